What follows belongs to an exercise in optimizing a design on an open flow for small area; a production flow would make more cautious choices.
RTL that was checked went through simulation tests only; none was proved equivalent to the original.
The runs stand in the order in which they began. Some may have run side by side, so a run need not build on the results above it, and the first need not be the original design.
Not every run is shown, and edits may drop behaviour that the tests do not exercise.
Function not checked in runs 4 to 9: the RTL went through the layout flow alone.
Power figures rest on the tool's default switching activity, not on a simulated workload.

[flow/run.sh]
#!/bin/bash
# synth_recipe.tcl (not shown) runs the flow's synth.tcl, then flattens the netlist and writes it again
# the make line also repeats each setting of config.mk as NAME=value (left out here)
make -C /OpenROAD-flow-scripts/flow DESIGN_CONFIG=/design/flow/config.mk WORK_HOME=/design/flow/orfs CLKGATE_MAP_FILE= SYNTH_SCRIPT=/design/flow/synth_recipe.tcl finish
[flow/config.mk]
export PLATFORM = sky130hd
export DESIGN_NAME = CPU
export DESIGN_NICKNAME = CPU
export VERILOG_FILES = /design/flow/design.v
export SDC_FILE = /design/flow/constraint.sdc
export NUM_CORES = 4
export LEC_CHECK = 0
export CAP_MARGIN = 20
export CORE_MARGIN = 2
export CORE_UTILIZATION = 40
export SETUP_SLACK_MARGIN = 0.2
export SLEW_MARGIN = 20
[flow/constraint.sdc]
create_clock -name core_clock -period 7.0 [get_ports {clk}]
set_input_delay 1.4000 -clock core_clock [delete_from_list [all_inputs] [get_ports {clk}]]
set_output_delay 1.4000 -clock core_clock [all_outputs]
set_load 0.01 [all_outputs]
[flow/design.v]
module    Prgm_Counter(clk, reset, PCsrc, address, PCreg);
input                 PCsrc, clk, reset;
input         [8 : 0] address;
output    reg [7 : 0] PCreg;
wire          [7 : 0] temp;
assign    temp = PCreg + 1;
always@(posedge clk, negedge reset)
begin
    if (reset == 0) begin
        PCreg = 0;
	end
    else begin
        if (PCsrc == 1)
            PCreg = temp + address;
        else
            PCreg = temp;
    end
end
endmodule
module ALU (ALUselect, ALUin1, ALUin2, ALUout);
    input		[3  : 0]	ALUselect;
    input		[15 : 0]	ALUin1, ALUin2;
    output	reg	[15 : 0]	ALUout;
    always@(*) 
    begin 
		if  (ALUselect == 0 || ALUselect == 5 || ALUselect == 7 || ALUselect == 8)
			ALUout = ALUin1 + ALUin2;
		else if (ALUselect == 1) 
			ALUout = ALUin1 << ALUin2;
		else if  (ALUselect == 2) 
			ALUout = ALUin1 >> ALUin2;
		else if (ALUselect == 3)
			ALUout = ALUin1 | ALUin2;
		else  if (ALUselect == 4)
			ALUout = ALUin1 & ALUin2;
		else if (ALUselect == 6)
			ALUout = ALUin2;
		else
			ALUout = 0;
    end
endmodule
module Control_Unit(clk, reset, inst_in, opCode, dst, src1, src2, shamt, iconst, jconst, regWrite, memWrite, PCsrc, memtoReg, ALUsrc);
input					clk, reset;
input		[15 : 0]	inst_in;
output		[3  : 0]	opCode;
output		[5  : 0]	iconst; 
output		[8  : 0]	jconst;
output		[2  : 0]	dst, src1, src2, shamt;
output	reg				regWrite, memWrite, PCsrc, memtoReg;  
output	reg	[1  : 0]	ALUsrc;  
assign	opCode	=	inst_in	[3  :  0];
assign	dst		=	inst_in	[6  :  4];
assign	src1	=	inst_in	[9  :  7];
assign	src2	=	inst_in	[12 : 10];
assign	shamt	=	inst_in	[15 : 13];
assign	iconst	=	inst_in	[15 : 10];
assign	jconst	=	inst_in	[12 :  4];
always@(*) begin
    if (reset == 0) begin
        regWrite	= 0;
        memWrite	= 0;
        PCsrc		= 0;
        memtoReg	= 0;
		ALUsrc		= 0;
    end  
    else begin  
        if (opCode < 4'b 1000)
            regWrite = 1'b 1;
        else
            regWrite = 1'b 0;
        if (opCode == 4'b 1000)
            memWrite = 1'b 1;
        else
            memWrite = 1'b 0;
        if (opCode == 4'b 1001)
            PCsrc = 1'b 1;
        else
            PCsrc = 1'b 0;
        if (opCode == 4'b 0111)
            memtoReg = 1'b 1;
        else
            memtoReg = 1'b 0;   
		if (opCode == 4'b 0101 || opCode == 4'b 0110 || opCode == 4'b 0111 || opCode == 4'b 1000)
			ALUsrc = 2'b 01;
		else if (opCode == 4'b 0001 || opCode == 4'b 0010)
			ALUsrc = 2'b 10;
		else
			ALUsrc = 2'b 00;
    end  
end
endmodule
module DataPath (clk, reset, ALUselect, dst, src1, src2, shamt, iconst, regWrite, memtoReg, memWrite, ALUsrc, reg0, reg1, reg2, reg3, reg4, reg5, reg6, reg7, dataMemValue0, dataMemValue1, dataMemValue2, dataMemValue3, dataMemValue4, dataMemValue5, dataMemValue6, dataMemValue7, ALUout, ALUin1, ALUin2, regDataIn);
output		[15 : 0]	reg0, reg1, reg2, reg3, reg4, reg5, reg6, reg7, dataMemValue0, dataMemValue1, dataMemValue2, dataMemValue3, dataMemValue4, dataMemValue5, dataMemValue6, dataMemValue7, ALUout, ALUin1;
output reg	[15 : 0]	ALUin2;
output reg	[15 : 0]	regDataIn;
input					clk, reset, regWrite, memtoReg, memWrite;
input		[1  : 0]	ALUsrc;
input		[2  : 0]	dst, src1, src2, shamt;
input  		[3  : 0]	ALUselect;
input		[5  : 0]	iconst;
reg			[127 : 0]	regFile;
reg			[511 : 0]	dataMem;
localparam	[511 : 0]	DMEM_RESET = {
	{19{16'd0}},
	16'b 0100, 16'b 0011, 16'b 0010, 16'b 0001, 16'b 0101,	 
	16'b 0101, 16'b 1100, 16'b 1000, 16'b 0011,				 
	16'b 0110, 16'b 0001, 16'b 0010, 16'b 0100				 
};
wire		[15 : 0]	nextData;
wire		[15 : 0]	memReadData;
wire		[15 : 0]	dstData;
wire					memInRange;
assign ALUin1	=	regFile[16*src1 +: 16];
assign dstData	=	regFile[16*dst +: 16];
ALU		DP1	(ALUselect, ALUin1, ALUin2, ALUout);
assign	  reg0 = regFile[  0 +: 16];
assign	  reg1 = regFile[ 16 +: 16];
assign    reg2 = regFile[ 32 +: 16];
assign    reg3 = regFile[ 48 +: 16];
assign    reg4 = regFile[ 64 +: 16];
assign    reg5 = regFile[ 80 +: 16];
assign    reg6 = regFile[ 96 +: 16];
assign    reg7 = regFile[112 +: 16];
assign	  dataMemValue0  = dataMem[  0 +: 16];
assign	  dataMemValue1  = dataMem[ 16 +: 16];
assign    dataMemValue2  = dataMem[ 32 +: 16];
assign    dataMemValue3  = dataMem[ 48 +: 16];
assign    dataMemValue4  = dataMem[ 64 +: 16];
assign    dataMemValue5  = dataMem[ 80 +: 16];
assign    dataMemValue6  = dataMem[ 96 +: 16];
assign    dataMemValue7  = dataMem[112 +: 16];
assign memInRange	=	(ALUout[15 : 5] == 11'd0);
assign memReadData	=	memInRange ? dataMem[16*ALUout[4 : 0] +: 16] : 16'd0;
assign nextData		=	(memtoReg == 1) ? memReadData : ALUout;
always@(posedge clk, negedge reset)
begin
	if (reset == 0) begin
		regFile	<=	128'd0;
		dataMem	<=	DMEM_RESET;
	end  
	else begin
		if (regWrite == 1)
			regFile[16*dst +: 16]			<=	nextData;
		if (memWrite == 1 && memInRange)
			dataMem[16*ALUout[4 : 0] +: 16]	<=	dstData;
	end  
end  
always@(posedge clk)
begin
	if (reset == 1)
		regDataIn	<=	nextData;
end
always@(*)
begin
	if (ALUsrc == 0)
		ALUin2	=	regFile[16*src2 +: 16];
	else if (ALUsrc == 1)
		ALUin2 = {10'd0, iconst};
	else if (ALUsrc == 2)
		ALUin2 = {13'd0, shamt};
	else
		ALUin2 = 16'd0;
end
endmodule
module	CPU(clk, reset, instr, pc, reg0, reg1, reg2, reg3, reg4, reg5, reg6, reg7, dataMemValue0, dataMemValue1, dataMemValue2, dataMemValue3, dataMemValue4, dataMemValue5, dataMemValue6, dataMemValue7, ALUout, ALUin1, ALUin2, regDataIn);
output	[15 : 0]	reg0, reg1, reg2, reg3, reg4, reg5, reg6, reg7, dataMemValue0, dataMemValue1, dataMemValue2, dataMemValue3, dataMemValue4, dataMemValue5, dataMemValue6, dataMemValue7, ALUout, ALUin1, ALUin2, regDataIn;
input				clk, reset;
input	[15 : 0]	instr;
output	[7  : 0]	pc;
wire	[7  : 0]	prgm_cntr;
wire 				PCsrc, regWrite, memWrite, memtoReg;
wire	[1  : 0]	ALUsrc;
wire 	[3  : 0]	opCode;
wire	[2	: 0]	dst, src1, src2, shamt;
wire	[5  : 0]	iconst;
wire	[8  : 0]	jconst;
assign pc		=	prgm_cntr;
Prgm_Counter	C1	(clk, reset, PCsrc, jconst, prgm_cntr);
Control_Unit	C2	(clk, reset, instr, opCode, dst, src1, src2, shamt, iconst, jconst, regWrite, memWrite, PCsrc, memtoReg, ALUsrc);
DataPath		C3	(clk, reset, opCode, dst, src1, src2, shamt, iconst, regWrite, memtoReg, memWrite, ALUsrc, reg0, reg1, reg2, reg3, reg4, reg5, reg6, reg7, dataMemValue0, dataMemValue1, dataMemValue2, dataMemValue3, dataMemValue4, dataMemValue5, dataMemValue6, dataMemValue7, ALUout, ALUin1, ALUin2, regDataIn);
endmodule
==> flow_summary_export.csv, run 1 <==
group,metric,value,unit
power_and_ir_drop,leakage,22.9,nW
sta,final_max_slew_viol_count,0,
synthesis,synth_flop_cell,"dfrtp_1",
placed_design,dp_hpwl,115,mm
route,routed_wl,156,mm
critical_path,cp-startpoint,"instr[12]",
power_and_ir_drop,powerDensity,241,nW/µm²
final_layout,fin_area,49400,µm²
final_layout,fin_nets,4317,
sta,fin_setup_tns,0,ns
sta,grt_setup_unrepaired,"true",
clock_tree,tritoncts,"built",
floorplanning,coreArea,95300,µm²
sta,setup_viol,0,
final_layout,final_common_cell,"dfrtp_1",
sta,clock_skew,0.0477,ns
critical_path,worstReg2RegEnd,"C3.dataMem[283]",
floorplanning,die-height,314,µm
clock_tree,htreeDepth,3,
route,drcViolationCount,0,
synthesis,synth_edf_count,16,
critical_path,crit_path_end_kind,"output port",
global_route,gr-total-overflow,0,
clock_tree,clk_latency,0.67,ns
placed_design,dp.cells,5422,
final_layout,fin_util,51.8,%
placed_design,portBuffers,345,
synthesis,ys_async_sr_fraction,97.6,%
critical_path,critPathCapture,"ALUout[6]",
critical_path,crit_required,5.60,ns
critical_path,r2r_cells,25,
sta,finalWorstSetupSlack,0.201,ns
final_layout,multi_input_area,19500,µm²
route,dr.pass1.iters,6,
clock_tree,numCtsBuffers,74,
global_route,grt_max_degree,131,
final_layout,drive_gt1_share,28.1,%
sta,fin_crit,6.80,ns
critical_path,r2r_slack,1.03,ns
sta,worst_pin_slew,1.05,ns
route,vias,32887,
run_status,status,"complete, no violations",
power_and_ir_drop,max-vdd-ir-drop,0.000154,V
hold_path,worstHoldPathType,"flip-flop to flip-flop",
sta,maxSlewHeadroom,29.5,%
floorplanning,io_pins,346,
final_layout,stdcell_count,5572,
clock_tree,cts.path.max_buffers,3,
critical_path,start_kind,"primary input",
sta,hold_violations,0,
synthesis,avgSynthCellArea,10.5,µm²
clock_tree,clock_sinks,664,
power_and_ir_drop,power,11.9,mW
floorplanning,die_area,98800,µm²
synthesis,syn_nets,3728,
floorplanning,num_rows,113,
synthesis,yosysWarnings,4,
placed_design,placed_cell_area,46400,µm²
final_layout,layout_common_cells,"dfrtp_1 (629), nand2_1 (589), buf_4 (485), clkdlybuf4s50_1 (322), mux2_2 (291)",
synthesis,synth_cell_type_count,108,
critical_path,r2r-start,"C3.regFile[96]",
route,drt_iter0_drc,3568,
final_layout,n_antenna_cell,0,
sta,fmax,147,MHz
global_route,grt_pass1_wl,226,mm
route,ant_nets,0,
critical_path,arrival,5.40,ns
global_route,grt_pass1_vias,32071,
synthesis,synth_cells,3662,
global_route,grt_usage,30.9,%
run,max_cap_violations,0,
sta,period_share,97.1,%
clock_tree,cts-root-buf,"clkbuf_16",
sta,whs,0.484,ns
clock_tree,clk_pin_slew,0.05,ns
final_layout,syn_to_final_growth,28.2,%
final_layout,fillCellCount,8539,
floorplanning,start_util,40.4,%
placed_design,gp_congestion,1.03,
synthesis,synth_seq_area_share,43.4,%
critical_path,critPathMaxFanout,7,
critical_path,path_class,"primary input to output port",
final_layout,seq_area,16700,µm²
route,wl_per_cell,27.9,µm
clock_tree,holdBufCountCts,0,
global_route,antenna_found_initial,3,
route,viasPerCell,5.90,
synthesis,ys_ff_latch,664,
synthesis,netlist_area,38500,µm²
floorplanning,die_w,314,µm
placed_design,place_ws,-0.271,ns
metal layers:
layer | vias to the layer above | wire, µm | GRT usage [%]
met5 | - | 23 | 0
met4 | 4 | 9090 | 15.8
met3 | 335 | 12100 | 5.25
met2 | 1534 | 70100 | 48.3
met1 | 16698 | 64400 | 41.5
li1 | 14316 | - | -
registers in the layout (all words and copies together), names as in the netlist:
| signal | count |
|---|---|
| C1.PCreg | 8 |
| C3.dataMem | 512 |
| C3.regDataIn | 16 |
| C3.regFile | 128 |
critical path: stages:
cell,delay (ns)
clkdlybuf4s50_1,0.51
buf_4,0.19
nand2_1,0.21
buf_4,0.23
buf_4,0.16
o22ai_1,0.09
a211oi_1,0.82
nor4_4,0.08
buf_4,0.20
nand4_4,0.15
buf_4,0.13
o221ai_1,0.11
a221o_2,0.46
o21a_4,0.17
clkdlybuf4s50_1,0.48
cells by family (layout without fill, tap and decap cells):
| kind of cell | after synthesis | after routing | share of synthesized area, % |
|---|---|---|---|
| AND/OR/NAND/NOR | 1062 | 1062 | 13.0 |
| multiplexers | 728 | 728 | 22.8 |
| flip-flops | 664 | 664 | 43.4 |
| AO/OA/AOI/OAI | 661 | 661 | 11.6 |
| buffers and inverters | 470 | 1115 | 6.88 |
| adder cells (fa/ha/maj) | 48 | 48 | 1.60 |
| XOR/XNOR | 29 | 29 | 0.659 |
synth_stat cells, drive strengths merged, types with 43 or more instances:
cell / count / share of area [%]
nand2: 600 / 5.9
nor2: 105 / 1.1
nand3: 138 / 2.2
clkbuf: 133 / 1.3
o22ai: 58 / 0.97
o21ai: 194 / 2.6
a31oi: 47 / 0.78
ha: 46 / 1.5
mux2i: 113 / 2.9
a21oi: 91 / 1.2
mux4: 65 / 3.8
mux2: 550 / 16
buf: 273 / 5.0
a22oi: 63 / 1.2
inv: 60 / 0.58
dfrtp: 629 / 41
and3: 53 / 0.86
nor3: 43 / 0.63
worst min path at each step:
| stage | slack [ns] | depth (start not counted) | start | to |
|---|---|---|---|---|
| final | 0.48 | 1 | C3.dataMem[286] | C3.dataMem[286] |
| after global routing | 0.50 | 1 | C3.dataMem[327] | C3.dataMem[327] |
| after CTS | 0.49 | 1 | C3.dataMem[408] | C3.dataMem[408] |
| after detailed placement | 0.47 | 1 | C3.dataMem[153] | C3.dataMem[153] |
| after global placement | 0.47 | 1 | C3.dataMem[155] | C3.dataMem[155] |
| after floorplan | 0.46 | 1 | C3.dataMem[150] | C3.dataMem[150] |
cell type report:
type                       instances  share of cell area, %
inverter                          64                  0.504
multi-input combinational       2528                   39.4
clock inverter                    24                  0.603
tap                             1265                   3.20
sequential                       664                   33.8
clock buffer                     108                   4.56
timing repair buffer             919                   17.9
what timing repair did:
action | CTS | global route
pin swaps | 9 | 12
resized for setup | 42 | 39
buffers inserted | 14 | 4
endpoints found under the setup margin | 15 | 559
power breakdown:
group | internal, mW | total [mW] | switching (mW)
sequential | 4.00 | 4.30 | 0.300
clock | 2.36 | 4.07 | 1.70
combinational | 1.49 | 3.54 | 2.05
==> inputs of run 2 (changes only) <==
==> flow/config.mk (replaced) <==
export PLATFORM = sky130hd
export DESIGN_NAME = CPU
export DESIGN_NICKNAME = CPU
export VERILOG_FILES = /design/flow/design.v
export SDC_FILE = /design/flow/constraint.sdc
export NUM_CORES = 4
export LEC_CHECK = 0
export ABC_AREA = 1
export CAP_MARGIN = 20
export CORE_MARGIN = 2
export CORE_UTILIZATION = 60
export CTS_BUF_LIST = sky130_fd_sc_hd__clkbuf_4 sky130_fd_sc_hd__clkbuf_8
export CTS_CLUSTER_SIZE = 30
export SETUP_SLACK_MARGIN = 0.05
export SLEW_MARGIN = 20
==> run 2 against run 1 <==
Net effect:
- still clean
- fmax up 1.1%
- die area down 28%
- global-route usage up 12 points
- utilization up 19 points
- clock power down 3%
- critical endpoint is now ALUout[5]
- largest power group unchanged
==> flow_summary_export.csv, run 2 <==
group,metric,value,unit
clock_tree,holdBufCountCts,0,
clock_tree,clk_latency,0.81,ns
synthesis,synth_fa_ha_area_share,1.49,%
critical_path,critPathMaxFanout,22,
synthesis,synth_seq_area_share,40.6,%
synthesis,synth_flop_cell,"dfrtp_1",
placed_design,dp_hpwl,104,mm
placed_design,gp_congestion,1.05,
run_status,status,"complete, no violations",
route,drt_iter0_drc,5462,
route,ant_nets,0,
final_layout,drive_gt1_share,11.7,%
floorplanning,start_util,60.4,%
sta,clock_skew,0.0759,ns
clock_tree,cts.path.max_buffers,3,
run,max_cap_violations,0,
synthesis,synthTopCellsByArea,"dfrtp_1 (38%), nand2_1 (13%), nand3_1 (11%)",
global_route,grt_usage,42.5,%
route,wl_per_cell,21.2,µm
synthesis,yosysWarnings,4,
synthesis,ys_top_cells_by_count,"nand2_1 (1441), nand3_1 (907), inv_1 (873)",
route,top_layer_used,"met5",
synthesis,synth.top_cell.area_share,38.2,%
critical_path,path_class,"primary input to output port",
synthesis,synth_xor_area_share,0.319,%
sta,maxSlewHeadroom,21.3,%
global_route,grt_pass1_vias,39126,
synthesis,synth_mux_area_share,0,%
floorplanning,num_rows,96,
synthesis,synth_largest_area_cell,"dfrtp_1",
synthesis,netlist_area,41200,µm²
synthesis,ys_ff_latch,664,
final_layout,top_register,"C3.dataMem",
sta,hold_violations,0,
final_layout,largest_reg_flops,512,
clock_tree,numCtsBuffers,112,
route,dr.pass1.iters,7,
hold_path,hold_start,"C3.dataMem[177]",
placed_design,place_ws,-0.0646,ns
synthesis,synth_simple_gate_area_share,29.3,%
floorplanning,die-height,266,µm
final_layout,syn_to_final_growth,18.0,%
critical_path,r2r_cells,32,
critical_path,worstReg2RegEnd,"C3.regFile[60]",
synthesis,avgSynthCellArea,6.97,µm²
hold_path,holdPathStages,2,
hold_path,worstHoldPathType,"flip-flop to flip-flop",
power_and_ir_drop,p_seq_share,35.4,%
floorplanning,die_w,266,µm
synthesis,synth_top_family_by_area,"simple AND/OR/NAND/NOR gates",
power_and_ir_drop,pwr-share-clk,31.5,%
floorplanning,die_area,70800,µm²
synthesis,synth-compound-area-share,13.1,%
final_layout,final_common_cell,"nand2_1",
clock_tree,clk_pin_slew,0.05,ns
placed_design,portBuffers,345,
global_route,grt_pass1_wl,231,mm
power_and_ir_drop,p_comb_share,33.1,%
sta,finalWorstSetupSlack,0.277,ns
synthesis,synth_most_common_cell,"nand2_1",
critical_path,start_kind,"primary input",
critical_path,critPathCapture,"ALUout[5]",
sta,final_max_slew_viol_count,0,
route,dr_wl_met2,66.0,mm
sta,fmax,149,MHz
final_layout,fin_nets,6206,
synthesis,synth_edf_count,16,
global_route,gr-total-overflow,0,
route,routed_wl,151,mm
sta,fin_crit,6.72,ns
power_and_ir_drop,powerDensity,258,nW/µm²
final_layout,largestRegisters,"C3.dataMem (512), C3.regFile (128), C3.regDataIn (16)",
route,wl_met1,59.0,mm
final_layout,fin_util,71.3,%
clock_tree,tritoncts,"built",
sta,grt_setup_unrepaired,"false",
synthesis,synth_cell_type_count,58,
synthesis,syn_nets,5978,
global_route,antenna_found_initial,3,
sta,period_share,96.0,%
power_and_ir_drop,netSwitchingFraction,38.1,%
sta,worst_pin_slew,1.18,ns
clock_tree,cts-root-buf,"clkbuf_8",
clock_tree,clock_sinks,664,
route,viasPerCell,5.84,
critical_path,cp-startpoint,"instr[12]",
final_layout,layout_common_cells,"nand2_1 (1438), nand3_1 (905), inv_1 (871), dfrtp_1 (629), o21ai_0 (344)",
critical_path,r2r_slack,1.73,ns
synthesis,ys_async_sr_fraction,97.6,%
route,drcViolationCount,0,
route,dr_wl_met3,15.4,mm
power_and_ir_drop,leakage,23.9,nW
critical_path,crit_path_end_kind,"output port",
sta,setup_viol,0,
power_and_ir_drop,max-vdd-ir-drop,0.000293,V
floorplanning,io_pins,346,
power_and_ir_drop,power_switching,4.78,mW
critical_path,r2r-start,"C3.regFile[80]",
floorplanning,coreArea,68200,µm²
global_route,grt_max_degree,121,
critical_path,arrival,5.32,ns
clock_tree,htreeDepth,3,
power_and_ir_drop,internal_power,7.78,mW
synthesis,synth_cells,5912,
route,vias,41546,
critical_path,crit_required,5.60,ns
## run 2: final cells by class
type / instances / area [µm²]
diodes: 1 / 2.50
clock buffers: 188 / 2330
clock inverters: 21 / 265
fillers: 5698 / 19600
inverters: 919 / 3460
multi-input cells: 3815 / 18400
flip-flops and latches: 664 / 16700
well taps: 882 / 1100
repair buffers: 628 / 6340
## run 2: worst min path at each step
stage / endpoint / slack, ns
final: C3.dataMem[177] / 0.47
after global routing: C3.dataMem[216] / 0.50
after CTS: C3.dataMem[177] / 0.47
after detailed placement: C3.dataMem[194] / 0.47
after global placement: C3.dataMem[243] / 0.46
after floorplan: C3.dataMem[243] / 0.44
## run 2: metrics by stage
stage	instances	hold slack [ns]	setup TNS [ns]	instance area, µm²	power [mW]
after floorplan	5912	0.444	0	41200	6.52
after global placement	6906	0.458	-0.105	45900	8.48
after detailed placement	6906	0.465	-0.121	45900	8.49
after CTS	7115	0.473	0	48500	12.4
after global routing	7118	0.500	0	48600	13.0
final	7118	0.474	0	48600	12.6
## run 2: repair_timing
item,CTS,global route
setup endpoints to repair,3,10
pin swaps,0,7
gates resized for setup,7,20
setup buffers,0,2
## run 2: cell families (layout without fill, tap and decap cells)
group / Yosys count / after routing
compound gates: 992 / 992
xor+xnor: 15 / 15
other cells: 0 / 1
flops: 664 / 664
fa+ha+maj: 48 / 48
buf+inv: 1433 / 1756
simple gates: 2760 / 2760
## run 2: power groups by stage
stage	Sequential (mW)	Combinational (mW)	Clock (mW)
2_1_floorplan	4.46	2.06	0
3_3_place_gp	4.48	3.99	0
3_5_place_dp	4.48	4.01	0
4_1_cts	4.42	4.04	3.97
5_1_grt	4.46	4.44	4.14
6_report	4.44	4.15	3.96
## run 2: worst max-delay path: stages
cell and delay, ns:
clkdlybuf4s50_1 0.66, buf_4 0.22, buf_4 0.23, nand3_1 0.11, nand2_1 0.09, nor2_2 0.05
nor2_1 0.23, nand2_1 0.13, nor2_4 0.11, buf_12 0.17, nand3_1 0.12, nand2_1 0.12
nand3_1 0.10, a21oi_1 0.34, nand2_1 0.09, nand2_1 0.07, nand2_1 0.05, nand4_1 0.07
o21ai_0 0.15, inv_1 0.21, clkdlybuf4s50_1 0.57
## run 2: layer usage
| metal | vias up | global-route usage (%) |
|---|---|---|
| li1 | 19108 | - |
| met3 | 531 | 7.90 |
| met4 | 2 | 27.3 |
| met5 | - | 0 |
| met1 | 19354 | 56.2 |
| met2 | 2551 | 64.3 |
==> inputs of run 3 (changes only) <==
--- a/flow/config.mk
+++ b/flow/config.mk
@@ -9,7 +9,5 @@
 export CAP_MARGIN = 20
 export CORE_MARGIN = 2
 export CORE_UTILIZATION = 60
-export CTS_BUF_LIST = sky130_fd_sc_hd__clkbuf_4 sky130_fd_sc_hd__clkbuf_8
-export CTS_CLUSTER_SIZE = 30
 export SETUP_SLACK_MARGIN = 0.05
 export SLEW_MARGIN = 20
==> run 3 against run 2 <==
Net effect:
- non-clock buffer count stayed put
- power up 0.93%
- critical path depth unchanged
- synthesized cell count stayed put
- global-route usage up 0.26 points
- sequential power about the same
- critical path type unchanged
- largest cell class unchanged
==> flow_summary_export.csv, run 3 <==
group,metric,value,unit
placed_design,dp_hpwl,104,mm
sta,fmax,148,MHz
run,max_cap_violations,0,
clock_tree,holdBufCountCts,0,
final_layout,syn_to_final_growth,17.8,%
floorplanning,start_util,60.4,%
clock_tree,numCtsBuffers,75,
final_layout,drive_gt1_share,10.5,%
clock_tree,tritoncts,"built",
floorplanning,io_pins,346,
global_route,grt_usage,42.7,%
route,viasPerCell,5.90,
global_route,grt_pass1_wl,232,mm
synthesis,synth_cells,5912,
power_and_ir_drop,leakage,23.8,nW
hold_path,worstHoldPathType,"flip-flop to flip-flop",
clock_tree,cts-root-buf,"clkbuf_16",
critical_path,path_class,"primary input to output port",
critical_path,start_kind,"primary input",
placed_design,placed_cell_area,45900,µm²
route,drt_iter0_drc,5443,
critical_path,cp-startpoint,"instr[12]",
critical_path,arrival,5.34,ns
clock_tree,clock_sinks,664,
run_status,status,"complete, no violations",
clock_tree,clk_latency,0.64,ns
floorplanning,coreArea,68200,µm²
critical_path,max_stage_delay,0.67,ns
synthesis,synthTopCellsByArea,"dfrtp_1 (38%), nand2_1 (13%), nand3_1 (11%)",
synthesis,synth_edf_count,16,
sta,period_share,96.3,%
power_and_ir_drop,max-vdd-ir-drop,0.000301,V
sta,fin_setup_tns,0,ns
route,ant_nets,0,
route,wl_per_cell,21.5,µm
clock_tree,htreeDepth,3,
synthesis,syn_nets,5978,
critical_path,r2r-start,"C3.regFile[112]",
critical_path,r2r_slack,1.74,ns
route,routed_wl,152,mm
final_layout,top_register,"C3.dataMem",
floorplanning,die-height,266,µm
final_layout,n_antenna_cell,0,
synthesis,yosysWarnings,4,
final_layout,final_common_cell,"nand2_1",
route,vias,41583,
sta,hold_violations,0,
final_layout,fin_area,48500,µm²
sta,setup_viol,0,
critical_path,critPathCapture,"ALUout[5]",
sta,whs,0.472,ns
critical_path,worstReg2RegEnd,"C3.dataMem[110]",
critical_path,crit_required,5.60,ns
final_layout,fillCellCount,5680,
clock_tree,clk_pin_slew,0.05,ns
power_and_ir_drop,powerDensity,261,nW/µm²
sta,final_max_slew_viol_count,0,
synthesis,synth_cell_type_count,58,
global_route,gr-total-overflow,0,
synthesis,synth_flop_cell,"dfrtp_1",
sta,clock_skew,0.0219,ns
floorplanning,die_w,266,µm
critical_path,r2r_cells,33,
sta,fin_crit,6.74,ns
route,drcViolationCount,0,
sta,grt_setup_unrepaired,"false",
synthesis,avgSynthCellArea,6.97,µm²
placed_design,portBuffers,345,
final_layout,largestRegisters,"C3.dataMem (512), C3.regFile (128), C3.regDataIn (16)",
critical_path,crit_path_end_kind,"output port",
synthesis,synth_most_common_cell,"nand2_1",
clock_tree,cts.path.max_buffers,3,
critical_path,crit_path_top_delay_cell,"clkdlybuf4s50_1",
final_layout,largest_reg_flops,512,
critical_path,worstPathCellList,"clkdlybuf4s50_1 -> buf_4 -> buf_4 -> nand3_1 -> nand2_1 -> nor2_2 -> nor2_1 -> nand2_1 -> nor2_4 -> buf_12 -> nand3_1 -> nand2_1 -> nand3_1 -> a21oi_1 -> nand2_1 -> nand2_1 -> nand2_1 -> nand4_1 -> o21ai_0 -> inv_1 -> clkdlybuf4s50_1",
power_and_ir_drop,power,12.7,mW
route,dr.pass1.iters,8,
final_layout,layout_common_cells,"nand2_1 (1438), nand3_1 (905), inv_1 (871), dfrtp_1 (629), o21ai_0 (344)",
global_route,antenna_found_initial,1,
placed_design,gp_congestion,1.05,
critical_path,critPathMaxFanout,22,
final_layout,fin_nets,6169,
sta,worst_pin_slew,1.19,ns
floorplanning,die_area,70800,µm²
synthesis,synth.top_cell.area_share,38.2,%
synthesis,synth_largest_area_cell,"dfrtp_1",
critical_path,path_common_cell,"nand2_1",
global_route,grt_pass1_vias,39217,
global_route,grt_max_degree,121,
synthesis,ys_top_cells_by_count,"nand2_1 (1441), nand3_1 (907), inv_1 (873)",
synthesis,ys_ff_latch,664,
synthesis,ys_async_sr_fraction,97.6,%
sta,maxSlewHeadroom,20.6,%
floorplanning,num_rows,96,
synthesis,netlist_area,41200,µm²
synthesis,synth_seq_area_share,40.6,%
## run 3: cell count changes in the layout (fill, tap and decap cells not counted), moves of 2 or more
cell,before,now
clkbuf_16,0,75
clkbuf_4,41,0
clkinv_1,8,10
clkinv_2,10,20
inv_6,2,5
clkbuf_8,147,11
bufinv_16,3,6
clkinvlp_4,3,1
clkinv_4,0,3
clkbuf_1,0,14
inv_12,3,0
## run 3: worst min-delay path by stage
| stage | cells after the start | startpoint | slack [ns] | end |
|---|---|---|---|---|
| 5_1_grt | 2 | C3.dataMem[216] | 0.50 | C3.dataMem[216] |
| 3_3_place_gp | 2 | C3.dataMem[243] | 0.46 | C3.dataMem[243] |
| 2_1_floorplan | 2 | C3.dataMem[243] | 0.44 | C3.dataMem[243] |
| 6_report | 2 | C3.dataMem[177] | 0.47 | C3.dataMem[177] |
| 3_5_place_dp | 2 | C3.dataMem[194] | 0.47 | C3.dataMem[194] |
| 4_1_cts | 2 | C3.dataMem[177] | 0.47 | C3.dataMem[177] |
## run 3: kinds of logic after synthesis
logic type / Yosys count / share of synthesized area, %
simple gates: 2760 / 29.3
buf+inv: 1433 / 15.2
compound gates: 992 / 13.1
flops: 664 / 40.6
fa+ha+maj: 48 / 1.49
xor+xnor: 15 / 0.319
## run 3: critical path, delay by kind of cell
| kind | cells | cell delay [ns] |
|---|---|---|
| AO/OA/AOI/OAI | 2 | 0.51 |
| AND/OR/NAND/NOR | 13 | 1.33 |
| buffers and inverters | 6 | 2.06 |
## run 3: routing by layer
metal  share of wire [%]  global-route usage (%)  vias to the layer above  wire [µm]
li1                    -                       -                    19035          -
met1                  39                    56.5                    19419      58500
met2                  44                    64.4                     2553      66300
met3                  10                    8.02                      576      15600
met4                 7.4                    28.0                        0      11200
met5                   0                       0                        -          0
## run 3: area by class of cell
type	count	area, µm²	area share (%)
Clock buffer	100	2080	4.29
Clock inverter	39	438	0.902
Inverter	919	3460	7.13
Multi-Input combinational cell	3815	18400	37.9
Sequential cell	664	16700	34.4
Tap cell	882	1100	2.27
Timing Repair Buffer	628	6340	13.1
## run 3: repair_timing
item                                    in CTS  in global routing
setup buffers                                0                  2
endpoints found under the setup margin       3                 10
gates resized for setup                      7                 20
hold endpoints to repair                     0                  0
gates cloned                                 0                  0
pin swaps                                    0                  7
## run 3: stage by stage
step                      worst slack (ns)  util, %  std cells
after global routing                0.0559     71.1       7047
final                                0.258     71.1       7047
after detailed placement           -0.0646     67.3       6906
after global placement             -0.0529     67.3       6906
after floorplan                      0.681        -       5912
after CTS                           0.0704     71.0       7045
## run 3: report_power, final
| part | internal (mW) | switching [mW] | leakage, nW |
|---|---|---|---|
| clock network | 2.34 | 1.73 | 1.25 |
| registers | 4.09 | 0.348 | 7.04 |
| logic | 1.45 | 2.71 | 15.5 |
| total | 7.89 | 4.78 | 23.8 |
==> inputs of run 4 (changes only) <==
==> flow/design.v (replaced) <==
module    Prgm_Counter(clk, reset, PCsrc, offset, PCreg);
input                 PCsrc, clk, reset;
input         [7 : 0] offset;
output    reg [7 : 0] PCreg;
always@(posedge clk, negedge reset)
begin
    if (reset == 0)
        PCreg <= 8'd0;
    else
        PCreg <= PCreg + (PCsrc ? offset : 8'd0) + 8'd1;
end
endmodule
module ALU (op, A, B, sh, imm, ALUout);
    input		[3  : 0]	op;
    input		[15 : 0]	A, B;		 
    input		[2  : 0]	sh;
    input		[5  : 0]	imm;
    output	reg	[15 : 0]	ALUout;
    wire		[15 : 0]	addB = (op == 4'd0) ? B : {10'd0, imm};
    wire		[15 : 0]	sum  = A + addB;
    always@(*)
    begin
        case (op)
            4'd0, 4'd5, 4'd7, 4'd8:	ALUout = sum;
            4'd1:					ALUout = A << sh;
            4'd2:					ALUout = A >> sh;
            4'd3:					ALUout = A | B;
            4'd4:					ALUout = A & B;
            4'd6:					ALUout = {10'd0, imm};
            default:				ALUout = 16'd0;
        endcase
    end
endmodule
module Control_Unit(inst_in, isJump, isSw, isLw, regWrite, useImm, useSh);
input		[15 : 0]	inst_in;
output					isJump, isSw, isLw, regWrite, useImm, useSh;
wire		[3  : 0]	op = inst_in[3 : 0];
assign isJump	= (op == 4'd9);
assign isSw		= (op == 4'd8);
assign isLw		= (op == 4'd7);
assign regWrite	= ~op[3];
assign useImm	= (op == 4'd5 || op == 4'd6 || op == 4'd7 || op == 4'd8);
assign useSh	= (op == 4'd1 || op == 4'd2);
endmodule
module DataPath (clk, reset, nextData, regDataIn);
input					clk, reset;
input		[15 : 0]	nextData;
output reg	[15 : 0]	regDataIn;
always@(posedge clk)
begin
	if (reset == 1)
		regDataIn	<=	nextData;
end
endmodule
module Word (clk, reset, we, d, q);
parameter	[15 : 0]	INIT = 16'd0;
input					clk, reset, we;
input		[15 : 0]	d;
output reg	[15 : 0]	q;
always@(posedge clk, negedge reset)
begin
	if (reset == 0)
		q	<=	INIT;
	else if (we)
		q	<=	d;
end
endmodule
module RegFile (clk, reset, ra, rb, wa, we, wd, qa, qb, r0, r1, r2, r3, r4, r5, r6, r7);
input					clk, reset, we;
input		[2  : 0]	ra, rb, wa;
input		[15 : 0]	wd;
output		[15 : 0]	qa, qb, r0, r1, r2, r3, r4, r5, r6, r7;
wire		[7  : 0]	wsel;
genvar w;
generate
	for (w = 0; w < 8; w = w + 1) begin : g_ws
		assign wsel[w] = we && (wa == w);
	end
endgenerate
Word	W0 (clk, reset, wsel[0], wd, r0);
Word	W1 (clk, reset, wsel[1], wd, r1);
Word	W2 (clk, reset, wsel[2], wd, r2);
Word	W3 (clk, reset, wsel[3], wd, r3);
Word	W4 (clk, reset, wsel[4], wd, r4);
Word	W5 (clk, reset, wsel[5], wd, r5);
Word	W6 (clk, reset, wsel[6], wd, r6);
Word	W7 (clk, reset, wsel[7], wd, r7);
Mux8	MA (ra, r0, r1, r2, r3, r4, r5, r6, r7, qa);
Mux8	MB (rb, r0, r1, r2, r3, r4, r5, r6, r7, qb);
endmodule
module Mux8 (s, i0, i1, i2, i3, i4, i5, i6, i7, y);
input		[2  : 0]	s;
input		[15 : 0]	i0, i1, i2, i3, i4, i5, i6, i7;
output reg	[15 : 0]	y;
always@(*)
	case (s)
		3'd0: y = i0;	3'd1: y = i1;	3'd2: y = i2;	3'd3: y = i3;
		3'd4: y = i4;	3'd5: y = i5;	3'd6: y = i6;	default: y = i7;
	endcase
endmodule
module DataMem (clk, reset, addr, we, wd, rdata, m0, m1, m2, m3, m4, m5, m6, m7);
input					clk, reset, we;
input		[15 : 0]	addr, wd;
output reg	[15 : 0]	rdata;
output		[15 : 0]	m0, m1, m2, m3, m4, m5, m6, m7;
localparam	[511 : 0]	DMEM_RESET = {
	{19{16'd0}},
	16'd4, 16'd3, 16'd2, 16'd1, 16'd5,	 
	16'd5, 16'd12, 16'd8, 16'd3,		 
	16'd6, 16'd1, 16'd2, 16'd4			 
};
wire					inRange	=	(addr[15 : 5] == 11'd0);
wire		[31 : 0]	sel;
wire		[511 : 0]	mem;
genvar w;
generate
	for (w = 0; w < 32; w = w + 1) begin : g_w
		assign sel[w] = (addr[4 : 0] == w);
		Word #(.INIT(DMEM_RESET[16*w +: 16])) W (clk, reset, we && inRange && sel[w], wd, mem[16*w +: 16]);
	end
endgenerate
assign m0 = mem[  0 +: 16];
assign m1 = mem[ 16 +: 16];
assign m2 = mem[ 32 +: 16];
assign m3 = mem[ 48 +: 16];
assign m4 = mem[ 64 +: 16];
assign m5 = mem[ 80 +: 16];
assign m6 = mem[ 96 +: 16];
assign m7 = mem[112 +: 16];
integer k;
always@(*)
begin
	rdata = 16'd0;
	for (k = 0; k < 32; k = k + 1)
		rdata = rdata | (mem[16*k +: 16] & {16{sel[k]}});
	rdata = inRange ? rdata : 16'd0;
end
endmodule
module	CPU(clk, reset, instr, pc, reg0, reg1, reg2, reg3, reg4, reg5, reg6, reg7, dataMemValue0, dataMemValue1, dataMemValue2, dataMemValue3, dataMemValue4, dataMemValue5, dataMemValue6, dataMemValue7, ALUout, ALUin1, ALUin2, regDataIn);
output	[15 : 0]	reg0, reg1, reg2, reg3, reg4, reg5, reg6, reg7, dataMemValue0, dataMemValue1, dataMemValue2, dataMemValue3, dataMemValue4, dataMemValue5, dataMemValue6, dataMemValue7, ALUout, ALUin1, ALUin2, regDataIn;
input				clk, reset;
input	[15 : 0]	instr;
output	[7  : 0]	pc;
wire	[3  : 0]	op		=	instr[3 : 0];
wire	[2  : 0]	rd		=	instr[6 : 4];
wire	[2  : 0]	rs1		=	instr[9 : 7];
wire	[2  : 0]	rs2		=	instr[12 : 10];
wire	[2  : 0]	sh		=	instr[15 : 13];
wire	[5  : 0]	imm		=	instr[15 : 10];
wire				isJump, isSw, isLw, regWrite, useImm, useSh;
Control_Unit	C2	(instr, isJump, isSw, isLw, regWrite, useImm, useSh);
Prgm_Counter	C1	(clk, reset, isJump, instr[11 : 4], pc);
wire	[2  : 0]	addrB	=	isSw ? rd : rs2;
wire	[15 : 0]	portA, portB;
RegFile			RF	(clk, reset, rs1, addrB, rd, regWrite, nextData, portA, portB,
					 reg0, reg1, reg2, reg3, reg4, reg5, reg6, reg7);
assign ALUin1 = portA;
assign ALUin2 = useSh ? {13'd0, sh} : useImm ? {10'd0, imm} : portB;
ALU				DP1	(op, portA, portB, sh, imm, ALUout);
wire	[15 : 0]	memRead;
DataMem			DM	(clk, reset, ALUout, isSw, portB, memRead,
					 dataMemValue0, dataMemValue1, dataMemValue2, dataMemValue3,
					 dataMemValue4, dataMemValue5, dataMemValue6, dataMemValue7);
wire	[15 : 0]	nextData	=	isLw ? memRead : ALUout;
DataPath		RDI	(clk, reset, nextData, regDataIn);
endmodule
==> flow/flow/run.sh (new file) <==
#!/bin/bash
# Standard ORFS layout with two changes: synthesis maps logic with an
# area-oriented ABC script (flow/abc_area.script), and the ports are
# buffered with the smallest buffer cell.
set -euo pipefail
W=$(pwd)
rm -rf "$W/scripts_mod"
cp -r "$FLOW_HOME/scripts" "$W/scripts_mod"
cp "$W/flow/abc_area.script" "$W/scripts_mod/abc_area.script"
bash "$W/standard.sh" "SCRIPTS_DIR=$W/scripts_mod" \
  "BUFFER_PORTS_ARGS=-buffer_cell sky130_fd_sc_hd__buf_1" finish > "$W/standard_make.log" 2>&1
==> flow/flow/abc_area.script (new file) <==
strash
dch -f
&get -n
&nf -R 1000 -p
&put
topo
==> flow/standard.sh (new file) <==
#!/bin/bash
# synth_recipe.tcl (not shown) runs the flow's synth.tcl, then flattens the netlist and writes it again
# the make line also repeats each setting of config.mk as NAME=value (left out here)
make -C /OpenROAD-flow-scripts/flow DESIGN_CONFIG=/design/flow/config.mk WORK_HOME=/design/flow/orfs CLKGATE_MAP_FILE= SYNTH_SCRIPT=/design/flow/synth_recipe.tcl "${@:-finish}"
--- a/flow/config.mk
+++ b/flow/config.mk
@@ -8,6 +8,6 @@
 export ABC_AREA = 1
 export CAP_MARGIN = 20
 export CORE_MARGIN = 2
-export CORE_UTILIZATION = 60
+export CORE_UTILIZATION = 40
 export SETUP_SLACK_MARGIN = 0.05
 export SLEW_MARGIN = 20
removed: flow/run.sh
==> run 4 against run 3 <==
Net effect:
- now fails the layout checks on negative setup slack
- flip-flop and latch count stayed put
- design area is 15% lower
- sequential power is 7.4% higher
- utilization is 14 points lower
- sequential share of layout area is 6.1 points higher
- via count is 29% lower
- die area is 6.5% higher
- clock-buffer cell count is 7 higher
- fmax is 4.2% lower
- critical endpoint is now ALUout[10]
- largest cell class is now flip-flops and latches
- largest power group unchanged
==> flow_summary_export.csv, run 4 <==
group,metric,value,unit
route,viasPerCell,5.93,
critical_path,r2r_cells,26,
global_route,grt_usage,32.9,%
route,vias,29718,
final_layout,fillCellCount,6513,
power_and_ir_drop,powerDensity,283,nW/µm²
global_route,grt_max_degree,167,
sta,hold_violations,0,
route,routed_wl,128,mm
critical_path,critPathCapture,"ALUout[10]",
final_layout,stdcell_count,5012,
sta,fmax,142,MHz
final_layout,seq_area,16700,µm²
run_status,check.faults,"negative setup slack",
sta,maxSlewHeadroom,40.0,%
global_route,antenna_found_initial,1,
clock_tree,clock_sinks,664,
sta,fin_crit,7.04,ns
clock_tree,cts-root-buf,"clkbuf_16",
sta,period_share,101,%
clock_tree,numCtsBuffers,74,
synthesis,synth_mux_area_share,0.244,%
route,ant_nets,0,
placed_design,dp.cells,4788,
sta,finalWorstSetupSlack,-0.0353,ns
power_and_ir_drop,internal_power,7.68,mW
sta,setup_viol,3,
critical_path,arrival,5.64,ns
critical_path,path_class,"primary input to output port",
floorplanning,io_pins,346,
synthesis,synth_seq_area_share,57.1,%
synthesis,yosysWarnings,15,
synthesis,netlist_area,29300,µm²
synthesis,synth_edf_count,16,
critical_path,path_delay_family,"simple AND/OR/NAND/NOR gates",
critical_path,max_stage_delay,0.34,ns
synthesis,synth_fa_ha_area_share,1.08,%
synthesis,ys_top_cells_by_count,"nor2_1 (652), dfrtp_1 (629), a21oi_1 (607)",
sta,worst_pin_slew,0.901,ns
floorplanning,coreArea,72700,µm²
critical_path,r2r_slack,1.31,ns
power_and_ir_drop,power,11.6,mW
final_layout,top_register,"DM.g_w.W.q",
global_route,grt_pass1_vias,27846,
synthesis,synth_cell_type_count,51,
final_layout,n_antenna_cell,0,
floorplanning,num_rows,99,
critical_path,critPathBufInv,7,
clock_tree,htreeDepth,3,
synthesis,ys_ff_latch,664,
synthesis,synth_cells,3060,
power_and_ir_drop,netSwitchingFraction,34.0,%
final_layout,drive_gt1_share,24.0,%
synthesis,synth_most_common_cell,"nor2_1",
route,dr.pass1.iters,6,
clock_tree,clk_pin_slew,0.06,ns
critical_path,start_kind,"primary input",
hold_path,worstHoldPathType,"flip-flop to flip-flop",
floorplanning,die_area,75400,µm²
route,drt_iter0_drc,3567,
global_route,gr-total-overflow,0,
synthesis,synth_xor_area_share,0.329,%
critical_path,worstReg2RegEnd,"RDI.regDataIn[13]",
floorplanning,die_w,275,µm
synthesis,ys_async_sr_fraction,97.6,%
run_status,status,"complete, but fails checks",
critical_path,r2r-start,"RF.W0.q[0]",
critical_path,cp.depth,29,
final_layout,multi_input_area,14300,µm²
critical_path,critPathMaxFanout,5,
floorplanning,die-height,275,µm
clock_tree,tritoncts,"built",
power_and_ir_drop,p_comb_share,23.9,%
run,max_cap_violations,0,
clock_tree,holdBufCountCts,0,
sta,clock_skew,0.0288,ns
synthesis,synth_largest_area_cell,"dfrtp_1",
critical_path,crit_path_top_delay_cell,"fa_2",
synthesis,synth_flop_cell,"dfrtp_1",
final_layout,fin_util,56.6,%
placed_design,gp_congestion,0.997,
final_layout,final_common_cell,"dfrtp_1",
floorplanning,start_util,40.3,%
synthesis,synth-compound-area-share,25.0,%
power_and_ir_drop,max-vdd-ir-drop,0.000245,V
global_route,grt_pass1_wl,184,mm
clock_tree,clk_latency,0.66,ns
synthesis,avgSynthCellArea,9.57,µm²
synthesis,syn_nets,3102,
sta,final_max_slew_viol_count,0,
critical_path,crit_required,5.60,ns
power_and_ir_drop,leakage,18.6,nW
power_and_ir_drop,p_seq_share,41.0,%
placed_design,dp_hpwl,88.4,mm
final_layout,layout_common_cells,"dfrtp_1 (629), nor2_1 (611), a21oi_1 (592), buf_4 (386), buf_1 (331)",
final_layout,syn_to_final_growth,40.7,%
synthesis,synth_top_family_by_area,"compound AO/OA/AOI/OAI gates",
critical_path,cp-startpoint,"instr[2]",
power_and_ir_drop,power_switching,3.96,mW
critical_path,crit_path_end_kind,"output port",
route,drcViolationCount,0,
synthesis,synth_simple_gate_area_share,15.7,%
power_and_ir_drop,pwr-share-clk,35.2,%
route,wl_per_cell,25.6,µm
final_layout,fin_nets,4035,
clock_tree,cts.path.max_buffers,3,
sta,grt_setup_unrepaired,"true",
synthesis,synthTopCellsByArea,"dfrtp_1 (54%), a21oi_1 (10%), nor2_1 (8.4%)",
placed_design,portBuffers,345,
synthesis,synth.top_cell.area_share,53.8,%
final_layout,largest_reg_flops,512,
[run 4: cell types whose count changed after synthesis, sizes merged, moves of 203 or more]
cell	before	now
a21oi	316	607
a22oi	5	284
buf	311	0
clkbuf	203	0
inv	911	0
nand2	1463	210
nand3	924	49
nor2	303	652
o21ai	607	174
[run 4: worst min-delay path, delay by kind of cell, from the launching register on]
family / cells / cell delay [ns]
AO/OA/AOI/OAI: 1 / 0.04
flip-flops: 1 / 0.37
AND/OR/NAND/NOR: 1 / 0.09
[run 4: logic make-up (layout without fill, tap and decap cells)]
family | Yosys count | in the layout
DFF | 664 | 664
muxes | 7 | 7
buffers and inverters | 44 | 1036
and+or+nand+nor | 1091 | 1092
AOI/OAI and AO/OA | 1219 | 1219
xor gates and xnor gates | 11 | 11
adders and majority gates | 24 | 24
[run 4: area by class of cell]
class	instances	area share, %
clock buffers	107	5.16
clock inverters	29	1.06
inverters	44	0.483
multi-input cells	2353	34.6
flip-flops and latches	664	40.6
well taps	959	2.91
repair buffers	856	15.2
[run 4: worst min-delay path by stage]
stage,startpoint,endpoint,slack (ns),cells after the start
final,DM.g_w[12].W.q[2],DM.g_w[12].W.q[2],0.51,2
after global routing,DM.g_w[3].W.q[1],DM.g_w[3].W.q[1],0.54,2
after CTS,DM.g_w[12].W.q[2],DM.g_w[12].W.q[2],0.51,2
after detailed placement,DM.g_w[8].W.q[2],DM.g_w[8].W.q[2],0.50,2
after global placement,DM.g_w[8].W.q[0],DM.g_w[8].W.q[0],0.49,2
after floorplan,DM.g_w[11].W.q[0],DM.g_w[11].W.q[0],0.48,2
[run 4: per-stage QoR]
| stage | setup slack [ns] | area (µm²) | hold slack, ns | setup TNS (ns) |
|---|---|---|---|---|
| 2_1_floorplan | -1.02 | 30100 | 0.481 | -540.48 |
| 3_3_place_gp | -0.669 | 36600 | 0.488 | -141.42 |
| 3_5_place_dp | -0.711 | 36600 | 0.496 | -194.36 |
| 4_1_cts | -0.0139 | 39400 | 0.505 | -0.0139 |
| 5_1_grt | -0.355 | 41200 | 0.541 | -7.95 |
| 6_report | -0.0353 | 41200 | 0.507 | -0.0678 |
[run 4: metal layers]
metal	part of all wire, %	vias to the layer above	routed length (µm)	GRT usage (%)
li1	-	13297	-	-
met1	40	14730	51500	43.8
met2	47	1403	60300	53.1
met3	7.8	286	9980	5.53
met4	5.0	2	6460	14.6
met5	0.0070	-	9	0
[run 4: power groups by stage]
stage	Combinational (mW)	Sequential, mW	Clock, mW
after global routing	2.97	4.81	4.29
final	2.78	4.77	4.09
after floorplan	1.03	4.75	0
after global placement	2.41	4.81	0
after detailed placement	2.45	4.81	0
after CTS	2.48	4.75	4.13
[run 4: what timing repair did]
action,in CTS,in global routing
buffers inserted,13,62
cloned,0,14
endpoints found under the hold margin,0,0
pin swaps,33,133
setup endpoints to repair,34,174
gates resized for setup,35,372
==> inputs of run 5 (changes only) <==
--- a/flow/design.v
+++ b/flow/design.v
@@ -2,34 +2,98 @@
 input                 PCsrc, clk, reset;
 input         [7 : 0] offset;
 output    reg [7 : 0] PCreg;
+wire          [8 : 0] sum = {PCreg, 1'b1} + {(PCsrc ? offset : 8'd0), 1'b1};
 always@(posedge clk, negedge reset)
 begin
     if (reset == 0)
         PCreg <= 8'd0;
     else
-        PCreg <= PCreg + (PCsrc ? offset : 8'd0) + 8'd1;
-end
-endmodule
-module ALU (op, A, B, sh, imm, ALUout);
+        PCreg <= sum[8 : 1];
+end
+endmodule
+module ALU (op, A, X, sh, ALUout);
     input		[3  : 0]	op;
-    input		[15 : 0]	A, B;		 
+    input		[15 : 0]	A, X;
     input		[2  : 0]	sh;
-    input		[5  : 0]	imm;
     output	reg	[15 : 0]	ALUout;
-    wire		[15 : 0]	addB = (op == 4'd0) ? B : {10'd0, imm};
-    wire		[15 : 0]	sum  = A + addB;
+    wire		[15 : 0]	sum;
+    Adder16		ADD	(A, X, sum);
+    wire					left = ~op[1];
+    wire		[15 : 0]	Arev, src, shr, shrRev;
+    genvar i;
+    generate
+        for (i = 0; i < 16; i = i + 1) begin : g_rev
+            assign Arev[i]   = A[15 - i];
+            assign shrRev[i] = shr[15 - i];
+        end
+    endgenerate
+    assign src = left ? Arev : A;
+    assign shr = src >> sh;
     always@(*)
     begin
         case (op)
             4'd0, 4'd5, 4'd7, 4'd8:	ALUout = sum;
-            4'd1:					ALUout = A << sh;
-            4'd2:					ALUout = A >> sh;
-            4'd3:					ALUout = A | B;
-            4'd4:					ALUout = A & B;
-            4'd6:					ALUout = {10'd0, imm};
+            4'd1:					ALUout = shrRev;
+            4'd2:					ALUout = shr;
+            4'd3:					ALUout = A | X;
+            4'd4:					ALUout = A & X;
+            4'd6:					ALUout = X;
             default:				ALUout = 16'd0;
         endcase
     end
+endmodule
+module Adder16 (a, b, s);
+    input		[15 : 0]	a, b;
+    output		[15 : 0]	s;
+    wire		[15 : 0]	g = a & b;
+    wire		[15 : 0]	p = a ^ b;
+    wire		[15 : 0]	G1, P1, G2, P2, G3, P3;
+    wire		[15 : 0]	C;
+    genvar i;
+    generate
+        for (i = 0; i < 16; i = i + 1) begin : g_l1
+            if (i % 2 == 1) begin : g_o
+                assign G1[i] = g[i] | (p[i] & g[i-1]);
+                assign P1[i] = p[i] & p[i-1];
+            end else begin : g_e
+                assign G1[i] = g[i];
+                assign P1[i] = p[i];
+            end
+        end
+        for (i = 0; i < 16; i = i + 1) begin : g_l2
+            if (i % 4 == 3) begin : g_o
+                assign G2[i] = G1[i] | (P1[i] & G1[i-2]);
+                assign P2[i] = P1[i] & P1[i-2];
+            end else begin : g_e
+                assign G2[i] = G1[i];
+                assign P2[i] = P1[i];
+            end
+        end
+        for (i = 0; i < 16; i = i + 1) begin : g_l3
+            if (i % 8 == 7) begin : g_o
+                assign G3[i] = G2[i] | (P2[i] & G2[i-4]);
+                assign P3[i] = P2[i] & P2[i-4];
+            end else begin : g_e
+                assign G3[i] = G2[i];
+                assign P3[i] = P2[i];
+            end
+        end
+    endgenerate
+    assign C[0]  = g[0];
+    assign C[1]  = G1[1];
+    assign C[3]  = G2[3];
+    assign C[7]  = G3[7];
+    assign C[15] = G3[15] | (P3[15] & C[7]);
+    assign C[11] = G2[11] | (P2[11] & C[7]);
+    assign C[5]  = G1[5]  | (P1[5]  & C[3]);
+    assign C[9]  = G1[9]  | (P1[9]  & C[7]);
+    assign C[13] = G1[13] | (P1[13] & C[11]);
+    generate
+        for (i = 2; i < 16; i = i + 2) begin : g_l7
+            assign C[i] = g[i] | (p[i] & C[i-1]);
+        end
+    endgenerate
+    assign s = p ^ {C[14 : 0], 1'b0};
 endmodule
 module Control_Unit(inst_in, isJump, isSw, isLw, regWrite, useImm, useSh);
 input		[15 : 0]	inst_in;
@@ -156,7 +220,7 @@
 					 reg0, reg1, reg2, reg3, reg4, reg5, reg6, reg7);
 assign ALUin1 = portA;
 assign ALUin2 = useSh ? {13'd0, sh} : useImm ? {10'd0, imm} : portB;
-ALU				DP1	(op, portA, portB, sh, imm, ALUout);
+ALU				DP1	(op, portA, ALUin2, sh, ALUout);
 wire	[15 : 0]	memRead;
 DataMem			DM	(clk, reset, ALUout, isSw, portB, memRead,
 					 dataMemValue0, dataMemValue1, dataMemValue2, dataMemValue3,
==> run 5 against run 4 <==
Net effect:
- setup slack worse by 0.91 ns
- hold slack worse by 0.0047 ns
- clock power decreased by 1%
- power rose by 2.0%
- still fails the layout checks on negative setup slack
- clock skew is 0.014 ns higher
- critical path depth grew 6
- global-route usage shrank 1.5 points
- first-iteration DRC count down 10%
- fmax down 11%
- sequential power barely moved
==> flow_summary_export.csv, run 5 <==
group,metric,value,unit
run_status,status,"complete, but fails checks",
run_status,check.faults,"negative setup slack",
route,vias,29684,
final_layout,fin_nets,4078,
route,wl_per_cell,25.1,µm
critical_path,arrival,6.55,ns
floorplanning,die-height,275,µm
synthesis,synth_edf_count,16,
sta,setup_viol,669,
critical_path,critPathMaxFanout,4,
synthesis,synth_seq_area_share,57.1,%
final_layout,top_register,"DM.g_w.W.q",
floorplanning,coreArea,72700,µm²
global_route,grt_pass1_vias,27460,
clock_tree,cts.path.max_buffers,3,
placed_design,dp_hpwl,83.0,mm
power_and_ir_drop,powerDensity,272,nW/µm²
clock_tree,cts-root-buf,"clkbuf_16",
synthesis,avgSynthCellArea,9.76,µm²
sta,fin_crit,7.95,ns
final_layout,syn_to_final_growth,49.1,%
critical_path,path_common_cell,"a21o_1",
synthesis,synth_cells,3002,
synthesis,synth_flop_cell,"dfrtp_1",
clock_tree,holdBufCountCts,0,
clock_tree,htreeDepth,3,
final_layout,fin_util,60.1,%
critical_path,crit_path_top_delay_cell,"fa_2",
placed_design,placed_cell_area,36800,µm²
route,drcViolationCount,0,
global_route,gr-total-overflow,0,
floorplanning,die_area,75400,µm²
power_and_ir_drop,leakage,19.4,nW
clock_tree,tritoncts,"built",
sta,final_max_slew_viol_count,0,
sta,hold_violations,0,
final_layout,n_antenna_cell,0,
synthesis,synth.top_cell.area_share,53.7,%
floorplanning,io_pins,346,
sta,maxSlewHeadroom,40.2,%
floorplanning,start_util,40.3,%
sta,period_share,114,%
synthesis,synth_cell_type_count,49,
final_layout,largest_reg_flops,512,
placed_design,gp_congestion,1.01,
floorplanning,num_rows,99,
critical_path,crit_required,5.60,ns
global_route,antenna_found_initial,0,
global_route,grt_pass1_wl,178,mm
synthesis,synth_most_common_cell,"dfrtp_1",
route,ant_nets,0,
route,routed_wl,126,mm
final_layout,final_common_cell,"dfrtp_1",
sta,finalWorstSetupSlack,-0.949,ns
clock_tree,clk_pin_slew,0.05,ns
synthesis,synth_largest_area_cell,"dfrtp_1",
placed_design,portBuffers,345,
synthesis,netlist_area,29300,µm²
global_route,grt_usage,31.4,%
critical_path,max_stage_delay,0.35,ns
final_layout,fillCellCount,6016,
floorplanning,die_w,275,µm
final_layout,drive_gt1_share,30.0,%
route,dr.pass1.iters,12,
critical_path,path_class,"primary input to output port",
clock_tree,clk_latency,0.64,ns
power_and_ir_drop,max-vdd-ir-drop,0.000223,V
sta,grt_setup_unrepaired,"true",
hold_path,worstHoldPathType,"flip-flop to flip-flop",
critical_path,crit_path_end_kind,"output port",
final_layout,layout_common_cells,"dfrtp_1 (629), nor2_1 (454), a21oi_1 (413), buf_4 (408), a22oi_1 (334)",
sta,worst_pin_slew,0.896,ns
sta,clock_skew,0.0426,ns
critical_path,start_kind,"primary input",
synthesis,ys_async_sr_fraction,97.6,%
global_route,grt_max_degree,145,
final_layout,fin_area,43700,µm²
clock_tree,clock_sinks,664,
route,drt_iter0_drc,3210,
sta,fmax,126,MHz
clock_tree,numCtsBuffers,75,
synthesis,ys_top_cells_by_count,"dfrtp_1 (629), nor2_1 (617), a21oi_1 (580)",
route,viasPerCell,5.90,
synthesis,syn_nets,3068,
synthesis,ys_ff_latch,664,
synthesis,synthTopCellsByArea,"dfrtp_1 (54%), a21oi_1 (9.9%), a22oi_1 (8.6%)",
synthesis,yosysWarnings,15,
run,max_cap_violations,0,
run 5: changes by cell type in the layout (fill, tap and decap cells not counted), sizes merged, moves of 36 or more:
cell,change
nand3,-36
a22oi,+53
nor2,-36
buf,+60
run 5: final timing paths:
path	slack [ns]	end	cells after the start	startpoint
hold reg to reg	0.50	DM.g_w[10].W.q[1]	2	DM.g_w[10].W.q[1]
min in group asynchronous	0.77	DM.g_w[4].W.q[8]	1	reset
setup reg to reg	0.57	DM.g_w[21].W.q[1]	38	RF.W6.q[0]
setup / recovery	-0.95	ALUout[15]	35	instr[1]
hold / removal	0.50	DM.g_w[10].W.q[1]	2	DM.g_w[10].W.q[1]
max in group asynchronous	5.03	DM.g_w[1].W.q[10]	2	reset
run 5: metrics by stage:
stage	TNS, ns	hold WS (ns)	cells	total power, mW	worst slack, ns
after global routing	-659.73	0.525	5030	12.3	-1.14
final	-503.27	0.502	5030	11.9	-0.949
after global placement	-799.26	0.489	4773	7.29	-1.53
after detailed placement	-845.02	0.491	4773	7.33	-1.59
after floorplan	-1514.02	0.481	3002	5.73	-2.56
after CTS	-365.75	0.503	4983	11.5	-0.899
run 5: area by class of cell:
class	instances	area (µm²)	share of cell area [%]
Tap cell	959	1200	2.75
Clock inverter	25	320	0.733
Multi-Input combinational cell	2278	15300	35.0
Sequential cell	664	16700	38.3
Timing Repair Buffer	933	7740	17.7
Inverter	60	235	0.538
Clock buffer	111	2190	5.02
run 5: where the power goes:
part / switching (mW) / internal, mW
clock network: 1.68 / 2.37
registers: 0.514 / 4.27
logic: 1.85 / 1.19
total: 4.04 / 7.83
run 5: kinds of logic after synthesis:
group | synth area share [%]
AOI/OAI and AO/OA | 23.8
xor gates and xnor gates | 0.419
adders and majority gates | 2.28
buffers and inverters | 0.769
DFF | 57.1
muxes | 1.05
and+or+nand+nor | 14.6
run 5: critical path: cells and delay by family:
| kind | cells | cell delay, ns |
|---|---|---|
| xor+xnor | 1 | 0.17 |
| compound gates | 13 | 1.78 |
| simple gates | 10 | 1.26 |
| buf+inv | 7 | 0.75 |
| fa+ha+maj | 3 | 0.90 |
| mux | 1 | 0.29 |
run 5: repair_timing:
item / in CTS / in global routing
resized for setup: 177 / 603
endpoints found under the setup margin: 669 / 670
endpoints found under the hold margin: 0 / 0
gates cloned: 21 / 30
setup buffers: 53 / 25
pin swaps: 52 / 94
run 5: metal layers:
layer,global-route usage [%],part of all wire (%),vias up
met1,41.9,40,14647
met4,16.7,6.6,0
met5,0,0,-
met3,5.02,7.6,376
li1,-,-,13147
met2,49.3,46,1514
==> inputs of run 6 (changes only) <==
--- a/flow/config.mk
+++ b/flow/config.mk
@@ -9,5 +9,6 @@
 export CAP_MARGIN = 20
 export CORE_MARGIN = 2
 export CORE_UTILIZATION = 40
+export GPL_TIMING_DRIVEN = 0
 export SETUP_SLACK_MARGIN = 0.05
 export SLEW_MARGIN = 20
==> run 6 against run 5 <==
Net effect:
- the layout still fails its checks (negative setup slack)
- cell count down 2.1%
- synthesized cell count unchanged
- sequential power down 1%
- setup slack worse by 0.36 ns
- largest cell class unchanged
- highest routed layer is now met5
==> flow_summary_export.csv, run 6 <==
group,metric,value,unit
floorplanning,coreArea,72700,µm²
sta,fin_crit,8.31,ns
sta,fmax,120,MHz
floorplanning,num_rows,99,
run_status,check.faults,"negative setup slack",
power_and_ir_drop,leakage,19.6,nW
synthesis,yosysWarnings,15,
sta,period_share,119,%
run,max_cap_violations,0,
synthesis,synth_cell_type_count,49,
final_layout,syn_to_final_growth,54.7,%
synthesis,synth_most_common_cell,"dfrtp_1",
global_route,grt_pass1_vias,26892,
critical_path,arrival,6.91,ns
route,wl_per_cell,28.3,µm
route,drcViolationCount,0,
route,dr.pass1.iters,7,
critical_path,crit_path_end_kind,"output port",
global_route,gr-total-overflow,0,
power_and_ir_drop,max-vdd-ir-drop,0.000231,V
clock_tree,cts.path.max_buffers,3,
final_layout,n_antenna_cell,0,
synthesis,synth_edf_count,16,
floorplanning,die_area,75400,µm²
floorplanning,start_util,40.3,%
synthesis,syn_nets,3068,
clock_tree,tritoncts,"built",
critical_path,r2r_cells,26,
synthesis,netlist_area,29300,µm²
synthesis,synth_cells,3002,
sta,finalWorstSetupSlack,-1.31,ns
route,vias,30936,
floorplanning,die-height,275,µm
hold_path,holdPathStages,2,
critical_path,crit_required,5.60,ns
placed_design,dp_hpwl,81.7,mm
global_route,grt_pass1_wl,178,mm
run_status,status,"complete, but fails checks",
global_route,grt_max_degree,33,
final_layout,final_common_cell,"dfrtp_1",
critical_path,crit_path_top_delay_cell,"fa_2",
route,routed_wl,140,mm
synthesis,ys_top_cells_by_count,"dfrtp_1 (629), nor2_1 (617), a21oi_1 (580)",
route,viasPerCell,6.28,
critical_path,critPathMaxFanout,5,
final_layout,fin_nets,3970,
final_layout,layout_common_cells,"dfrtp_1 (629), nor2_1 (350), a21oi_1 (337), buf_1 (331), a22oi_1 (324)",
synthesis,avgSynthCellArea,9.76,µm²
final_layout,top_register,"DM.g_w.W.q",
placed_design,gp_congestion,0.935,
final_layout,largest_reg_flops,512,
route,ant_nets,0,
sta,maxSlewHeadroom,13.9,%
sta,fin_setup_tns,-703.24,ns
synthesis,synthTopCellsByArea,"dfrtp_1 (54%), a21oi_1 (9.9%), a22oi_1 (8.6%)",
sta,clock_skew,0.0384,ns
clock_tree,clk_latency,0.65,ns
sta,worst_pin_slew,1.28,ns
synthesis,ys_async_sr_fraction,97.6,%
placed_design,portBuffers,345,
final_layout,fin_util,62.3,%
clock_tree,htreeDepth,3,
final_layout,drive_gt1_share,34.7,%
route,drt_iter0_drc,4228,
floorplanning,die_w,275,µm
clock_tree,clk_pin_slew,0.06,ns
sta,setup_viol,672,
power_and_ir_drop,powerDensity,263,nW/µm²
floorplanning,io_pins,346,
critical_path,path_class,"primary input to output port",
hold_path,worstHoldPathType,"flip-flop to flip-flop",
critical_path,max_stage_delay,0.43,ns
clock_tree,clock_sinks,664,
sta,final_max_slew_viol_count,0,
sta,hold_violations,0,
synthesis,ys_ff_latch,664,
sta,grt_setup_unrepaired,"true",
global_route,grt_usage,31.8,%
synthesis,synth.top_cell.area_share,53.7,%
synthesis,synth_seq_area_share,57.1,%
synthesis,synth_largest_area_cell,"dfrtp_1",
critical_path,path_common_cell,"a21o_1",
clock_tree,cts-root-buf,"clkbuf_16",
critical_path,start_kind,"primary input",
clock_tree,numCtsBuffers,74,
synthesis,synth_flop_cell,"dfrtp_1",
global_route,antenna_found_initial,1,
## run 6: final timing paths
check	end	slack [ns]	start
min reg2reg	DM.g_w[10].W.q[1]	0.50	DM.g_w[10].W.q[1]
max in group asynchronous	DM.g_w[26].W.q[10]	4.33	reset
min	DM.g_w[10].W.q[1]	0.50	DM.g_w[10].W.q[1]
max reg2reg	DM.g_w[31].W.q[6]	0.32	RF.W0.q[3]
max	ALUout[8]	-1.31	instr[0]
min in group asynchronous	C1.PCreg[0]	0.82	reset
## run 6: layout make-up
type / count / area [µm²]
inverter: 60 / 285
tap: 959 / 1200
clock inverter: 28 / 314
sequential: 664 / 16700
timing repair buffer: 812 / 7950
timing repair inverter: 1 / 16.3
fill: 5580 / 27400
multi-input combinational: 2291 / 16700
clock buffer: 108 / 2130
## run 6: kinds of logic after synthesis
group           synth area share [%]
xor+xnor                       0.419
compound gates                  23.8
simple gates                    14.6
buf+inv                        0.769
fa+ha+maj                       2.28
mux                             1.05
flops                           57.1
## run 6: power by group
group | total [mW] | internal (mW) | switching, mW
combinational | 3.22 | 1.18 | 2.04
clock | 3.98 | 2.25 | 1.73
sequential | 4.73 | 4.27 | 0.458
## run 6: worst max-delay path, delay by kind of cell
family          cells  cell delay (ns)
simple gates        6             0.89
compound gates     10             2.10
mux                 1             0.35
fa+ha+maj           2             0.67
buf+inv            11             1.45
## run 6: through the flow
step	std cells	hold WS, ns	total power, mW	setup WS [ns]	cell area [µm²]
floorplan	3002	0.481	5.73	-2.56	29700
global placement	4306	0.492	6.78	-31.65	32100
detailed placement	4418	0.493	7.02	-4.46	34400
CTS	4750	0.504	11.5	-1.19	40100
global route	4923	0.523	12.3	-1.47	45300
finish	4923	0.503	11.9	-1.31	45300
## run 6: per-layer routing
layer | track usage [%] | part of all wire [%] | vias up | routed length, µm
li1 | - | - | 12986 | -
met1 | 40.8 | 36 | 15341 | 49900
met2 | 49.2 | 45 | 2032 | 62900
met3 | 7.25 | 11 | 575 | 15200
met4 | 19.0 | 8.2 | 2 | 11500
met5 | 0 | 0.0079 | - | 11
## run 6: repair_timing
action                     4_1_cts  5_1_grt
resized for setup              425      806
hold buffers                     0        0
buffers inserted               178      111
cloned                          20       71
setup endpoints to repair      672      672
pin swaps                      186      154
==> inputs of run 7 (changes only) <==
==> flow/flow/run.sh (replaced) <==
#!/bin/bash
# Standard ORFS layout with these changes: synthesis maps logic with an
# area-oriented ABC script (flow/abc_area.script), except the adder, which
# is mapped with ORFS's speed script (flow/patch_synth.py); and the ports
# are buffered with the smallest buffer cell.
set -euo pipefail
W=$(pwd)
rm -rf "$W/scripts_mod"
cp -r "$FLOW_HOME/scripts" "$W/scripts_mod"
cp "$W/flow/abc_area.script" "$W/scripts_mod/abc_area.script"
python3 "$W/flow/patch_synth.py" "$W/scripts_mod/synth.tcl"
bash "$W/standard.sh" "SCRIPTS_DIR=$W/scripts_mod" \
  "BUFFER_PORTS_ARGS=-buffer_cell sky130_fd_sc_hd__buf_1" finish > "$W/standard_make.log" 2>&1
==> flow/flow/patch_synth.py (new file) <==
# Patch the copied ORFS synth.tcl: keep module Adder16 as its own module
# through synthesis and map it with ABC's speed script; the rest of the
# design is mapped with the area script. synth_recipe.tcl flattens afterwards.
import sys
path = sys.argv[1]
s = open(path).read()
a = "hierarchy -check -top $::env(DESIGN_NAME)\n"
assert a in s
s = s.replace(a, a + "setattr -mod -set keep_hierarchy 1 Adder16\n", 1)
b = "  log_cmd abc {*}$abc_args\n"
assert b in s
s = s.replace(b,
    "  set fast_args [lreplace $abc_args 1 1 $::env(SCRIPTS_DIR)/abc_speed.script]\n"
    "  log_cmd abc {*}$abc_args $::env(DESIGN_NAME)\n"
    "  log_cmd abc {*}$fast_args Adder16\n", 1)
open(path, "w").write(s)
--- a/flow/config.mk
+++ b/flow/config.mk
@@ -9,6 +9,5 @@
 export CAP_MARGIN = 20
 export CORE_MARGIN = 2
 export CORE_UTILIZATION = 40
-export GPL_TIMING_DRIVEN = 0
 export SETUP_SLACK_MARGIN = 0.05
 export SLEW_MARGIN = 20
==> run 7 against run 6 <==
Net effect:
- the layout still fails its checks (negative setup slack)
- register-to-register slack better by 0.68 ns
- setup slack better by 0.91 ns
- sequential power up 3%
- routed wire length down 4.9%
==> flow_summary_export.csv, run 7 <==
group,metric,value,unit
global_route,antenna_found_initial,3,
route,wl_per_cell,26.4,µm
critical_path,arrival,5.99,ns
synthesis,avgSynthCellArea,9.86,µm²
sta,fmax,135,MHz
global_route,grt_max_degree,156,
critical_path,r2r_cells,26,
route,drcViolationCount,0,
clock_tree,clk_pin_slew,0.06,ns
route,viasPerCell,6.07,
synthesis,synth_flop_cell,"dfrtp_1",
synthesis,ys_async_sr_fraction,97.6,%
floorplanning,die-height,274,µm
critical_path,path_delay_family,"compound AO/OA/AOI/OAI gates",
synthesis,synth_edf_count,16,
final_layout,top_register,"DM.g_w.W.q",
sta,finalWorstSetupSlack,-0.391,ns
final_layout,fin_nets,4057,
critical_path,crit_required,5.60,ns
final_layout,drive_gt1_share,34.4,%
hold_path,holdPathStages,2,
clock_tree,clk_latency,0.63,ns
final_layout,fin_util,62.7,%
run,max_cap_violations,0,
synthesis,netlist_area,29100,µm²
floorplanning,start_util,40.5,%
synthesis,ys_ff_latch,664,
synthesis,syn_nets,2997,
route,dr.pass1.iters,8,
clock_tree,cts-root-buf,"clkbuf_16",
floorplanning,io_pins,346,
critical_path,crit_path_end_kind,"output port",
sta,worst_pin_slew,0.915,ns
critical_path,max_stage_delay,0.53,ns
placed_design,placed_cell_area,36800,µm²
global_route,grt_usage,33.4,%
clock_tree,tritoncts,"built",
final_layout,fillCellCount,5779,
critical_path,cp.depth,27,
clock_tree,numCtsBuffers,74,
synthesis,synth_largest_area_cell,"dfrtp_1",
floorplanning,die_w,274,µm
placed_design,gp_congestion,0.984,
placed_design,portBuffers,345,
floorplanning,coreArea,71700,µm²
run_status,check.faults,"negative setup slack",
critical_path,start_kind,"primary input",
final_layout,stdcell_count,5018,
sta,hold_violations,0,
sta,clock_skew,0.0280,ns
hold_path,worstHoldPathType,"flip-flop to flip-flop",
critical_path,crit_path_top_delay_cell,"fa_2",
synthesis,synth_cell_type_count,50,
synthesis,synth_cells,2950,
global_route,grt_pass1_wl,188,mm
global_route,gr-total-overflow,0,
final_layout,largest_reg_flops,512,
clock_tree,clock_sinks,664,
power_and_ir_drop,leakage,19.6,nW
final_layout,n_antenna_cell,0,
clock_tree,htreeDepth,3,
critical_path,path_common_cell,"buf_6",
placed_design,dp_hpwl,84.3,mm
clock_tree,cts.path.max_buffers,3,
synthesis,ys_top_cells_by_count,"dfrtp_1 (629), a21oi_1 (587), nor2_1 (584)",
critical_path,path_class,"primary input to output port",
critical_path,critPathMaxFanout,5,
power_and_ir_drop,max-vdd-ir-drop,0.000233,V
synthesis,synthTopCellsByArea,"dfrtp_1 (54%), a21oi_1 (10%), a22oi_1 (8.9%)",
final_layout,syn_to_final_growth,54.7,%
global_route,grt_pass1_vias,29227,
route,ant_nets,0,
route,vias,30439,
floorplanning,die_area,74900,µm²
final_layout,layout_common_cells,"dfrtp_1 (629), buf_4 (393), nor2_1 (375), a21oi_1 (348), buf_1 (333)",
sta,setup_viol,568,
sta,whs,0.509,ns
sta,grt_setup_unrepaired,"true",
route,drt_iter0_drc,3542,
power_and_ir_drop,powerDensity,271,nW/µm²
route,routed_wl,133,mm
synthesis,synth_most_common_cell,"dfrtp_1",
final_layout,final_common_cell,"dfrtp_1",
sta,maxSlewHeadroom,38.6,%
sta,final_max_slew_viol_count,0,
floorplanning,num_rows,98,
synthesis,synth.top_cell.area_share,54.1,%
placed_design,dp.cells,4715,
sta,period_share,106,%
sta,fin_crit,7.39,ns
critical_path,critPathBufInv,9,
synthesis,yosysWarnings,15,
run_status,status,"complete, but fails checks",
synthesis,synth_seq_area_share,57.5,%
final_layout,fin_area,45000,µm²
## run 7: changes by cell type after synthesis, moves of 8 or more
cell	previous run	this run
nand2_1	202	161
nor2_1	617	584
and3_1	2	33
ha_1	39	20
a222oi_1	4	19
or4_1	1	16
clkinv_1	60	46
inv_1	0	14
nor4_1	17	3
nand2b_1	22	11
a221o_1	8	0
nand3_1	13	21
## run 7: worst min-delay path, delay by kind of cell (launching register included)
family / cells / cell delay, ns
AND/OR/NAND/NOR: 1 / 0.09
AO/OA/AOI/OAI: 1 / 0.05
flip-flops: 1 / 0.37
## run 7: layer usage
layer	global-route usage [%]	vias up	wire (µm)
li1	-	13176	-
met1	42.9	15229	51200
met2	53.9	1638	62900
met3	6.38	390	10800
met4	17.1	6	7630
met5	0	-	38
## run 7: path summary, 6_finish.rpt
check / to / from / slack (ns)
max in group asynchronous: DM.g_w[2].W.q[4] / reset / 4.50
min reg2reg: DM.g_w[12].W.q[2] / DM.g_w[12].W.q[2] / 0.51
max: ALUout[10] / instr[0] / -0.39
min in group asynchronous: DM.g_w[17].W.q[12] / reset / 0.83
min: DM.g_w[12].W.q[2] / DM.g_w[12].W.q[2] / 0.51
max reg2reg: DM.g_w[28].W.q[11] / RF.W3.q[5] / 1.00
## run 7: Yosys stat by module, one instance, submodules excluded
module	cell area, µm²	flops+latches	times used
CPU	28500	664	1
Adder16	584	0	1
## run 7: logic make-up (layout without fill, tap and decap cells)
| logic type | after synthesis | count (layout) | share of synthesized area [%] |
|---|---|---|---|
| XOR/XNOR | 15 | 15 | 0.452 |
| buffers and inverters | 60 | 1178 | 0.774 |
| AND/OR/NAND/NOR | 969 | 969 | 14.3 |
| AO/OA/AOI/OAI | 1185 | 1185 | 24.4 |
| adder cells (fa/ha/maj) | 29 | 29 | 1.48 |
| multiplexers | 28 | 28 | 1.13 |
| flip-flops | 664 | 664 | 57.5 |
## run 7: layout make-up
cell class	instances	area [µm²]	share of cell area (%)
Sequential cell	664	16700	37.2
Timing Repair Buffer	984	8920	19.8
Inverter	60	236	0.526
Clock buffer	109	2170	4.83
Tap cell	950	1190	2.64
Multi-Input combinational cell	2226	15500	34.4
Clock inverter	25	258	0.573
## run 7: metrics by stage
stage / worst slack (ns) / power [mW] / TNS [ns]
finish: -0.391 / 12.2 / -87.48
global route: -0.552 / 12.6 / -215.97
CTS: -0.357 / 11.9 / -20.99
detailed placement: -1.03 / 7.55 / -545.97
global placement: -0.939 / 7.51 / -558.82
floorplan: -1.34 / 5.90 / -738.38
## run 7: report_power, final
| part | internal, mW | switching (mW) |
|---|---|---|
| Combinational | 1.38 | 1.99 |
| Clock | 2.31 | 1.65 |
| Sequential | 4.32 | 0.559 |
## run 7: what timing repair did
| action | CTS | global route |
|---|---|---|
| setup endpoints to repair | 667 | 670 |
| hold endpoints to repair | 0 | 0 |
| buffers inserted | 70 | 53 |
| resized for setup | 334 | 561 |
| hold buffers | 0 | 0 |
| cloned | 48 | 22 |
| pin swaps | 63 | 113 |
==> inputs of run 8 (changes only) <==
--- a/flow/design.v
+++ b/flow/design.v
@@ -10,6 +10,25 @@
     else
         PCreg <= sum[8 : 1];
 end
+endmodule
+module ExecUnit (instr, r0, r1, r2, r3, r4, r5, r6, r7, ALUin1, ALUin2, ALUout, storeN);
+input		[15 : 0]	instr, r0, r1, r2, r3, r4, r5, r6, r7;
+output		[15 : 0]	ALUin1, ALUin2, ALUout, storeN;
+wire		[15 : 0]	portB;
+wire		[3  : 0]	op		=	instr[3 : 0];
+wire		[2  : 0]	rd		=	instr[6 : 4];
+wire		[2  : 0]	rs1		=	instr[9 : 7];
+wire		[2  : 0]	rs2		=	instr[12 : 10];
+wire		[2  : 0]	sh		=	instr[15 : 13];
+wire		[5  : 0]	imm		=	instr[15 : 10];
+wire					isSw	=	(op == 4'd8);
+wire					useImm	=	(op == 4'd5 || op == 4'd6 || op == 4'd7 || op == 4'd8);
+wire					useSh	=	(op == 4'd1 || op == 4'd2);
+Mux8	MA (rs1, r0, r1, r2, r3, r4, r5, r6, r7, ALUin1);
+Mux8	MB (isSw ? rd : rs2, r0, r1, r2, r3, r4, r5, r6, r7, portB);
+assign storeN = ~portB;
+assign ALUin2 = useSh ? {13'd0, sh} : useImm ? {10'd0, imm} : portB;
+ALU		DP1	(op, ALUin1, ALUin2, sh, ALUout);
 endmodule
 module ALU (op, A, X, sh, ALUout);
     input		[3  : 0]	op;
@@ -129,11 +148,11 @@
 		q	<=	d;
 end
 endmodule
-module RegFile (clk, reset, ra, rb, wa, we, wd, qa, qb, r0, r1, r2, r3, r4, r5, r6, r7);
+module RegFile (clk, reset, wa, we, wd, r0, r1, r2, r3, r4, r5, r6, r7);
 input					clk, reset, we;
-input		[2  : 0]	ra, rb, wa;
+input		[2  : 0]	wa;
 input		[15 : 0]	wd;
-output		[15 : 0]	qa, qb, r0, r1, r2, r3, r4, r5, r6, r7;
+output		[15 : 0]	r0, r1, r2, r3, r4, r5, r6, r7;
 wire		[7  : 0]	wsel;
 genvar w;
 generate
@@ -149,18 +168,15 @@
 Word	W5 (clk, reset, wsel[5], wd, r5);
 Word	W6 (clk, reset, wsel[6], wd, r6);
 Word	W7 (clk, reset, wsel[7], wd, r7);
-Mux8	MA (ra, r0, r1, r2, r3, r4, r5, r6, r7, qa);
-Mux8	MB (rb, r0, r1, r2, r3, r4, r5, r6, r7, qb);
 endmodule
 module Mux8 (s, i0, i1, i2, i3, i4, i5, i6, i7, y);
 input		[2  : 0]	s;
 input		[15 : 0]	i0, i1, i2, i3, i4, i5, i6, i7;
-output reg	[15 : 0]	y;
-always@(*)
-	case (s)
-		3'd0: y = i0;	3'd1: y = i1;	3'd2: y = i2;	3'd3: y = i3;
-		3'd4: y = i4;	3'd5: y = i5;	3'd6: y = i6;	default: y = i7;
-	endcase
+output		[15 : 0]	y;
+assign y =	({16{s == 3'd0}} & i0) | ({16{s == 3'd1}} & i1) |
+			({16{s == 3'd2}} & i2) | ({16{s == 3'd3}} & i3) |
+			({16{s == 3'd4}} & i4) | ({16{s == 3'd5}} & i5) |
+			({16{s == 3'd6}} & i6) | ({16{s == 3'd7}} & i7);
 endmodule
 module DataMem (clk, reset, addr, we, wd, rdata, m0, m1, m2, m3, m4, m5, m6, m7);
 input					clk, reset, we;
@@ -214,17 +230,16 @@
 wire				isJump, isSw, isLw, regWrite, useImm, useSh;
 Control_Unit	C2	(instr, isJump, isSw, isLw, regWrite, useImm, useSh);
 Prgm_Counter	C1	(clk, reset, isJump, instr[11 : 4], pc);
-wire	[2  : 0]	addrB	=	isSw ? rd : rs2;
-wire	[15 : 0]	portA, portB;
-RegFile			RF	(clk, reset, rs1, addrB, rd, regWrite, nextData, portA, portB,
-					 reg0, reg1, reg2, reg3, reg4, reg5, reg6, reg7);
-assign ALUin1 = portA;
-assign ALUin2 = useSh ? {13'd0, sh} : useImm ? {10'd0, imm} : portB;
-ALU				DP1	(op, portA, ALUin2, sh, ALUout);
+wire	[15 : 0]	nextData;
+wire	[15 : 0]	r0, r1, r2, r3, r4, r5, r6, r7;
+RegFile			RF	(clk, reset, rd, regWrite, nextData, r0, r1, r2, r3, r4, r5, r6, r7);
+assign {reg0, reg1, reg2, reg3, reg4, reg5, reg6, reg7} = {r0, r1, r2, r3, r4, r5, r6, r7};
+wire	[15 : 0]	storeN;
+ExecUnit		EX	(instr, r0, r1, r2, r3, r4, r5, r6, r7, ALUin1, ALUin2, ALUout, storeN);
 wire	[15 : 0]	memRead;
-DataMem			DM	(clk, reset, ALUout, isSw, portB, memRead,
+DataMem			DM	(clk, reset, ALUout, isSw, ~storeN, memRead,
 					 dataMemValue0, dataMemValue1, dataMemValue2, dataMemValue3,
 					 dataMemValue4, dataMemValue5, dataMemValue6, dataMemValue7);
-wire	[15 : 0]	nextData	=	isLw ? memRead : ALUout;
+assign				nextData	=	isLw ? memRead : ALUout;
 DataPath		RDI	(clk, reset, nextData, regDataIn);
 endmodule
==> flow/flow/run.sh (replaced) <==
#!/bin/bash
# Standard ORFS layout with these changes: synthesis maps logic with an
# area-oriented ABC script (flow/abc_area.script), except the register reads and ALU (module ExecUnit), which
# is mapped with a delay-oriented script (flow/abc_fast.script, flow/patch_synth.py); and the ports
# are buffered with the smallest buffer cell.
set -euo pipefail
W=$(pwd)
rm -rf "$W/scripts_mod"
cp -r "$FLOW_HOME/scripts" "$W/scripts_mod"
cp "$W/flow/abc_area.script" "$W/flow/abc_fast.script" "$W/scripts_mod/"
python3 "$W/flow/patch_synth.py" "$W/scripts_mod/synth.tcl"
bash "$W/standard.sh" "SCRIPTS_DIR=$W/scripts_mod" \
  "BUFFER_PORTS_ARGS=-buffer_cell sky130_fd_sc_hd__buf_1" finish > "$W/standard_make.log" 2>&1
==> flow/flow/abc_fast.script (new file) <==
strash
dch -f
&get -n
&nf -p
&put
topo
==> flow/flow/patch_synth.py (replaced) <==
# Patch the copied ORFS synth.tcl: keep module ExecUnit (register reads,
# operand selection, ALU) as its own module through synthesis and map it with
# a delay-oriented ABC script (abc_fast.script, copied beside synth.tcl); the
# rest of the design is mapped with the area script. synth_recipe.tcl
# flattens the design afterwards.
import sys
path = sys.argv[1]
s = open(path).read()
a = "hierarchy -check -top $::env(DESIGN_NAME)\n"
assert a in s
s = s.replace(a, a + "setattr -mod -set keep_hierarchy 1 ExecUnit\n", 1)
b = "  log_cmd abc {*}$abc_args\n"
assert b in s
s = s.replace(b,
    "  set fast_args [lreplace $abc_args 1 1 $::env(SCRIPTS_DIR)/abc_fast.script]\n"
    "  log_cmd abc {*}$abc_args $::env(DESIGN_NAME)\n"
    "  log_cmd abc {*}$fast_args ExecUnit\n", 1)
open(path, "w").write(s)
==> run 8 against run 7 <==
Net effect:
- still fails the layout checks on negative setup slack
- critical path depth increased by 1
- clock power is essentially flat
- flip-flop and latch count unchanged
- via count down 3.5%
- synthesized area increased by 0.97%
==> flow_summary_export.csv, run 8 <==
group,metric,value,unit
floorplanning,die-height,275,µm
global_route,gr-total-overflow,0,
route,routed_wl,133,mm
hold_path,whs_endpoint,"DM.g_w[8].W.q[0]",
floorplanning,die_w,275,µm
sta,period_share,115,%
sta,clock_skew,0.0206,ns
route,dr.pass1.iters,6,
sta,worst_pin_slew,1.02,ns
synthesis,syn_nets,2987,
floorplanning,die_area,75600,µm²
synthesis,synth_edf_count,16,
run_status,status,"complete, but fails checks",
placed_design,gp_congestion,0.986,
floorplanning,num_rows,99,
clock_tree,holdBufCountCts,0,
route,drcViolationCount,0,
power_and_ir_drop,powerDensity,298,nW/µm²
critical_path,arrival,6.64,ns
run_status,check.faults,"negative setup slack",
power_and_ir_drop,leakage,18.3,nW
sta,fin_crit,8.04,ns
final_layout,drive_gt1_share,23.0,%
global_route,grt_pass1_vias,26816,
synthesis,synth.top_cell.area_share,53.6,%
hold_path,hold_start,"DM.g_w[8].W.q[0]",
sta,maxSlewHeadroom,31.8,%
route,wl_per_cell,27.3,µm
sta,finalWorstSetupSlack,-1.04,ns
global_route,grt_max_degree,165,
synthesis,synth_seq_area_share,56.9,%
power_and_ir_drop,max-vdd-ir-drop,0.000207,V
synthesis,ys_top_cells_by_count,"dfrtp_1 (629), nor2_1 (549), a21oi_1 (532)",
synthesis,netlist_area,29400,µm²
route,vias,29379,
final_layout,layout_common_cells,"dfrtp_1 (629), nor2_1 (507), a21oi_1 (498), buf_4 (382), buf_1 (333)",
global_route,antenna_found_initial,1,
placed_design,dp.cells,4680,
clock_tree,clk_latency,0.62,ns
synthesis,synth_fa_ha_area_share,2.28,%
critical_path,critPathMaxFanout,6,
route,ant_nets,0,
sta,whs,0.504,ns
floorplanning,io_pins,346,
floorplanning,start_util,40.3,%
synthesis,synth_top_family_by_area,"compound AO/OA/AOI/OAI gates",
final_layout,fin_util,56.3,%
hold_path,holdPathStages,2,
sta,grt_setup_unrepaired,"true",
critical_path,r2r_slack,0.80,ns
critical_path,worstReg2RegEnd,"DM.g_w[6].W.q[15]",
sta,fmax,124,MHz
sta,final_max_slew_viol_count,0,
floorplanning,coreArea,72800,µm²
clock_tree,numCtsBuffers,72,
synthesis,synth_flop_cell,"dfrtp_1",
synthesis,ys_async_sr_fraction,97.6,%
placed_design,portBuffers,345,
clock_tree,tritoncts,"built",
placed_design,dp_hpwl,90.2,mm
synthesis,synth_cell_type_count,47,
synthesis,yosysWarnings,14,
clock_tree,cts-root-buf,"clkbuf_16",
synthesis,synth_cells,2921,
run,max_cap_violations,0,
synthesis,ys_ff_latch,664,
clock_tree,clk_pin_slew,0.06,ns
hold_path,worstHoldPathType,"flip-flop to flip-flop",
critical_path,crit_path_end_kind,"output port",
synthesis,synth_most_common_cell,"dfrtp_1",
clock_tree,clock_sinks,664,
sta,setup_viol,670,
final_layout,fin_nets,3928,
final_layout,final_common_cell,"dfrtp_1",
synthesis,synth_simple_gate_area_share,14.3,%
synthesis,synth_xor_area_share,0.418,%
critical_path,start_kind,"primary input",
clock_tree,htreeDepth,3,
synthesis,synth_mux_area_share,1.53,%
route,drt_iter0_drc,3651,
final_layout,largest_reg_flops,512,
synthesis,synth-compound-area-share,23.7,%
clock_tree,cts.path.max_buffers,3,
global_route,grt_usage,32.2,%
final_layout,stdcell_count,4881,
critical_path,r2r_cells,30,
route,viasPerCell,6.02,
critical_path,r2r-start,"RF.W0.q[0]",
final_layout,top_register,"DM.g_w.W.q",
sta,hold_violations,0,
final_layout,syn_to_final_growth,39.6,%
global_route,grt_pass1_wl,181,mm
critical_path,path_class,"primary input to output port",
synthesis,avgSynthCellArea,10.1,µm²
synthesis,synth_largest_area_cell,"dfrtp_1",
synthesis,synthTopCellsByArea,"dfrtp_1 (54%), a21oi_1 (9.1%), nor2_1 (7.0%)",
critical_path,crit_required,5.60,ns
-- run 8: layout make-up --
type	count	area, µm²
Clock buffer	110	2190
Multi-Input combinational cell	2195	13700
Tap cell	959	1200
Clock inverter	23	259
Inverter	62	238
Timing Repair Buffer	867	6680
Fill cell	6462	31800
Antenna cell	1	2.50
Sequential cell	664	16700
-- run 8: repair_timing --
item	4_1_cts	5_1_grt
gates cloned	0	27
pin swaps	25	46
setup buffers	21	21
endpoints found under the setup margin	670	670
resized for setup	67	271
-- run 8: worst max-delay path, stage by stage --
cell and delay (ns):
buf_8 0.10, nor4b_4 0.32, buf_4 0.21, buf_12 0.11, mux2i_4 0.33, nor3b_4 0.31
a22oi_1 0.14, and4_4 0.20, nand2b_4 0.14, a31oi_4 0.17, clkinv_2 0.10, fa_2 0.40
inv_2 0.06, a21o_1 0.15, a21oi_4 0.07, buf_6 0.12, o21bai_4 0.10, a21oi_2 0.08
o21bai_2 0.17, a21oi_2 0.08, o21a_2 0.23, o21ai_4 0.26, a31oi_4 0.13, fa_2 0.55
o221ai_2 0.10, a221o_1 0.32, buf_6 0.15, buf_6 0.11
-- run 8: per-stage QoR --
step           setup TNS (ns)  cell area [µm²]  setup slack (ns)  power [mW]
3_5_place_dp         -1029.65            36300             -1.77        8.00
3_3_place_gp         -1054.11            36300             -1.79        7.97
4_1_cts               -429.85            39200             -1.05        12.0
6_report              -413.00            41000             -1.04        12.2
5_1_grt               -543.28            41000             -1.18        12.7
2_1_floorplan         -993.25            29600             -1.58        6.21
-- run 8: per-layer routing --
layer / GRT usage [%] / routed length (µm) / part of all wire (%) / up-vias
met5: 0 / 0 / 0 / -
met1: 44.8 / 53100 / 40 / 14471
li1: - / - / - / 12803
met3: 5.53 / 12600 / 9.5 / 365
met4: 10.7 / 6480 / 4.9 / 0
met2: 51.2 / 61100 / 46 / 1740
-- run 8: report_power, final --
group / leakage [nW] / total, mW / internal (mW) / switching, mW
sequential: 9.01 / 5.02 / 4.41 / 0.614
clock: 1.21 / 3.97 / 2.35 / 1.62
combinational: 8.04 / 3.25 / 1.26 / 1.99
-- run 8: cells by family (layout without fill, tap and decap cells) --
logic type	count (synthesis)	in the layout
muxes	42	42
adders and majority gates	48	48
DFF	664	664
AOI/OAI and AO/OA	1125	1125
and+or+nand+nor	966	966
buffers and inverters	62	1062
other	0	1
xor gates and xnor gates	14	14
-- run 8: how the worst max path moves through the flow --
stage | start | endpoint | slack (ns) | cells after the start
finish | instr[0] | ALUout[14] | -1.04 | 28
detailed placement | instr[2] | DM.g_w[28].W.q[7] | -1.77 | 34
global placement | instr[2] | DM.g_w[28].W.q[6] | -1.79 | 34
CTS | instr[1] | ALUout[15] | -1.05 | 32
floorplan | instr[2] | DM.g_w[23].W.q[11] | -1.58 | 28
global route | instr[0] | ALUout[14] | -1.18 | 28
-- run 8: per-module statistics from Yosys, one instance, submodules excluded --
module	cells inside	flops+latches	times used	area, µm²
CPU	2448	664	1	25900
ExecUnit	473	0	1	3480
==> inputs of run 9 (changes only) <==
--- a/flow/design.v
+++ b/flow/design.v
@@ -24,8 +24,16 @@
 wire					isSw	=	(op == 4'd8);
 wire					useImm	=	(op == 4'd5 || op == 4'd6 || op == 4'd7 || op == 4'd8);
 wire					useSh	=	(op == 4'd1 || op == 4'd2);
-Mux8	MA (rs1, r0, r1, r2, r3, r4, r5, r6, r7, ALUin1);
-Mux8	MB (isSw ? rd : rs2, r0, r1, r2, r3, r4, r5, r6, r7, portB);
+wire		[7  : 0]	selA, selB;
+genvar k;
+generate
+	for (k = 0; k < 8; k = k + 1) begin : g_sel
+		assign selA[k] = (rs1 == k);
+		assign selB[k] = isSw ? (rd == k) : (rs2 == k);
+	end
+endgenerate
+Mux8	MA (selA, r0, r1, r2, r3, r4, r5, r6, r7, ALUin1);
+Mux8	MB (selB, r0, r1, r2, r3, r4, r5, r6, r7, portB);
 assign storeN = ~portB;
 assign ALUin2 = useSh ? {13'd0, sh} : useImm ? {10'd0, imm} : portB;
 ALU		DP1	(op, ALUin1, ALUin2, sh, ALUout);
@@ -170,13 +178,11 @@
 Word	W7 (clk, reset, wsel[7], wd, r7);
 endmodule
 module Mux8 (s, i0, i1, i2, i3, i4, i5, i6, i7, y);
-input		[2  : 0]	s;
+input		[7  : 0]	s;
 input		[15 : 0]	i0, i1, i2, i3, i4, i5, i6, i7;
 output		[15 : 0]	y;
-assign y =	({16{s == 3'd0}} & i0) | ({16{s == 3'd1}} & i1) |
-			({16{s == 3'd2}} & i2) | ({16{s == 3'd3}} & i3) |
-			({16{s == 3'd4}} & i4) | ({16{s == 3'd5}} & i5) |
-			({16{s == 3'd6}} & i6) | ({16{s == 3'd7}} & i7);
+assign y =	({16{s[0]}} & i0) | ({16{s[1]}} & i1) | ({16{s[2]}} & i2) | ({16{s[3]}} & i3) |
+			({16{s[4]}} & i4) | ({16{s[5]}} & i5) | ({16{s[6]}} & i6) | ({16{s[7]}} & i7);
 endmodule
 module DataMem (clk, reset, addr, we, wd, rdata, m0, m1, m2, m3, m4, m5, m6, m7);
 input					clk, reset, we;
==> flow/flow/run.sh (replaced) <==
#!/bin/bash
# Standard ORFS layout with these changes:
# - synthesis maps logic with ABC scripts of its own (flow/patch_synth.py):
#   an area-oriented one for most of the design, delay-oriented ones for the
#   register reads, operand selection and ALU;
# - no full-adder extraction before ABC (ADDER_MAP_FILE empty);
# - the ports are buffered with the smallest buffer cell.
# Every tool's output goes to ORFS's logs under orfs/logs and to standard_make.log.
set -euo pipefail
W=$(pwd)
rm -rf "$W/scripts_mod"
cp -r "$FLOW_HOME/scripts" "$W/scripts_mod"
cp "$W/flow/abc_area.script" "$W/flow/abc_fast.script" "$W/flow/abc_add.script" "$W/scripts_mod/"
python3 "$W/flow/patch_synth.py" "$W/scripts_mod/synth.tcl"
bash "$W/standard.sh" "SCRIPTS_DIR=$W/scripts_mod" "ADDER_MAP_FILE=" \
  "BUFFER_PORTS_ARGS=-buffer_cell sky130_fd_sc_hd__buf_1" finish > "$W/standard_make.log" 2>&1
==> flow/flow/abc_add.script (new file) <==
strash
dch -f
map
topo
==> flow/flow/patch_synth.py (replaced) <==
# Patch the copied ORFS synth.tcl so that ABC maps three parts of the design
# with different scripts (all copied beside synth.tcl):
#   Adder16  (the ALU's adder)                      abc_add.script  (delay)
#   ExecUnit (register reads, operands, ALU)        abc_fast.script (delay)
#   the rest (register file, data memory, PC, ...)  abc_area.script (area)
# Adder16 and ExecUnit are kept as modules through synthesis only;
# synth_recipe.tcl flattens the design afterwards.
import sys
path = sys.argv[1]
s = open(path).read()
a = "hierarchy -check -top $::env(DESIGN_NAME)\n"
assert a in s
s = s.replace(a, a + "setattr -mod -set keep_hierarchy 1 ExecUnit Adder16\n", 1)
b = "  log_cmd abc {*}$abc_args\n"
assert b in s
s = s.replace(b,
    "  set fast_args [lreplace $abc_args 1 1 $::env(SCRIPTS_DIR)/abc_fast.script]\n"
    "  set add_args [lreplace $abc_args 1 1 $::env(SCRIPTS_DIR)/abc_add.script]\n"
    "  log_cmd abc {*}$abc_args $::env(DESIGN_NAME)\n"
    "  log_cmd abc {*}$fast_args ExecUnit\n"
    "  log_cmd abc {*}$add_args Adder16\n", 1)
open(path, "w").write(s)
==> run 9 against run 8 <==
Net effect:
- the layout still fails its checks (negative setup slack)
- non-clock buffer count up 57
- flip-flop and latch count unchanged
- sequential share of layout area hardly changed
- first-iteration DRC count is 15% lower
- design area hardly changed
- register-to-register slack better by 0.52 ns
- power is 3.2% higher
- utilization fell by 0.24 points
- critical endpoint is now ALUout[15]
==> flow_summary_export.csv, run 9 <==
group,metric,value,unit
critical_path,crit_path_end_kind,"output port",
sta,fin_setup_tns,-0.0352,ns
floorplanning,start_util,40.5,%
floorplanning,num_rows,99,
route,wl_per_cell,26.3,µm
final_layout,syn_to_final_growth,38.5,%
placed_design,place_ws,-0.963,ns
critical_path,critPathMaxFanout,7,
placed_design,portBuffers,345,
sta,final_max_slew_viol_count,0,
power_and_ir_drop,powerDensity,308,nW/µm²
global_route,grt_pass1_vias,28442,
synthesis,netlist_area,29600,µm²
sta,period_share,101,%
route,ant_nets,0,
critical_path,arrival,5.64,ns
route,routed_wl,132,mm
final_layout,top_register,"DM.g_w.W.q",
sta,finalWorstSetupSlack,-0.0352,ns
clock_tree,htreeDepth,3,
power_and_ir_drop,max-vdd-ir-drop,0.000206,V
clock_tree,numCtsBuffers,73,
global_route,grt_pass1_wl,190,mm
clock_tree,clock_sinks,664,
final_layout,layout_common_cells,"dfrtp_1 (629), nor2_1 (555), a21oi_1 (532), buf_4 (479), buf_1 (337)",
global_route,grt_max_degree,153,
final_layout,drive_gt1_share,22.5,%
synthesis,synth_largest_area_cell,"dfrtp_1",
synthesis,synth.top_cell.area_share,53.2,%
sta,worst_pin_slew,0.949,ns
synthesis,ys_async_sr_fraction,97.6,%
run_status,status,"complete, but fails checks",
route,drcViolationCount,0,
final_layout,stdcell_count,5015,
synthesis,ys_top_cells_by_count,"dfrtp_1 (629), nor2_1 (570), a21oi_1 (542)",
critical_path,crit_required,5.60,ns
run_status,check.faults,"negative setup slack",
clock_tree,clk_pin_slew,0.06,ns
route,viasPerCell,6.03,
global_route,grt_usage,34.0,%
clock_tree,cts.path.max_buffers,3,
floorplanning,coreArea,73100,µm²
critical_path,path_class,"primary input to output port",
critical_path,start_kind,"primary input",
synthesis,synth_seq_area_share,56.5,%
power_and_ir_drop,power,12.6,mW
synthesis,synth_edf_count,16,
synthesis,synthTopCellsByArea,"dfrtp_1 (53%), a21oi_1 (9.2%), nor2_1 (7.2%)",
placed_design,gp_congestion,1.01,
clock_tree,tritoncts,"built",
synthesis,syn_nets,3016,
synthesis,avgSynthCellArea,9.86,µm²
synthesis,synth_most_common_cell,"dfrtp_1",
sta,grt_setup_unrepaired,"true",
sta,maxSlewHeadroom,36.4,%
sta,clock_skew,0.0454,ns
final_layout,largest_reg_flops,512,
global_route,antenna_found_initial,1,
final_layout,fin_area,41000,µm²
final_layout,fin_nets,4015,
hold_path,worstHoldPathType,"flip-flop to flip-flop",
clock_tree,cts-root-buf,"clkbuf_16",
synthesis,synth_cell_type_count,55,
placed_design,placed_cell_area,37600,µm²
sta,setup_viol,1,
sta,fin_crit,7.04,ns
sta,hold_violations,0,
final_layout,final_common_cell,"dfrtp_1",
floorplanning,die_w,276,µm
route,dr.pass1.iters,26,
synthesis,synth_flop_cell,"dfrtp_1",
synthesis,ys_ff_latch,664,
synthesis,synth_cells,2998,
power_and_ir_drop,leakage,18.4,nW
final_layout,fillCellCount,6495,
placed_design,dp_hpwl,95.1,mm
placed_design,dp.cells,4849,
global_route,gr-total-overflow,0,
route,vias,30233,
floorplanning,die_area,76100,µm²
route,drt_iter0_drc,3097,
floorplanning,die-height,276,µm
synthesis,yosysWarnings,14,
sta,fmax,142,MHz
floorplanning,io_pins,346,
clock_tree,holdBufCountCts,0,
run,max_cap_violations,0,
clock_tree,clk_latency,0.67,ns
-- run 9: stage by stage --
stage / hold WS, ns / util (%)
floorplan: 0.481 / -
global placement: 0.491 / 51.5
detailed placement: 0.492 / 51.5
CTS: 0.505 / 55.3
global route: 0.535 / 56.0
finish: 0.506 / 56.0
-- run 9: final cells by class --
class	count	area [µm²]	share of cell area, %
Sequential cell	664	16700	40.8
Multi-Input combinational cell	2299	13700	33.4
Timing Repair Buffer	924	6740	16.5
Clock buffer	100	2090	5.10
Tap cell	959	1200	2.93
Clock inverter	32	398	0.971
Inverter	35	131	0.321
Antenna cell	2	5.00	0.0122
-- run 9: report_power, final --
group          total [mW]  switching, mW  internal [mW]
Combinational        3.53           2.17           1.36
Sequential           5.11          0.646           4.46
Clock                3.99           1.72           2.27
Total                12.6           4.54           8.10
-- run 9: modules after synthesis, one instance, submodules excluded --
module / flip-flops and latches / copies in the design / area [µm²]
Adder16: 0 / 1 / 612
ExecUnit: 0 / 1 / 3140
CPU: 664 / 1 / 25800
-- run 9: path summary, 6_finish.rpt --
| kind | start | end | slack, ns | depth (start not counted) |
|---|---|---|---|---|
| min reg2reg | DM.g_w[10].W.q[1] | DM.g_w[10].W.q[1] | 0.51 | 2 |
| max in group asynchronous | reset | RF.W1.q[8] | 4.73 | 3 |
| min in group asynchronous | reset | DM.g_w[4].W.q[6] | 0.85 | 1 |
| max | instr[2] | ALUout[15] | -0.04 | 26 |
| min | DM.g_w[10].W.q[1] | DM.g_w[10].W.q[1] | 0.51 | 2 |
| max reg2reg | RF.W0.q[0] | RDI.regDataIn[13] | 1.32 | 19 |
-- run 9: repair_timing --
action | CTS | global route
gates resized for setup | 46 | 83
endpoints found under the setup margin | 652 | 653
buffers inserted | 12 | 18
gates cloned | 0 | 2
pin swaps | 22 | 41
-- run 9: kinds of logic (layout without fill, tap and decap cells) --
group	count (synthesis)	in the layout	share of synthesized area (%)
compound gates	1121	1121	23.2
xor+xnor	31	31	0.918
fa+ha+maj	3	3	0.102
buf+inv	35	1091	0.444
flops	664	664	56.5
mux	44	44	2.20
other cells	0	2	0
simple gates	1100	1100	16.6
-- run 9: worst max-delay path, cell delays in order --
cell and delay, ns:
buf_8 0.10, nor4b_4 0.28, buf_6 0.20, buf_8 0.14, mux2i_4 0.32, buf_6 0.19
nor3_4 0.06, buf_6 0.14, buf_4 0.16, a22o_1 0.21, nor3_4 0.22, buf_12 0.16
nor2_4 0.04, or2_4 0.23, and2_4 0.14, nand2_1 0.05, nor2_1 0.05, nor2_2 0.20
a21oi_4 0.10, o21bai_4 0.18, o2bb2ai_2 0.11, nand2_1 0.06, a222oi_1 0.37, o311ai_2 0.18
buf_4 0.18, buf_6 0.11
-- run 9: routing by layer --
layer,up-vias,part of all wire [%],track usage [%],routed length (µm)
met3,375,9.7,6.47,12800
li1,13254,-,-,-
met4,2,5.7,17.2,7500
met1,14876,39,45.3,51300
met5,-,0.0076,0,10
met2,1726,46,53.0,60300
==> inputs of run 10 (changes only) <==
--- a/flow/design.v
+++ b/flow/design.v
@@ -11,9 +11,9 @@
         PCreg <= sum[8 : 1];
 end
 endmodule
-module ExecUnit (instr, r0, r1, r2, r3, r4, r5, r6, r7, ALUin1, ALUin2, ALUout, storeN);
+module ExecUnit (instr, r0, r1, r2, r3, r4, r5, r6, r7, ALUin1, ALUin2, ALUout, storeN, memAddr);
 input		[15 : 0]	instr, r0, r1, r2, r3, r4, r5, r6, r7;
-output		[15 : 0]	ALUin1, ALUin2, ALUout, storeN;
+output		[15 : 0]	ALUin1, ALUin2, ALUout, storeN, memAddr;
 wire		[15 : 0]	portB;
 wire		[3  : 0]	op		=	instr[3 : 0];
 wire		[2  : 0]	rd		=	instr[6 : 4];
@@ -36,15 +36,18 @@
 Mux8	MB (selB, r0, r1, r2, r3, r4, r5, r6, r7, portB);
 assign storeN = ~portB;
 assign ALUin2 = useSh ? {13'd0, sh} : useImm ? {10'd0, imm} : portB;
-ALU		DP1	(op, ALUin1, ALUin2, sh, ALUout);
-endmodule
-module ALU (op, A, X, sh, ALUout);
+ALU		DP1	(op, ALUin1, portB, imm, sh, ALUout, memAddr);
+endmodule
+module ALU (op, A, B, imm, sh, ALUout, sumI);
     input		[3  : 0]	op;
-    input		[15 : 0]	A, X;
+    input		[15 : 0]	A, B;
+    input		[5  : 0]	imm;
     input		[2  : 0]	sh;
     output	reg	[15 : 0]	ALUout;
-    wire		[15 : 0]	sum;
-    Adder16		ADD	(A, X, sum);
+    output		[15 : 0]	sumI;
+    wire		[15 : 0]	sumB;
+    Adder16		ADD	(A, B, sumB);
+    assign sumI = A + {10'd0, imm};
     wire					left = ~op[1];
     wire		[15 : 0]	Arev, src, shr, shrRev;
     genvar i;
@@ -59,12 +62,13 @@
     always@(*)
     begin
         case (op)
-            4'd0, 4'd5, 4'd7, 4'd8:	ALUout = sum;
+            4'd0:					ALUout = sumB;
+            4'd5, 4'd7, 4'd8:		ALUout = sumI;
             4'd1:					ALUout = shrRev;
             4'd2:					ALUout = shr;
-            4'd3:					ALUout = A | X;
-            4'd4:					ALUout = A & X;
-            4'd6:					ALUout = X;
+            4'd3:					ALUout = A | B;
+            4'd4:					ALUout = A & B;
+            4'd6:					ALUout = {10'd0, imm};
             default:				ALUout = 16'd0;
         endcase
     end
@@ -240,10 +244,10 @@
 wire	[15 : 0]	r0, r1, r2, r3, r4, r5, r6, r7;
 RegFile			RF	(clk, reset, rd, regWrite, nextData, r0, r1, r2, r3, r4, r5, r6, r7);
 assign {reg0, reg1, reg2, reg3, reg4, reg5, reg6, reg7} = {r0, r1, r2, r3, r4, r5, r6, r7};
-wire	[15 : 0]	storeN;
-ExecUnit		EX	(instr, r0, r1, r2, r3, r4, r5, r6, r7, ALUin1, ALUin2, ALUout, storeN);
+wire	[15 : 0]	storeN, memAddr;
+ExecUnit		EX	(instr, r0, r1, r2, r3, r4, r5, r6, r7, ALUin1, ALUin2, ALUout, storeN, memAddr);
 wire	[15 : 0]	memRead;
-DataMem			DM	(clk, reset, ALUout, isSw, ~storeN, memRead,
+DataMem			DM	(clk, reset, memAddr, isSw, ~storeN, memRead,
 					 dataMemValue0, dataMemValue1, dataMemValue2, dataMemValue3,
 					 dataMemValue4, dataMemValue5, dataMemValue6, dataMemValue7);
 assign				nextData	=	isLw ? memRead : ALUout;
==> flow/flow/run.sh (replaced) <==
#!/bin/bash
# Standard ORFS layout with these changes:
# - synthesis maps logic with ABC scripts of its own (flow/patch_synth.py):
#   an area-oriented one for most of the design, delay-oriented ones for the
#   register reads, operand selection and ALU;
# - no full-adder extraction before ABC (ADDER_MAP_FILE empty);
# - the ports are buffered with the smallest buffer cell;
# - the clock tree uses larger sink clusters of clkbuf_16 and no dummy loads.
# Every tool's output goes to ORFS's logs under orfs/logs and to standard_make.log.
set -euo pipefail
W=$(pwd)
rm -rf "$W/scripts_mod"
cp -r "$FLOW_HOME/scripts" "$W/scripts_mod"
cp "$W/flow/abc_area.script" "$W/flow/abc_fast.script" "$W/flow/abc_add.script" "$W/scripts_mod/"
python3 "$W/flow/patch_synth.py" "$W/scripts_mod/synth.tcl"
bash "$W/standard.sh" "SCRIPTS_DIR=$W/scripts_mod" "ADDER_MAP_FILE=" \
  "BUFFER_PORTS_ARGS=-buffer_cell sky130_fd_sc_hd__buf_1" \
  "CTS_ARGS=-sink_clustering_enable -repair_clock_nets -dont_use_dummy_load -sink_clustering_size 24 -sink_clustering_max_diameter 120 -sink_clustering_buffer sky130_fd_sc_hd__clkbuf_16 -buf_list {sky130_fd_sc_hd__clkbuf_8 sky130_fd_sc_hd__clkbuf_16}" finish > "$W/standard_make.log" 2>&1
--- a/flow/config.mk
+++ b/flow/config.mk
@@ -8,6 +8,6 @@
 export ABC_AREA = 1
 export CAP_MARGIN = 20
 export CORE_MARGIN = 2
-export CORE_UTILIZATION = 40
-export SETUP_SLACK_MARGIN = 0.05
+export CORE_UTILIZATION = 45
+export SETUP_SLACK_MARGIN = 0.1
 export SLEW_MARGIN = 20
==> run 10 against run 9 <==
Net effect:
- now clean on timing, DRC and antenna
- clock-buffer cell count down 66
- clock skew grew 0.0092 ns
- sequential share of layout area increased by 3.5 points
- combinational power fell by 35%
- clock power shrank 47%
- fmax increased by 2.6%
- critical endpoint unchanged
- largest cell class unchanged
- largest power group unchanged
- highest routed layer is now met4
==> flow_summary_export.csv, run 10 <==
group,metric,value,unit
run_status,status,"complete, no violations",
synthesis,netlist_area,30100,µm²
route,dr_wl_met2,65.3,mm
hold_path,worstHoldPathType,"flip-flop to flip-flop",
sta,finalWorstSetupSlack,0.141,ns
power_and_ir_drop,internal_power,6.09,mW
sta,fmax,146,MHz
sta,final_max_slew_viol_count,0,
route,ant_nets,0,
global_route,grt_max_degree,171,
final_layout,drive_gt1_share,15.7,%
final_layout,fin_nets,3880,
power_and_ir_drop,power,9.22,mW
placed_design,gp_congestion,0.943,
final_layout,syn_to_final_growth,25.5,%
clock_tree,numCtsBuffers,34,
synthesis,synth_cells,3068,
power_and_ir_drop,leakage,16.9,nW
power_and_ir_drop,p_comb_share,24.7,%
synthesis,avgSynthCellArea,9.81,µm²
clock_tree,cts-root-buf,"clkbuf_16",
synthesis,ys_ff_latch,664,
critical_path,path_class,"primary input to output port",
clock_tree,holdBufCountCts,0,
critical_path,critPathMaxFanout,10,
synthesis,synth_most_common_cell,"dfrtp_1",
critical_path,worstPathCellList,"buf_8 -> nor4b_4 -> buf_12 -> mux2_2 -> nor3_2 -> buf_6 -> buf_4 -> a22oi_1 -> nand4_1 -> or2b_2 -> nand2_1 -> nand3_2 -> a21oi_4 -> buf_6 -> o21bai_4 -> a21oi_2 -> o21bai_1 -> nand3_1 -> nand2_1 -> a32oi_1 -> o21ai_1 -> a221o_1 -> buf_2",
synthesis,synth_largest_area_cell,"dfrtp_1",
floorplanning,die-height,263,µm
placed_design,dp_hpwl,99.9,mm
power_and_ir_drop,power_switching,3.12,mW
clock_tree,clk_latency,0.60,ns
clock_tree,clk_pin_slew,0.07,ns
clock_tree,htreeDepth,2,
global_route,grt_pass1_vias,28606,
clock_tree,tritoncts,"built",
synthesis,synthTopCellsByArea,"dfrtp_1 (52%), a21oi_1 (9.3%), nor2_1 (7.1%)",
global_route,antenna_found_initial,0,
final_layout,layout_common_cells,"dfrtp_1 (629), nor2_1 (568), a21oi_1 (556), buf_4 (344), buf_1 (336)",
power_and_ir_drop,powerDensity,244,nW/µm²
sta,hold_violations,0,
floorplanning,die_w,263,µm
route,routed_wl,137,mm
global_route,grt_pass1_wl,198,mm
synthesis,yosysWarnings,14,
floorplanning,die_area,69000,µm²
route,viasPerCell,6.35,
synthesis,synth_flop_cell,"dfrtp_1",
sta,period_share,98.0,%
critical_path,max_stage_delay,0.38,ns
sta,worst_pin_slew,1.03,ns
synthesis,ys_top_cells_by_count,"dfrtp_1 (629), nor2_1 (573), a21oi_1 (559)",
clock_tree,clock_sinks,664,
global_route,gr-total-overflow,0,
final_layout,n_antenna_cell,0,
placed_design,place_ws,0.00411,ns
power_and_ir_drop,pwr-share-clk,22.8,%
route,drt_iter0_drc,3654,
synthesis,synth.top_cell.area_share,52.3,%
power_and_ir_drop,netSwitchingFraction,33.9,%
power_and_ir_drop,p_seq_share,52.5,%
floorplanning,io_pins,346,
synthesis,ys_async_sr_fraction,97.6,%
final_layout,fillCellCount,5848,
synthesis,synth_edf_count,16,
critical_path,arrival,5.46,ns
synthesis,synth_seq_area_share,55.6,%
floorplanning,coreArea,66000,µm²
sta,fin_crit,6.86,ns
global_route,grt_usage,38.8,%
synthesis,synth_cell_type_count,60,
route,vias,29976,
critical_path,critPathBufInv,6,
route,wl_per_cell,29.0,µm
floorplanning,num_rows,94,
route,dr.pass1.iters,8,
power_and_ir_drop,max-vdd-ir-drop,0.000223,V
sta,clock_skew,0.0546,ns
final_layout,final_common_cell,"dfrtp_1",
sta,grt_setup_unrepaired,"true",
floorplanning,start_util,45.6,%
sta,maxSlewHeadroom,31.1,%
route,wl_met1,51.8,mm
route,drcViolationCount,0,
clock_tree,cts.path.max_buffers,3,
critical_path,path_delay_family,"simple AND/OR/NAND/NOR gates",
final_layout,top_register,"DM.g_w.W.q",
placed_design,portBuffers,345,
route,dr_wl_met3,10.9,mm
critical_path,crit_required,5.60,ns
sta,setup_viol,0,
synthesis,syn_nets,3086,
final_layout,fin_util,57.2,%
final_layout,largest_reg_flops,512,
route,top_layer_used,"met4",
run,max_cap_violations,0,
critical_path,start_kind,"primary input",
critical_path,crit_path_top_delay_cell,"mux2_2",
critical_path,crit_path_end_kind,"output port",
-- run 10: cell count changes after synthesis, moves of 11 or more --
cell | before | now
o2111ai_1 | 14 | 0
mux2i_1 | 12 | 23
nor4bb_1 | 1 | 16
a22oi_1 | 256 | 283
a21oi_1 | 542 | 559
nand4_1 | 88 | 37
clkinv_1 | 35 | 47
a22o_1 | 70 | 49
-- run 10: layout make-up --
class / instances / area, µm² / share of cell area (%)
Clock buffer: 34 / 851 / 2.25
Multi-Input combinational cell: 2357 / 13700 / 36.3
Sequential cell: 664 / 16700 / 44.3
Inverter: 47 / 176 / 0.467
Timing Repair Buffer: 758 / 5200 / 13.8
Tap cell: 864 / 1080 / 2.86
-- run 10: power groups by stage --
stage	Clock (mW)	Combinational (mW)	Sequential (mW)
finish	2.10	2.28	4.84
global route	2.25	2.44	4.89
CTS	2.12	2.23	4.82
detailed placement	0	2.21	4.90
global placement	0	2.16	4.87
floorplan	0	0.970	4.85
-- run 10: modules after synthesis, one instance, submodules excluded --
module,cells,flops+latches
Adder16,110,0
CPU,2446,664
ExecUnit,512,0
-- run 10: cells by family after synthesis --
group / after synthesis / share of synthesized area [%]
muxes: 40 / 1.78
xor gates and xnor gates: 43 / 1.25
AOI/OAI and AO/OA: 1180 / 24.1
and+or+nand+nor: 1090 / 16.6
adders and majority gates: 4 / 0.133
DFF: 664 / 55.6
buffers and inverters: 47 / 0.586
-- run 10: routing by layer --
| metal | global-route usage, % | vias up |
|---|---|---|
| li1 | - | 13011 |
| met5 | 0 | - |
| met2 | 64.1 | 1682 |
| met1 | 49.5 | 14906 |
| met4 | 21.7 | 0 |
| met3 | 5.41 | 377 |
-- run 10: path summary, 6_finish.rpt --
path / from / cells after the start / slack (ns) / to
min reg2reg: DM.g_w[12].W.q[2] / 2 / 0.52 / DM.g_w[12].W.q[2]
min in group asynchronous: reset / 1 / 0.96 / RF.W7.q[6]
max in group asynchronous: reset / 2 / 4.46 / DM.g_w[5].W.q[4]
min: DM.g_w[12].W.q[2] / 2 / 0.52 / DM.g_w[12].W.q[2]
max reg2reg: RF.W7.q[0] / 19 / 1.58 / RDI.regDataIn[1]
max: instr[1] / 23 / 0.14 / ALUout[15]
-- run 10: repair_timing --
item / CTS / global route
resized for setup: 21 / 57
setup endpoints to repair: 4 / 11
hold endpoints to repair: 0 / 0
pin swaps: 11 / 28
buffers inserted: 7 / 14
-- run 10: per-stage QoR --
step                area, µm²  cells  setup TNS [ns]  hold WS, ns
detailed placement      36500   4668               0        0.492
finish                  37700   4724               0        0.516
global route            37700   4724         -0.0120        0.519
global placement        36400   4668               0        0.491
CTS                     37400   4709               0        0.510
floorplan               30100   3068               0        0.481
-- run 10: worst min-delay path: stages, from the launching register on --
cell	delay [ns]
dfstp_2	0.37
nor2_1	0.09
a21oi_1	0.05
==> inputs of run 11 (changes only) <==
--- a/flow/config.mk
+++ b/flow/config.mk
@@ -8,6 +8,6 @@
 export ABC_AREA = 1
 export CAP_MARGIN = 20
 export CORE_MARGIN = 2
-export CORE_UTILIZATION = 45
+export CORE_UTILIZATION = 50
 export SETUP_SLACK_MARGIN = 0.1
 export SLEW_MARGIN = 20
==> run 11 against run 10 <==
Net effect:
- still clean
- design area fell by 2.1%
- hold slack got worse by 0.0029 ns
- clock-buffer cell count did not move
- critical path depth fell by 1
- flip-flop and latch count did not move
- register-to-register slack got worse by 0.21 ns
- clock skew rose by 0.015 ns
- utilization rose by 5.2 points
==> flow_summary_export.csv, run 11 <==
group,metric,value,unit
global_route,grt_pass1_vias,28231,
sta,final_max_slew_viol_count,0,
synthesis,ys_async_sr_fraction,97.6,%
final_layout,n_antenna_cell,0,
synthesis,synthTopCellsByArea,"dfrtp_1 (52%), a21oi_1 (9.3%), nor2_1 (7.1%)",
floorplanning,coreArea,59200,µm²
clock_tree,tritoncts,"built",
sta,clock_skew,0.0693,ns
floorplanning,num_rows,89,
synthesis,ys_top_cells_by_count,"dfrtp_1 (629), nor2_1 (573), a21oi_1 (559)",
placed_design,place_ws,-0.143,ns
final_layout,syn_to_final_growth,22.8,%
synthesis,synth_cell_type_count,60,
sta,setup_viol,0,
synthesis,netlist_area,30100,µm²
placed_design,portBuffers,345,
global_route,antenna_found_initial,1,
critical_path,crit_path_top_delay_cell,"a2111o_1",
final_layout,largest_reg_flops,512,
critical_path,arrival,5.41,ns
floorplanning,die-height,249,µm
power_and_ir_drop,netSwitchingFraction,34.0,%
synthesis,synth.top_cell.area_share,52.3,%
sta,fmax,147,MHz
sta,period_share,97.3,%
global_route,grt_usage,41.7,%
route,vias,29993,
critical_path,r2r-start,"RF.W4.q[3]",
critical_path,cp-startpoint,"instr[1]",
power_and_ir_drop,power_switching,3.11,mW
critical_path,worstReg2RegEnd,"RDI.regDataIn[4]",
clock_tree,clk_pin_slew,0.09,ns
route,viasPerCell,6.57,
power_and_ir_drop,internal_power,6.03,mW
synthesis,syn_nets,3086,
critical_path,crit_required,5.60,ns
sta,maxSlewHeadroom,17.2,%
synthesis,synth_seq_area_share,55.6,%
clock_tree,clock_sinks,664,
final_layout,fin_nets,3811,
clock_tree,cts-root-buf,"clkbuf_16",
synthesis,ys_ff_latch,664,
clock_tree,holdBufCountCts,0,
route,drt_iter0_drc,3378,
synthesis,synth_largest_area_cell,"dfrtp_1",
sta,hold_violations,0,
final_layout,final_common_cell,"dfrtp_1",
global_route,gr-total-overflow,0,
sta,fin_crit,6.81,ns
final_layout,drive_gt1_share,14.3,%
clock_tree,numCtsBuffers,34,
placed_design,gp_congestion,1.01,
synthesis,yosysWarnings,14,
synthesis,synth_flop_cell,"dfrtp_1",
run,max_cap_violations,0,
sta,worst_pin_slew,1.24,ns
placed_design,dp_hpwl,96.0,mm
route,wl_per_cell,28.8,µm
critical_path,crit_path_end_kind,"output port",
run_status,status,"complete, no violations",
critical_path,cp.depth,22,
power_and_ir_drop,leakage,16.5,nW
clock_tree,clk_latency,0.61,ns
critical_path,critPathMaxFanout,8,
route,drcViolationCount,0,
sta,grt_setup_unrepaired,"false",
critical_path,r2r_slack,1.37,ns
critical_path,r2r_cells,16,
power_and_ir_drop,powerDensity,247,nW/µm²
critical_path,start_kind,"primary input",
route,dr.pass1.iters,6,
power_and_ir_drop,p_seq_share,52.9,%
final_layout,layout_common_cells,"dfrtp_1 (629), nor2_1 (566), a21oi_1 (554), buf_1 (335), buf_4 (293)",
critical_path,critPathCapture,"ALUout[15]",
critical_path,critPathBufInv,6,
global_route,grt_max_degree,169,
critical_path,worstPathCellList,"clkbuf_4 -> nor4b_4 -> buf_12 -> mux2i_1 -> buf_4 -> nor3_2 -> buf_6 -> buf_4 -> a22oi_2 -> nand2_1 -> a2111o_1 -> xor2_2 -> a31o_2 -> o21bai_4 -> a21oi_2 -> o21bai_1 -> o2bb2ai_1 -> nand2_1 -> a32oi_1 -> o21ai_1 -> a221o_1 -> buf_2",
power_and_ir_drop,power,9.14,mW
clock_tree,htreeDepth,2,
final_layout,fin_util,62.4,%
power_and_ir_drop,pwr-share-clk,23.2,%
synthesis,avgSynthCellArea,9.81,µm²
critical_path,path_class,"primary input to output port",
power_and_ir_drop,max-vdd-ir-drop,0.000262,V
route,routed_wl,131,mm
floorplanning,die_area,62200,µm²
floorplanning,io_pins,346,
critical_path,max_stage_delay,0.52,ns
route,ant_nets,0,
global_route,grt_pass1_wl,192,mm
synthesis,synth_edf_count,16,
critical_path,path_delay_family,"compound AO/OA/AOI/OAI gates",
synthesis,synth_most_common_cell,"dfrtp_1",
power_and_ir_drop,p_comb_share,23.9,%
synthesis,synth_cells,3068,
hold_path,worstHoldPathType,"flip-flop to flip-flop",
clock_tree,cts.path.max_buffers,3,
sta,finalWorstSetupSlack,0.188,ns
floorplanning,die_w,249,µm
final_layout,top_register,"DM.g_w.W.q",
floorplanning,start_util,50.8,%
-- run 11: changes by cell type in the layout (fill, tap and decap cells not counted), moves of 3 or more --
cell    delta
buf_4     -51
buf_12    -10
and4_2     -3
buf_6      -6
-- run 11: cell families (layout without fill, tap and decap cells) --
group           after synthesis  in the layout  share of synthesized area [%]
compound gates             1180           1180                           24.1
buf+inv                      47            770                          0.586
mux                          40             40                           1.78
simple gates               1090           1090                           16.6
flops                       664            664                           55.6
xor+xnor                     43             43                           1.25
fa+ha+maj                     4              4                          0.133
-- run 11: per-module statistics from Yosys (local to each module, per instance) --
module | area, µm² | flip-flops and latches | copies in the design
Adder16 | 612 | 0 | 1
CPU | 25800 | 664 | 1
ExecUnit | 3670 | 0 | 1
-- run 11: area by class of cell --
cell class,instances,area (µm²)
multi-input cells,2357,13700
inverters,47,176
clock buffers,34,851
well taps,773,967
flip-flops and latches,664,16700
repair buffers,689,4520
fillers,5041,22300
-- run 11: how the worst min path moves through the flow --
stage | from | end | slack (ns) | cells after the start
after global placement | DM.g_w[8].W.q[0] | DM.g_w[8].W.q[0] | 0.49 | 2
after floorplan | DM.g_w[11].W.q[1] | DM.g_w[11].W.q[1] | 0.48 | 2
after detailed placement | DM.g_w[12].W.q[2] | DM.g_w[12].W.q[2] | 0.49 | 2
final | DM.g_w[8].W.q[0] | DM.g_w[8].W.q[0] | 0.51 | 2
after global routing | DM.g_w[8].W.q[0] | DM.g_w[8].W.q[0] | 0.53 | 2
after CTS | DM.g_w[8].W.q[0] | DM.g_w[8].W.q[0] | 0.51 | 2
-- run 11: timing repair --
action	in CTS	in global routing
pin swaps	3	27
endpoints found under the setup margin	5	10
gates resized for setup	6	71
buffers inserted	1	4
gates cloned	0	0
-- run 11: power by group through the flow --
stage	sequential (mW)	combinational [mW]	clock (mW)
3_3_place_gp	4.87	2.05	0
5_1_grt	4.89	2.34	2.26
3_5_place_dp	4.90	2.10	0
2_1_floorplan	4.85	0.970	0
4_1_cts	4.82	2.11	2.13
6_report	4.83	2.18	2.12
-- run 11: worst register-to-register path, delay by kind of cell, from the launching register on --
kind	cells	cell delay (ns)
XOR/XNOR	1	0.23
buffers and inverters	4	0.78
AND/OR/NAND/NOR	5	1.73
AO/OA/AOI/OAI	5	1.79
flip-flops	1	0.47
adder cells (fa/ha/maj)	1	0.41
-- run 11: metal layers --
metal  wire, µm  track usage (%)  part of all wire, %
met4       9720             25.4                  7.4
met3      11900             7.63                  9.1
met2      61000             66.4                   46
met5          0                0                    0
met1      48900             53.2                   37
-- run 11: metrics by stage --
stage / cell area, µm² / setup TNS [ns] / instances / hold slack (ns)
after floorplan: 30100 / 0 / 3068 / 0.481
after global placement: 35800 / -9.08 / 4525 / 0.490
after detailed placement: 35800 / -26.55 / 4525 / 0.492
after CTS: 36700 / 0 / 4560 / 0.509
after global routing: 37000 / 0 / 4564 / 0.528
final: 37000 / 0 / 4564 / 0.513
==> inputs of run 12 (changes only) <==
--- a/flow/config.mk
+++ b/flow/config.mk
@@ -9,5 +9,6 @@
 export CAP_MARGIN = 20
 export CORE_MARGIN = 2
 export CORE_UTILIZATION = 50
+export GPL_TIMING_DRIVEN = 0
 export SETUP_SLACK_MARGIN = 0.1
 export SLEW_MARGIN = 20
==> run 12 against run 11 <==
Net effect:
- now fails the layout checks on negative setup slack
- utilization up 0.95 points
- power down 0.47%
- register-to-register slack worse by 0.16 ns
- hold slack worse by 0.0021 ns
- cell count shrank 2.1%
- synthesized cell count stayed put
- global-route usage grew 0.76 points
- clock-buffer cell count fell by 3
- design area rose by 1.5%
- critical path depth grew 1
- clock power shrank 4%
- setup slack got worse by 0.28 ns
==> flow_summary_export.csv, run 12 <==
group,metric,value,unit
run_status,status,"complete, but fails checks",
run_status,check.faults,"negative setup slack",
final_layout,multi_input_area,14400,µm²
critical_path,critPathMaxFanout,7,
clock_tree,tritoncts,"built",
critical_path,max_stage_delay,0.39,ns
route,drcViolationCount,0,
clock_tree,clock_sinks,664,
power_and_ir_drop,powerDensity,242,nW/µm²
sta,setup_viol,3,
synthesis,avgSynthCellArea,9.81,µm²
final_layout,fin_nets,3708,
synthesis,ys_top_cells_by_count,"dfrtp_1 (629), nor2_1 (573), a21oi_1 (559)",
critical_path,cp-startpoint,"instr[2]",
critical_path,path_class,"primary input to output port",
sta,clock_skew,0.0450,ns
critical_path,r2r_slack,1.21,ns
critical_path,r2r-start,"RF.W7.q[3]",
floorplanning,coreArea,59200,µm²
final_layout,syn_to_final_growth,24.7,%
global_route,grt_pass1_vias,27923,
critical_path,crit_path_end_kind,"output port",
critical_path,critPathCapture,"ALUout[11]",
clock_tree,cts-root-buf,"clkbuf_16",
placed_design,dp_hpwl,90.8,mm
critical_path,worstReg2RegEnd,"RDI.regDataIn[15]",
synthesis,synthTopCellsByArea,"dfrtp_1 (52%), a21oi_1 (9.3%), nor2_1 (7.1%)",
route,wl_per_cell,30.4,µm
sta,maxSlewHeadroom,25.3,%
final_layout,drive_gt1_share,14.3,%
route,viasPerCell,6.68,
synthesis,synth.top_cell.area_share,52.3,%
synthesis,synth_most_common_cell,"dfrtp_1",
route,routed_wl,136,mm
floorplanning,die_area,62200,µm²
synthesis,synth_edf_count,16,
sta,fin_crit,7.09,ns
critical_path,start_kind,"primary input",
clock_tree,cts.path.max_buffers,3,
sta,period_share,101,%
synthesis,synth_cells,3068,
synthesis,yosysWarnings,14,
sta,fmax,141,MHz
synthesis,ys_ff_latch,664,
clock_tree,clk_latency,0.67,ns
clock_tree,clk_pin_slew,0.09,ns
floorplanning,die-height,249,µm
final_layout,largest_reg_flops,512,
global_route,grt_max_degree,47,
sta,grt_setup_unrepaired,"true",
clock_tree,htreeDepth,1,
hold_path,worstHoldPathType,"flip-flop to flip-flop",
sta,final_max_slew_viol_count,0,
sta,worst_pin_slew,1.12,ns
sta,finalWorstSetupSlack,-0.0892,ns
global_route,gr-total-overflow,0,
placed_design,gp_congestion,0.983,
placed_design,dp.cells,4317,
critical_path,worstPathCellList,"buf_12 -> nor4b_4 -> buf_6 -> buf_12 -> mux2i_4 -> buf_6 -> nor3_4 -> buf_8 -> a22o_1 -> a221oi_4 -> and3_4 -> clkinv_4 -> or2b_4 -> nand2_2 -> nand4_1 -> a21oi_4 -> nor2_4 -> o21ai_2 -> a21boi_1 -> xor2_1 -> a222oi_1 -> nand3_1 -> buf_2",
global_route,grt_pass1_wl,194,mm
global_route,grt_usage,42.5,%
clock_tree,holdBufCountCts,0,
final_layout,stdcell_count,4466,
final_layout,fillCellCount,4937,
synthesis,synth_cell_type_count,60,
route,drt_iter0_drc,3155,
sta,hold_violations,0,
synthesis,netlist_area,30100,µm²
power_and_ir_drop,max-vdd-ir-drop,0.000215,V
final_layout,layout_common_cells,"dfrtp_1 (629), nor2_1 (565), a21oi_1 (553), buf_1 (329), a22oi_1 (251)",
placed_design,portBuffers,345,
synthesis,synth_largest_area_cell,"dfrtp_1",
critical_path,arrival,5.69,ns
synthesis,ys_async_sr_fraction,97.6,%
floorplanning,io_pins,346,
route,ant_nets,0,
synthesis,synth_flop_cell,"dfrtp_1",
synthesis,syn_nets,3086,
critical_path,crit_required,5.60,ns
route,vias,29852,
floorplanning,num_rows,89,
floorplanning,die_w,249,µm
final_layout,top_register,"DM.g_w.W.q",
critical_path,crit_path_top_delay_cell,"a222oi_1",
critical_path,r2r_cells,15,
global_route,antenna_found_initial,12,
synthesis,synth_seq_area_share,55.6,%
route,dr.pass1.iters,6,
clock_tree,numCtsBuffers,31,
final_layout,seq_area,16700,µm²
floorplanning,start_util,50.8,%
power_and_ir_drop,leakage,16.3,nW
run,max_cap_violations,0,
final_layout,final_common_cell,"dfrtp_1",
placed_design,place_ws,-2.39,ns
## run 12: cell counts after synthesis
Identical to the previous run, type by type.
## run 12: cell type report
cell class	count	area share, %
tap	773	2.58
antenna	5	0.0333
sequential	664	44.6
timing repair buffer	580	11.9
inverter	47	0.524
multi-input combinational	2366	38.4
clock buffer	31	2.07
## run 12: timing repair
item	in CTS	in global routing
setup endpoints to repair	685	393
resized for setup	139	58
pin swaps	48	30
buffers inserted	73	26
gates cloned	9	3
## run 12: metrics by stage
step                power [mW]  instance area, µm²  TNS (ns)  util [%]  hold slack, ns
CTS                       8.97               37000   -0.0179      62.4           0.510
floorplan                 5.82               30100         0         -           0.481
global route              9.42               37500    -0.792      63.3           0.528
finish                    9.09               37500    -0.177      63.3           0.511
detailed placement        6.85               34900   -757.38      58.9           0.493
global placement          6.62               32400         -      54.7           0.491
## run 12: per-module statistics from Yosys (local to each module, per instance)
module / times used / flip-flops and latches / area (µm²)
ExecUnit: 1 / 0 / 3670
Adder16: 1 / 0 / 612
CPU: 1 / 664 / 25800
## run 12: critical path: cells and delay by family
kind                   cells  cell delay (ns)
AO/OA/AOI/OAI              6             1.37
XOR/XNOR                   1             0.20
buffers and inverters      7             0.97
multiplexers               1             0.27
AND/OR/NAND/NOR            8             1.42
## run 12: power by group
group | internal [mW] | leakage, nW | switching, mW
clock | 0.788 | 0.382 | 1.24
sequential | 4.39 | 9.03 | 0.394
combinational | 0.758 | 6.91 | 1.52
total | 5.94 | 16.3 | 3.15
## run 12: how the worst min path moves through the flow
stage / slack, ns / end / start / cells past startpoint
3_5_place_dp: 0.49 / DM.g_w[9].W.q[0] / DM.g_w[9].W.q[0] / 2
3_3_place_gp: 0.49 / DM.g_w[11].W.q[0] / DM.g_w[11].W.q[0] / 2
6_report: 0.51 / DM.g_w[9].W.q[0] / DM.g_w[9].W.q[0] / 2
5_1_grt: 0.53 / DM.g_w[10].W.q[1] / DM.g_w[10].W.q[1] / 2
2_1_floorplan: 0.48 / DM.g_w[11].W.q[1] / DM.g_w[11].W.q[1] / 2
4_1_cts: 0.51 / DM.g_w[9].W.q[0] / DM.g_w[9].W.q[0] / 2
## run 12: cell families after synthesis
family	share of synthesized area (%)
flip-flops	55.6
AO/OA/AOI/OAI	24.1
adder cells (fa/ha/maj)	0.133
AND/OR/NAND/NOR	16.6
buffers and inverters	0.586
multiplexers	1.78
XOR/XNOR	1.25
## run 12: routing by layer
layer / global-route usage (%) / vias to the layer above / wire length [µm]
li1: - / 12688 / -
met1: 54.0 / 14705 / 49800
met2: 66.0 / 1952 / 60900
met3: 10.0 / 497 / 14600
met4: 26.2 / 10 / 10400
met5: 0 / - / 78
==> inputs of run 13 (changes only) <==
--- a/flow/config.mk
+++ b/flow/config.mk
@@ -9,6 +9,5 @@
 export CAP_MARGIN = 20
 export CORE_MARGIN = 2
 export CORE_UTILIZATION = 50
-export GPL_TIMING_DRIVEN = 0
-export SETUP_SLACK_MARGIN = 0.1
+export SETUP_SLACK_MARGIN = 0.03
 export SLEW_MARGIN = 20
==> run 13 against run 12 <==
Net effect:
- the run now finishes clean
- clock power up 3%
- power down 0.24%
- synthesized area unchanged
- setup slack better by 0.27 ns
- die area unchanged
- fmax up 3.9%
- via count about the same
- critical endpoint unchanged
- design area down 2.7%
- first-iteration DRC count up 8.9%
- non-clock buffer count up 72
- flip-flop and latch count unchanged
==> flow_summary_export.csv, run 13 <==
group,metric,value,unit
synthesis,ys_top_cells_by_count,"dfrtp_1 (629), nor2_1 (573), a21oi_1 (559)",
final_layout,drive_gt1_share,12.9,%
placed_design,dp.cells,4492,
floorplanning,io_pins,346,
placed_design,portBuffers,345,
final_layout,final_common_cell,"dfrtp_1",
sta,worst_pin_slew,1.17,ns
route,vias,29844,
final_layout,top_register,"DM.g_w.W.q",
synthesis,synth_most_common_cell,"dfrtp_1",
power_and_ir_drop,max-vdd-ir-drop,0.000232,V
clock_tree,clk_latency,0.60,ns
synthesis,ys_ff_latch,664,
run_status,status,"complete, no violations",
synthesis,synth_seq_area_share,55.6,%
floorplanning,die-height,249,µm
synthesis,syn_nets,3086,
floorplanning,num_rows,89,
clock_tree,holdBufCountCts,0,
clock_tree,clk_pin_slew,0.10,ns
floorplanning,coreArea,59200,µm²
final_layout,syn_to_final_growth,21.3,%
sta,final_max_slew_viol_count,0,
power_and_ir_drop,power,9.07,mW
critical_path,start_kind,"primary input",
sta,fmax,147,MHz
route,ant_nets,0,
route,routed_wl,132,mm
floorplanning,die_w,249,µm
critical_path,critPathMaxFanout,7,
synthesis,synth.top_cell.area_share,52.3,%
synthesis,synthTopCellsByArea,"dfrtp_1 (52%), a21oi_1 (9.3%), nor2_1 (7.1%)",
clock_tree,cts.path.max_buffers,3,
final_layout,stdcell_count,4529,
synthesis,yosysWarnings,14,
critical_path,worstPathCellList,"clkbuf_2 -> nor4b_4 -> buf_6 -> mux2i_1 -> buf_4 -> nor3_2 -> a22o_1 -> a221oi_2 -> and3_4 -> clkinv_1 -> or2b_2 -> nand2_1 -> nand4_1 -> a21oi_1 -> buf_4 -> nor2_1 -> o21ai_1 -> a21boi_1 -> xor2_1 -> a222oi_1 -> nand3_1 -> buf_2",
critical_path,max_stage_delay,0.48,ns
critical_path,path_common_cell,"buf_4",
clock_tree,clock_sinks,664,
route,wl_per_cell,29.1,µm
final_layout,layout_common_cells,"dfrtp_1 (629), nor2_1 (568), a21oi_1 (557), buf_1 (338), a22oi_1 (283)",
run,max_cap_violations,0,
sta,hold_violations,0,
route,drcViolationCount,0,
synthesis,synth_edf_count,16,
critical_path,path_class,"primary input to output port",
sta,grt_setup_unrepaired,"true",
global_route,grt_max_degree,167,
hold_path,worstHoldPathType,"flip-flop to flip-flop",
final_layout,largest_reg_flops,512,
critical_path,crit_path_top_delay_cell,"nor3_2",
sta,period_share,97.4,%
sta,clock_skew,0.0960,ns
sta,finalWorstSetupSlack,0.179,ns
global_route,grt_pass1_wl,192,mm
synthesis,synth_largest_area_cell,"dfrtp_1",
clock_tree,tritoncts,"built",
synthesis,avgSynthCellArea,9.81,µm²
synthesis,netlist_area,30100,µm²
floorplanning,die_area,62200,µm²
placed_design,gp_congestion,1.00,
global_route,antenna_found_initial,6,
critical_path,r2r_slack,1.40,ns
global_route,grt_pass1_vias,28482,
placed_design,dp_hpwl,95.5,mm
critical_path,arrival,5.42,ns
sta,fin_setup_tns,0,ns
synthesis,synth_cells,3068,
critical_path,crit_path_end_kind,"output port",
placed_design,place_ws,-0.0300,ns
synthesis,ys_async_sr_fraction,97.6,%
global_route,grt_usage,41.9,%
sta,setup_viol,0,
global_route,gr-total-overflow,0,
sta,maxSlewHeadroom,21.7,%
clock_tree,cts-root-buf,"clkbuf_16",
sta,fin_crit,6.82,ns
synthesis,synth_cell_type_count,60,
clock_tree,htreeDepth,2,
clock_tree,numCtsBuffers,34,
synthesis,synth_flop_cell,"dfrtp_1",
route,drt_iter0_drc,3435,
route,dr.pass1.iters,8,
power_and_ir_drop,leakage,16.2,nW
final_layout,fin_nets,3774,
route,viasPerCell,6.59,
final_layout,fin_util,61.6,%
power_and_ir_drop,powerDensity,249,nW/µm²
floorplanning,start_util,50.8,%
critical_path,crit_required,5.60,ns
[run 13: cell counts after synthesis]
Identical to the previous run, type by type.
[run 13: area by class of cell]
cell class | count | area, µm²
antenna | 2 | 5.00
clock buffer | 34 | 851
fill | 5075 | 22700
inverter | 47 | 176
multi-input combinational | 2357 | 13600
sequential | 664 | 16700
tap | 773 | 967
timing repair buffer | 652 | 4190
[run 13: power by group]
| group | leakage [nW] | switching (mW) | internal (mW) |
|---|---|---|---|
| registers | 9.03 | 0.448 | 4.39 |
| clock network | 0.419 | 1.23 | 0.874 |
| logic | 6.77 | 1.41 | 0.724 |
| total | 16.2 | 3.08 | 5.99 |
[run 13: critical path, delay by kind of cell]
family          cells  cell delay, ns
compound gates      6            1.05
xor+xnor            1            0.15
buf+inv             6            0.96
mux                 1            0.08
simple gates        8            1.76
[run 13: metal layers]
metal / routed length (µm) / global-route usage, % / part of all wire (%)
met1: 48700 / 53.3 / 37
met2: 60100 / 65.7 / 46
met3: 12500 / 7.78 / 9.5
met4: 10600 / 28.2 / 8.0
met5: 39 / 0 / 0.030
[run 13: cells by family (layout without fill, tap and decap cells)]
group	Yosys count	count (layout)	synth area share, %
AOI/OAI and AO/OA	1180	1180	24.1
and+or+nand+nor	1090	1090	16.6
DFF	664	664	55.6
buffers and inverters	47	733	0.586
xor gates and xnor gates	43	43	1.25
muxes	40	40	1.78
adders and majority gates	4	4	0.133
other	0	2	0
[run 13: what timing repair did]
action	4_1_cts	5_1_grt
gates resized for setup	0	35
endpoints found under the setup margin	0	9
setup buffers	0	1
[run 13: path summary, 6_finish.rpt]
kind / startpoint / end / cells after the start
max in group asynchronous: reset / DM.g_w[4].W.q[5] / 2
min in group asynchronous: reset / RF.W7.q[11] / 1
min: DM.g_w[8].W.q[2] / DM.g_w[8].W.q[2] / 2
max reg2reg: RF.W7.q[0] / RDI.regDataIn[13] / 17
max: instr[1] / ALUout[11] / 22
min reg2reg: DM.g_w[8].W.q[2] / DM.g_w[8].W.q[2] / 2
[run 13: stage by stage]
step	hold slack, ns	cell area [µm²]
after floorplan	0.481	30100
final	0.508	36500
after detailed placement	0.495	35500
after global placement	0.489	35500
after CTS	0.509	36400
after global routing	0.525	36500
[run 13: Yosys stat by module, one instance, submodules excluded]
module    cells inside  cell area, µm²  copies in the design
CPU               2446           25800                     1
Adder16            110             612                     1
ExecUnit           512            3670                     1
==> inputs of run 14 (changes only) <==
==> flow/flow/abc_fast.script (replaced) <==
strash
dch -f
&get -n
&nf -R 1000 -p
&put
topo
--- a/flow/config.mk
+++ b/flow/config.mk
@@ -6,8 +6,8 @@
 export NUM_CORES = 4
 export LEC_CHECK = 0
 export ABC_AREA = 1
-export CAP_MARGIN = 20
+export CAP_MARGIN = 10
 export CORE_MARGIN = 2
-export CORE_UTILIZATION = 50
+export CORE_UTILIZATION = 60
 export SETUP_SLACK_MARGIN = 0.03
-export SLEW_MARGIN = 20
+export SLEW_MARGIN = 10
==> run 14 against run 13 <==
Net effect:
- flip-flop and latch count unchanged
- combinational power increased by 5%
- sequential share of layout area increased by 0.65 points
- sequential power about the same
- cell count decreased by 2.4%
- synthesized cell count increased by 0.33%
- critical endpoint is now ALUout[14]
- register-to-register slack improved by 0.21 ns
- power increased by 1.3%
==> flow_summary_export.csv, run 14 <==
group,metric,value,unit
final_layout,largest_reg_flops,512,
synthesis,netlist_area,29700,µm²
global_route,grt_pass1_vias,30309,
synthesis,synth_flop_cell,"dfrtp_1",
placed_design,gp_congestion,1.07,
clock_tree,numCtsBuffers,34,
floorplanning,die_w,226,µm
sta,period_share,98.1,%
floorplanning,num_rows,81,
synthesis,avgSynthCellArea,9.64,µm²
floorplanning,die-height,226,µm
hold_path,worstHoldPathType,"flip-flop to flip-flop",
route,routed_wl,137,mm
sta,fin_crit,6.87,ns
critical_path,start_kind,"primary input",
run,max_cap_violations,0,
power_and_ir_drop,leakage,16.0,nW
synthesis,syn_nets,3096,
synthesis,ys_ff_latch,664,
global_route,grt_max_degree,177,
critical_path,crit_path_end_kind,"output port",
sta,hold_violations,0,
floorplanning,die_area,51200,µm²
power_and_ir_drop,max-vdd-ir-drop,0.000300,V
final_layout,layout_common_cells,"dfrtp_1 (629), nor2_1 (590), a21oi_1 (556), buf_1 (340), a22oi_1 (286)",
placed_design,portBuffers,345,
sta,setup_viol,0,
clock_tree,cts.path.max_buffers,3,
sta,fmax,146,MHz
global_route,grt_pass1_wl,198,mm
route,dr.pass1.iters,10,
critical_path,crit_required,5.60,ns
run_status,status,"complete, no violations",
sta,maxSlewHeadroom,14.7,%
route,wl_per_cell,31.0,µm
global_route,antenna_found_initial,12,
final_layout,drive_gt1_share,12.9,%
placed_design,dp_hpwl,96.0,mm
floorplanning,coreArea,48800,µm²
sta,clock_skew,0.0993,ns
route,viasPerCell,7.19,
route,drcViolationCount,0,
synthesis,synth_cells,3078,
clock_tree,tritoncts,"built",
final_layout,stdcell_count,4421,
synthesis,synth_largest_area_cell,"dfrtp_1",
final_layout,final_common_cell,"dfrtp_1",
sta,final_max_slew_viol_count,0,
route,vias,31786,
power_and_ir_drop,powerDensity,255,nW/µm²
final_layout,syn_to_final_growth,21.3,%
synthesis,ys_async_sr_fraction,97.6,%
clock_tree,cts-root-buf,"clkbuf_16",
critical_path,path_class,"primary input to output port",
clock_tree,clk_pin_slew,0.09,ns
sta,worst_pin_slew,1.28,ns
final_layout,fin_nets,3771,
route,drt_iter0_drc,5151,
synthesis,synth_most_common_cell,"dfrtp_1",
sta,fin_setup_tns,0,ns
synthesis,synthTopCellsByArea,"dfrtp_1 (53%), a21oi_1 (9.4%), nor2_1 (7.6%)",
synthesis,synth_seq_area_share,56.4,%
floorplanning,start_util,60.7,%
clock_tree,holdBufCountCts,0,
critical_path,arrival,5.47,ns
final_layout,top_register,"DM.g_w.W.q",
synthesis,synth_edf_count,16,
global_route,grt_usage,53.4,%
clock_tree,htreeDepth,2,
route,ant_nets,0,
synthesis,synth.top_cell.area_share,53.1,%
placed_design,dp.cells,4370,
clock_tree,clock_sinks,664,
global_route,gr-total-overflow,0,
synthesis,ys_top_cells_by_count,"dfrtp_1 (629), nor2_1 (604), a21oi_1 (559)",
critical_path,critPathMaxFanout,7,
clock_tree,clk_latency,0.60,ns
synthesis,yosysWarnings,14,
power_and_ir_drop,power,9.19,mW
floorplanning,io_pins,346,
synthesis,synth_cell_type_count,47,
==> run 14: cell types whose count changed after synthesis, moves of 11 or more <==
cell      previous run  this run
a221oi_1            48        60
o21ai_0            167       178
nand2_1            201       232
nor4bb_1            16         0
nor2_1             573       604
==> run 14: final timing paths <==
| path | from | end | slack [ns] | depth (start not counted) |
|---|---|---|---|---|
| worst max-delay path | instr[1] | ALUout[14] | 0.13 | 23 |
| worst min-delay path | DM.g_w[9].W.q[0] | DM.g_w[9].W.q[0] | 0.51 | 2 |
| worst max register to register | RF.W4.q[3] | RDI.regDataIn[4] | 1.61 | 16 |
| worst min register to register | DM.g_w[9].W.q[0] | DM.g_w[9].W.q[0] | 0.51 | 2 |
| max in group asynchronous | reset | DM.g_w[4].W.q[12] | 4.56 | 3 |
| min in group asynchronous | reset | RF.W4.q[5] | 0.73 | 1 |
==> run 14: metrics by stage <==
stage | utilization, % | hold WS [ns] | cell area (µm²) | worst slack, ns
2_1_floorplan | - | 0.481 | 29700 | 0.0388
3_3_place_gp | 71.1 | 0.491 | 34700 | -0.267
3_5_place_dp | 71.1 | 0.491 | 34700 | -0.364
4_1_cts | 72.9 | 0.507 | 35600 | 0.0353
5_1_grt | 73.6 | 0.532 | 36000 | -0.0274
6_report | 73.7 | 0.509 | 36000 | 0.131
==> run 14: layout make-up <==
class	instances	area (µm²)
Timing Repair Buffer	639	4070
Sequential cell	664	16700
Multi-Input combinational cell	2364	13300
Fill cell	3343	12900
Inverter	50	188
Tap cell	664	831
Clock buffer	34	851
Antenna cell	6	15.0
==> run 14: what timing repair did <==
action | in CTS | in global routing
resized for setup | 17 | 71
buffers inserted | 0 | 10
pin swaps | 6 | 28
setup endpoints to repair | 11 | 12
==> run 14: per-module statistics from Yosys, one instance, submodules excluded <==
| module | cells | flops+latches | area, µm² |
|---|---|---|---|
| Adder16 | 110 | 0 | 612 |
| CPU | 2446 | 664 | 25800 |
| ExecUnit | 522 | 0 | 3240 |
==> run 14: routing by layer <==
metal	wire, µm	global-route usage, %	up-vias	share of wire (%)
li1	-	-	12716	-
met1	44400	64.9	14993	32
met2	57200	77.1	3108	42
met3	21400	20.0	955	16
met4	14200	41.6	14	10
met5	92	0	-	0.067
==> run 14: kinds of logic (layout without fill, tap and decap cells) <==
| group | count (synthesis) | after routing | share of synthesized area, % |
|---|---|---|---|
| compound gates | 1186 | 1186 | 24.5 |
| xor+xnor | 42 | 42 | 1.24 |
| fa+ha+maj | 3 | 3 | 0.101 |
| buf+inv | 50 | 723 | 0.633 |
| flops | 664 | 664 | 56.4 |
| mux | 28 | 28 | 0.987 |
| other cells | 0 | 6 | 0 |
| simple gates | 1105 | 1105 | 16.2 |
==> run 14: where the power goes <==
group / switching (mW) / leakage [nW] / internal (mW) / total (mW)
Clock: 1.21 / 0.419 / 0.873 / 2.09
Combinational: 1.51 / 6.50 / 0.717 / 2.23
Sequential: 0.494 / 9.03 / 4.38 / 4.87
==> run 14: worst max-delay path, stage by stage <==
cell      delay, ns
clkbuf_2       0.12
nor3_4         0.28
and2_4         0.23
nor2_1         0.06
or2_4          0.26
buf_4          0.15
nand2_2        0.08
nor2_1         0.05
buf_4          0.16
buf_4          0.17
a22oi_1        0.18
and3_4         0.24
clkinv_1       0.14
xor2_1         0.21
nand4_1        0.18
a21oi_4        0.23
o21bai_4       0.10
a21oi_2        0.16
nor2_1         0.07
xor2_1         0.14
a221o_1        0.36
a221o_1        0.33
buf_2          0.16
==> inputs of run 15 (changes only) <==
==> flow/flow/abc_fast.script (replaced) <==
strash
dch -f
&get -n
&nf -p
&put
topo
--- a/flow/config.mk
+++ b/flow/config.mk
@@ -6,8 +6,8 @@
 export NUM_CORES = 4
 export LEC_CHECK = 0
 export ABC_AREA = 1
-export CAP_MARGIN = 10
+export CAP_MARGIN = 20
 export CORE_MARGIN = 2
 export CORE_UTILIZATION = 60
-export SETUP_SLACK_MARGIN = 0.03
-export SLEW_MARGIN = 10
+export SETUP_SLACK_MARGIN = 0.1
+export SLEW_MARGIN = 20
==> run 15 against run 14 <==
Net effect:
- still clean
- design area about the same
- die area up 1.4%
- utilization fell by 1.5 points
- global-route usage down 3.9 points
- cell count fell by 0.63%
- clock skew down 0.053 ns
- critical path type unchanged
- largest cell class unchanged
- largest power group unchanged
- highest routed layer unchanged
==> flow_summary_export.csv, run 15 <==
group,metric,value,unit
critical_path,critPathBufInv,5,
floorplanning,io_pins,346,
critical_path,path_class,"primary input to output port",
clock_tree,numCtsBuffers,31,
critical_path,r2r_cells,16,
sta,hold_violations,0,
route,drcViolationCount,0,
floorplanning,num_rows,82,
clock_tree,clk_pin_slew,0.09,ns
synthesis,ys_async_sr_fraction,97.6,%
hold_path,worstHoldPathType,"flip-flop to flip-flop",
critical_path,path_common_cell,"buf_1",
synthesis,synth_flop_cell,"dfrtp_1",
sta,worst_pin_slew,1.05,ns
power_and_ir_drop,internal_power,5.91,mW
power_and_ir_drop,powerDensity,250,nW/µm²
synthesis,synthTopCellsByArea,"dfrtp_1 (52%), a21oi_1 (9.3%), nor2_1 (7.1%)",
synthesis,yosysWarnings,14,
final_layout,syn_to_final_growth,19.7,%
global_route,grt_pass1_vias,29992,
sta,final_max_slew_viol_count,0,
clock_tree,holdBufCountCts,0,
final_layout,final_common_cell,"dfrtp_1",
sta,grt_setup_unrepaired,"true",
critical_path,cp.depth,21,
hold_path,hold_start,"DM.g_w[8].W.q[0]",
global_route,grt_pass1_wl,192,mm
global_route,grt_usage,49.5,%
power_and_ir_drop,max-vdd-ir-drop,0.000246,V
placed_design,gp_congestion,1.09,
power_and_ir_drop,leakage,16.1,nW
synthesis,ys_top_cells_by_count,"dfrtp_1 (629), nor2_1 (573), a21oi_1 (559)",
final_layout,fin_nets,3738,
placed_design,portBuffers,345,
synthesis,synth.top_cell.area_share,52.3,%
synthesis,synth_simple_gate_area_share,16.6,%
final_layout,layout_common_cells,"dfrtp_1 (629), nor2_1 (567), a21oi_1 (555), buf_1 (341), a22oi_1 (277)",
sta,maxSlewHeadroom,29.3,%
power_and_ir_drop,pwr-share-clk,22.0,%
synthesis,synth_seq_area_share,55.6,%
route,routed_wl,130,mm
critical_path,arrival,5.35,ns
power_and_ir_drop,netSwitchingFraction,34.3,%
clock_tree,cts-root-buf,"clkbuf_16",
synthesis,synth_largest_area_cell,"dfrtp_1",
synthesis,synth_most_common_cell,"dfrtp_1",
sta,period_share,96.5,%
final_layout,fillCellCount,3632,
route,vias,30950,
synthesis,synth_top_family_by_area,"compound AO/OA/AOI/OAI gates",
critical_path,crit_path_end_kind,"output port",
synthesis,netlist_area,30100,µm²
critical_path,worstPathCellList,"buf_1 -> nor4b_4 -> buf_12 -> mux2_4 -> and3_1 -> buf_6 -> a22o_1 -> a221oi_2 -> and3_4 -> clkinv_1 -> nor2_1 -> o21ai_2 -> nand3_2 -> nand2_1 -> a31oi_2 -> o21ai_1 -> xor2_1 -> a222oi_1 -> o21ai_0 -> a221o_1 -> buf_1",
floorplanning,coreArea,49900,µm²
critical_path,r2r-start,"RF.W7.q[0]",
run_status,status,"complete, no violations",
critical_path,crit_required,5.60,ns
critical_path,max_stage_delay,0.40,ns
floorplanning,die-height,228,µm
power_and_ir_drop,p_comb_share,24.1,%
final_layout,top_register,"DM.g_w.W.q",
floorplanning,die_area,52000,µm²
floorplanning,start_util,60.3,%
global_route,gr-total-overflow,0,
route,wl_per_cell,29.6,µm
critical_path,crit_path_top_delay_cell,"a221o_1",
clock_tree,cts.path.max_buffers,3,
placed_design,dp_hpwl,92.4,mm
synthesis,synth_xor_area_share,1.25,%
global_route,antenna_found_initial,7,
synthesis,ys_ff_latch,664,
synthesis,synth_mux_area_share,1.78,%
synthesis,synth-compound-area-share,24.1,%
synthesis,synth_cell_type_count,60,
sta,fmax,148,MHz
synthesis,syn_nets,3086,
route,dr.pass1.iters,9,
route,ant_nets,0,
clock_tree,htreeDepth,1,
critical_path,path_delay_family,"compound AO/OA/AOI/OAI gates",
global_route,grt_max_degree,194,
placed_design,dp.cells,4351,
critical_path,critPathMaxFanout,6,
floorplanning,die_w,228,µm
clock_tree,tritoncts,"built",
clock_tree,clk_latency,0.66,ns
synthesis,avgSynthCellArea,9.81,µm²
power_and_ir_drop,power_switching,3.08,mW
synthesis,synth_fa_ha_area_share,0.133,%
sta,fin_setup_tns,0,ns
power_and_ir_drop,p_seq_share,54.0,%
critical_path,start_kind,"primary input",
sta,clock_skew,0.0459,ns
synthesis,synth_edf_count,16,
route,drt_iter0_drc,4295,
critical_path,cp-startpoint,"instr[0]",
final_layout,drive_gt1_share,12.5,%
run,max_cap_violations,0,
sta,fin_crit,6.75,ns
clock_tree,clock_sinks,664,
final_layout,stdcell_count,4393,
route,viasPerCell,7.05,
sta,setup_viol,0,
final_layout,largest_reg_flops,512,
synthesis,synth_cells,3068,
hold_path,holdPathStages,2,
-- run 15: changes by cell type after synthesis, moves of 10 or more --
cell,before,now
and4b_1,0,10
nor4bb_1,0,16
nor2_1,604,573
o21ai_0,178,167
mux4_2,0,10
nor4b_1,0,10
a221oi_1,60,48
nand2_1,232,201
-- run 15: cell families (layout without fill, tap and decap cells) --
kind of cell / after synthesis / after routing
adders and majority gates: 4 / 4
other: 0 / 3
muxes: 40 / 40
xor gates and xnor gates: 43 / 43
AOI/OAI and AO/OA: 1180 / 1181
and+or+nand+nor: 1090 / 1090
buffers and inverters: 47 / 696
DFF: 664 / 664
-- run 15: path summary, 6_finish.rpt --
check                                    end  slack, ns
hold / removal              DM.g_w[8].W.q[0]       0.51
hold reg to reg             DM.g_w[8].W.q[0]       0.51
setup / recovery                   ALUout[7]       0.25
min in group asynchronous         RF.W2.q[5]       0.86
setup reg to reg            RDI.regDataIn[1]       1.16
max in group asynchronous  DM.g_w[31].W.q[3]       4.55
-- run 15: stage by stage --
| stage | area, µm² | power (mW) | util, % | worst slack [ns] | hold slack (ns) |
|---|---|---|---|---|---|
| final | 36000 | 8.99 | 72.2 | 0.246 | 0.509 |
| after global routing | 36000 | 9.29 | 72.2 | 0.0367 | 0.536 |
| after CTS | 35700 | 8.83 | 71.6 | 0.0888 | 0.507 |
| after detailed placement | 34900 | 6.94 | 70.0 | 0.0715 | 0.491 |
| after global placement | 34900 | 6.82 | 69.9 | 0.0673 | 0.490 |
| after floorplan | 30100 | 5.82 | - | 0.0688 | 0.481 |
-- run 15: power groups by stage --
stage          combinational, mW  clock, mW  sequential [mW]
5_1_grt                     2.30       2.09             4.90
4_1_cts                     2.06       1.95             4.82
2_1_floorplan              0.970          0             4.85
6_report                    2.16       1.98             4.85
3_5_place_dp                2.05          0             4.90
3_3_place_gp                1.96          0             4.86
-- run 15: worst min-delay path, stage by stage, from the launching register on --
cell and delay [ns]:
dfstp_2 0.38, nor2_1 0.09, a21oi_1 0.04
-- run 15: repair_timing --
| item | in CTS | in global routing |
|---|---|---|
| gates resized for setup | 2 | 68 |
| setup endpoints to repair | 3 | 10 |
| hold endpoints to repair | 0 | 0 |
| pin swaps | 1 | 23 |
| gates cloned | 0 | 1 |
| setup buffers | 1 | 5 |
-- run 15: metal layers --
metal	GRT usage (%)	wire, µm	share of wire [%]	vias up
met3	14.5	17100	13	712
met2	74.7	56800	44	2618
met4	36.3	12200	9.4	8
met5	0	55	0.042	-
li1	-	-	-	12748
met1	60.9	43600	34	14864
-- run 15: modules after synthesis (local to each module, per instance) --
| module | cell area, µm² | flops+latches | cells |
|---|---|---|---|
| ExecUnit | 3670 | 0 | 512 |
| CPU | 25800 | 664 | 2446 |
| Adder16 | 612 | 0 | 110 |
-- run 15: cell type report --
class | count | area, µm² | share of cell area (%)
Clock buffer | 31 | 776 | 2.15
Timing Repair Buffer | 618 | 3750 | 10.4
Tap cell | 672 | 841 | 2.34
Antenna cell | 3 | 7.51 | 0.0209
Inverter | 47 | 180 | 0.500
Sequential cell | 664 | 16700 | 46.4
Multi-Input combinational cell | 2358 | 13700 | 38.1
==> inputs of run 16 (changes only) <==
--- a/flow/flow/run.sh
+++ b/flow/flow/run.sh
@@ -1,12 +1,14 @@
 #!/bin/bash
-# Standard ORFS layout with these changes:
+# Standard ORFS layout (standard.sh) with these changes:
 # - synthesis maps logic with ABC scripts of its own (flow/patch_synth.py):
-#   an area-oriented one for most of the design, delay-oriented ones for the
-#   register reads, operand selection and ALU;
+#   an area-oriented one (abc_area.script) for most of the design and
+#   delay-oriented ones for the register reads and ALU (abc_fast.script) and
+#   the adder (abc_add.script);
 # - no full-adder extraction before ABC (ADDER_MAP_FILE empty);
 # - the ports are buffered with the smallest buffer cell;
-# - the clock tree uses larger sink clusters of clkbuf_16 and no dummy loads.
-# Every tool's output goes to ORFS's logs under orfs/logs and to standard_make.log.
+# - the clock tree uses sink clusters of up to 24 registers driven by
+#   clkbuf_16 and no dummy loads.
+# ORFS writes each tool's log under orfs/logs; make's output is in standard_make.log.
 set -euo pipefail
 W=$(pwd)
 rm -rf "$W/scripts_mod"
==> flow/flow/abc_area.script (replaced) <==
strash
&get -n
&dc2
&syn2
&dch -f
&nf -R 1000 -p
&put
topo
--- a/flow/flow/patch_synth.py
+++ b/flow/flow/patch_synth.py
@@ -1,8 +1,8 @@
 # Patch the copied ORFS synth.tcl so that ABC maps three parts of the design
-# with different scripts (all copied beside synth.tcl):
-#   Adder16  (the ALU's adder)                      abc_add.script  (delay)
-#   ExecUnit (register reads, operands, ALU)        abc_fast.script (delay)
-#   the rest (register file, data memory, PC, ...)  abc_area.script (area)
+# separately, each with its own script (all copied beside synth.tcl):
+#   Adder16  (the ALU's register-register adder)    abc_add.script  (delay-oriented)
+#   ExecUnit (register reads, operands, ALU)        abc_fast.script
+#   the rest (register file, data memory, PC, ...)  abc_area.script (area-oriented)
 # Adder16 and ExecUnit are kept as modules through synthesis only;
 # synth_recipe.tcl flattens the design afterwards.
 import sys
--- a/flow/config.mk
+++ b/flow/config.mk
@@ -9,5 +9,5 @@
 export CAP_MARGIN = 20
 export CORE_MARGIN = 2
 export CORE_UTILIZATION = 60
-export SETUP_SLACK_MARGIN = 0.1
+export SETUP_SLACK_MARGIN = 0.05
 export SLEW_MARGIN = 20
==> run 16 against run 15 <==
Net effect:
- synthesized area is 0.91% lower
- clock skew is 0.0013 ns lower
- sequential power is 8.0% lower
- via count is 3.2% higher
- combinational power is 38% higher
- sequential share of layout area is 0.37 points lower
- clock power hardly changed
- flip-flop and latch count stayed put
- synthesized cell count is 0.42% lower
- design area is 0.81% higher
- clock-buffer cell count stayed put
==> flow_summary_export.csv, run 16 <==
group,metric,value,unit
power_and_ir_drop,power,9.44,mW
route,drt_iter0_drc,5492,
global_route,gr-total-overflow,0,
placed_design,gp_congestion,1.05,
sta,final_max_slew_viol_count,0,
synthesis,avgSynthCellArea,9.76,µm²
clock_tree,holdBufCountCts,0,
floorplanning,io_pins,346,
critical_path,crit_required,5.60,ns
floorplanning,die-height,227,µm
clock_tree,clock_sinks,664,
sta,hold_violations,0,
floorplanning,num_rows,81,
clock_tree,cts.path.max_buffers,3,
synthesis,syn_nets,3073,
critical_path,crit_path_end_kind,"output port",
final_layout,layout_common_cells,"nand2_1 (672), dfrtp_1 (629), o21ai_0 (558), buf_4 (352), buf_1 (340)",
final_layout,largest_reg_flops,512,
floorplanning,die_w,227,µm
global_route,grt_usage,52.0,%
synthesis,synth_edf_count,16,
run_status,status,"complete, no violations",
critical_path,path_class,"primary input to output port",
global_route,antenna_found_initial,5,
route,vias,31945,
clock_tree,cts-root-buf,"clkbuf_16",
synthesis,synth_most_common_cell,"nand2_1",
synthesis,synth_seq_area_share,56.1,%
final_layout,fin_nets,3832,
synthesis,synth_cell_type_count,61,
critical_path,arrival,5.54,ns
sta,fmax,144,MHz
power_and_ir_drop,leakage,15.6,nW
final_layout,fillCellCount,3531,
synthesis,synth_flop_cell,"dfrtp_1",
route,dr.pass1.iters,11,
route,routed_wl,134,mm
route,ant_nets,0,
route,viasPerCell,7.13,
final_layout,fin_util,74.1,%
clock_tree,clk_latency,0.66,ns
critical_path,max_stage_delay,0.55,ns
route,wl_per_cell,30.0,µm
sta,maxSlewHeadroom,23.9,%
synthesis,ys_ff_latch,664,
synthesis,synth_largest_area_cell,"dfrtp_1",
clock_tree,numCtsBuffers,31,
floorplanning,die_area,51500,µm²
final_layout,syn_to_final_growth,21.7,%
run,max_cap_violations,0,
sta,grt_setup_unrepaired,"true",
synthesis,ys_top_cells_by_count,"nand2_1 (673), dfrtp_1 (629), o21ai_0 (563)",
synthesis,synthTopCellsByArea,"dfrtp_1 (53%), o21ai_0 (9.5%), nand2_1 (8.5%)",
sta,worst_pin_slew,1.14,ns
placed_design,dp_hpwl,97.4,mm
clock_tree,htreeDepth,1,
global_route,grt_pass1_vias,30498,
final_layout,final_common_cell,"nand2_1",
sta,fin_crit,6.94,ns
clock_tree,clk_pin_slew,0.10,ns
synthesis,ys_async_sr_fraction,97.6,%
placed_design,portBuffers,345,
clock_tree,tritoncts,"built",
floorplanning,start_util,60.9,%
sta,whs,0.486,ns
synthesis,yosysWarnings,14,
synthesis,synth.top_cell.area_share,52.8,%
final_layout,fin_area,36300,µm²
route,drcViolationCount,0,
floorplanning,coreArea,49000,µm²
synthesis,synth_cells,3055,
critical_path,critPathMaxFanout,15,
sta,clock_skew,0.0447,ns
final_layout,top_register,"DM.g_w.W.q",
placed_design,placed_cell_area,35300,µm²
power_and_ir_drop,max-vdd-ir-drop,0.000247,V
critical_path,worstPathCellList,"buf_1 -> buf_4 -> buf_4 -> buf_4 -> and4b_1 -> a2111oi_0 -> nand3_2 -> buf_4 -> mux4_2 -> mux2_1 -> nand2_1 -> o21ai_0 -> a211o_1 -> a21o_1 -> buf_1",
critical_path,start_kind,"primary input",
sta,period_share,99.1,%
power_and_ir_drop,powerDensity,260,nW/µm²
global_route,grt_max_degree,154,
global_route,grt_pass1_wl,195,mm
final_layout,drive_gt1_share,13.6,%
critical_path,path_common_cell,"buf_4",
critical_path,crit_path_top_delay_cell,"a2111oi_0",
sta,fin_setup_tns,0,ns
hold_path,worstHoldPathType,"flip-flop to flip-flop",
synthesis,netlist_area,29800,µm²
sta,setup_viol,0,
==> run 16: cells by family after synthesis <==
kind of cell	after synthesis	share of synthesized area [%]
flip-flops	664	56.1
XOR/XNOR	44	1.29
AO/OA/AOI/OAI	1128	23.5
AND/OR/NAND/NOR	1128	16.6
buffers and inverters	48	0.604
multiplexers	40	1.79
adder cells (fa/ha/maj)	3	0.101
==> run 16: final timing paths <==
path	from	to	slack (ns)	cells after the start
worst max-delay path	instr[9]	ALUout[14]	0.06	15
worst min-delay path	DM.g_w[9].W.q[0]	DM.g_w[9].W.q[0]	0.49	2
worst max register to register	RF.W4.q[0]	RDI.regDataIn[7]	1.13	18
worst min register to register	DM.g_w[9].W.q[0]	DM.g_w[9].W.q[0]	0.49	2
max in group asynchronous	reset	DM.g_w[17].W.q[11]	4.43	3
min in group asynchronous	reset	DM.g_w[0].W.q[5]	0.76	1
==> run 16: Yosys stat by module, one instance, submodules excluded <==
module / area, µm² / flip-flops and latches / copies in the design
Adder16: 612 / 0 / 1
ExecUnit: 3670 / 0 / 1
CPU: 25500 / 664 / 1
==> run 16: worst max-delay path: cells and delay by family <==
family	cells	cell delay, ns
buffers and inverters	6	1.18
and+or+nand+nor	3	0.66
AOI/OAI and AO/OA	4	1.50
muxes	2	0.77
==> run 16: routing by layer <==
metal / GRT usage (%) / routed length [µm]
met5: 0 / 27
met4: 36.4 / 12300
met3: 16.6 / 19200
met2: 77.7 / 58200
met1: 64.5 / 44600
==> run 16: area by class of cell <==
type / instances / area (µm²) / area share [%]
antenna: 4 / 10.0 / 0.0276
clock buffer: 31 / 776 / 2.14
inverter: 48 / 181 / 0.500
multi-input combinational: 2343 / 13200 / 36.5
sequential: 664 / 16700 / 46.1
tap: 664 / 831 / 2.29
timing repair buffer: 726 / 4530 / 12.5
==> run 16: power by group <==
part | total (mW) | switching (mW) | internal, mW | leakage [nW]
clock | 2.01 | 1.23 | 0.788 | 0.382
combinational | 2.97 | 2.02 | 0.948 | 6.37
sequential | 4.46 | 0.382 | 4.08 | 8.86
total | 9.44 | 3.63 | 5.81 | 15.6
==> run 16: through the flow <==
stage	instances	setup WS, ns
3_5_place_dp	4438	-0.512
2_1_floorplan	3055	0.0688
6_report	4480	0.0607
3_3_place_gp	4438	-0.243
5_1_grt	4476	-0.0609
4_1_cts	4471	0.0583
==> run 16: what timing repair did <==
action	4_1_cts	5_1_grt
setup endpoints to repair	2	134
pin swaps	1	18
setup buffers	2	5
resized for setup	3	56
hold endpoints to repair	0	0
==> inputs of run 17 (changes only) <==
--- a/flow/flow/run.sh
+++ b/flow/flow/run.sh
@@ -1,8 +1,8 @@
 #!/bin/bash
 # Standard ORFS layout (standard.sh) with these changes:
 # - synthesis maps logic with ABC scripts of its own (flow/patch_synth.py):
-#   an area-oriented one (abc_area.script) for most of the design and
-#   delay-oriented ones for the register reads and ALU (abc_fast.script) and
+#   area-oriented ones for most of the design (abc_area.script) and for the
+#   register reads and ALU (abc_fast.script), and a delay-oriented one for
 #   the adder (abc_add.script);
 # - no full-adder extraction before ABC (ADDER_MAP_FILE empty);
 # - the ports are buffered with the smallest buffer cell;
==> flow/flow/abc_fast.script (replaced) <==
strash
dch -f
&get -n
&nf -R 1000 -p
&put
topo
--- a/flow/config.mk
+++ b/flow/config.mk
@@ -9,5 +9,5 @@
 export CAP_MARGIN = 20
 export CORE_MARGIN = 2
 export CORE_UTILIZATION = 60
-export SETUP_SLACK_MARGIN = 0.05
+export SETUP_SLACK_MARGIN = 0.03
 export SLEW_MARGIN = 20
==> run 17 against run 16 <==
Net effect:
- routed wire length decreased by 6.3%
- flip-flop and latch count stayed put
- design area down 3.3%
- register-to-register slack improved by 0.27 ns
- setup slack improved by 0.025 ns
- combinational power decreased by 7.1%
- global-route usage is 2.9 points lower
- clock skew shrank 0.021 ns
- first-iteration DRC count decreased by 3.9%
- synthesized cell count rose by 0.33%
- hold slack improved by 0.00098 ns
- clock power is essentially flat
- critical endpoint unchanged
- largest cell class unchanged
- largest power group unchanged
==> flow_summary_export.csv, run 17 <==
group,metric,value,unit
hold_path,worstHoldPathType,"flip-flop to flip-flop",
power_and_ir_drop,p_seq_share,48.5,%
synthesis,synth_seq_area_share,56.9,%
power_and_ir_drop,powerDensity,262,nW/µm²
placed_design,portBuffers,345,
clock_tree,cts.path.max_buffers,3,
floorplanning,die-height,225,µm
power_and_ir_drop,power_switching,3.49,mW
sta,fin_crit,6.91,ns
placed_design,placed_cell_area,34100,µm²
route,ant_nets,0,
synthesis,yosysWarnings,14,
power_and_ir_drop,pwr-share-clk,21.5,%
synthesis,synth_cell_type_count,49,
clock_tree,htreeDepth,1,
synthesis,avgSynthCellArea,9.59,µm²
clock_tree,clock_sinks,664,
critical_path,crit_required,5.60,ns
clock_tree,clk_latency,0.64,ns
power_and_ir_drop,netSwitchingFraction,38.0,%
power_and_ir_drop,power,9.19,mW
power_and_ir_drop,p_comb_share,30.0,%
floorplanning,coreArea,48600,µm²
clock_tree,cts-root-buf,"clkbuf_16",
global_route,grt_usage,49.1,%
final_layout,drive_gt1_share,11.3,%
final_layout,final_common_cell,"nand2_1",
global_route,grt_max_degree,138,
placed_design,dp_hpwl,89.2,mm
final_layout,stdcell_count,4365,
final_layout,layout_common_cells,"nand2_1 (701), dfrtp_1 (629), o21ai_0 (572), buf_1 (340), buf_4 (272)",
sta,finalWorstSetupSlack,0.0861,ns
synthesis,synth.top_cell.area_share,53.6,%
route,wl_per_cell,28.8,µm
synthesis,synth_cells,3065,
clock_tree,numCtsBuffers,31,
route,drcViolationCount,0,
sta,whs,0.487,ns
final_layout,fin_util,72.2,%
global_route,antenna_found_initial,2,
synthesis,syn_nets,3083,
synthesis,ys_top_cells_by_count,"nand2_1 (704), dfrtp_1 (629), o21ai_0 (574)",
sta,worst_pin_slew,1.19,ns
route,drt_iter0_drc,5279,
clock_tree,clk_pin_slew,0.07,ns
critical_path,start_kind,"primary input",
synthesis,netlist_area,29400,µm²
run_status,status,"complete, no violations",
power_and_ir_drop,max-vdd-ir-drop,0.000296,V
final_layout,largest_reg_flops,512,
synthesis,synth_flop_cell,"dfrtp_1",
power_and_ir_drop,internal_power,5.70,mW
critical_path,path_class,"primary input to output port",
power_and_ir_drop,leakage,14.9,nW
sta,period_share,98.8,%
sta,maxSlewHeadroom,20.2,%
final_layout,syn_to_final_growth,19.5,%
floorplanning,start_util,60.4,%
route,routed_wl,126,mm
synthesis,synthTopCellsByArea,"dfrtp_1 (54%), o21ai_0 (9.8%), nand2_1 (9.0%)",
sta,setup_viol,0,
sta,final_max_slew_viol_count,0,
final_layout,fillCellCount,3605,
critical_path,critPathMaxFanout,16,
synthesis,synth_edf_count,16,
floorplanning,die_w,225,µm
final_layout,fin_area,35100,µm²
clock_tree,tritoncts,"built",
floorplanning,die_area,50800,µm²
placed_design,dp.cells,4327,
critical_path,crit_path_end_kind,"output port",
route,viasPerCell,6.99,
synthesis,ys_ff_latch,664,
placed_design,gp_congestion,1.08,
floorplanning,num_rows,81,
global_route,grt_pass1_vias,29316,
placed_design,place_ws,-0.209,ns
sta,clock_skew,0.0237,ns
synthesis,ys_async_sr_fraction,97.6,%
global_route,grt_pass1_wl,184,mm
clock_tree,holdBufCountCts,0,
route,dr.pass1.iters,10,
route,vias,30493,
sta,fin_setup_tns,0,ns
run,max_cap_violations,0,
sta,fmax,145,MHz
final_layout,top_register,"DM.g_w.W.q",
global_route,gr-total-overflow,0,
floorplanning,io_pins,346,
critical_path,arrival,5.51,ns
synthesis,synth_most_common_cell,"nand2_1",
final_layout,fin_nets,3761,
synthesis,synth_largest_area_cell,"dfrtp_1",
sta,hold_violations,0,
run 17: cell types whose count changed after synthesis, moves of 10 or more:
cell / before / now
a221oi_1: 35 / 47
and4b_1: 10 / 0
mux4_2: 10 / 0
nand2_1: 673 / 704
nor2_1: 213 / 244
nor4b_1: 10 / 0
nor4bb_1: 16 / 0
o21ai_0: 563 / 574
run 17: layout make-up:
cell class / instances / area (µm²) / share of cell area [%]
Antenna cell: 2 / 5.00 / 0.0143
Clock buffer: 31 / 776 / 2.21
Inverter: 51 / 193 / 0.549
Multi-Input combinational cell: 2350 / 12700 / 36.3
Sequential cell: 664 / 16700 / 47.6
Tap cell: 622 / 778 / 2.22
Timing Repair Buffer: 645 / 3900 / 11.1
run 17: logic make-up after synthesis:
family,count (synthesis),share of synthesized area [%]
AO/OA/AOI/OAI,1134,23.9
XOR/XNOR,43,1.28
adder cells (fa/ha/maj),2,0.0681
buffers and inverters,51,0.651
flip-flops,664,56.9
multiplexers,28,0.996
AND/OR/NAND/NOR,1143,16.3
run 17: power groups by stage:
stage	clock network [mW]	registers [mW]	logic, mW
CTS	1.96	4.43	2.60
global placement	0	4.50	2.54
finish	1.98	4.45	2.76
detailed placement	0	4.50	2.58
floorplan	0	4.44	1.10
global route	2.09	4.45	2.86
run 17: worst paths after layout:
path	cells past startpoint	startpoint	slack, ns	end
setup / recovery	23	instr[2]	0.09	ALUout[14]
hold / removal	2	DM.g_w[8].W.q[0]	0.49	DM.g_w[8].W.q[0]
setup reg to reg	17	RF.W2.q[2]	1.40	RDI.regDataIn[11]
hold reg to reg	2	DM.g_w[8].W.q[0]	0.49	DM.g_w[8].W.q[0]
max in group asynchronous	3	reset	4.47	DM.g_w[4].W.q[14]
min in group asynchronous	1	reset	0.76	RF.W2.q[5]
run 17: what timing repair did:
action / in CTS / in global routing
setup buffers: 1 / 4
setup endpoints to repair: 7 / 13
gates resized for setup: 10 / 43
pin swaps: 4 / 13
run 17: routing by layer:
layer / track usage, % / up-vias / routed length (µm)
li1: - / 12632 / -
met1: 65.5 / 14596 / 44200
met2: 68.7 / 2671 / 52200
met3: 18.1 / 594 / 20400
met4: 29.1 / 0 / 8910
met5: 0 / - / 0
run 17: per-module statistics from Yosys (local to each module, per instance):
module    flip-flops and latches  cell area [µm²]
CPU                          664            25500
ExecUnit                       0             3240
Adder16                        0              612
run 17: critical path, stage by stage:
cell and delay [ns]:
buf_1 0.09, nor3_2 0.23, buf_4 0.15, nand2_2 0.14
buf_4 0.19, or4_1 0.41, o41ai_2 0.09, buf_12 0.21
a22oi_1 0.08, and4_1 0.25, clkinv_1 0.07, or2b_2 0.29
nand2_1 0.13, nand4_1 0.14, a21oi_2 0.16, buf_4 0.14
o21bai_4 0.10, a21oi_4 0.19, nor2_1 0.07, xor2_1 0.16
a221o_1 0.32, a221o_1 0.31, buf_2 0.16
==> inputs of run 18 (changes only) <==
--- a/flow/flow/run.sh
+++ b/flow/flow/run.sh
@@ -1,8 +1,8 @@
 #!/bin/bash
 # Standard ORFS layout (standard.sh) with these changes:
 # - synthesis maps logic with ABC scripts of its own (flow/patch_synth.py):
-#   area-oriented ones for most of the design (abc_area.script) and for the
-#   register reads and ALU (abc_fast.script), and a delay-oriented one for
+#   an area-oriented one (abc_area.script) for most of the design and
+#   delay-oriented ones for the register reads and ALU (abc_fast.script) and
 #   the adder (abc_add.script);
 # - no full-adder extraction before ABC (ADDER_MAP_FILE empty);
 # - the ports are buffered with the smallest buffer cell;
==> flow/flow/abc_fast.script (replaced) <==
strash
dch -f
&get -n
&nf -p
&put
topo
--- a/flow/config.mk
+++ b/flow/config.mk
@@ -8,6 +8,6 @@
 export ABC_AREA = 1
 export CAP_MARGIN = 20
 export CORE_MARGIN = 2
-export CORE_UTILIZATION = 60
-export SETUP_SLACK_MARGIN = 0.03
+export CORE_UTILIZATION = 63
+export SETUP_SLACK_MARGIN = 0.1
 export SLEW_MARGIN = 20
==> run 18 against run 17 <==
Net effect:
- still clean
- cell count decreased by 1.1%
- sequential share of layout area decreased by 0.35 points
- synthesized area increased by 1.5%
- clock-buffer cell count increased by 3
- die area decreased by 3.3%
- power increased by 1.3%
- flip-flop and latch count unchanged
- clock power increased by 6%
- sequential power about the same
- critical path type unchanged
- largest power group unchanged
==> flow_summary_export.csv, run 18 <==
group,metric,value,unit
clock_tree,cts.path.max_buffers,3,
critical_path,r2r-start,"RF.W3.q[0]",
global_route,gr-total-overflow,0,
synthesis,synth-compound-area-share,23.5,%
global_route,grt_pass1_vias,29796,
synthesis,synth_flop_cell,"dfrtp_1",
final_layout,syn_to_final_growth,18.6,%
sta,fin_setup_tns,0,ns
route,wl_per_cell,29.3,µm
critical_path,critPathMaxFanout,11,
placed_design,dp.cells,4272,
global_route,use_met2,75.9,%
route,drcViolationCount,0,
clock_tree,htreeDepth,2,
placed_design,place_ws,-0.180,ns
critical_path,path_class,"primary input to output port",
global_route,antenna_found_initial,4,
power_and_ir_drop,max-vdd-ir-drop,0.000234,V
sta,maxSlewHeadroom,16.6,%
synthesis,yosysWarnings,14,
floorplanning,die-height,222,µm
critical_path,crit_required,5.60,ns
synthesis,synth.top_cell.area_share,52.8,%
route,vias,31074,
route,dr.pass1.iters,28,
placed_design,gp_congestion,1.10,
hold_path,worstHoldPathType,"flip-flop to flip-flop",
route,viasPerCell,7.20,
final_layout,final_common_cell,"nand2_1",
sta,fin_crit,6.86,ns
route,drt_iter0_drc,5430,
route,ant_nets,0,
global_route,grt.busiest_layer,"met2",
sta,final_max_slew_viol_count,0,
sta,whs,0.488,ns
final_layout,layout_common_cells,"nand2_1 (672), dfrtp_1 (629), o21ai_0 (560), buf_1 (340), buf_4 (244)",
sta,setup_viol,0,
final_layout,fillCellCount,3285,
global_route,use_met1,64.3,%
synthesis,synth_simple_gate_area_share,16.6,%
placed_design,placed_cell_area,34300,µm²
global_route,grtUsageMet3,16.6,%
floorplanning,num_rows,79,
sta,finalWorstSetupSlack,0.137,ns
global_route,grt_pass1_wl,187,mm
run,max_cap_violations,0,
clock_tree,holdBufCountCts,0,
clock_tree,tritoncts,"built",
final_layout,top_register,"DM.g_w.W.q",
global_route,grt_usage,51.0,%
critical_path,start_kind,"primary input",
critical_path,cp-startpoint,"instr[1]",
global_route,grt_max_degree,174,
synthesis,synth_xor_area_share,1.29,%
power_and_ir_drop,powerDensity,263,nW/µm²
synthesis,synth_mux_area_share,1.79,%
critical_path,crit_path_end_kind,"output port",
synthesis,syn_nets,3073,
route,routed_wl,126,mm
synthesis,synth_edf_count,16,
clock_tree,clk_pin_slew,0.09,ns
final_layout,drive_gt1_share,10.8,%
clock_tree,clk_latency,0.62,ns
clock_tree,numCtsBuffers,34,
floorplanning,io_pins,346,
floorplanning,start_util,63.9,%
sta,grt_setup_unrepaired,"true",
synthesis,ys_ff_latch,664,
final_layout,fin_area,35400,µm²
final_layout,largest_reg_flops,512,
synthesis,synthTopCellsByArea,"dfrtp_1 (53%), o21ai_0 (9.5%), nand2_1 (8.5%)",
critical_path,arrival,5.46,ns
sta,hold_violations,0,
synthesis,synth_most_common_cell,"nand2_1",
clock_tree,clock_sinks,664,
floorplanning,die_w,222,µm
synthesis,synth_cells,3055,
placed_design,portBuffers,345,
synthesis,avgSynthCellArea,9.76,µm²
sta,worst_pin_slew,1.25,ns
synthesis,synth_largest_area_cell,"dfrtp_1",
synthesis,netlist_area,29800,µm²
clock_tree,cts-root-buf,"clkbuf_16",
floorplanning,coreArea,46700,µm²
run_status,status,"complete, no violations",
critical_path,r2r_slack,1.13,ns
synthesis,synth_cell_type_count,61,
sta,clock_skew,0.104,ns
final_layout,stdcell_count,4315,
final_layout,fin_nets,3726,
power_and_ir_drop,leakage,15.0,nW
sta,fmax,146,MHz
floorplanning,die_area,49100,µm²
placed_design,dp_hpwl,90.8,mm
synthesis,ys_async_sr_fraction,97.6,%
synthesis,ys_top_cells_by_count,"nand2_1 (673), dfrtp_1 (629), o21ai_0 (563)",
synthesis,synth_fa_ha_area_share,0.101,%
hold_path,hold_start,"DM.g_w[22].W.q[6]",
final_layout,fin_util,75.8,%
sta,period_share,98.0,%
power_and_ir_drop,power,9.31,mW
synthesis,synth_seq_area_share,56.1,%
synthesis,synth_top_family_by_area,"compound AO/OA/AOI/OAI gates",
## run 18: changes by cell type in the layout (fill, tap and decap cells not counted), sizes merged, moves of 10 or more
cell,previous run,this run
a221oi,47,35
and4b,0,10
buf,641,614
mux4,0,10
nand2,704,673
nor2,244,213
nor4b,0,10
nor4bb,0,16
o21ai,574,563
## run 18: final cells by class
class                           count  area [µm²]  share of cell area (%)
Antenna cell                        2        5.00                  0.0142
Clock buffer                       34         851                    2.41
Inverter                           48         184                   0.520
Multi-Input combinational cell   2343       13200                    37.2
Sequential cell                   664       16700                    47.3
Tap cell                          607         759                    2.15
Timing Repair Buffer              617        3680                    10.4
## run 18: modules after synthesis (local to each module, per instance)
module    cells  area, µm²  times used
Adder16     110        612           1
CPU        2433      25500           1
ExecUnit    512       3670           1
## run 18: worst max-delay path, cell delays in order
cell and delay (ns):
buf_2 0.16, nor4b_4 0.29, buf_6 0.18, buf_12 0.11, mux2i_4 0.26, nor3_2 0.11
buf_4 0.20, a22o_1 0.18, a221oi_1 0.22, and3_4 0.23, clkinv_1 0.06, and2_2 0.20
a21oi_2 0.22, nand2_1 0.14, a31oi_2 0.20, o21ai_0 0.13, xor2_1 0.16, a222oi_1 0.40
o21ai_0 0.14, a221o_1 0.31, buf_1 0.14
## run 18: worst paths after layout
| check | to | cells after the start |
|---|---|---|
| max in group asynchronous | DM.g_w[5].W.q[2] | 2 |
| hold reg to reg | DM.g_w[22].W.q[6] | 2 |
| setup reg to reg | RDI.regDataIn[6] | 19 |
| setup / recovery | ALUout[7] | 21 |
| hold / removal | DM.g_w[22].W.q[6] | 2 |
| min in group asynchronous | DM.g_w[6].W.q[8] | 1 |
## run 18: logic make-up (layout without fill, tap and decap cells)
| logic type | Yosys count | after routing |
|---|---|---|
| AOI/OAI and AO/OA | 1128 | 1128 |
| DFF | 664 | 664 |
| xor gates and xnor gates | 44 | 44 |
| muxes | 40 | 40 |
| other | 0 | 2 |
| buffers and inverters | 48 | 699 |
| and+or+nand+nor | 1128 | 1128 |
| adders and majority gates | 3 | 3 |
## run 18: report_power, final
part	switching, mW	internal (mW)
logic	1.94	0.850
registers	0.354	4.08
clock network	1.22	0.873
## run 18: what timing repair did
item                       in CTS  in global routing
hold endpoints to repair        0                  0
setup buffers                   1                  6
pin swaps                       1                 10
setup endpoints to repair       3                 56
resized for setup               7                 42
## run 18: metal layers
metal	vias to the layer above	share of wire, %
li1	12665	-
met1	14803	33
met2	2828	43
met3	770	16
met4	8	8.4
met5	-	0.048
==> inputs of run 19 (changes only) <==
--- a/flow/flow/run.sh
+++ b/flow/flow/run.sh
@@ -1,8 +1,8 @@
 #!/bin/bash
 # Standard ORFS layout (standard.sh) with these changes:
 # - synthesis maps logic with ABC scripts of its own (flow/patch_synth.py):
-#   an area-oriented one (abc_area.script) for most of the design and
-#   delay-oriented ones for the register reads and ALU (abc_fast.script) and
+#   area-oriented ones for most of the design (abc_area.script) and for the
+#   register reads and ALU (abc_fast.script), and a delay-oriented one for
 #   the adder (abc_add.script);
 # - no full-adder extraction before ABC (ADDER_MAP_FILE empty);
 # - the ports are buffered with the smallest buffer cell;
==> flow/flow/abc_fast.script (replaced) <==
strash
dch -f
&get -n
&nf -R 1000 -p
&put
topo
--- a/flow/config.mk
+++ b/flow/config.mk
@@ -9,5 +9,5 @@
 export CAP_MARGIN = 20
 export CORE_MARGIN = 2
 export CORE_UTILIZATION = 63
-export SETUP_SLACK_MARGIN = 0.1
+export SETUP_SLACK_MARGIN = 0.03
 export SLEW_MARGIN = 20
==> run 19 against run 18 <==
Net effect:
- still clean
- synthesized area down 1.4%
- hold slack better by 0.0069 ns
- die area down 1.4%
- first-iteration DRC count up 36%
==> flow_summary_export.csv, run 19 <==
group,metric,value,unit
run_status,status,"complete, no violations",
final_layout,multi_input_area,12700,µm²
sta,fmax,145,MHz
placed_design,dp_hpwl,91.5,mm
critical_path,r2r-start,"RF.W4.q[2]",
synthesis,yosysWarnings,14,
global_route,grt_pass1_wl,194,mm
global_route,antenna_found_initial,7,
floorplanning,num_rows,79,
final_layout,largest_reg_flops,512,
floorplanning,coreArea,46300,µm²
floorplanning,start_util,63.5,%
floorplanning,io_pins,346,
global_route,grt_max_degree,197,
critical_path,arrival,5.50,ns
final_layout,syn_to_final_growth,19.5,%
clock_tree,clk_pin_slew,0.10,ns
sta,grt_setup_unrepaired,"true",
final_layout,drive_gt1_share,11.1,%
route,ant_nets,0,
clock_tree,clock_sinks,664,
floorplanning,die_w,220,µm
synthesis,synth_flop_cell,"dfrtp_1",
placed_design,gp_congestion,1.07,
power_and_ir_drop,power,9.26,mW
final_layout,fin_util,75.9,%
hold_path,worstHoldPathType,"flip-flop to flip-flop",
synthesis,synthTopCellsByArea,"dfrtp_1 (54%), o21ai_0 (9.8%), nand2_1 (9.0%)",
critical_path,path_class,"primary input to output port",
synthesis,synth_seq_area_share,56.9,%
synthesis,ys_top_cells_by_count,"nand2_1 (704), dfrtp_1 (629), o21ai_0 (574)",
critical_path,cp-startpoint,"instr[7]",
sta,clock_skew,0.0349,ns
clock_tree,cts.path.max_buffers,3,
hold_path,hold_start,"DM.g_w[22].W.q[7]",
floorplanning,die_area,48400,µm²
sta,worst_pin_slew,1.12,ns
synthesis,synth_largest_area_cell,"dfrtp_1",
power_and_ir_drop,max-vdd-ir-drop,0.000249,V
clock_tree,numCtsBuffers,31,
synthesis,synth_cell_type_count,49,
synthesis,synth_edf_count,16,
final_layout,seq_area,16700,µm²
synthesis,ys_async_sr_fraction,97.6,%
final_layout,layout_common_cells,"nand2_1 (701), dfrtp_1 (629), o21ai_0 (570), buf_1 (341), buf_4 (258)",
route,dr.pass1.iters,14,
final_layout,stdcell_count,4344,
placed_design,placed_cell_area,34100,µm²
critical_path,crit_path_end_kind,"output port",
route,vias,32077,
critical_path,crit_required,5.60,ns
global_route,grt_usage,55.0,%
sta,fin_setup_tns,0,ns
power_and_ir_drop,leakage,14.9,nW
floorplanning,die-height,220,µm
synthesis,synth.top_cell.area_share,53.6,%
final_layout,fillCellCount,3055,
clock_tree,holdBufCountCts,0,
route,routed_wl,134,mm
route,drcViolationCount,0,
synthesis,synth_cells,3065,
synthesis,avgSynthCellArea,9.59,µm²
global_route,gr-total-overflow,0,
sta,maxSlewHeadroom,24.9,%
final_layout,fin_nets,3753,
route,viasPerCell,7.38,
final_layout,top_register,"DM.g_w.W.q",
final_layout,fin_area,35100,µm²
sta,final_max_slew_viol_count,0,
power_and_ir_drop,powerDensity,264,nW/µm²
final_layout,final_common_cell,"nand2_1",
clock_tree,cts-root-buf,"clkbuf_16",
clock_tree,htreeDepth,1,
sta,period_share,98.5,%
global_route,grt_pass1_vias,30852,
placed_design,portBuffers,345,
sta,setup_viol,0,
synthesis,synth_most_common_cell,"nand2_1",
synthesis,netlist_area,29400,µm²
sta,fin_crit,6.90,ns
synthesis,ys_ff_latch,664,
critical_path,start_kind,"primary input",
synthesis,syn_nets,3083,
placed_design,dp.cells,4303,
sta,hold_violations,0,
route,wl_per_cell,30.7,µm
clock_tree,clk_latency,0.68,ns
route,drt_iter0_drc,7386,
clock_tree,tritoncts,"built",
run,max_cap_violations,0,
critical_path,critPathMaxFanout,9,
-- run 19: cell count changes in the layout (fill, tap and decap cells not counted), sizes merged, moves of 10 or more --
cell / before / now
a221oi: 35 / 47
and4b: 10 / 0
buf: 614 / 634
mux4: 10 / 0
nand2: 673 / 704
nor2: 213 / 244
nor4b: 10 / 0
nor4bb: 16 / 0
o21ai: 563 / 574
-- run 19: per-layer routing --
layer / GRT usage (%) / wire length [µm] / vias to the layer above / share of wire, %
met5: 1.88 / 98 / - / 0.073
met4: 32.9 / 11600 / 10 / 8.7
met3: 25.8 / 24100 / 1023 / 18
met2: 76.2 / 54300 / 3396 / 41
met1: 70.0 / 43500 / 15029 / 33
li1: - / - / 12619 / -
-- run 19: final timing paths --
path | endpoint | slack [ns] | cells past startpoint
worst max-delay path | ALUout[9] | 0.10 | 18
worst min-delay path | DM.g_w[22].W.q[7] | 0.49 | 2
worst max register to register | RDI.regDataIn[3] | 1.39 | 19
worst min register to register | DM.g_w[22].W.q[7] | 0.49 | 2
max in group asynchronous | DM.g_w[14].W.q[13] | 4.52 | 3
min in group asynchronous | RF.W4.q[6] | 0.86 | 1
-- run 19: kinds of logic (layout without fill, tap and decap cells) --
| group | after synthesis | count (layout) | share of synthesized area, % |
|---|---|---|---|
| simple gates | 1143 | 1143 | 16.3 |
| compound gates | 1134 | 1134 | 23.9 |
| flops | 664 | 664 | 56.9 |
| buf+inv | 51 | 719 | 0.651 |
| xor+xnor | 43 | 43 | 1.28 |
| mux | 28 | 28 | 0.996 |
| fa+ha+maj | 2 | 2 | 0.0681 |
| other cells | 0 | 4 | 0 |
-- run 19: final cells by class --
cell class,instances,share of cell area (%)
Antenna cell,4,0.0285
Clock buffer,31,2.21
Timing Repair Buffer,637,11.1
Multi-Input combinational cell,2350,36.3
Inverter,51,0.545
Sequential cell,664,47.6
Tap cell,607,2.16
-- run 19: Yosys stat by module (local to each module, per instance) --
module	cells	times used	area, µm²
CPU	2433	1	25500
ExecUnit	522	1	3240
Adder16	110	1	612
-- run 19: repair_timing --
action | CTS | global route
setup endpoints to repair | 5 | 16
resized for setup | 4 | 46
pin swaps | 1 | 15
setup buffers | 1 | 4
-- run 19: worst max-delay path, cell delays in order --
cell      delay [ns]
buf_1           0.26
buf_4           0.21
and3b_1         0.30
buf_4           0.22
a22o_1          0.18
a221oi_1        0.24
nand3_1         0.29
buf_4           0.28
mux2_1          0.31
nand2_1         0.07
o21ai_0         0.12
nand2_1         0.09
o21ai_0         0.19
nand2_1         0.12
o21ai_0         0.24
a221o_1         0.37
a221o_1         0.41
buf_1           0.18
-- run 19: metrics by stage --
step                hold slack (ns)  setup slack (ns)
CTS                           0.492            0.0524
detailed placement            0.471            -0.350
global route                  0.504           -0.0242
global placement              0.460           -0.0427
finish                        0.495             0.103
floorplan                     0.449            0.0850
-- run 19: power by group --
| part | internal (mW) | total [mW] | switching (mW) |
|---|---|---|---|
| Combinational | 0.839 | 2.84 | 2.00 |
| Sequential | 4.07 | 4.41 | 0.333 |
| Clock | 0.788 | 2.02 | 1.23 |
| Total | 5.70 | 9.26 | 3.56 |

==> separate check: timing with driven ports <==
In the flow no input, the clock included, has a driving cell. The finished layouts below were timed again as built, in two steps. Step 1 sets driving cells, clkbuf_16 on the clock port and buf_2 on the other inputs (assumed; they add their load-dependent delay and slew). Step 2 also shifts input and output timing later by t, the mid clock arrival at the registers, as if the neighbouring blocks saw the same clock. a / b / c = ideal ports / drivers / drivers and shift; a / b = the first two.
run | shift t [ns] | slack for setup (ns) | worst setup path at the end | latest minus earliest clock arrival (ns) | worst slew at a driven data input, ns
run 1 | 0.714 | 0.201 / 0.148 / -0.315 | input to register | 0.047 / 0.048 | 0.07
run 2 | 0.836 | 0.277 / 0.255 / 0.093 | input to register | 0.076 / 0.076 | 0.08
run 3 | 0.702 | 0.258 / 0.236 / 0.102 | input to register | 0.022 / 0.022 | 0.08
run 4 | 0.707 | -0.035 / -0.061 / -0.649 | input to register | 0.034 / 0.034 | 0.04
run 5 | 0.684 | -0.949 / -0.983 / -1.585 | input to register | 0.043 / 0.042 | 0.09
run 6 | 0.694 | -1.306 / -1.374 / -1.968 | input to register | 0.038 / 0.038 | 0.12
run 7 | 0.680 | -0.391 / -0.427 / -1.028 | input to register | 0.029 / 0.029 | 0.05
run 8 | 0.684 | -1.042 / -1.082 / -1.494 | input to register | 0.024 / 0.024 | 0.07
run 9 | 0.699 | -0.035 / -0.077 / -0.562 | input to register | 0.050 / 0.050 | 0.08
run 10 | 0.638 | 0.141 / 0.081 / 0.017 | input to register | 0.064 / 0.064 | 0.08
run 11 | 0.643 | 0.188 / 0.145 / -0.138 | input to register | 0.069 / 0.070 | 0.05
run 12 | 0.718 | -0.089 / -0.197 / -0.486 | input to register | 0.045 / 0.045 | 0.17
run 13 | 0.618 | 0.179 / 0.052 / -0.245 | input to register | 0.096 / 0.096 | 0.15
run 14 | 0.615 | 0.131 / 0.108 / -0.193 | input to register | 0.107 / 0.107 | 0.04
run 15 | 0.695 | 0.246 / 0.213 / -0.276 | input to register | 0.046 / 0.046 | 0.06
run 16 | 0.706 | 0.061 / 0.039 / -0.452 | input to register | 0.045 / 0.045 | 0.04
run 17 | 0.692 | 0.086 / 0.065 / -0.325 | input to register | 0.023 / 0.023 | 0.04
run 18 | 0.636 | 0.137 / 0.109 / -0.352 | input to register | 0.104 / 0.104 | 0.05
run 19 | 0.712 | 0.103 / 0.068 / -0.461 | input to register | 0.049 / 0.049 | 0.06
Met with ideal ports but missed after step 2: setup timing in 9 of these runs. For run 6, which loses most, drivers alone change the setup slack by -0.068 ns; drivers and shift together by -0.662 ns.
